Context: an optimization exercise on an open-source flow, tuned for small area. The choices shown serve that exercise and are no tape-out recipe.
Where RTL was checked, it was by simulation tests only, not by an equivalence proof against the original.
Runs are listed by start time; runs that overlapped did not see each other's results, and the first one shown may already differ from the original design.
Not every run is shown, and edits may drop behaviour that the tests do not exercise.
Only the layout flow was run in runs 1, 3, 4 and 13 to 15; the RTL was not checked for function there.

==> design.v <==
module nChannelServoController #(			
	parameter channels=16,					 
	parameter ADDR_WIDTH=(
   (channels <= 2) ? 1 : 
   (channels <= 4) ? 2 : 
   (channels <= 8) ? 3 : 
   (channels <= 16) ? 4 : 
   (channels <= 32) ? 5 : 
   (channels <= 64) ? 6 : 
   (channels <= 128) ? 7 : 
   (channels <= 256) ? 8 : 
   (channels <= 512) ? 9 : 
   (channels <= 1024) ? 10 : 
   (channels <= 2048) ? 11 : 
   (channels <= 4096) ? 12 : 16 )
)
(								 
	input clock,										
	input reset,						 
	input [7:0] control,					 
	input [ADDR_WIDTH-1:0] address,				 
	input load,						 
	output [channels-1:0] pwm,				 
	output reg [6:0] decodedValue1,				 
	output reg [6:0] decodedValue2				 
);
wire enable;
frequencyDivider FrequencyDivider(			
	.clock(clock),
	.reset(reset),
	.enable(enable)
);
genvar i;							 
integer x;							 
reg [channels-1:0] load_value;					 
always @ (*) begin
	case(control[3:0])					 
		4'b0000: decodedValue1=7'b1000000;
		4'b0001: decodedValue1=7'b1111001;
		4'b0010: decodedValue1=7'b0100100;
		4'b0011: decodedValue1=7'b0110000;
		4'b0100: decodedValue1=7'b0011001;
		4'b0101: decodedValue1=7'b0010010;
		4'b0110: decodedValue1=7'b0000010;
		4'b0111: decodedValue1=7'b0111000;
		4'b1000: decodedValue1=7'b0000000;
		4'b1001: decodedValue1=7'b0011000;
		4'b1010: decodedValue1=7'b1001000;
		4'b1011: decodedValue1=7'b0000011;
		4'b1100: decodedValue1=7'b0100111;
		4'b1101: decodedValue1=7'b0100000;
		4'b1110: decodedValue1=7'b0000100;
		4'b1111: decodedValue1=7'b0001110;
	endcase
	case(control[7:4])					 
		4'b0000: decodedValue2=7'b1000000;
		4'b0001: decodedValue2=7'b1111001;
		4'b0010: decodedValue2=7'b0100100;
		4'b0011: decodedValue2=7'b0110000;
		4'b0100: decodedValue2=7'b0011001;
		4'b0101: decodedValue2=7'b0010010;
		4'b0110: decodedValue2=7'b0000010;
		4'b0111: decodedValue2=7'b0111000;
		4'b1000: decodedValue2=7'b0000000;
		4'b1001: decodedValue2=7'b0011000;
		4'b1010: decodedValue2=7'b1001000;
		4'b1011: decodedValue2=7'b0000011;
		4'b1100: decodedValue2=7'b0100111;
		4'b1101: decodedValue2=7'b0100000;
		4'b1110: decodedValue2=7'b0000100;
		4'b1111: decodedValue2=7'b0001110;
	endcase
end
always @ (*) begin						 
	for(x=0;x<channels;x=x+1) begin					
		if((address==x[ADDR_WIDTH-1:0])&load) begin	 
			load_value[x]=1'b1;									
		end
		else begin
			load_value[x]=1'b0;			 
		end
	end
end
generate
	for(i=0;i<channels;i=i+1) begin : servo			 
		singleChannelServo servoMotor_loop(
			.clock(clock),
			.reset(reset),
			.enable(enable),
			.load(load_value[i]),
			.control(control),
			.pwm(pwm[i])
		);
	end
endgenerate
endmodule
module frequencyDivider#(
	parameter frequency=50000000
)
(
	input clock,
	input reset,
	output enable
);
integer count;
integer count_next;
reg dividedClock;
localparam integer countmax=frequency/256000;				 
localparam integer counttotal=frequency/128000;				 
always @ (*) begin
	if(count==(counttotal)) begin
		count_next=0;
	end
	else begin
		count_next=count;
	end
	count_next=count_next+1;
end
assign enable=(count_next<=(countmax))&~dividedClock;		 
always @ (posedge clock) begin
	if(reset) begin
		count<=0;
		dividedClock<=1'b0;
	end
	else begin
		count<=count_next;
		if(count_next<=(countmax)) begin		 
			dividedClock<=1'b1;
		end
		else begin					 
			dividedClock<=1'b0;
		end
	end
end
endmodule
module singleChannelServo(
	input clock,
	input reset,
	input enable,						 
	input load,						 
	input [7:0] control,					 
	output reg pwm						 
);
integer counter;						 
integer countermax;		 				 
localparam integer countertotal=2560;					 
always @ (posedge clock) begin
	if(reset) begin
		counter=0;
		countermax=0;
		pwm<=1'b0;
	end
	else if(enable) begin
		if(load==1'b1) begin
			countermax=(64+control);		 
		end
		if(counter==(countertotal)) begin
			counter=0;
		end
		counter=counter+1;
		if(counter<=(countermax)) begin
			pwm<=1'b1;
		end
		else begin
			pwm<=1'b0;
		end
	end
end
endmodule
==> run.sh <==
#!/bin/bash
# synth_recipe.tcl (not shown) runs the flow's synth.tcl, then flattens the netlist and writes it again
# the make line also repeats each setting of config.mk as NAME=value (left out here)
make -C /OpenROAD-flow-scripts/flow DESIGN_CONFIG=/design/flow/config.mk WORK_HOME=/design/flow/orfs CLKGATE_MAP_FILE= SYNTH_SCRIPT=/design/flow/synth_recipe.tcl finish
==> config.mk <==
export PLATFORM = sky130hd
export DESIGN_NAME = nChannelServoController
export DESIGN_NICKNAME = nChannelServoController
export VERILOG_FILES = /design/flow/design.v
export SDC_FILE = /design/flow/constraint.sdc
export NUM_CORES = 4
export LEC_CHECK = 0
export CAP_MARGIN = 20
export CORE_MARGIN = 2
export CORE_UTILIZATION = 40
export SLEW_MARGIN = 20
==> constraint.sdc <==
create_clock -name core_clock -period 20.0 [get_ports {clock}]
set_input_delay 4.0000 -clock core_clock [delete_from_list [all_inputs] [get_ports {clock}]]
set_output_delay 4.0000 -clock core_clock [all_outputs]
set_load 0.01 [all_outputs]
==> implementation parameters, run 1 <==
Parameter                              Value

Run status
  Run status ... no timing/DRC/antenna violations

Setup path
  Arrival time at the worst endpoint ... 6480 ps
  Worst Setup Path Type ... primary input to output port
  Crit path capture type ... output port
  CP Launch Type ... primary input
  Worst-path fanout max ... 9
  Required time of the critical path ... 16000 ps

Clocking
  # resized after CTS ... 0
  CTS clock-pin slew for the worst setup and hold paths ... 60 ps
  CTS Buf Count ... 121
  Deepest clock path buffer count ... 3
  Number of clock sinks ... 1073
  TritonCTS clock tree ... yes
  CTS H-Tree Depth ... 3
  Insertion delay to the later sink of the worst-skew pair ... 740 ps
  Hold bufs inserted after CTS ... 0
  Root buffer cell ... sky130_fd_sc_hd__clkbuf_16
  Post-CTS setup buffer count ... 0

Timing
  Number of setup violations in the final report ... 0
  Hold Fails Final Rpt ... 0
  Achievable Freq ... 0.09542 GHz
  Final critical path time including I/O delays and setup ... 10480 ps
  Setup Total Neg Slack ... 0 ps
  Final clock period utilization by the worst path ... 52.40%
  Slew at the pin closest to its max-slew limit ... 1072 ps
  Slew margin rel. ... 28.27%
  Final setup skew ... 23.85 ps
  RSZ-0062 raised after global routing ... no
  Number of max-slew violations in the final report ... 0

GRT
  First-pass GRT wire length ... 243.6 mm
  Overall routing resource usage ... 17.87%
  Initial antenna violation count ... 1
  Vias in the first global route ... 49140
  Grt ovf ... 0
  Largest net degree at the start of global routing ... 186

Floorplanning
  Core area ... 155800 sq um
  Width of the chip ... 399.9 um
  Vertical extent of the die ... 399.9 um
  Row count ... 145
  Die ar. ... 159900 sq um
  # IOs ... 45
  Effective utilization at floorplan ... 40.22%

Final layout
  NumNets Final ... 8017
  Post-route core utilization ... 43.92%
  Non-filler cells, final ... 9619
  Share of post-route cells with drive strength above 1 ... 5.833%
  Synthesis-to-layout area growth ... 9.197%

Place
  Weighted congestion reported at the end of routability-driven placement ... 0.8243
  Post-DP HPWL ... 95.79 mm
  Count of buffers inserted at the top-level ports ... 44
  Placed cells ... 9397

Yosys
  Count of cell types in the netlist ... 80
  Async set or reset register ratio after synthesis ... 0%
  Post-synth top area share ... 34.27%
  Cell with the most instances after synthesis ... sky130_fd_sc_hd__dfxtp_1
  Most area-hungry cell type in the Yosys netlist ... sky130_fd_sc_hd__dfxtp_1
  Cells after synthesis ... 7711
  Yosys reg bits ... 1073
  Average cell area after synthesis ... 8.129 sq um
  Post-synthesis instance area ... 62690 sq um
  Cell types occupying the most area after synthesis ... sky130_fd_sc_hd__dfxtp_1 34%, sky130_fd_sc_hd__ha_1 11%, sky130_fd_sc_hd__a21oi_1 5.1%
  Most common library cells after synthesis ... 1073 x sky130_fd_sc_hd__dfxtp_1, 816 x sky130_fd_sc_hd__nand2_1, 665 x sky130_fd_sc_hd__nor2_1
  Post-Synthesis Net Count ... 8266
  Count of warnings emitted by yosys ... 3
  Most used DFF post-synth ... sky130_fd_sc_hd__dfxtp_1
  Sequential-to-total area share from yosys stat ... 34.27%
  Number of enable flip-flop cells after synthesis ... 0

Hold path
  Worst min-delay path class ... flip-flop to flip-flop

Routing
  Detailed Routing Iterations Pass 1 ... 5
  WL per Instance ... 15.10 um
  Wire length after detailed routing ... 145.2 mm
  Number of nets still failing antenna checks after routing ... 0
  DRC violations left ... 0
  Number of DRC violations after detailed-routing iteration 0 ... 3243
  Average via count per standard cell ... 5.396
  Vias ... 51900

Run
  Maxcap violations ... 0
==> placed cells by master (no fill, tap or decap), types with 215 or more instances in the layout <==
| master | count |
|---|---|
| sky130_fd_sc_hd__ha_1 | 539 |
| sky130_fd_sc_hd__o21ai_0 | 423 |
| sky130_fd_sc_hd__xor2_1 | 215 |
| sky130_fd_sc_hd__a21oi_1 | 633 |
| sky130_fd_sc_hd__and2_1 | 391 |
| sky130_fd_sc_hd__dfxtp_1 | 1073 |
| sky130_fd_sc_hd__nor2_1 | 665 |
| sky130_fd_sc_hd__nand3_1 | 229 |
| sky130_fd_sc_hd__or3_1 | 249 |
| sky130_fd_sc_hd__nand2_1 | 816 |
| sky130_fd_sc_hd__xnor2_1 | 316 |
==> layer usage <==
metal,vias up,track usage (%),wire length [um]
li1,26820,-,-
met1,24250,24.61,72170
met2,641,29.51,65280
met3,185,2.336,4671
met4,0,4.236,3107
met5,-,0,0
==> final cells by class <==
cell class	count	area, sq um
Sequential cell	1073	21480
Clock buffer	169	3530
Inverter	93	349.1
Antenna cell	1	2.502
Multi-Input combinational cell	6070	38900
Timing Repair Buffer	103	915.9
Fill cell	15270	87390
Tap cell	2058	2575
Clock inverter	52	695.7
==> cell families (layout without fill, tap and decap cells) <==
kind of cell,count (synthesis),after routing,synth area share [%]
other,0,1,0
AO/OA/AOI/OAI,1580,1580,14.98
multiplexers,84,84,1.365
flip-flops,1073,1073,34.27
adder cells (fa/ha/maj),540,540,10.78
XOR/XNOR,531,531,7.419
AND/OR/NAND/NOR,3335,3335,27.39
buffers and inverters,568,417,3.798
==> worst max-delay path, stage by stage <==
cell,delay [ps]
sky130_fd_sc_hd__clkdlybuf4s50_1,590
sky130_fd_sc_hd__clkinv_1,460
sky130_fd_sc_hd__ha_1,520
sky130_fd_sc_hd__o21ai_0,170
sky130_fd_sc_hd__nand2_1,70
sky130_fd_sc_hd__o21ai_0,110
sky130_fd_sc_hd__clkdlybuf4s50_1,560
==> sequential cells by signal, indices dropped and copies added (netlist names) <==
name / flops
servo.servoMotor_loop.countermax: 512
servo.servoMotor_loop.counter: 512
FrequencyDivider.count: 32
FrequencyDivider.dividedClock: 1
servo.servoMotor_loop.pwm: 16
==> per-stage QoR <==
step | setup WS, ps | hold WS, ps | cell area, sq um
2_1_floorplan | 10810 | 429.6 | 62690
3_3_place_gp | 9526 | 441.0 | 64210
3_5_place_dp | 9523 | 443.5 | 64210
4_1_cts | 9511 | 460.1 | 68440
5_1_grt | 9380 | 466.0 | 68450
6_report | 9520 | 455.6 | 68450
==> final timing paths <==
kind | from | to | slack, ps | cells past startpoint
worst min-delay path | servo[3].servoMotor_loop.countermax[12]$_SDFFE_PP0P_ | servo[3].servoMotor_loop.countermax[12]$_SDFFE_PP0P_ | 460 | 1
worst max-delay path | control[1] | decodedValue1[1] | 9520 | 7
worst max register to register | FrequencyDivider.count[18]$_SDFF_PP0_ | servo[15].servoMotor_loop.counter[30]$_SDFFE_PP0P_ | 13880 | 18
worst min register to register | servo[3].servoMotor_loop.countermax[12]$_SDFFE_PP0P_ | servo[3].servoMotor_loop.countermax[12]$_SDFFE_PP0P_ | 460 | 1
Power of run 1 is not shown: the default activity estimate is doubtful for this run.
==> inputs of run 2 (changes only) <==
==> design.v (replaced) <==
module nChannelServoController (
	input clock,
	input reset,
	input [7:0] control,
	input [3:0] address,
	input load,
	output [15:0] pwm,
	output reg [6:0] decodedValue1,
	output reg [6:0] decodedValue2
);
function [6:0] seg7;
	input [3:0] v;
	case (v)
		4'h0: seg7 = 7'b1000000;
		4'h1: seg7 = 7'b1111001;
		4'h2: seg7 = 7'b0100100;
		4'h3: seg7 = 7'b0110000;
		4'h4: seg7 = 7'b0011001;
		4'h5: seg7 = 7'b0010010;
		4'h6: seg7 = 7'b0000010;
		4'h7: seg7 = 7'b0111000;
		4'h8: seg7 = 7'b0000000;
		4'h9: seg7 = 7'b0011000;
		4'hA: seg7 = 7'b1001000;
		4'hB: seg7 = 7'b0000011;
		4'hC: seg7 = 7'b0100111;
		4'hD: seg7 = 7'b0100000;
		4'hE: seg7 = 7'b0000100;
		4'hF: seg7 = 7'b0001110;
	endcase
endfunction
always @(*) begin
	decodedValue1 = seg7(control[3:0]);
	decodedValue2 = seg7(control[7:4]);
end
reg [8:0] count;
wire tick = (count == 9'd390);
always @(posedge clock) begin
	if (reset)
		count <= 9'd390;
	else
		count <= tick ? 9'd1 : count + 9'd1;
end
reg [7:0] lo;
reg [3:0] hi;
always @(posedge clock) begin
	if (reset) begin
		lo <= 8'd191;
		hi <= 4'd10;
	end else if (tick) begin
		lo <= lo + 8'd1;
		if (lo == 8'd255)
			hi <= hi + 4'd1;
		else if (lo == 8'd191 && hi == 4'd10)
			hi <= 4'd0;
	end
end
wire early = (hi == 4'd0);
wire mid   = (hi == 4'd1);
function lt8;
	input [7:0] a;
	input [7:0] b;
	integer j;
	reg l;
	begin
		l = b[0] & ~a[0];
		for (j = 1; j < 8; j = j + 1)
			l = (b[j] & l) | (b[j] & ~a[j]) | (l & ~a[j]);
		lt8 = l;
	end
endfunction
reg [7:0] duty   [0:15];
reg [15:0] loaded;
genvar i;
generate
	for (i = 0; i < 16; i = i + 1) begin : ch
		always @(posedge clock) begin
			if (tick && load && address == i)
				duty[i] <= control;
			if (reset)
				loaded[i] <= 1'b0;
			else if (tick && load && address == i)
				loaded[i] <= 1'b1;
		end
		assign pwm[i] = loaded[i] & (early | (mid & lt8(lo, duty[i])));
	end
endgenerate
endmodule
==> run 2 against run 1 <==
  * Maximum frequency is 0.40% lower
  * Clock-buffer cell count is 151 lower
  * Final area is 87% lower
  * Hold slack better by 35 ps
  * Non-clock buffer count is 46 lower
  * Largest cell class is now flip-flops and latches
==> implementation parameters, run 2 <==
Parameter                              Value

Timing
  RSZ-0062 raised after global routing ... no (unchanged)
  Final critical path time including I/O delays and setup ... 10520 ps (was 10480 ps)
  Slew margin rel. ... 27.92% (was 28.27%)
  Final setup skew ... 11.58 ps (was 23.85 ps)
  Setup Total Neg Slack ... 0 ps (unchanged)
  Hold Fails Final Rpt ... 0 (unchanged)
  Number of max-slew violations in the final report ... 0 (unchanged)
  Slew at the pin closest to its max-slew limit ... 1075 ps (was 1072 ps)
  Number of setup violations in the final report ... 0 (unchanged)
  Achievable Freq ... 0.09504 GHz (was 0.09542 GHz)
  Final clock period utilization by the worst path ... 52.61% (was 52.40%)

Yosys
  Most common library cells after synthesis ... 128 x sky130_fd_sc_hd__edfxtp_1, 76 x sky130_fd_sc_hd__inv_1, 57 x sky130_fd_sc_hd__nand2_1 (was 1073 x sky130_fd_sc_hd__dfxtp_1, 816 x sky130_fd_sc_hd__nand2_1, 665 x sky130_fd_sc_hd__nor2_1)
  Most area-hungry cell type in the Yosys netlist ... sky130_fd_sc_hd__edfxtp_1 (was sky130_fd_sc_hd__dfxtp_1)
  Cells after synthesis ... 698 (was 7711)
  Async set or reset register ratio after synthesis ... 0% (unchanged)
  Share of the synthesized area in compound gates (AO/OA/AOI/OAI) ... 15.95% (was 14.98%)
  Cell types occupying the most area after synthesis ... sky130_fd_sc_hd__edfxtp_1 50%, sky130_fd_sc_hd__dfxtp_1 9.6%, sky130_fd_sc_hd__inv_1 3.7% (was sky130_fd_sc_hd__dfxtp_1 34%, sky130_fd_sc_hd__ha_1 11%, sky130_fd_sc_hd__a21oi_1 5.1%)
  Average cell area after synthesis ... 11.08 sq um (was 8.129 sq um)
  Sequential-to-total area share from yosys stat ... 59.28% (was 34.27%)
  Post-Synthesis Net Count ... 730 (was 8266)
  Fraction of the mapped netlist area in adder cells ... 4.821% (was 10.78%)
  Post-synth top area share ... 49.70% (was 34.27%)
  Most used DFF post-synth ... sky130_fd_sc_hd__edfxtp_1 (was sky130_fd_sc_hd__dfxtp_1)
  Largest family of logic cells by synthesized area ... compound AO/OA/AOI/OAI gates (was simple AND/OR/NAND/NOR gates)
  Simple-gate portion of the synthesized area ... 12.23% (was 27.39%)
  Xor/xnor share of the synthesized area ... 1.472% (was 7.419%)
  Yosys reg bits ... 165 (was 1073)
  Count of cell types in the netlist ... 39 (was 80)
  Number of enable flip-flop cells after synthesis ... 128 (was 0)
  Cell with the most instances after synthesis ... sky130_fd_sc_hd__edfxtp_1 (was sky130_fd_sc_hd__dfxtp_1)
  Post-synthesis mux area share ... 0.6471% (was 1.365%)
  Post-synthesis instance area ... 7734 sq um (was 62690 sq um)
  Count of warnings emitted by yosys ... 2 (was 3)

Clocking
  Post-CTS setup buffer count ... 0 (unchanged)
  TritonCTS clock tree ... yes (unchanged)
  CTS clock-pin slew for the worst setup and hold paths ... 60 ps (about the same)
  Root buffer cell ... sky130_fd_sc_hd__clkbuf_16 (unchanged)
  Insertion delay to the later sink of the worst-skew pair ... 420 ps (was 740 ps)
  Deepest clock path buffer count ... 2 (was 3)
  Number of clock sinks ... 165 (was 1073)
  # resized after CTS ... 0 (unchanged)
  Hold bufs inserted after CTS ... 0 (unchanged)
  CTS Buf Count ... 17 (was 121)
  CTS H-Tree Depth ... 4 (was 3)

Final layout
  Commonest non-fill, non-tap cell in the layout ... sky130_fd_sc_hd__edfxtp_1 (was sky130_fd_sc_hd__dfxtp_1)
  NumNets Final ... 769 (was 8017)
  Ant. Diodes ... 0 (was 1)
  Synthesis-to-layout area growth ... 17.21% (was 9.197%)
  Total of fill cells in the finished design ... 1662 (was 15270)
  Most frequent cells in the layout ... 128 x sky130_fd_sc_hd__edfxtp_1, 75 x sky130_fd_sc_hd__inv_1, 57 x sky130_fd_sc_hd__nand2_1 (was 1073 x sky130_fd_sc_hd__dfxtp_1, 816 x sky130_fd_sc_hd__nand2_1, 665 x sky130_fd_sc_hd__nor2_1)
  Register ranked first by flip-flop count ... duty
  Max reg flops ... 128
  Share of post-route cells with drive strength above 1 ... 7.200% (was 5.833%)

GRT
  Grt ovf ... 0 (unchanged)
  Overall routing resource usage ... 18.54% (was 17.87%)
  Initial antenna violation count ... 0 (was 1)
  Largest net degree at the start of global routing ... 37 (was 186)
  Vias in the first global route ... 5496 (was 49140)
  First-pass GRT wire length ... 28.72 mm (was 243.6 mm)

Setup path
  CP Launch Type ... primary input (unchanged)
  CP dominant cell by count ... sky130_fd_sc_hd__clkdlybuf4s50_1
  Termination of the worst setup path ... decodedValue2[1] (was decodedValue1[1])
  Worst-path fanout max ... 21 (was 9)
  R2r worst-path depth ... 4 (was 18)
  Worst Setup Path Type ... primary input to output port (unchanged)
  Critical path, cell by cell ... clkdlybuf4s50_1 > inv_1 > ha_1 > xor2_1 > nand2_1 > o21ai_0 > clkdlybuf4s50_1 (was clkdlybuf4s50_1 > clkinv_1 > ha_1 > o21ai_0 > nand2_1 > o21ai_0 > clkdlybuf4s50_1)
  End of the worst register-to-register path ... duty[13][6]$_DFFE_PP_ (was servo[15].servoMotor_loop.counter[30]$_SDFFE_PP0P_)
  Slack of the worst reg-to-reg path ... 16790 ps (was 13880 ps)
  Critical path depth ... 7 (unchanged)
  Cell at the slowest stage of the critical path ... sky130_fd_sc_hd__clkdlybuf4s50_1 (unchanged)
  Worst R2R Start ... count[4]$_SDFF_PP0_ (was FrequencyDivider.count[18]$_SDFF_PP0_)
  Arrival time at the worst endpoint ... 6520 ps (was 6480 ps)
  Delay of the slowest cell on the worst path ... 1040 ps (was 590 ps)
  Top delay family on crit path ... buffers and inverters (unchanged)
  Startpoint of the worst setup timing path ... control[5] (was control[1])
  Crit path capture type ... output port (unchanged)
  Buf+Inv Stages, Crit Path ... 3 (unchanged)
  Required time of the critical path ... 16000 ps (about the same)

Routing
  DRC violations left ... 0 (unchanged)
  Number of DRC violations after detailed-routing iteration 0 ... 353 (was 3243)
  Number of nets still failing antenna checks after routing ... 0 (unchanged)
  Average via count per standard cell ... 5.453 (was 5.396)
  Detailed Routing Iterations Pass 1 ... 6 (was 5)
  Wire length after detailed routing ... 18.17 mm (was 145.2 mm)
  WL per Instance ... 17.99 um (was 15.10 um)
  Vias ... 5508 (was 51900)

Place
  Count of buffers inserted at the top-level ports ... 44 (unchanged)
  Weighted congestion reported at the end of routability-driven placement ... 0.8203 (was 0.8243)
  Post-DP HPWL ... 10.87 mm (was 95.79 mm)

Floorplanning
  # IOs ... 45 (unchanged)
  Die ar. ... 20460 sq um (was 159900 sq um)
  Row count ... 50 (was 145)
  Effective utilization at floorplan ... 41.07% (was 40.22%)
  Core area ... 18830 sq um (was 155800 sq um)
  Vertical extent of the die ... 143.0 um (was 399.9 um)
  Width of the chip ... 143.0 um (was 399.9 um)

Run status
  Run status ... no timing/DRC/antenna violations (unchanged)

Hold path
  Worst min-delay path class ... flip-flop to flip-flop (unchanged)

Run
  Maxcap violations ... 0 (unchanged)
## run 2: changes by cell type in the layout (fill, tap and decap cells not counted), sizes merged, moves of 140 or more
cell / before / now
or3: 252 / 0
nand3: 233 / 7
and2: 391 / 0
dfxtp: 1073 / 37
xnor2: 316 / 6
nor4: 141 / 1
xor2: 215 / 7
o21ai: 425 / 43
nand4: 207 / 4
clkbuf: 169 / 18
nand2: 817 / 57
a21oi: 634 / 8
nor2: 666 / 40
ha: 540 / 17
## run 2: logic make-up after synthesis
family	after synthesis
multiplexers	5
adder cells (fa/ha/maj)	33
buffers and inverters	115
XOR/XNOR	13
AO/OA/AOI/OAI	179
flip-flops	165
AND/OR/NAND/NOR	188
## run 2: how the worst min path moves through the flow
stage,startpoint,cells past startpoint,end
finish,loaded[9]$_SDFFE_PP0P_,1,loaded[9]$_SDFFE_PP0P_
floorplan,count[0]$_SDFF_PP0_,1,count[0]$_SDFF_PP0_
CTS,loaded[1]$_SDFFE_PP0P_,1,loaded[1]$_SDFFE_PP0P_
global placement,loaded[1]$_SDFFE_PP0P_,1,loaded[1]$_SDFFE_PP0P_
detailed placement,loaded[1]$_SDFFE_PP0P_,1,loaded[1]$_SDFFE_PP0P_
global route,loaded[7]$_SDFFE_PP0P_,1,loaded[7]$_SDFFE_PP0P_
## run 2: per-layer routing
layer | GRT usage, % | share of wire (%) | wire length (um) | vias to the layer above
met1 | 23.03 | 44 | 7961 | 2684
met5 | 0 | 0 | 0 | -
met2 | 31.78 | 49 | 8946 | 143
met3 | 4.393 | 5.3 | 971 | 33
met4 | 6.149 | 1.6 | 294 | 0
li1 | - | - | - | 2648
## run 2: per-stage QoR
| step | instances | area (sq um) | worst slack (ps) | hold slack (ps) | utilization [%] |
|---|---|---|---|---|---|
| 6_report | 1010 | 9065 | 9478 | 490.5 | 48.14 |
| 3_5_place_dp | 978 | 8473 | 9471 | 477.1 | 45.00 |
| 5_1_grt | 1010 | 9065 | 9271 | 514.9 | 48.14 |
| 2_1_floorplan | 698 | 7734 | 11120 | 457.9 | - |
| 4_1_cts | 1010 | 9055 | 9452 | 493.3 | 48.09 |
| 3_3_place_gp | 978 | 8473 | 9572 | 471.8 | 45.00 |
## run 2: cell type report
class	instances	area, sq um	area share [%]
clock buffer	18	429.2	4.734
clock inverter	14	152.6	1.684
multi-input combinational	418	2743	30.26
timing repair buffer	57	538.0	5.935
inverter	78	292.8	3.230
sequential	165	4584	50.57
tap	260	325.3	3.589
## run 2: worst register-to-register path: stages (launching register included)
cell	delay (ps)
sky130_fd_sc_hd__dfxtp_1	340
sky130_fd_sc_hd__or4b_4	560
sky130_fd_sc_hd__nor2_1	750
sky130_fd_sc_hd__nand4b_1	460
sky130_fd_sc_hd__nor2_1	710
Power of run 2 is not shown: the default activity estimate is doubtful for this run.
==> inputs of run 3 (changes only) <==
==> design.v (replaced) <==
module nChannelServoController (
	input clock,
	input reset,
	input [7:0] control,
	input [3:0] address,
	input load,
	output [15:0] pwm,
	output reg [6:0] decodedValue1,
	output reg [6:0] decodedValue2
);
function [6:0] seg7;
	input [3:0] v;
	case (v)
		4'h0: seg7 = 7'b1000000;
		4'h1: seg7 = 7'b1111001;
		4'h2: seg7 = 7'b0100100;
		4'h3: seg7 = 7'b0110000;
		4'h4: seg7 = 7'b0011001;
		4'h5: seg7 = 7'b0010010;
		4'h6: seg7 = 7'b0000010;
		4'h7: seg7 = 7'b0111000;
		4'h8: seg7 = 7'b0000000;
		4'h9: seg7 = 7'b0011000;
		4'hA: seg7 = 7'b1001000;
		4'hB: seg7 = 7'b0000011;
		4'hC: seg7 = 7'b0100111;
		4'hD: seg7 = 7'b0100000;
		4'hE: seg7 = 7'b0000100;
		4'hF: seg7 = 7'b0001110;
	endcase
endfunction
always @(*) begin
	decodedValue1 = seg7(control[3:0]);
	decodedValue2 = seg7(control[7:4]);
end
reg [3:0] ptr;
reg [4:0] slow;
wire wrap = (ptr == 4'd14);
wire tick = wrap & (slow == 5'd25);
always @(posedge clock) begin
	if (reset) begin
		ptr  <= 4'd14;
		slow <= 5'd25;
	end else begin
		ptr <= wrap ? 4'd0 : ptr + 4'd1;
		if (wrap)
			slow <= tick ? 5'd0 : slow + 5'd1;
	end
end
reg [7:0] lo;
reg [3:0] hi;
always @(posedge clock) begin
	if (reset) begin
		lo <= 8'hC1;
		hi <= 4'd0;
	end else if (tick) begin
		lo <= lo + 8'd1;
		if (lo == 8'hFF)
			hi <= hi + 4'd1;
		else if (lo == 8'hC0 && hi == 4'd10)
			hi <= 4'd0;
	end
end
function le8;
	input [7:0] a;
	input [7:0] b;
	integer j;
	reg l;
	begin
		l = 1'b1;
		for (j = 0; j < 8; j = j + 1)
			l = (b[j] & l) | (b[j] & ~a[j]) | (l & ~a[j]);
		le8 = l;
	end
endfunction
function high;
	input [7:0] d;
	input [7:0] lo_;
	input [3:0] hi_;
	high = (hi_ == 4'd0) | ((hi_ == 4'd1) & le8(lo_, d));
endfunction
reg [3:0] paddr;
reg [7:0] pctl;
always @(posedge clock) begin
	if (reset | tick)
		paddr <= (load & ~reset) ? address : 4'hF;
	if (tick)
		pctl <= control;
end
reg sweep;
always @(posedge clock)
	sweep <= reset | (sweep & ~(wrap & ~tick));
reg [8:0] ring [0:14];			 
wire wr = (paddr == ptr);
wire [8:0] ins = wr ? {1'b1, pctl} : {ring[0][8] & ~sweep, ring[0][7:0]};
integer j;
always @(posedge clock) begin
	for (j = 0; j < 14; j = j + 1)
		ring[j] <= ring[j + 1];
	ring[14] <= ins;
end
reg [14:0] shadow;
always @(posedge clock)
	shadow <= {ring[0][8] & high(ring[0][7:0], lo, hi), shadow[14:1]};
wire upd = tick & ~sweep;
wire ovr = ~reset & high(control, lo, hi);
reg [14:0] pwm_r;
genvar r;
generate
	for (r = 0; r < 15; r = r + 1) begin : ch
		wire sel = reset | (tick & load & (address == r));
		always @(posedge clock)
			pwm_r[r] <= sel ? ovr : (upd ? shadow[(r + 1) % 15] : pwm_r[r]);
	end
endgenerate
reg [7:0] duty15;
reg loaded15;
reg pwm15;
wire sel15 = tick & load & (address == 4'd15);
wire [7:0] duty15_n = sel15 ? control : duty15;
wire loaded15_n = ~reset & (loaded15 | sel15);
always @(posedge clock) begin
	duty15 <= duty15_n;
	loaded15 <= loaded15_n;
	if (reset)
		pwm15 <= 1'b0;
	else if (tick)
		pwm15 <= loaded15_n & high(duty15_n, lo, hi);
end
assign pwm = {pwm15, pwm_r};
endmodule
--- a/config.mk
+++ b/config.mk
@@ -6,4 +6,5 @@
 export NUM_CORES = 4
 export LEC_CHECK = 0
+export ABC_AREA = 1
 export CAP_MARGIN = 20
 export CORE_MARGIN = 2
==> run 3 against run 2 <==
  * Still clean on timing, DRC and antenna
  * Register-to-register slack better by 510 ps
  * Worst setup slack better by 250 ps
  * Clock skew down 0.89 ps
  * Synthesized cell count down 7.0%
  * Non-clock buffer count down 11
  * Hold slack worse by 170 ps
  * Critical path depth down 1
  * Final area down 11%
  * Sequential share of layout area up 4.5 points
  * Routed wire length down 32%
  * Core utilization up 1.2 points
==> implementation parameters, run 3 <==
Parameter                              Value

Floorplanning
  Width of the chip ... 133.0 um (was 143.0 um)
  # IOs ... 45 (unchanged)
  Vertical extent of the die ... 133.0 um (was 143.0 um)
  Row count ... 47 (was 50)
  Core area ... 16410 sq um (was 18830 sq um)
  Die ar. ... 17680 sq um (was 20460 sq um)
  Effective utilization at floorplan ... 40.54% (was 41.07%)

Place
  Count of buffers inserted at the top-level ports ... 44 (unchanged)
  Weighted congestion reported at the end of routability-driven placement ... 0.7945 (was 0.8203)
  Post-DP HPWL ... 8.271 mm (was 10.87 mm)
  Pre-CTS setup slack ... 9760 ps (was 9471 ps)

Final layout
  Most frequent cells in the layout ... 182 x sky130_fd_sc_hd__dfxtp_1, 125 x sky130_fd_sc_hd__nand2_1, 71 x sky130_fd_sc_hd__inv_1 (was 128 x sky130_fd_sc_hd__edfxtp_1, 75 x sky130_fd_sc_hd__inv_1, 57 x sky130_fd_sc_hd__nand2_1)
  Synthesis-to-layout area growth ... 21.63% (was 17.21%)
  Commonest non-fill, non-tap cell in the layout ... sky130_fd_sc_hd__dfxtp_1 (was sky130_fd_sc_hd__edfxtp_1)
  Register ranked first by flip-flop count ... ring (was duty)
  Total of fill cells in the finished design ... 1498 (was 1662)
  Post-route core utilization ... 49.31% (was 48.14%)
  Max reg flops ... 135 (was 128)
  Share of post-route cells with drive strength above 1 ... 8.901% (was 7.200%)
  NumNets Final ... 736 (was 769)
  Ant. Diodes ... 0 (unchanged)

Routing
  Detailed Routing Iterations Pass 1 ... 5 (was 6)
  DRC violations left ... 0 (unchanged)
  Average via count per standard cell ... 4.661 (was 5.453)
  WL per Instance ... 13.23 um (was 17.99 um)
  Wire length after detailed routing ... 12.42 mm (was 18.17 mm)
  Number of DRC violations after detailed-routing iteration 0 ... 285 (was 353)
  Vias ... 4377 (was 5508)
  Number of nets still failing antenna checks after routing ... 0 (unchanged)

Yosys
  Async set or reset register ratio after synthesis ... 0% (unchanged)
  Average cell area after synthesis ... 10.25 sq um (was 11.08 sq um)
  Sequential-to-total area share from yosys stat ... 66.97% (was 59.28%)
  Cell types occupying the most area after synthesis ... sky130_fd_sc_hd__dfxtp_1 55%, sky130_fd_sc_hd__edfxtp_1 12%, sky130_fd_sc_hd__nand2_1 7.1% (was sky130_fd_sc_hd__edfxtp_1 50%, sky130_fd_sc_hd__dfxtp_1 9.6%, sky130_fd_sc_hd__inv_1 3.7%)
  Number of enable flip-flop cells after synthesis ... 27 (was 128)
  Count of warnings emitted by yosys ... 2 (unchanged)
  Count of cell types in the netlist ... 38 (was 39)
  Post-Synthesis Net Count ... 682 (was 730)
  Yosys reg bits ... 209 (was 165)
  Post-synth top area share ... 54.78% (was 49.70%)
  Cell with the most instances after synthesis ... sky130_fd_sc_hd__dfxtp_1 (was sky130_fd_sc_hd__edfxtp_1)
  Most common library cells after synthesis ... 182 x sky130_fd_sc_hd__dfxtp_1, 125 x sky130_fd_sc_hd__nand2_1, 71 x sky130_fd_sc_hd__inv_1 (was 128 x sky130_fd_sc_hd__edfxtp_1, 76 x sky130_fd_sc_hd__inv_1, 57 x sky130_fd_sc_hd__nand2_1)
  Most used DFF post-synth ... sky130_fd_sc_hd__dfxtp_1 (was sky130_fd_sc_hd__edfxtp_1)
  Post-synthesis instance area ... 6651 sq um (was 7734 sq um)
  Cells after synthesis ... 649 (was 698)
  Most area-hungry cell type in the Yosys netlist ... sky130_fd_sc_hd__dfxtp_1 (was sky130_fd_sc_hd__edfxtp_1)

Run status
  Run status ... no timing/DRC/antenna violations (unchanged)

GRT
  Initial antenna violation count ... 0 (unchanged)
  Grt ovf ... 0 (unchanged)
  Largest net degree at the start of global routing ... 35 (was 37)
  First-pass GRT wire length ... 20.72 mm (was 28.72 mm)
  Overall routing resource usage ... 14.31% (was 18.54%)
  Vias in the first global route ... 4352 (was 5496)

Timing
  Slew at the pin closest to its max-slew limit ... 780.8 ps (was 1075 ps)
  Final critical path time including I/O delays and setup ... 10270 ps (was 10520 ps)
  Number of setup violations in the final report ... 0 (unchanged)
  Final clock period utilization by the worst path ... 51.36% (was 52.61%)
  Slew margin rel. ... 47.79% (was 27.92%)
  Number of max-slew violations in the final report ... 0 (unchanged)
  RSZ-0062 raised after global routing ... no (unchanged)
  Setup Total Neg Slack ... 0 ps (unchanged)
  Hold Fails Final Rpt ... 0 (unchanged)
  Final setup skew ... 10.68 ps (was 11.58 ps)
  Achievable Freq ... 0.09736 GHz (was 0.09504 GHz)
  Post-layout worst setup margin ... 9729 ps (was 9478 ps)

Clocking
  CTS clock-pin slew for the worst setup and hold paths ... 60 ps (about the same)
  Hold bufs inserted after CTS ... 0 (unchanged)
  Insertion delay to the later sink of the worst-skew pair ... 500 ps (was 420 ps)
  Root buffer cell ... sky130_fd_sc_hd__clkbuf_16 (unchanged)
  # resized after CTS ... 0 (unchanged)
  CTS H-Tree Depth ... 1 (was 4)
  Number of clock sinks ... 209 (was 165)
  Deepest clock path buffer count ... 3 (was 2)
  CTS Buf Count ... 22 (was 17)
  Post-CTS setup buffer count ... 0 (unchanged)
  TritonCTS clock tree ... yes (unchanged)

Setup path
  Worst Setup Path Type ... primary input to output port (unchanged)
  CP dominant cell by count ... sky130_fd_sc_hd__clkdlybuf4s50_1 (unchanged)
  Crit path capture type ... output port (unchanged)
  Cell at the slowest stage of the critical path ... sky130_fd_sc_hd__clkdlybuf4s50_1 (unchanged)
  Required time of the critical path ... 16000 ps (about the same)
  Delay of the slowest cell on the worst path ... 630 ps (was 1040 ps)
  CP Launch Type ... primary input (unchanged)
  Arrival time at the worst endpoint ... 6270 ps (was 6520 ps)
  Top delay family on crit path ... buffers and inverters (unchanged)
  Buf+Inv Stages, Crit Path ... 3 (unchanged)
  Critical path, cell by cell ... clkdlybuf4s50_1 > inv_1 > ha_1 > or2_2 > a22oi_1 > clkdlybuf4s50_1 (was clkdlybuf4s50_1 > inv_1 > ha_1 > xor2_1 > nand2_1 > o21ai_0 > clkdlybuf4s50_1)
  Worst-path fanout max ... 7 (was 21)

Run
  Maxcap violations ... 0 (unchanged)

Hold path
  Worst min-delay path class ... flip-flop to flip-flop (unchanged)
[run 3: cell types whose count changed after synthesis, moves of 21 or more]
cell / before / now
sky130_fd_sc_hd__o22ai_1: 34 / 13
sky130_fd_sc_hd__a22oi_1: 32 / 2
sky130_fd_sc_hd__dfxtp_1: 37 / 182
sky130_fd_sc_hd__nand3_1: 7 / 38
sky130_fd_sc_hd__edfxtp_1: 128 / 27
sky130_fd_sc_hd__nand2_1: 57 / 125
sky130_fd_sc_hd__clkbuf_1: 35 / 8
[run 3: kinds of logic after synthesis]
family          Yosys count  share of synthesized area (%)
xor+xnor                  6                         0.7901
compound gates           90                          7.788
flops                   209                          66.97
simple gates            232                          15.07
buf+inv                  90                          5.324
fa+ha+maj                18                          3.386
mux                       4                         0.6772
[run 3: final cells by class]
type	count	area [sq um]	area share, %
tap	220	275.3	3.402
clock inverter	12	128.9	1.593
multi-input combinational	350	1843	22.78
timing repair buffer	46	475.5	5.877
inverter	74	277.8	3.433
clock buffer	28	635.6	7.856
sequential	209	4454	55.06
[run 3: stage by stage]
| stage | std cells | instance area (sq um) | hold WS (ps) |
|---|---|---|---|
| after floorplan | 649 | 6651 | 309.6 |
| after global placement | 898 | 7298 | 312.4 |
| after detailed placement | 898 | 7298 | 312.1 |
| after CTS | 938 | 8063 | 320.3 |
| after global routing | 939 | 8090 | 326.1 |
| final | 939 | 8090 | 324.3 |
[run 3: final timing paths]
kind / cells after the start / slack [ps] / startpoint / endpoint
max reg2reg: 7 / 17300 / slow[0]$_SDFFE_PP1N_ / pwm_r[11]$_DFFE_PP_
max: 6 / 9730 / control[4] / decodedValue2[3]
min: 0 / 320 / ring[7][8]$_DFF_P_ / ring[6][8]$_DFF_P_
min reg2reg: 0 / 320 / ring[7][8]$_DFF_P_ / ring[6][8]$_DFF_P_
[run 3: metal layers]
layer	up-vias	routed length [um]	global-route usage, %
met3	21	665	2.989
li1	2218	-	-
met1	2039	5940	19.48
met5	-	0	0
met4	0	313	4.839
met2	99	5502	22.80
[run 3: worst register-to-register path: stages, from the launching register on]
cell	delay (ps)
sky130_fd_sc_hd__dfxtp_1	420
sky130_fd_sc_hd__ha_1	180
sky130_fd_sc_hd__nand2_1	80
sky130_fd_sc_hd__nor2_4	170
sky130_fd_sc_hd__nand2_2	230
sky130_fd_sc_hd__inv_1	550
sky130_fd_sc_hd__nand2_1	540
sky130_fd_sc_hd__nand2_1	240
Power of run 3 is not shown: the default activity estimate is doubtful for this run.
==> inputs of run 4 (changes only) <==
--- a/config.mk
+++ b/config.mk
@@ -9,4 +9,5 @@
 export CAP_MARGIN = 20
 export CORE_MARGIN = 2
-export CORE_UTILIZATION = 40
+export CORE_UTILIZATION = 60
+export CTS_BUF_LIST = sky130_fd_sc_hd__clkbuf_4
 export SLEW_MARGIN = 20
==> run 4 against run 3 <==
  * Still clean on timing, DRC and antenna
  * Final area down 3.8%
  * Hold slack worse by 48 ps
  * Worst setup slack better by 57 ps
  * Flip-flop and latch count unchanged
  * Sequential share of layout area up 2.2 points
  * Register-to-register slack about the same
  * Global-route usage up 7.5 points
  * Clock-buffer cell count up 41
  * Die area down 32%
  * Critical path type unchanged
==> implementation parameters, run 4 <==
Parameter                              Value

Run status
  Run status ... no timing/DRC/antenna violations (unchanged)

Setup path
  Crit path capture type ... output port (unchanged)
  Slack of the worst reg-to-reg path ... 17300 ps (about the same)
  CP Launch Type ... primary input (unchanged)
  Arrival time at the worst endpoint ... 6210 ps (was 6270 ps)
  Worst Setup Path Type ... primary input to output port (unchanged)
  End of the worst register-to-register path ... pwm_r[8]$_DFFE_PP_ (was pwm_r[11]$_DFFE_PP_)
  R2r worst-path depth ... 7 (unchanged)
  Worst R2R Start ... slow[0]$_SDFFE_PP1N_ (unchanged)
  Worst-path fanout max ... 8 (was 7)
  Required time of the critical path ... 16000 ps (about the same)

Routing
  Detailed Routing Iterations Pass 1 ... 4 (was 5)
  Wire length after detailed routing ... 12.46 mm (was 12.42 mm)
  Number of DRC violations after detailed-routing iteration 0 ... 262 (was 285)
  Number of nets still failing antenna checks after routing ... 0 (unchanged)
  Vias ... 4513 (was 4377)
  WL per Instance ... 13.89 um (was 13.23 um)
  Average via count per standard cell ... 5.031 (was 4.661)
  DRC violations left ... 0 (unchanged)

Final layout
  Share of post-route cells with drive strength above 1 ... 12.68% (was 8.901%)
  Area of all sequential standard cells ... 4454 sq um (unchanged)
  Register ranked first by flip-flop count ... ring (unchanged)
  Total of fill cells in the finished design ... 866 (was 1498)
  Commonest non-fill, non-tap cell in the layout ... sky130_fd_sc_hd__dfxtp_1 (unchanged)
  Max reg flops ... 135 (unchanged)
  NumNets Final ... 761 (was 736)
  Most frequent cells in the layout ... 182 x sky130_fd_sc_hd__dfxtp_1, 125 x sky130_fd_sc_hd__nand2_1, 71 x sky130_fd_sc_hd__inv_1 (unchanged)
  Ant. Diodes ... 0 (unchanged)
  Synthesis-to-layout area growth ... 16.99% (was 21.63%)
  Area occupied by multi-input gates ... 1843 sq um (unchanged)

Floorplanning
  Vertical extent of the die ... 109.3 um (was 133.0 um)
  Width of the chip ... 109.3 um (was 133.0 um)
  Row count ... 38 (was 47)
  Effective utilization at floorplan ... 61.36% (was 40.54%)
  # IOs ... 45 (unchanged)
  Core area ... 10840 sq um (was 16410 sq um)
  Die ar. ... 11940 sq um (was 17680 sq um)

Clocking
  CTS H-Tree Depth ... 2 (was 1)
  TritonCTS clock tree ... yes (unchanged)
  Root buffer cell ... sky130_fd_sc_hd__clkbuf_4 (was sky130_fd_sc_hd__clkbuf_16)
  Deepest clock path buffer count ... 3 (unchanged)
  CTS clock-pin slew for the worst setup and hold paths ... 70 ps (was 60 ps)
  Number of clock sinks ... 209 (unchanged)
  Post-CTS setup buffer count ... 0 (unchanged)
  CTS Buf Count ... 49 (was 22)
  Hold bufs inserted after CTS ... 0 (unchanged)
  # resized after CTS ... 0 (unchanged)
  Insertion delay to the later sink of the worst-skew pair ... 640 ps (was 500 ps)

GRT
  First-pass GRT wire length ... 20.12 mm (was 20.72 mm)
  Largest net degree at the start of global routing ... 35 (unchanged)
  Initial antenna violation count ... 0 (unchanged)
  Grt ovf ... 0 (unchanged)
  Overall routing resource usage ... 21.83% (was 14.31%)
  Vias in the first global route ... 4346 (was 4352)

Yosys
  Cell types occupying the most area after synthesis ... sky130_fd_sc_hd__dfxtp_1 55%, sky130_fd_sc_hd__edfxtp_1 12%, sky130_fd_sc_hd__nand2_1 7.1% (unchanged)
  Cells after synthesis ... 649 (unchanged)
  Sequential-to-total area share from yosys stat ... 66.97% (unchanged)
  Most used DFF post-synth ... sky130_fd_sc_hd__dfxtp_1 (unchanged)
  Count of warnings emitted by yosys ... 2 (unchanged)
  Async set or reset register ratio after synthesis ... 0% (unchanged)
  Post-Synthesis Net Count ... 682 (unchanged)
  Cell with the most instances after synthesis ... sky130_fd_sc_hd__dfxtp_1 (unchanged)
  Yosys reg bits ... 209 (unchanged)
  Count of cell types in the netlist ... 38 (unchanged)
  Post-synthesis instance area ... 6651 sq um (unchanged)
  Most area-hungry cell type in the Yosys netlist ... sky130_fd_sc_hd__dfxtp_1 (unchanged)
  Number of enable flip-flop cells after synthesis ... 27 (unchanged)
  Post-synth top area share ... 54.78% (unchanged)
  Average cell area after synthesis ... 10.25 sq um (unchanged)
  Most common library cells after synthesis ... 182 x sky130_fd_sc_hd__dfxtp_1, 125 x sky130_fd_sc_hd__nand2_1, 71 x sky130_fd_sc_hd__inv_1 (unchanged)

Timing
  Slew at the pin closest to its max-slew limit ... 1066 ps (was 780.8 ps)
  Setup Total Neg Slack ... 0 ps (unchanged)
  Final clock period utilization by the worst path ... 51.07% (was 51.36%)
  Number of max-slew violations in the final report ... 0 (unchanged)
  Final critical path time including I/O delays and setup ... 10210 ps (was 10270 ps)
  Slew margin rel. ... 28.83% (was 47.79%)
  Achievable Freq ... 0.09790 GHz (was 0.09736 GHz)
  Number of setup violations in the final report ... 0 (unchanged)
  RSZ-0062 raised after global routing ... no (unchanged)
  Hold Fails Final Rpt ... 0 (unchanged)
  Final setup skew ... 49.04 ps (was 10.68 ps)

Place
  Post-DP HPWL ... 8.032 mm (was 8.271 mm)
  Weighted congestion reported at the end of routability-driven placement ... 0.8551 (was 0.7945)
  Count of buffers inserted at the top-level ports ... 44 (unchanged)

Run
  Maxcap violations ... 0 (unchanged)

Hold path
  Endpoint, Worst Hold ... ring[9][4]$_DFF_P_ (was ring[6][8]$_DFF_P_)
  Launch instance of the worst min-delay path ... ring[10][4]$_DFF_P_ (was ring[7][8]$_DFF_P_)
  Worst min-delay path class ... flip-flop to flip-flop (unchanged)
  Number of cells traversed by the worst hold path ... 0 (unchanged)
[run 4: worst max-delay path, stage by stage]
cell	delay, ps
sky130_fd_sc_hd__clkdlybuf4s50_1	620
sky130_fd_sc_hd__inv_1	160
sky130_fd_sc_hd__ha_1	330
sky130_fd_sc_hd__or2_2	320
sky130_fd_sc_hd__a21oi_1	210
sky130_fd_sc_hd__clkdlybuf4s50_1	570
[run 4: layout make-up]
type,instances,share of cell area [%]
clock buffer,69,6.657
clock inverter,11,0.9326
multi-input combinational,350,23.69
sequential,209,57.24
timing repair buffer,44,5.660
inverter,74,3.570
tap,140,2.251
[run 4: cells by family after synthesis]
logic type	count (synthesis)	synth area share [%]
buffers and inverters	90	5.324
multiplexers	4	0.6772
AND/OR/NAND/NOR	232	15.07
adder cells (fa/ha/maj)	18	3.386
AO/OA/AOI/OAI	90	7.788
flip-flops	209	66.97
XOR/XNOR	6	0.7901
[run 4: per-stage QoR]
stage	worst slack [ps]	hold slack (ps)	util, %	std cells	area [sq um]
finish	9785	276.6	71.78	897	7781
global route	9704	314.9	71.78	897	7781
CTS	9812	293.8	71.78	897	7781
detailed placement	9809	312.1	66.33	817	7191
global placement	9861	312.0	66.33	817	7191
floorplan	11040	309.6	-	649	6651
[run 4: worst max-delay path by stage]
stage	endpoint	slack (ps)	depth (start not counted)	start
after floorplan	decodedValue2[3]	11040	4	control[5]
after global placement	decodedValue2[3]	9860	6	control[4]
after detailed placement	decodedValue2[3]	9810	6	control[4]
after CTS	decodedValue1[3]	9810	6	control[1]
after global routing	decodedValue1[3]	9700	6	control[1]
final	decodedValue1[1]	9790	6	control[1]
[run 4: per-layer routing]
metal	track usage [%]	vias up	part of all wire [%]
li1	-	2284	-
met1	28.31	2098	46
met2	34.16	106	46
met3	6.283	25	5.7
met4	9.765	0	2.4
met5	0	-	0
Power of run 4 is not shown: the default activity estimate is doubtful for this run.
==> inputs of run 5 (changes only) <==
--- a/design.v
+++ b/design.v
@@ -34,16 +34,18 @@
 	decodedValue2 = seg7(control[7:4]);
 end
+localparam [3:0] P = 4'd8;
+localparam [4:0] E = 5'd10;
 reg [3:0] ptr;
 reg [4:0] slow;
-wire wrap = (ptr == 4'd14);
-wire tick = wrap & (slow == 5'd25);
+wire wrap = (ptr == P);
+wire send = (slow == E);
+wire tick = wrap & send;
 always @(posedge clock) begin
 	if (reset) begin
-		ptr  <= 4'd14;
-		slow <= 5'd25;
+		ptr  <= P;
+		slow <= E;
 	end else begin
-		ptr <= wrap ? 4'd0 : ptr + 4'd1;
-		if (wrap)
-			slow <= tick ? 5'd0 : slow + 5'd1;
+		ptr  <= {ptr[2:0], ptr[3] ^ ptr[2]};
+		slow <= {slow[3] & ~send, slow[2:0], slow[4] ^ slow[2]};
 	end
 end
@@ -84,5 +86,5 @@
 always @(posedge clock) begin
 	if (reset | tick)
-		paddr <= (load & ~reset) ? address : 4'hF;
+		paddr <= (load & ~reset) ? ~address : 4'h0;
 	if (tick)
 		pctl <= control;
@@ -100,4 +102,5 @@
 	ring[14] <= ins;
 end
+localparam [59:0] POS = {4'd1, 4'd2, 4'd5, 4'd3, 4'd9, 4'd6, 4'd11, 4'd0, 4'd4, 4'd8, 4'd10, 4'd14, 4'd7, 4'd13, 4'd12};
 reg [14:0] shadow;
 always @(posedge clock)
@@ -111,5 +114,5 @@
 		wire sel = reset | (tick & load & (address == r));
 		always @(posedge clock)
-			pwm_r[r] <= sel ? ovr : (upd ? shadow[(r + 1) % 15] : pwm_r[r]);
+			pwm_r[r] <= sel ? ovr : (upd ? shadow[POS[4*r +: 4]] : pwm_r[r]);
 	end
 endgenerate
--- a/config.mk
+++ b/config.mk
@@ -10,4 +10,6 @@
 export CORE_MARGIN = 2
 export CORE_UTILIZATION = 60
-export CTS_BUF_LIST = sky130_fd_sc_hd__clkbuf_4
+export CTS_BUF_LIST = sky130_fd_sc_hd__clkbuf_16
+export CTS_CLUSTER_DIAMETER = 100
+export CTS_CLUSTER_SIZE = 28
 export SLEW_MARGIN = 20
==> run 5 against run 4 <==
  * Via count fell by 6.5%
  * Hold slack better by 46 ps
  * Flip-flop and latch count did not move
  * Sequential share of layout area up 2.4 points
  * Die area decreased by 0.69%
  * Critical path depth unchanged
  * Worst setup slack better by 43 ps
  * Global-route usage decreased by 1.8 points
  * Synthesized cell count shrank 0.92%
  * Register-to-register slack improved by 60 ps
  * Cell count fell by 7.6%
  * Clock skew fell by 32 ps
  * Critical endpoint is now decodedValue1[3]
==> implementation parameters, run 5 <==
Parameter                              Value

Timing
  Slew margin rel. ... 47.68% (was 28.83%)
  Setup Total Neg Slack ... 0 ps (unchanged)
  Final critical path time including I/O delays and setup ... 10170 ps (was 10210 ps)
  Hold Fails Final Rpt ... 0 (unchanged)
  Final setup skew ... 17.40 ps (was 49.04 ps)
  Number of setup violations in the final report ... 0 (unchanged)
  Number of max-slew violations in the final report ... 0 (unchanged)
  Slew at the pin closest to its max-slew limit ... 784.0 ps (was 1066 ps)
  Achievable Freq ... 0.09831 GHz (was 0.09790 GHz)
  RSZ-0062 raised after global routing ... no (unchanged)
  Final clock period utilization by the worst path ... 50.86% (was 51.07%)
  Post-layout worst setup margin ... 9828 ps (was 9785 ps)

GRT
  Met2 Use GR ... 31.59% (was 34.16%)
  Met3 Track Usage GR ... 3.288% (was 6.283%)
  Vias in the first global route ... 4075 (was 4346)
  Grt ovf ... 0 (unchanged)
  Initial antenna violation count ... 0 (unchanged)
  First-pass GRT wire length ... 18.89 mm (was 20.12 mm)
  M1 GR Usage ... 28.59% (was 28.31%)
  Overall routing resource usage ... 20.05% (was 21.83%)
  Largest net degree at the start of global routing ... 47 (was 35)
  Layer with the highest usage ... met2 (unchanged)

Setup path
  Cell at the slowest stage of the critical path ... sky130_fd_sc_hd__clkdlybuf4s50_1 (unchanged)
  Required time of the critical path ... 16000 ps (about the same)
  Critical path, cell by cell ... clkdlybuf4s50_1 > inv_1 > ha_1 > or2_2 > a22oi_1 > clkdlybuf4s50_1 (was clkdlybuf4s50_1 > inv_1 > ha_1 > or2_2 > a21oi_1 > clkdlybuf4s50_1)
  Worst-path fanout max ... 8 (unchanged)
  Delay of the slowest cell on the worst path ... 620 ps (about the same)
  CP Launch Type ... primary input (unchanged)
  Arrival time at the worst endpoint ... 6170 ps (was 6210 ps)
  CP dominant cell by count ... sky130_fd_sc_hd__clkdlybuf4s50_1 (unchanged)
  Crit path capture type ... output port (unchanged)
  Worst Setup Path Type ... primary input to output port (unchanged)

Floorplanning
  # IOs ... 45 (unchanged)
  Vertical extent of the die ... 108.9 um (was 109.3 um)
  Die ar. ... 11860 sq um (was 11940 sq um)
  Core area ... 10790 sq um (was 10840 sq um)
  Width of the chip ... 108.9 um (was 109.3 um)
  Effective utilization at floorplan ... 61.19% (was 61.36%)
  Row count ... 38 (unchanged)

Final layout
  Most frequent cells in the layout ... 182 x sky130_fd_sc_hd__dfxtp_1, 123 x sky130_fd_sc_hd__nand2_1, 80 x sky130_fd_sc_hd__inv_1 (was 182 x sky130_fd_sc_hd__dfxtp_1, 125 x sky130_fd_sc_hd__nand2_1, 71 x sky130_fd_sc_hd__inv_1)
  Synthesis-to-layout area growth ... 13.02% (was 16.99%)
  Ant. Diodes ... 0 (unchanged)
  Max reg flops ... 135 (unchanged)
  Share of post-route cells with drive strength above 1 ... 4.644% (was 12.68%)
  Non-filler cells, final ... 829 (was 897)
  Register ranked first by flip-flop count ... ring (unchanged)
  Commonest non-fill, non-tap cell in the layout ... sky130_fd_sc_hd__dfxtp_1 (unchanged)
  NumNets Final ... 717 (was 761)
  Total of fill cells in the finished design ... 831 (was 866)

Yosys
  Simple-gate portion of the synthesized area ... 14.97% (was 15.07%)
  Yosys reg bits ... 209 (unchanged)
  Sequential-to-total area share from yosys stat ... 67.45% (was 66.97%)
  Post-synth top area share ... 55.17% (was 54.78%)
  Most common library cells after synthesis ... 182 x sky130_fd_sc_hd__dfxtp_1, 123 x sky130_fd_sc_hd__nand2_1, 75 x sky130_fd_sc_hd__inv_1 (was 182 x sky130_fd_sc_hd__dfxtp_1, 125 x sky130_fd_sc_hd__nand2_1, 71 x sky130_fd_sc_hd__inv_1)
  Post-synthesis instance area ... 6604 sq um (was 6651 sq um)
  Largest family of logic cells by synthesized area ... simple AND/OR/NAND/NOR gates (unchanged)
  Cell types occupying the most area after synthesis ... sky130_fd_sc_hd__dfxtp_1 55%, sky130_fd_sc_hd__edfxtp_1 12%, sky130_fd_sc_hd__nand2_1 7.0% (was sky130_fd_sc_hd__dfxtp_1 55%, sky130_fd_sc_hd__edfxtp_1 12%, sky130_fd_sc_hd__nand2_1 7.1%)
  Post-Synthesis Net Count ... 675 (was 682)
  Cells after synthesis ... 643 (was 649)
  Count of cell types in the netlist ... 40 (was 38)
  Post-synthesis mux area share ... 0.6821% (was 0.6772%)
  Average cell area after synthesis ... 10.27 sq um (was 10.25 sq um)
  Most used DFF post-synth ... sky130_fd_sc_hd__dfxtp_1 (unchanged)
  Cell with the most instances after synthesis ... sky130_fd_sc_hd__dfxtp_1 (unchanged)
  Share of the synthesized area in compound gates (AO/OA/AOI/OAI) ... 7.465% (was 7.788%)
  Number of enable flip-flop cells after synthesis ... 27 (unchanged)
  Async set or reset register ratio after synthesis ... 0% (unchanged)
  Xor/xnor share of the synthesized area ... 0.6631% (was 0.7901%)
  Fraction of the mapped netlist area in adder cells ... 3.221% (was 3.386%)
  Most area-hungry cell type in the Yosys netlist ... sky130_fd_sc_hd__dfxtp_1 (unchanged)
  Count of warnings emitted by yosys ... 2 (unchanged)

Clocking
  Deepest clock path buffer count ... 3 (unchanged)
  CTS Buf Count ... 11 (was 49)
  CTS H-Tree Depth ... 1 (was 2)
  Post-CTS setup buffer count ... 0 (unchanged)
  TritonCTS clock tree ... yes (unchanged)
  Root buffer cell ... sky130_fd_sc_hd__clkbuf_16 (was sky130_fd_sc_hd__clkbuf_4)
  CTS clock-pin slew for the worst setup and hold paths ... 100 ps (was 70 ps)
  Hold bufs inserted after CTS ... 0 (unchanged)
  Insertion delay to the later sink of the worst-skew pair ... 450 ps (was 640 ps)
  # resized after CTS ... 0 (unchanged)
  Number of clock sinks ... 209 (unchanged)

Run
  Maxcap violations ... 0 (unchanged)

Run status
  Run status ... no timing/DRC/antenna violations (unchanged)

Routing
  Number of DRC violations after detailed-routing iteration 0 ... 255 (was 262)
  Wire length after detailed routing ... 11.41 mm (was 12.46 mm)
  Number of nets still failing antenna checks after routing ... 0 (unchanged)
  DRC violations left ... 0 (unchanged)
  WL per Instance ... 13.76 um (was 13.89 um)
  Vias ... 4219 (was 4513)
  Detailed Routing Iterations Pass 1 ... 5 (was 4)
  Average via count per standard cell ... 5.089 (was 5.031)

Place
  Placed cells ... 812 (was 817)
  Weighted congestion reported at the end of routability-driven placement ... 0.8476 (was 0.8551)
  Count of buffers inserted at the top-level ports ... 44 (unchanged)
  Post-DP HPWL ... 7.645 mm (was 8.032 mm)
  Pre-CTS setup slack ... 9830 ps (was 9809 ps)

Hold path
  Worst min-delay path class ... flip-flop to flip-flop (unchanged)
run 5: cell types whose count changed after synthesis, moves of 3 or more:
cell                       delta
sky130_fd_sc_hd__a21oi_1      -7
sky130_fd_sc_hd__clkbuf_1     +4
sky130_fd_sc_hd__inv_1        +4
sky130_fd_sc_hd__nand2_2      -4
sky130_fd_sc_hd__nor2_2       +3
sky130_fd_sc_hd__o21ai_0      +5
run 5: cell type report:
class	count	area [sq um]	share of cell area, %
flip-flops and latches	209	4454	59.68
multi-input cells	340	1783	23.89
repair buffers	45	447.9	6.002
inverters	78	292.8	3.923
clock buffers	11	275.3	3.688
well taps	140	175.2	2.347
clock inverters	6	35.03	0.4694
run 5: critical path: cells and delay by family:
family	cells	cell delay, ps
fa+ha+maj	1	330
compound gates	1	180
buf+inv	3	1350
simple gates	1	310
run 5: stage by stage:
step                      hold WS, ps  util, %  cell area [sq um]
after floorplan                 309.6        -               6604
after global placement          313.0    66.28               7153
after detailed placement        312.1    66.28               7153
after CTS                       328.1    69.15               7463
after global routing            334.9    69.15               7463
final                           322.8    69.15               7463
run 5: worst paths after layout:
| path | from | to | slack [ps] | cells past startpoint |
|---|---|---|---|---|
| worst max-delay path | control[1] | decodedValue1[3] | 9830 | 6 |
| worst min-delay path | ring[1][1]$_DFF_P_ | ring[0][1]$_DFF_P_ | 320 | 0 |
| worst max register to register | ptr[2]$_SDFF_PP0_ | pwm15$_SDFFE_PP0N_ | 17360 | 17 |
| worst min register to register | ring[1][1]$_DFF_P_ | ring[0][1]$_DFF_P_ | 320 | 0 |
run 5: kinds of logic (layout without fill, tap and decap cells):
logic type | after synthesis | after routing
flip-flops | 209 | 209
buffers and inverters | 94 | 140
AND/OR/NAND/NOR | 228 | 228
XOR/XNOR | 5 | 5
adder cells (fa/ha/maj) | 17 | 17
multiplexers | 4 | 4
AO/OA/AOI/OAI | 86 | 86
run 5: per-layer routing:
metal | up-vias | share of wire (%) | wire (um)
met4 | 0 | 1.4 | 162
met1 | 1970 | 49 | 5552
met5 | - | 0 | 0
met2 | 94 | 45 | 5155
met3 | 12 | 4.7 | 534
li1 | 2143 | - | -
Power of run 5 is not shown: the default activity estimate is doubtful for this run.
==> inputs of run 6 (changes only) <==
--- a/config.mk
+++ b/config.mk
@@ -10,6 +10,6 @@
 export CORE_MARGIN = 2
 export CORE_UTILIZATION = 60
-export CTS_BUF_LIST = sky130_fd_sc_hd__clkbuf_16
+export CTS_BUF_LIST = sky130_fd_sc_hd__clkbuf_8
 export CTS_CLUSTER_DIAMETER = 100
-export CTS_CLUSTER_SIZE = 28
+export CTS_CLUSTER_SIZE = 16
 export SLEW_MARGIN = 20
==> run 6 against run 5 <==
  * Still clean on timing, DRC and antenna
  * Sequential share of layout area rose by 0.24 points
  * Maximum frequency barely moved
  * Global-route usage fell by 0.26 points
  * Synthesized area did not move
  * Worst setup slack got worse by 9.6 ps
  * Hold slack improved by 1.8 ps
  * Register-to-register slack improved by 20 ps
  * Critical endpoint unchanged
==> implementation parameters, run 6 <==
Parameter                              Value

Yosys
  Most common library cells after synthesis ... 182 x sky130_fd_sc_hd__dfxtp_1, 123 x sky130_fd_sc_hd__nand2_1, 75 x sky130_fd_sc_hd__inv_1 (unchanged)
  Yosys reg bits ... 209 (unchanged)
  Post-synth top area share ... 55.17% (unchanged)
  Sequential-to-total area share from yosys stat ... 67.45% (unchanged)
  Post-synthesis instance area ... 6604 sq um (unchanged)
  Async set or reset register ratio after synthesis ... 0% (unchanged)
  Number of enable flip-flop cells after synthesis ... 27 (unchanged)
  Count of cell types in the netlist ... 40 (unchanged)
  Most area-hungry cell type in the Yosys netlist ... sky130_fd_sc_hd__dfxtp_1 (unchanged)
  Most used DFF post-synth ... sky130_fd_sc_hd__dfxtp_1 (unchanged)
  Post-Synthesis Net Count ... 675 (unchanged)
  Cell with the most instances after synthesis ... sky130_fd_sc_hd__dfxtp_1 (unchanged)
  Cell types occupying the most area after synthesis ... sky130_fd_sc_hd__dfxtp_1 55%, sky130_fd_sc_hd__edfxtp_1 12%, sky130_fd_sc_hd__nand2_1 7.0% (unchanged)
  Count of warnings emitted by yosys ... 2 (unchanged)
  Cells after synthesis ... 643 (unchanged)
  Average cell area after synthesis ... 10.27 sq um (unchanged)

GRT
  Met2 Use GR ... 31.10% (was 31.59%)
  Layer with the highest usage ... met2 (unchanged)
  Largest net degree at the start of global routing ... 47 (unchanged)
  Met3 Track Usage GR ... 3.108% (was 3.288%)
  Grt ovf ... 0 (unchanged)
  First-pass GRT wire length ... 18.73 mm (was 18.89 mm)
  Vias in the first global route ... 4036 (was 4075)
  M1 GR Usage ... 28.39% (was 28.59%)
  Overall routing resource usage ... 19.79% (was 20.05%)
  Initial antenna violation count ... 0 (unchanged)

Floorplanning
  Width of the chip ... 108.9 um (unchanged)
  Row count ... 38 (unchanged)
  Vertical extent of the die ... 108.9 um (unchanged)
  Die ar. ... 11860 sq um (unchanged)
  Core area ... 10790 sq um (unchanged)
  Effective utilization at floorplan ... 61.19% (unchanged)
  # IOs ... 45 (unchanged)

Timing
  Setup Total Neg Slack ... 0 ps (unchanged)
  Worst hold-check slack ... 324.6 ps (was 322.8 ps)
  Slew at the pin closest to its max-slew limit ... 788.6 ps (was 784.0 ps)
  Number of setup violations in the final report ... 0 (unchanged)
  RSZ-0062 raised after global routing ... no (unchanged)
  Final setup skew ... 22.98 ps (was 17.40 ps)
  Slew margin rel. ... 47.37% (was 47.68%)
  Final clock period utilization by the worst path ... 50.91% (was 50.86%)
  Number of max-slew violations in the final report ... 0 (unchanged)
  Hold Fails Final Rpt ... 0 (unchanged)
  Final critical path time including I/O delays and setup ... 10180 ps (was 10170 ps)
  Achievable Freq ... 0.09822 GHz (was 0.09831 GHz)

Routing
  Detailed Routing Iterations Pass 1 ... 5 (unchanged)
  Vias ... 4236 (was 4219)
  Number of DRC violations after detailed-routing iteration 0 ... 256 (was 255)
  Average via count per standard cell ... 5.055 (was 5.089)
  WL per Instance ... 13.62 um (was 13.76 um)
  DRC violations left ... 0 (unchanged)
  Wire length after detailed routing ... 11.41 mm (about the same)
  Number of nets still failing antenna checks after routing ... 0 (unchanged)

Final layout
  Area of all sequential standard cells ... 4454 sq um (unchanged)
  Share of post-route cells with drive strength above 1 ... 5.444% (was 4.644%)
  Area occupied by multi-input gates ... 1783 sq um (unchanged)
  Ant. Diodes ... 0 (unchanged)
  Area of all placed cells without fillers ... 7433 sq um (was 7463 sq um)
  Most frequent cells in the layout ... 182 x sky130_fd_sc_hd__dfxtp_1, 123 x sky130_fd_sc_hd__nand2_1, 83 x sky130_fd_sc_hd__inv_1 (was 182 x sky130_fd_sc_hd__dfxtp_1, 123 x sky130_fd_sc_hd__nand2_1, 80 x sky130_fd_sc_hd__inv_1)
  Total of fill cells in the finished design ... 839 (was 831)
  Register ranked first by flip-flop count ... ring (unchanged)
  Max reg flops ... 135 (unchanged)
  Commonest non-fill, non-tap cell in the layout ... sky130_fd_sc_hd__dfxtp_1 (unchanged)
  NumNets Final ... 723 (was 717)
  Synthesis-to-layout area growth ... 12.56% (was 13.02%)

Setup path
  Required time of the critical path ... 16000 ps (about the same)
  CP Launch Type ... primary input (unchanged)
  Crit path capture type ... output port (unchanged)
  Cell at the slowest stage of the critical path ... sky130_fd_sc_hd__clkdlybuf4s50_1 (unchanged)
  Delay of the slowest cell on the worst path ... 620 ps (about the same)
  Worst-path fanout max ... 8 (unchanged)
  Worst Setup Path Type ... primary input to output port (unchanged)
  CP dominant cell by count ... sky130_fd_sc_hd__clkdlybuf4s50_1 (unchanged)
  Buf+Inv Stages, Crit Path ... 3 (unchanged)
  Arrival time at the worst endpoint ... 6180 ps (was 6170 ps)
  Critical path, cell by cell ... clkdlybuf4s50_1 > inv_1 > ha_1 > or2_2 > a22oi_1 > clkdlybuf4s50_1 (unchanged)
  Top delay family on crit path ... buffers and inverters (unchanged)

Clocking
  # resized after CTS ... 0 (unchanged)
  Hold bufs inserted after CTS ... 0 (unchanged)
  Number of clock sinks ... 209 (unchanged)
  CTS clock-pin slew for the worst setup and hold paths ... 100 ps (about the same)
  TritonCTS clock tree ... yes (unchanged)
  Root buffer cell ... sky130_fd_sc_hd__clkbuf_8 (was sky130_fd_sc_hd__clkbuf_16)
  Deepest clock path buffer count ... 3 (unchanged)
  Post-CTS setup buffer count ... 0 (unchanged)
  CTS Buf Count ... 17 (was 11)
  CTS H-Tree Depth ... 1 (unchanged)
  Insertion delay to the later sink of the worst-skew pair ... 480 ps (was 450 ps)

Place
  Post-DP HPWL ... 7.645 mm (unchanged)
  Count of buffers inserted at the top-level ports ... 44 (unchanged)
  Area post-placement ... 7153 sq um (unchanged)
  Weighted congestion reported at the end of routability-driven placement ... 0.8476 (unchanged)

Run status
  Run status ... no timing/DRC/antenna violations (unchanged)

Hold path
  Worst min-delay path class ... flip-flop to flip-flop (unchanged)

Run
  Maxcap violations ... 0 (unchanged)
==> run 6: logic make-up (layout without fill, tap and decap cells) <==
family                   count (synthesis)  after routing  synth area share [%]
buffers and inverters                   94            149                 5.551
flip-flops                             209            209                 67.45
AO/OA/AOI/OAI                           86             86                 7.465
multiplexers                             4              4                0.6820
adder cells (fa/ha/maj)                 17             17                 3.221
XOR/XNOR                                 5              5                0.6631
AND/OR/NAND/NOR                        228            228                 14.97
==> run 6: worst reg2reg max path: cells and delay by family, from the launching register on <==
family                   cells  cell delay [ps]
AND/OR/NAND/NOR             15             1950
buffers and inverters        1               80
flip-flops                   1              330
adder cells (fa/ha/maj)      1              180
==> run 6: cell type report <==
class,count,area share (%)
multi-input combinational,340,23.99
clock buffer,17,3.148
timing repair buffer,45,6.026
sequential,209,59.92
inverter,78,3.939
clock inverter,9,0.6228
tap,140,2.357
==> run 6: stage by stage <==
step | cells | worst slack (ps) | utilization, %
after floorplan | 643 | 11040 | -
after global placement | 812 | 9862 | 66.28
after detailed placement | 812 | 9830 | 66.28
after CTS | 838 | 9814 | 68.87
after global routing | 838 | 9737 | 68.87
final | 838 | 9819 | 68.87
==> run 6: worst paths after layout <==
| path | startpoint | depth (start not counted) | slack, ps | endpoint |
|---|---|---|---|---|
| min reg2reg | ring[8][0]$_DFF_P_ | 0 | 320 | ring[7][0]$_DFF_P_ |
| max reg2reg | ptr[2]$_SDFF_PP0_ | 17 | 17380 | pwm15$_SDFFE_PP0N_ |
| min | ring[8][0]$_DFF_P_ | 0 | 320 | ring[7][0]$_DFF_P_ |
| max | control[1] | 6 | 9820 | decodedValue1[3] |
==> run 6: metal layers <==
| metal | vias to the layer above | share of wire, % |
|---|---|---|
| met1 | 1974 | 50 |
| met5 | - | 0 |
| li1 | 2156 | - |
| met4 | 0 | 1.8 |
| met3 | 16 | 4.1 |
| met2 | 90 | 44 |
Power of run 6 is not shown: the default activity estimate is doubtful for this run.
==> inputs of run 7 (changes only) <==
==> flow/run.sh (new file) <==
#!/bin/bash
# The standard layout, with the input and output port buffers made from
# the smallest buffer cell (sky130_fd_sc_hd__buf_1) instead of the one
# buffer_ports picks by default. Everything else is the standard flow.
set -euo pipefail
export BUFFER_PORTS_ARGS="-buffer_cell sky130_fd_sc_hd__buf_1"
bash standard.sh > standard.log 2>&1
==> standard.sh (new file) <==
#!/bin/bash
# synth_recipe.tcl (not shown) runs the flow's synth.tcl, then flattens the netlist and writes it again
# the make line also repeats each setting of config.mk as NAME=value (left out here)
make -C /OpenROAD-flow-scripts/flow DESIGN_CONFIG=/design/flow/config.mk WORK_HOME=/design/flow/orfs CLKGATE_MAP_FILE= SYNTH_SCRIPT=/design/flow/synth_recipe.tcl "${@:-finish}"
removed: run.sh
==> run 7 against run 6 <==
  * Worst setup slack improved by 710 ps
  * Clock skew increased by 1.5 ps
  * Flip-flop and latch count unchanged
  * Register-to-register slack got worse by 50 ps
  * Critical path type unchanged
==> implementation parameters, run 7 <==
Parameter                              Value

Timing
  Number of setup violations in the final report ... 0 (unchanged)
  Worst hold-check slack ... 315.9 ps (was 324.6 ps)
  Final setup skew ... 24.44 ps (was 22.98 ps)
  Hold Fails Final Rpt ... 0 (unchanged)
  Final clock period utilization by the worst path ... 47.34% (was 50.91%)
  Setup Total Neg Slack ... 0 ps (unchanged)
  Slew at the pin closest to its max-slew limit ... 783.6 ps (was 788.6 ps)
  Number of max-slew violations in the final report ... 0 (unchanged)
  RSZ-0062 raised after global routing ... no (unchanged)
  Final critical path time including I/O delays and setup ... 9467 ps (was 10180 ps)
  Slew margin rel. ... 47.71% (was 47.37%)
  Achievable Freq ... 0.1056 GHz (was 0.09822 GHz)

Yosys
  Sequential-to-total area share from yosys stat ... 67.45% (unchanged)
  Post-synth top area share ... 55.17% (unchanged)
  Most area-hungry cell type in the Yosys netlist ... sky130_fd_sc_hd__dfxtp_1 (unchanged)
  Async set or reset register ratio after synthesis ... 0% (unchanged)
  Post-synthesis instance area ... 6604 sq um (unchanged)
  Count of cell types in the netlist ... 40 (unchanged)
  Cell with the most instances after synthesis ... sky130_fd_sc_hd__dfxtp_1 (unchanged)
  Cell types occupying the most area after synthesis ... sky130_fd_sc_hd__dfxtp_1 55%, sky130_fd_sc_hd__edfxtp_1 12%, sky130_fd_sc_hd__nand2_1 7.0% (unchanged)
  Post-Synthesis Net Count ... 675 (unchanged)
  Most used DFF post-synth ... sky130_fd_sc_hd__dfxtp_1 (unchanged)
  Cells after synthesis ... 643 (unchanged)
  Yosys reg bits ... 209 (unchanged)
  Count of warnings emitted by yosys ... 2 (unchanged)
  Most common library cells after synthesis ... 182 x sky130_fd_sc_hd__dfxtp_1, 123 x sky130_fd_sc_hd__nand2_1, 75 x sky130_fd_sc_hd__inv_1 (unchanged)
  Number of enable flip-flop cells after synthesis ... 27 (unchanged)
  Average cell area after synthesis ... 10.27 sq um (unchanged)

Final layout
  Register ranked first by flip-flop count ... ring (unchanged)
  Area of all sequential standard cells ... 4454 sq um (unchanged)
  Max reg flops ... 135 (unchanged)
  Area occupied by multi-input gates ... 1783 sq um (unchanged)
  Non-filler cells, final ... 839 (was 838)
  Total of fill cells in the finished design ... 859 (was 839)
  Share of post-route cells with drive strength above 1 ... 5.579% (was 5.444%)
  Post-route core utilization ... 66.39% (was 68.87%)
  NumNets Final ... 723 (unchanged)
  Ant. Diodes ... 0 (unchanged)
  Synthesis-to-layout area growth ... 8.507% (was 12.56%)
  Most frequent cells in the layout ... 182 x sky130_fd_sc_hd__dfxtp_1, 123 x sky130_fd_sc_hd__nand2_1, 83 x sky130_fd_sc_hd__inv_1 (unchanged)
  Commonest non-fill, non-tap cell in the layout ... sky130_fd_sc_hd__dfxtp_1 (unchanged)

Clocking
  Insertion delay to the later sink of the worst-skew pair ... 500 ps (was 480 ps)
  Post-CTS setup buffer count ... 0 (unchanged)
  Hold bufs inserted after CTS ... 0 (unchanged)
  # resized after CTS ... 0 (unchanged)
  TritonCTS clock tree ... yes (unchanged)
  Number of clock sinks ... 209 (unchanged)
  Deepest clock path buffer count ... 3 (unchanged)
  CTS Buf Count ... 17 (unchanged)
  CTS H-Tree Depth ... 1 (unchanged)
  CTS clock-pin slew for the worst setup and hold paths ... 80 ps (was 100 ps)
  Root buffer cell ... sky130_fd_sc_hd__clkbuf_8 (unchanged)

Routing
  Detailed Routing Iterations Pass 1 ... 5 (unchanged)
  Average via count per standard cell ... 5.008 (was 5.055)
  WL per Instance ... 13.59 um (was 13.62 um)
  Vias ... 4202 (was 4236)
  Wire length after detailed routing ... 11.40 mm (was 11.41 mm)
  DRC violations left ... 0 (unchanged)
  Number of nets still failing antenna checks after routing ... 0 (unchanged)
  Number of DRC violations after detailed-routing iteration 0 ... 274 (was 256)

Setup path
  Worst-path fanout max ... 8 (unchanged)
  Crit path capture type ... output port (unchanged)
  CP Launch Type ... primary input (unchanged)
  Worst Setup Path Type ... primary input to output port (unchanged)
  R2r worst-path depth ... 17 (unchanged)
  CP dominant cell by count ... sky130_fd_sc_hd__buf_1 (was sky130_fd_sc_hd__clkdlybuf4s50_1)
  Delay of the slowest cell on the worst path ... 340 ps (was 620 ps)
  Arrival time at the worst endpoint ... 5470 ps (was 6180 ps)
  Worst R2R Start ... ptr[2]$_SDFF_PP0_ (unchanged)
  End of the worst register-to-register path ... pwm15$_SDFFE_PP0N_ (unchanged)
  Critical path, cell by cell ... buf_1 > inv_1 > ha_1 > or2_2 > a22oi_1 > buf_1 (was clkdlybuf4s50_1 > inv_1 > ha_1 > or2_2 > a22oi_1 > clkdlybuf4s50_1)
  Startpoint of the worst setup timing path ... control[1] (unchanged)
  Required time of the critical path ... 16000 ps (about the same)
  Slack of the worst reg-to-reg path ... 17330 ps (was 17380 ps)
  Cell at the slowest stage of the critical path ... sky130_fd_sc_hd__ha_1 (was sky130_fd_sc_hd__clkdlybuf4s50_1)

Floorplanning
  Width of the chip ... 108.9 um (unchanged)
  Vertical extent of the die ... 108.9 um (unchanged)
  Effective utilization at floorplan ... 61.19% (unchanged)
  Die ar. ... 11860 sq um (unchanged)
  # IOs ... 45 (unchanged)
  Core area ... 10790 sq um (unchanged)
  Row count ... 38 (unchanged)

Run
  Maxcap violations ... 0 (unchanged)

GRT
  Largest net degree at the start of global routing ... 29 (was 47)
  Vias in the first global route ... 3853 (was 4036)
  Grt ovf ... 0 (unchanged)
  Initial antenna violation count ... 0 (unchanged)
  Overall routing resource usage ... 19.56% (was 19.79%)
  First-pass GRT wire length ... 18.43 mm (was 18.73 mm)

Run status
  Run status ... no timing/DRC/antenna violations (unchanged)

Hold path
  Number of cells traversed by the worst hold path ... 0 (unchanged)
  Endpoint, Worst Hold ... ring[4][0]$_DFF_P_ (was ring[7][0]$_DFF_P_)
  Worst min-delay path class ... flip-flop to flip-flop (unchanged)
  Launch instance of the worst min-delay path ... ring[5][0]$_DFF_P_ (was ring[8][0]$_DFF_P_)

Place
  Count of buffers inserted at the top-level ports ... 44 (unchanged)
  Placed cells ... 812 (unchanged)
  Weighted congestion reported at the end of routability-driven placement ... 0.8442 (was 0.8476)
  Post-DP HPWL ... 7.581 mm (was 7.645 mm)
==> run 7: cell counts after synthesis <==
Identical to the previous run, type by type.
==> run 7: final cells by class <==
| type | count | share of cell area [%] |
|---|---|---|
| inverters | 78 | 4.086 |
| clock inverters | 10 | 0.7508 |
| flip-flops and latches | 209 | 62.16 |
| repair buffers | 45 | 2.410 |
| multi-input cells | 340 | 24.88 |
| well taps | 140 | 2.445 |
| clock buffers | 17 | 3.265 |
==> run 7: layer usage <==
metal / wire length (um) / part of all wire, % / vias to the layer above / global-route usage (%)
li1: - / - / 2164 / -
met1: 5721 / 50 / 1925 / 29.25
met2: 4826 / 42 / 87 / 28.57
met3: 514 / 4.5 / 26 / 3.646
met4: 339 / 3.0 / 0 / 6.593
met5: 0 / 0 / - / 0
==> run 7: worst max-delay path by stage <==
stage / to / slack, ps / cells after the start
floorplan: decodedValue2[1] / 11040 / 4
global placement: decodedValue1[3] / 10600 / 6
detailed placement: decodedValue1[3] / 10550 / 6
CTS: decodedValue1[3] / 10550 / 6
global route: decodedValue1[3] / 10380 / 6
finish: decodedValue1[3] / 10530 / 6
==> run 7: critical path, delay by kind of cell <==
kind / cells / cell delay (ps)
AO/OA/AOI/OAI: 1 / 180
AND/OR/NAND/NOR: 1 / 320
buffers and inverters: 3 / 630
adder cells (fa/ha/maj): 1 / 340
==> run 7: logic make-up (layout without fill, tap and decap cells) <==
kind of cell	count (synthesis)	count (layout)	synth area share, %
AO/OA/AOI/OAI	86	86	7.465
XOR/XNOR	5	5	0.6631
adder cells (fa/ha/maj)	17	17	3.221
buffers and inverters	94	150	5.551
flip-flops	209	209	67.45
multiplexers	4	4	0.6820
AND/OR/NAND/NOR	228	228	14.97
==> run 7: stage by stage <==
step	setup WS (ps)	area, sq um
6_report	10530	7166
4_1_cts	10550	7166
2_1_floorplan	11040	6604
3_5_place_dp	10550	6878
3_3_place_gp	10600	6878
5_1_grt	10380	7166
Power of run 7 is not shown: the default activity estimate is doubtful for this run.
==> inputs of run 8 (changes only) <==
==> flow/run.sh (replaced) <==
#!/bin/bash
# The standard layout with two changes:
#  - synthesis maps the combinational logic with flow/abc_area.script (see
#    flow/synth.tcl); everything else in synthesis is synth_recipe.tcl;
#  - the input and output port buffers are made from the smallest buffer cell
#    (sky130_fd_sc_hd__buf_1) instead of the one buffer_ports picks by default.
set -euo pipefail
export FLOW_WORK="$PWD"
export BUFFER_PORTS_ARGS="-buffer_cell sky130_fd_sc_hd__buf_1"
sed "s#SYNTH_SCRIPT=[^ ]*#SYNTH_SCRIPT=$PWD/flow/synth.tcl#" standard.sh > own.sh
grep -q "SYNTH_SCRIPT=$PWD/flow/synth.tcl" own.sh
bash own.sh > standard.log 2>&1
==> flow/abc_area.script (new file) <==
strash
dch
map -a
strash
dch
map -a
topo
dnsize -c
==> flow/synth.tcl (new file) <==
# The standard flow's synthesis script (synth_recipe.tcl, run unchanged) with one change:
# the abc call that maps the combinational logic reads flow/abc_area.script,
# an area-only mapping, instead of ORFS's abc_area.script. Registers are
# mapped before abc, by dfflibmap, exactly as in the standard synthesis.
set my_abc_script [file join $::env(FLOW_WORK) flow abc_area.script]
rename abc my_yosys_abc
proc abc {args} {
  set i [lsearch -exact $args -script]
  if { $i >= 0 } {
    set args [lreplace $args [expr { $i + 1 }] [expr { $i + 1 }] $::my_abc_script]
  }
  puts "abc script: $::my_abc_script"
  my_yosys_abc {*}$args
}
source [file join $::env(FLOW_WORK) synth_recipe.tcl]
==> run 8 against run 7 <==
  * The flow now stops in synthesis
==> implementation parameters, run 8 <==
Parameter                              Value

Run status
  Run status ... aborted with a tool error (was no timing/DRC/antenna violations)
  Stage where the flow stopped ... synthesis
  Error message ... ERROR: TCL interpreter returned an error: can't rename "abc": command doesn't exist

Yosys
  Count of warnings emitted by yosys ... 2 (unchanged)
==> inputs of run 9 (changes only) <==
--- a/flow/synth.tcl
+++ b/flow/synth.tcl
@@ -4,5 +4,4 @@
 # mapped before abc, by dfflibmap, exactly as in the standard synthesis.
 set my_abc_script [file join $::env(FLOW_WORK) flow abc_area.script]
-rename abc my_yosys_abc
 proc abc {args} {
   set i [lsearch -exact $args -script]
@@ -11,5 +10,5 @@
   }
   puts "abc script: $::my_abc_script"
-  my_yosys_abc {*}$args
+  yosys abc {*}$args
 }
 source [file join $::env(FLOW_WORK) synth_recipe.tcl]
==> run 9 against run 8 <==
  * The run now finishes clean
==> implementation parameters, run 9 <==
Parameter                              Value

Run
  Maxcap violations ... 0

Floorplanning
  Die ar. ... 11140 sq um
  Effective utilization at floorplan ... 60.74%
  Row count ... 37
  Vertical extent of the die ... 105.5 um
  # IOs ... 45
  Core area ... 10180 sq um
  Width of the chip ... 105.5 um

Yosys
  Share of the synthesized area in compound gates (AO/OA/AOI/OAI) ... 10.92%
  Count of cell types in the netlist ... 25
  Average cell area after synthesis ... 11.31 sq um
  Post-synthesis instance area ... 6186 sq um
  Number of enable flip-flop cells after synthesis ... 27
  Post-synthesis mux area share ... 0%
  Cells after synthesis ... 547
  Sequential-to-total area share from yosys stat ... 72.01%
  Cell with the most instances after synthesis ... sky130_fd_sc_hd__dfxtp_1
  Cell types occupying the most area after synthesis ... sky130_fd_sc_hd__dfxtp_1 59%, sky130_fd_sc_hd__edfxtp_1 13%, sky130_fd_sc_hd__nand2_1 5.0%
  Post-synth top area share ... 58.90%
  Fraction of the mapped netlist area in adder cells ... 3.439%
  Most common library cells after synthesis ... 182 x sky130_fd_sc_hd__dfxtp_1, 82 x sky130_fd_sc_hd__nand2_1, 54 x sky130_fd_sc_hd__o21ai_0
  Largest family of logic cells by synthesized area ... compound AO/OA/AOI/OAI gates
  Simple-gate portion of the synthesized area ... 10.03%
  Post-Synthesis Net Count ... 579
  Count of warnings emitted by yosys ... 2 (unchanged)
  Yosys reg bits ... 209
  Async set or reset register ratio after synthesis ... 0%
  Most area-hungry cell type in the Yosys netlist ... sky130_fd_sc_hd__dfxtp_1
  Xor/xnor share of the synthesized area ... 0.5663%
  Most used DFF post-synth ... sky130_fd_sc_hd__dfxtp_1

Clocking
  Insertion delay to the later sink of the worst-skew pair ... 490 ps
  Root buffer cell ... sky130_fd_sc_hd__clkbuf_8
  # resized after CTS ... 0
  Number of clock sinks ... 209
  Deepest clock path buffer count ... 3
  TritonCTS clock tree ... yes
  CTS H-Tree Depth ... 1
  Post-CTS setup buffer count ... 0
  CTS Buf Count ... 17
  CTS clock-pin slew for the worst setup and hold paths ... 110 ps
  Hold bufs inserted after CTS ... 0

Timing
  Number of setup violations in the final report ... 0
  RSZ-0062 raised after global routing ... no
  Achievable Freq ... 0.1056 GHz
  Hold Fails Final Rpt ... 0
  Slew margin rel. ... 36.74%
  Final critical path time including I/O delays and setup ... 9465 ps
  Final setup skew ... 35.57 ps
  Setup Total Neg Slack ... 0 ps
  Number of max-slew violations in the final report ... 0
  Final clock period utilization by the worst path ... 47.33%
  Slew at the pin closest to its max-slew limit ... 945.4 ps

Final layout
  Most frequent cells in the layout ... 182 x sky130_fd_sc_hd__dfxtp_1, 82 x sky130_fd_sc_hd__nand2_1, 54 x sky130_fd_sc_hd__o21ai_0
  Ant. Diodes ... 0
  Commonest non-fill, non-tap cell in the layout ... sky130_fd_sc_hd__dfxtp_1
  Register ranked first by flip-flop count ... ring
  Share of post-route cells with drive strength above 1 ... 4.376%
  Non-filler cells, final ... 753
  Synthesis-to-layout area growth ... 10.07%
  Area of all placed cells without fillers ... 6809 sq um
  Max reg flops ... 135
  NumNets Final ... 643

Routing
  Vias ... 3867
  Average via count per standard cell ... 5.135
  Detailed Routing Iterations Pass 1 ... 4
  Wire length after detailed routing ... 10.27 mm
  WL per Instance ... 13.64 um
  Number of nets still failing antenna checks after routing ... 0
  Number of DRC violations after detailed-routing iteration 0 ... 134
  DRC violations left ... 0

Place
  Placed cells ... 728
  Post-DP HPWL ... 7.110 mm
  Area post-placement ... 6529 sq um
  Count of buffers inserted at the top-level ports ... 44
  Weighted congestion reported at the end of routability-driven placement ... 0.8329

Setup path
  End of the worst register-to-register path ... pwm15$_SDFFE_PP0N_
  Crit path capture type ... output port
  Arrival time at the worst endpoint ... 5470 ps
  R2r worst-path depth ... 20
  Required time of the critical path ... 16000 ps
  Worst R2R Start ... ptr[2]$_SDFF_PP0_
  Slack of the worst reg-to-reg path ... 15270 ps
  Worst-path fanout max ... 8
  CP Launch Type ... primary input
  Worst Setup Path Type ... primary input to output port

Hold path
  Number of cells traversed by the worst hold path ... 0
  Endpoint, Worst Hold ... ring[9][8]$_DFF_P_
  Worst min-delay path class ... flip-flop to flip-flop
  Launch instance of the worst min-delay path ... ring[10][8]$_DFF_P_

GRT
  Overall routing resource usage ... 18.65%
  Grt ovf ... 0
  Vias in the first global route ... 3557
  Largest net degree at the start of global routing ... 34
  First-pass GRT wire length ... 16.68 mm
  Initial antenna violation count ... 0

Run status
  Run status ... no timing/DRC/antenna violations (was aborted with a tool error)
-- run 9: metal layers --
metal	vias up	routed length, um	GRT usage [%]
li1	1980	-	-
met1	1786	5018	25.85
met2	79	4562	29.82
met3	22	407	3.030
met4	0	285	6.861
met5	-	0	0
-- run 9: kinds of logic after synthesis --
group | after synthesis
adder cells (fa/ha/maj) | 17
AO/OA/AOI/OAI | 119
AND/OR/NAND/NOR | 149
XOR/XNOR | 4
flip-flops | 209
buffers and inverters | 49
-- run 9: area by class of cell --
type                    count  area, sq um
well taps                 136        170.2
flip-flops and latches    209         4454
fillers                   813         3376
clock inverters             8        46.29
repair buffers             46        180.2
multi-input cells         289         1544
inverters                  48        180.2
clock buffers              17        234.0
-- run 9: through the flow --
stage               setup WS, ps  hold WS, ps  utilization, %
global placement           10610        310.2           64.10
CTS                        10530        323.4           66.86
global route               10370        331.4           66.86
floorplan                  11030        309.6               -
detailed placement         10540        312.1           64.10
finish                     10530        319.6           66.86
-- run 9: worst max-delay path by stage --
stage | from | endpoint | slack [ps] | cells after the start
2_1_floorplan | control[4] | decodedValue2[3] | 11030 | 4
3_5_place_dp | control[1] | decodedValue1[3] | 10540 | 6
3_3_place_gp | control[1] | decodedValue1[3] | 10610 | 6
4_1_cts | control[1] | decodedValue1[3] | 10530 | 6
5_1_grt | control[1] | decodedValue1[3] | 10370 | 6
6_report | control[1] | decodedValue1[3] | 10530 | 6
-- run 9: critical path: stages --
cell and delay (ps):
sky130_fd_sc_hd__buf_1 250, sky130_fd_sc_hd__clkinv_1 220, sky130_fd_sc_hd__ha_1 340, sky130_fd_sc_hd__or2_2 310, sky130_fd_sc_hd__a32oi_1 170, sky130_fd_sc_hd__buf_1 170
Power of run 9 is not shown: the default activity estimate is doubtful for this run.
==> inputs of run 10 (changes only) <==
==> flow/run.sh (replaced) <==
#!/bin/bash
# The standard layout (standard.sh) with these changes:
#  - synthesis maps the combinational logic with flow/abc_area.script, an
#    area-only abc mapping (see flow/synth.tcl), and leaves adders to abc
#    instead of extracting half/full adder cells first (ADDER_MAP_FILE empty);
#    registers are mapped exactly as in the standard flow's synthesis;
#  - the input and output port buffers are made from the smallest buffer cell
#    (sky130_fd_sc_hd__buf_1) instead of the one buffer_ports picks by default.
# The make output goes to standard.log; ORFS keeps each step's log in orfs/logs.
set -euo pipefail
export FLOW_WORK="$PWD"
export BUFFER_PORTS_ARGS="-buffer_cell sky130_fd_sc_hd__buf_1"
sed "s#SYNTH_SCRIPT=[^ ]*#SYNTH_SCRIPT=$PWD/flow/synth.tcl ADDER_MAP_FILE=#" standard.sh > own.sh
grep -q "SYNTH_SCRIPT=$PWD/flow/synth.tcl ADDER_MAP_FILE=" own.sh
bash own.sh > standard.log 2>&1
==> flow/abc_area.script (replaced) <==
strash
ifraig
dch
map -a
topo
dnsize -c
==> run 10 against run 9 <==
  * Largest cell class unchanged
  * Still clean
  * Register-to-register slack improved by 480 ps
  * Synthesized cell count is 2.7% lower
  * Routed wire length down 4.3%
  * Worst setup slack improved by 310 ps
  * Hold slack better by 9.6 ps
  * Sequential share of layout area grew 2.1 points
==> implementation parameters, run 10 <==
Parameter                              Value

Setup path
  Worst Setup Path Type ... primary input to output port (unchanged)
  Arrival time at the worst endpoint ... 5150 ps (was 5470 ps)
  CP Launch Type ... primary input (unchanged)
  Crit path capture type ... output port (unchanged)
  Critical path, cell by cell ... buf_1 > clkinv_1 > nor2_1 > nor2_1 > xor2_1 > buf_1 (was buf_1 > clkinv_1 > ha_1 > or2_2 > a32oi_1 > buf_1)
  Buf+Inv Stages, Crit Path ... 3 (unchanged)
  Top delay family on crit path ... buffers and inverters (unchanged)
  Delay of the slowest cell on the worst path ... 240 ps (was 340 ps)
  Cell at the slowest stage of the critical path ... sky130_fd_sc_hd__clkinv_1 (was sky130_fd_sc_hd__ha_1)
  Worst-path fanout max ... 8 (unchanged)
  Required time of the critical path ... 16000 ps (about the same)

GRT
  Largest net degree at the start of global routing ... 37 (was 34)
  Initial antenna violation count ... 0 (unchanged)
  First-pass GRT wire length ... 16.73 mm (was 16.68 mm)
  Vias in the first global route ... 3619 (was 3557)
  Grt ovf ... 0 (unchanged)
  Overall routing resource usage ... 18.87% (was 18.65%)

Routing
  Average via count per standard cell ... 5.090 (was 5.135)
  Wire length after detailed routing ... 9.829 mm (was 10.27 mm)
  Vias ... 3751 (was 3867)
  Number of nets still failing antenna checks after routing ... 0 (unchanged)
  Detailed Routing Iterations Pass 1 ... 5 (was 4)
  WL per Instance ... 13.34 um (was 13.64 um)
  Number of DRC violations after detailed-routing iteration 0 ... 265 (was 134)
  DRC violations left ... 0 (unchanged)

Yosys
  Cell with the most instances after synthesis ... sky130_fd_sc_hd__dfxtp_1 (unchanged)
  Post-synth top area share ... 61.04% (was 58.90%)
  Number of enable flip-flop cells after synthesis ... 27 (unchanged)
  Post-Synthesis Net Count ... 547 (was 579)
  Cells after synthesis ... 532 (was 547)
  Sequential-to-total area share from yosys stat ... 74.62% (was 72.01%)
  Async set or reset register ratio after synthesis ... 0% (unchanged)
  Cell types occupying the most area after synthesis ... sky130_fd_sc_hd__dfxtp_1 61%, sky130_fd_sc_hd__edfxtp_1 14%, sky130_fd_sc_hd__nand2_1 4.7% (was sky130_fd_sc_hd__dfxtp_1 59%, sky130_fd_sc_hd__edfxtp_1 13%, sky130_fd_sc_hd__nand2_1 5.0%)
  Most common library cells after synthesis ... 182 x sky130_fd_sc_hd__dfxtp_1, 75 x sky130_fd_sc_hd__nand2_1, 52 x sky130_fd_sc_hd__clkinv_1, 52 x sky130_fd_sc_hd__o21ai_0, 44 x sky130_fd_sc_hd__nor2_1 (was 182 x sky130_fd_sc_hd__dfxtp_1, 82 x sky130_fd_sc_hd__nand2_1, 54 x sky130_fd_sc_hd__o21ai_0)
  Yosys reg bits ... 209 (unchanged)
  Post-synthesis instance area ... 5969 sq um (was 6186 sq um)
  Count of warnings emitted by yosys ... 2 (unchanged)
  Average cell area after synthesis ... 11.22 sq um (was 11.31 sq um)
  Most used DFF post-synth ... sky130_fd_sc_hd__dfxtp_1 (unchanged)
  Most area-hungry cell type in the Yosys netlist ... sky130_fd_sc_hd__dfxtp_1 (unchanged)
  Count of cell types in the netlist ... 23 (was 25)

Floorplanning
  Die ar. ... 10760 sq um (was 11140 sq um)
  Width of the chip ... 103.7 um (was 105.5 um)
  Core area ... 9729 sq um (was 10180 sq um)
  # IOs ... 45 (unchanged)
  Vertical extent of the die ... 103.7 um (was 105.5 um)
  Row count ... 36 (was 37)
  Effective utilization at floorplan ... 61.36% (was 60.74%)

Timing
  Hold Fails Final Rpt ... 0 (unchanged)
  RSZ-0062 raised after global routing ... no (unchanged)
  Setup Total Neg Slack ... 0 ps (unchanged)
  Slew at the pin closest to its max-slew limit ... 939.2 ps (was 945.4 ps)
  Achievable Freq ... 0.1093 GHz (was 0.1056 GHz)
  Final setup skew ... 29.05 ps (was 35.57 ps)
  Number of max-slew violations in the final report ... 0 (unchanged)
  Final clock period utilization by the worst path ... 45.77% (was 47.33%)
  Final critical path time including I/O delays and setup ... 9153 ps (was 9465 ps)
  Slew margin rel. ... 37.16% (was 36.74%)
  Number of setup violations in the final report ... 0 (unchanged)
  Worst hold-check slack ... 329.2 ps (was 319.6 ps)

Run status
  Run status ... no timing/DRC/antenna violations (unchanged)

Clocking
  CTS clock-pin slew for the worst setup and hold paths ... 100 ps (was 110 ps)
  Hold bufs inserted after CTS ... 0 (unchanged)
  CTS Buf Count ... 17 (unchanged)
  Insertion delay to the later sink of the worst-skew pair ... 480 ps (was 490 ps)
  Root buffer cell ... sky130_fd_sc_hd__clkbuf_8 (unchanged)
  Post-CTS setup buffer count ... 0 (unchanged)
  CTS H-Tree Depth ... 1 (unchanged)
  # resized after CTS ... 0 (unchanged)
  TritonCTS clock tree ... yes (unchanged)
  Deepest clock path buffer count ... 3 (unchanged)
  Number of clock sinks ... 209 (unchanged)

Final layout
  Commonest non-fill, non-tap cell in the layout ... sky130_fd_sc_hd__dfxtp_1 (unchanged)
  Max reg flops ... 135 (unchanged)
  Area of all sequential standard cells ... 4454 sq um (unchanged)
  Synthesis-to-layout area growth ... 10.50% (was 10.07%)
  Post-route core utilization ... 67.80% (was 66.86%)
  NumNets Final ... 612 (was 643)
  Register ranked first by flip-flop count ... ring (unchanged)
  Ant. Diodes ... 0 (unchanged)
  Total of fill cells in the finished design ... 760 (was 813)
  Share of post-route cells with drive strength above 1 ... 4.305% (was 4.376%)
  Most frequent cells in the layout ... 182 x sky130_fd_sc_hd__dfxtp_1, 75 x sky130_fd_sc_hd__nand2_1, 52 x sky130_fd_sc_hd__clkinv_1, 52 x sky130_fd_sc_hd__o21ai_0 (was 182 x sky130_fd_sc_hd__dfxtp_1, 82 x sky130_fd_sc_hd__nand2_1, 54 x sky130_fd_sc_hd__o21ai_0)
  Area occupied by multi-input gates ... 1313 sq um (was 1544 sq um)
  Non-filler cells, final ... 737 (was 753)

Place
  Post-DP HPWL ... 6.660 mm (was 7.110 mm)
  Count of buffers inserted at the top-level ports ... 44 (unchanged)
  Placed cells ... 711 (was 728)
  Weighted congestion reported at the end of routability-driven placement ... 0.8136 (was 0.8329)

Run
  Maxcap violations ... 0 (unchanged)

Hold path
  Worst min-delay path class ... flip-flop to flip-flop (unchanged)
## run 10: cell types whose count changed in the layout (fill, tap and decap cells not counted), moves of 3 or more
cell and change:
sky130_fd_sc_hd__ha_1 -17, sky130_fd_sc_hd__nor2_1 +12, sky130_fd_sc_hd__nand2_1 -7, sky130_fd_sc_hd__o221ai_1 -7, sky130_fd_sc_hd__a21oi_1 -6, sky130_fd_sc_hd__a221oi_1 +4
sky130_fd_sc_hd__clkinv_1 +4, sky130_fd_sc_hd__xor2_1 +4, sky130_fd_sc_hd__nor3_1 +3, sky130_fd_sc_hd__o22ai_1 +3
## run 10: per-stage QoR
stage               setup slack, ps  area [sq um]
finish                        10850          6596
global placement              11010          6316
CTS                           10880          6596
global route                  10740          6596
floorplan                     11360          5969
detailed placement            10890          6316
## run 10: cell type report
| cell class | count | share of cell area [%] |
|---|---|---|
| multi-input cells | 270 | 19.90 |
| flip-flops and latches | 209 | 67.53 |
| repair buffers | 47 | 2.845 |
| inverters | 52 | 2.959 |
| clock buffers | 17 | 3.547 |
| well taps | 133 | 2.523 |
| clock inverters | 9 | 0.7018 |
## run 10: cells by family after synthesis
family / share of synthesized area [%]
flip-flops: 74.62
AND/OR/NAND/NOR: 10.75
AO/OA/AOI/OAI: 10.19
buffers and inverters: 3.396
XOR/XNOR: 0.8803
adder cells (fa/ha/maj): 0.1677
## run 10: worst register-to-register path: stages, from the launching register on
cell,delay [ps]
sky130_fd_sc_hd__dfxtp_1,340
sky130_fd_sc_hd__clkinv_1,70
sky130_fd_sc_hd__nand2_1,70
sky130_fd_sc_hd__nor3_1,160
sky130_fd_sc_hd__clkinv_1,110
sky130_fd_sc_hd__nor2_1,90
sky130_fd_sc_hd__buf_4,230
sky130_fd_sc_hd__clkinv_1,280
sky130_fd_sc_hd__nor2_1,280
sky130_fd_sc_hd__nand3_1,490
sky130_fd_sc_hd__nand2_1,180
sky130_fd_sc_hd__o21ai_0,160
sky130_fd_sc_hd__a211oi_1,300
sky130_fd_sc_hd__nor2_1,60
sky130_fd_sc_hd__a221oi_1,220
sky130_fd_sc_hd__a221oi_1,80
sky130_fd_sc_hd__a21oi_1,130
sky130_fd_sc_hd__o21ai_0,100
sky130_fd_sc_hd__maj3_1,380
sky130_fd_sc_hd__o21ai_0,170
sky130_fd_sc_hd__a31oi_1,100
sky130_fd_sc_hd__nand3_1,90
sky130_fd_sc_hd__nand2_1,50
## run 10: routing by layer
metal	up-vias	part of all wire, %	GRT usage (%)	wire, um
met5	-	0	0	0
met4	0	2.5	6.950	247
li1	1912	-	-	-
met3	29	3.9	3.210	379
met2	83	47	31.03	4658
met1	1727	46	25.38	4543
## run 10: path summary, 6_finish.rpt
| kind | from | endpoint | slack [ps] | cells past startpoint |
|---|---|---|---|---|
| hold / removal | ring[12][8]$_DFF_P_ | ring[11][8]$_DFF_P_ | 330 | 0 |
| setup / recovery | control[6] | decodedValue2[3] | 10850 | 6 |
| setup reg to reg | ptr[2]$_SDFF_PP0_ | pwm15$_SDFFE_PP0N_ | 15750 | 22 |
| hold reg to reg | ring[12][8]$_DFF_P_ | ring[11][8]$_DFF_P_ | 330 | 0 |
Power of run 10 is not shown: the default activity estimate is doubtful for this run.
==> inputs of run 11 (changes only) <==
--- a/design.v
+++ b/design.v
@@ -51,17 +51,17 @@
 end
 reg [7:0] lo;
-reg [3:0] hi;
+reg [4:0] h;
 always @(posedge clock) begin
 	if (reset) begin
 		lo <= 8'hC1;
-		hi <= 4'd0;
+		h  <= 5'b00000;
 	end else if (tick) begin
 		lo <= lo + 8'd1;
 		if (lo == 8'hFF)
-			hi <= hi + 4'd1;
-		else if (lo == 8'hC0 && hi == 4'd10)
-			hi <= 4'd0;
+			h <= {h[3:0], ~h[4]};
 	end
 end
+wire early = ~h[4] & ~h[0] & lo[7] & lo[6] & (|lo[5:0]);
+wire mid   = h[0] & ~h[1];
 function le8;
 	input [7:0] a;
@@ -79,6 +79,7 @@
 	input [7:0] d;
 	input [7:0] lo_;
-	input [3:0] hi_;
-	high = (hi_ == 4'd0) | ((hi_ == 4'd1) & le8(lo_, d));
+	input early_;
+	input mid_;
+	high = early_ | (mid_ & le8(lo_, d));
 endfunction
 reg [3:0] paddr;
@@ -105,7 +106,7 @@
 reg [14:0] shadow;
 always @(posedge clock)
-	shadow <= {ring[0][8] & high(ring[0][7:0], lo, hi), shadow[14:1]};
+	shadow <= {ring[0][8] & high(ring[0][7:0], lo, early, mid), shadow[14:1]};
 wire upd = tick & ~sweep;
-wire ovr = ~reset & high(control, lo, hi);
+wire ovr = ~reset & high(control, lo, early, mid);
 reg [14:0] pwm_r;
 genvar r;
@@ -129,5 +130,5 @@
 		pwm15 <= 1'b0;
 	else if (tick)
-		pwm15 <= loaded15_n & high(duty15_n, lo, hi);
+		pwm15 <= loaded15_n & high(duty15_n, lo, early, mid);
 end
 assign pwm = {pwm15, pwm_r};
--- a/flow/run.sh
+++ b/flow/run.sh
@@ -5,4 +5,5 @@
 #    instead of extracting half/full adder cells first (ADDER_MAP_FILE empty);
 #    registers are mapped exactly as in the standard flow's synthesis;
+#  - clock tree synthesis adds no dummy loads (CTS_ARGS);
 #  - the input and output port buffers are made from the smallest buffer cell
 #    (sky130_fd_sc_hd__buf_1) instead of the one buffer_ports picks by default.
@@ -11,4 +12,6 @@
 export FLOW_WORK="$PWD"
 export BUFFER_PORTS_ARGS="-buffer_cell sky130_fd_sc_hd__buf_1"
+# CTS as ORFS runs it from config.mk's CTS settings, without dummy loads.
+export CTS_ARGS="-sink_clustering_enable -repair_clock_nets -sink_clustering_size 20 -sink_clustering_max_diameter 100 -buf_list sky130_fd_sc_hd__clkbuf_8 -dont_use_dummy_load"
 sed "s#SYNTH_SCRIPT=[^ ]*#SYNTH_SCRIPT=$PWD/flow/synth.tcl ADDER_MAP_FILE=#" standard.sh > own.sh
 grep -q "SYNTH_SCRIPT=$PWD/flow/synth.tcl ADDER_MAP_FILE=" own.sh
--- a/config.mk
+++ b/config.mk
@@ -12,4 +12,4 @@
 export CTS_BUF_LIST = sky130_fd_sc_hd__clkbuf_8
 export CTS_CLUSTER_DIAMETER = 100
-export CTS_CLUSTER_SIZE = 16
+export CTS_CLUSTER_SIZE = 20
 export SLEW_MARGIN = 20
==> run 11 against run 10 <==
  * Sequential share of layout area up 1.5 points
  * Via count shrank 0.91%
  * Non-clock buffer count unchanged
  * Maximum frequency about the same
  * First-iteration DRC count fell by 36%
  * Die area fell by 0.40%
  * Global-route usage barely moved
==> implementation parameters, run 11 <==
Parameter                              Value

Floorplanning
  Row count ... 36 (unchanged)
  # IOs ... 45 (unchanged)
  Width of the chip ... 103.5 um (was 103.7 um)
  Effective utilization at floorplan ... 61.38% (was 61.36%)
  Core area ... 9684 sq um (was 9729 sq um)
  Vertical extent of the die ... 103.5 um (was 103.7 um)
  Die ar. ... 10720 sq um (was 10760 sq um)

Yosys
  Simple-gate portion of the synthesized area ... 10.92% (was 10.75%)
  Post-synthesis instance area ... 5944 sq um (was 5969 sq um)
  Yosys reg bits ... 210 (was 209)
  Post-Synthesis Net Count ... 540 (was 547)
  Most common library cells after synthesis ... 183 x sky130_fd_sc_hd__dfxtp_1, 81 x sky130_fd_sc_hd__nand2_1, 46 x sky130_fd_sc_hd__o21ai_0 (was 182 x sky130_fd_sc_hd__dfxtp_1, 75 x sky130_fd_sc_hd__nand2_1, 52 x sky130_fd_sc_hd__clkinv_1, 52 x sky130_fd_sc_hd__o21ai_0, 44 x sky130_fd_sc_hd__nor2_1)
  Fraction of the mapped netlist area in adder cells ... 0% (was 0.1677%)
  Cell types occupying the most area after synthesis ... sky130_fd_sc_hd__dfxtp_1 62%, sky130_fd_sc_hd__edfxtp_1 14%, sky130_fd_sc_hd__nand2_1 5.1% (was sky130_fd_sc_hd__dfxtp_1 61%, sky130_fd_sc_hd__edfxtp_1 14%, sky130_fd_sc_hd__nand2_1 4.7%)
  Largest family of logic cells by synthesized area ... simple AND/OR/NAND/NOR gates (unchanged)
  Most area-hungry cell type in the Yosys netlist ... sky130_fd_sc_hd__dfxtp_1 (unchanged)
  Post-synthesis mux area share ... 0% (unchanged)
  Number of enable flip-flop cells after synthesis ... 27 (unchanged)
  Sequential-to-total area share from yosys stat ... 75.27% (was 74.62%)
  Share of the synthesized area in compound gates (AO/OA/AOI/OAI) ... 10.38% (was 10.19%)
  Count of warnings emitted by yosys ... 2 (unchanged)
  Cells after synthesis ... 525 (was 532)
  Async set or reset register ratio after synthesis ... 0% (unchanged)
  Post-synth top area share ... 61.63% (was 61.04%)
  Count of cell types in the netlist ... 22 (was 23)
  Xor/xnor share of the synthesized area ... 0.5893% (was 0.8803%)
  Most used DFF post-synth ... sky130_fd_sc_hd__dfxtp_1 (unchanged)
  Average cell area after synthesis ... 11.32 sq um (was 11.22 sq um)
  Cell with the most instances after synthesis ... sky130_fd_sc_hd__dfxtp_1 (unchanged)

Routing
  Detailed Routing Iterations Pass 1 ... 5 (unchanged)
  Number of DRC violations after detailed-routing iteration 0 ... 170 (was 265)
  Number of nets still failing antenna checks after routing ... 0 (unchanged)
  WL per Instance ... 13.93 um (was 13.34 um)
  Wire length after detailed routing ... 10.01 mm (was 9.829 mm)
  Vias ... 3717 (was 3751)
  Average via count per standard cell ... 5.177 (was 5.090)
  DRC violations left ... 0 (unchanged)

Final layout
  Share of post-route cells with drive strength above 1 ... 3.761% (was 4.305%)
  Register ranked first by flip-flop count ... ring (unchanged)
  Non-filler cells, final ... 718 (was 737)
  Max reg flops ... 135 (unchanged)
  Most frequent cells in the layout ... 183 x sky130_fd_sc_hd__dfxtp_1, 81 x sky130_fd_sc_hd__nand2_1, 46 x sky130_fd_sc_hd__o21ai_0 (was 182 x sky130_fd_sc_hd__dfxtp_1, 75 x sky130_fd_sc_hd__nand2_1, 52 x sky130_fd_sc_hd__clkinv_1, 52 x sky130_fd_sc_hd__o21ai_0)
  NumNets Final ... 602 (was 612)
  Synthesis-to-layout area growth ... 9.072% (was 10.50%)
  Area of all placed cells without fillers ... 6484 sq um (was 6596 sq um)
  Ant. Diodes ... 0 (unchanged)
  Post-route core utilization ... 66.95% (was 67.80%)
  Commonest non-fill, non-tap cell in the layout ... sky130_fd_sc_hd__dfxtp_1 (unchanged)
  Total of fill cells in the finished design ... 774 (was 760)

GRT
  Grt ovf ... 0 (unchanged)
  Overall routing resource usage ... 18.90% (was 18.87%)
  Initial antenna violation count ... 0 (unchanged)
  First-pass GRT wire length ... 16.65 mm (was 16.73 mm)
  Largest net degree at the start of global routing ... 34 (was 37)
  Vias in the first global route ... 3471 (was 3619)

Clocking
  Post-CTS setup buffer count ... 0 (unchanged)
  CTS clock-pin slew for the worst setup and hold paths ... 120 ps (was 100 ps)
  # resized after CTS ... 0 (unchanged)
  CTS H-Tree Depth ... 1 (unchanged)
  Insertion delay to the later sink of the worst-skew pair ... 480 ps (about the same)
  Hold bufs inserted after CTS ... 0 (unchanged)
  Number of clock sinks ... 210 (was 209)
  Deepest clock path buffer count ... 3 (unchanged)
  Root buffer cell ... sky130_fd_sc_hd__clkbuf_8 (unchanged)
  TritonCTS clock tree ... yes (unchanged)
  CTS Buf Count ... 14 (was 17)

Setup path
  Arrival time at the worst endpoint ... 5150 ps (about the same)
  Worst-path fanout max ... 7 (was 8)
  Worst Setup Path Type ... primary input to output port (unchanged)
  Crit path capture type ... output port (unchanged)
  Required time of the critical path ... 16000 ps (about the same)
  CP Launch Type ... primary input (unchanged)

Run status
  Run status ... no timing/DRC/antenna violations (unchanged)

Run
  Maxcap violations ... 0 (unchanged)

Place
  Placed cells ... 704 (was 711)
  Weighted congestion reported at the end of routability-driven placement ... 0.8973 (was 0.8136)
  Area post-placement ... 6291 sq um (was 6316 sq um)
  Post-DP HPWL ... 6.691 mm (was 6.660 mm)
  Count of buffers inserted at the top-level ports ... 44 (unchanged)

Timing
  Achievable Freq ... 0.1092 GHz (was 0.1093 GHz)
  Final critical path time including I/O delays and setup ... 9155 ps (was 9153 ps)
  Slew margin rel. ... 42.29% (was 37.16%)
  Number of setup violations in the final report ... 0 (unchanged)
  RSZ-0062 raised after global routing ... no (unchanged)
  Slew at the pin closest to its max-slew limit ... 862.4 ps (was 939.2 ps)
  Number of max-slew violations in the final report ... 0 (unchanged)
  Hold Fails Final Rpt ... 0 (unchanged)
  Final clock period utilization by the worst path ... 45.77% (about the same)
  Setup Total Neg Slack ... 0 ps (unchanged)
  Final setup skew ... 57.18 ps (was 29.05 ps)

Hold path
  Worst min-delay path class ... flip-flop to flip-flop (unchanged)
==> run 11: cell count changes after synthesis, moves of 3 or more <==
cell,change
sky130_fd_sc_hd__nand2_1,+6
sky130_fd_sc_hd__o21ai_0,-6
sky130_fd_sc_hd__clkinv_1,-9
sky130_fd_sc_hd__nor4_1,-3
==> run 11: cells by family after synthesis <==
kind of cell,count (synthesis)
flops,210
simple gates,159
compound gates,108
buf+inv,44
xor+xnor,4
==> run 11: metrics by stage <==
stage	hold WS [ps]	worst slack (ps)
after global placement	310.1	10950
after detailed placement	312.1	10890
final	321.8	10850
after global routing	332.9	10760
after floorplan	309.6	11340
after CTS	326.2	10890
==> run 11: cell type report <==
cell class	instances	area [sq um]	share of cell area [%]
multi-input combinational	271	1301	20.07
sequential	210	4474	69.01
clock buffer	14	192.7	2.972
tap	133	166.4	2.567
timing repair buffer	47	187.7	2.895
inverter	43	161.4	2.489
==> run 11: final timing paths <==
path                                           from             endpoint  slack, ps  cells after the start
worst max register to register    ptr[2]$_SDFF_PP0_   pwm15$_SDFFE_PP0N_      16210                     18
worst max-delay path                     control[2]     decodedValue1[0]      10850                      6
worst min register to register  ring[14][7]$_DFF_P_  ring[13][7]$_DFF_P_        320                      0
worst min-delay path            ring[14][7]$_DFF_P_  ring[13][7]$_DFF_P_        320                      0
==> run 11: routing by layer <==
layer / global-route usage (%) / up-vias / share of wire, %
met1: 26.72 / 1715 / 48
li1: - / 1889 / -
met2: 30.18 / 88 / 45
met5: 0 / - / 0
met3: 3.335 / 25 / 4.0
met4: 5.695 / 0 / 2.4
==> run 11: worst max-delay path: stages <==
cell,delay [ps]
sky130_fd_sc_hd__buf_1,220
sky130_fd_sc_hd__clkinv_1,230
sky130_fd_sc_hd__nor2_1,210
sky130_fd_sc_hd__nor2_1,130
sky130_fd_sc_hd__a31oi_1,180
sky130_fd_sc_hd__buf_1,170
Power of run 11 is not shown: the default activity estimate is doubtful for this run.
==> inputs of run 12 (changes only) <==
--- a/flow/run.sh
+++ b/flow/run.sh
@@ -13,5 +13,5 @@
 export BUFFER_PORTS_ARGS="-buffer_cell sky130_fd_sc_hd__buf_1"
 # CTS as ORFS runs it from config.mk's CTS settings, without dummy loads.
-export CTS_ARGS="-sink_clustering_enable -repair_clock_nets -sink_clustering_size 20 -sink_clustering_max_diameter 100 -buf_list sky130_fd_sc_hd__clkbuf_8 -dont_use_dummy_load"
+export CTS_ARGS="-sink_clustering_enable -repair_clock_nets -sink_clustering_size 16 -sink_clustering_max_diameter 100 -buf_list sky130_fd_sc_hd__clkbuf_8 -dont_use_dummy_load"
 sed "s#SYNTH_SCRIPT=[^ ]*#SYNTH_SCRIPT=$PWD/flow/synth.tcl ADDER_MAP_FILE=#" standard.sh > own.sh
 grep -q "SYNTH_SCRIPT=$PWD/flow/synth.tcl ADDER_MAP_FILE=" own.sh
--- a/config.mk
+++ b/config.mk
@@ -12,4 +12,4 @@
 export CTS_BUF_LIST = sky130_fd_sc_hd__clkbuf_8
 export CTS_CLUSTER_DIAMETER = 100
-export CTS_CLUSTER_SIZE = 20
+export CTS_CLUSTER_SIZE = 16
 export SLEW_MARGIN = 20
==> run 12 against run 11 <==
  * Cell count up 0.42%
  * First-iteration DRC count grew 1.8%
  * Worst setup slack improved by 8.5 ps
  * Critical path depth is the same
  * Core utilization is 0.43 points higher
  * Synthesized cell count did not move
  * Maximum frequency barely moved
  * Final area grew 0.64%
  * Routed wire length barely moved
  * Hold slack got worse by 63 ps
  * Non-clock buffer count unchanged
  * Clock skew rose by 5.5 ps
  * Critical endpoint is now decodedValue2[0]
  * Highest routed layer unchanged
==> implementation parameters, run 12 <==
Parameter                              Value

Run status
  Run status ... no timing/DRC/antenna violations (unchanged)

Clocking
  Deepest clock path buffer count ... 3 (unchanged)
  CTS H-Tree Depth ... 1 (unchanged)
  Number of clock sinks ... 210 (unchanged)
  CTS Buf Count ... 17 (was 14)
  CTS clock-pin slew for the worst setup and hold paths ... 90 ps (was 120 ps)
  Insertion delay to the later sink of the worst-skew pair ... 480 ps (about the same)
  TritonCTS clock tree ... yes (unchanged)
  Post-CTS setup buffer count ... 0 (unchanged)
  Root buffer cell ... sky130_fd_sc_hd__clkbuf_8 (unchanged)
  # resized after CTS ... 0 (unchanged)
  Hold bufs inserted after CTS ... 0 (unchanged)

Timing
  Slew margin rel. ... 42.59% (was 42.29%)
  Achievable Freq ... 0.1093 GHz (was 0.1092 GHz)
  Hold Fails Final Rpt ... 0 (unchanged)
  Final clock period utilization by the worst path ... 45.73% (was 45.77%)
  Final setup skew ... 62.72 ps (was 57.18 ps)
  Slew at the pin closest to its max-slew limit ... 858.0 ps (was 862.4 ps)
  Setup Total Neg Slack ... 0 ps (unchanged)
  RSZ-0062 raised after global routing ... no (unchanged)
  Number of max-slew violations in the final report ... 0 (unchanged)
  Final critical path time including I/O delays and setup ... 9146 ps (was 9155 ps)
  Number of setup violations in the final report ... 0 (unchanged)

GRT
  Largest net degree at the start of global routing ... 34 (unchanged)
  Initial antenna violation count ... 0 (unchanged)
  First-pass GRT wire length ... 16.62 mm (was 16.65 mm)
  Grt ovf ... 0 (unchanged)
  Overall routing resource usage ... 18.87% (was 18.90%)
  Vias in the first global route ... 3500 (was 3471)

Yosys
  Average cell area after synthesis ... 11.32 sq um (unchanged)
  Cell types occupying the most area after synthesis ... sky130_fd_sc_hd__dfxtp_1 62%, sky130_fd_sc_hd__edfxtp_1 14%, sky130_fd_sc_hd__nand2_1 5.1% (unchanged)
  Post-synthesis instance area ... 5944 sq um (unchanged)
  Number of enable flip-flop cells after synthesis ... 27 (unchanged)
  Count of warnings emitted by yosys ... 2 (unchanged)
  Cells after synthesis ... 525 (unchanged)
  Most common library cells after synthesis ... 183 x sky130_fd_sc_hd__dfxtp_1, 81 x sky130_fd_sc_hd__nand2_1, 46 x sky130_fd_sc_hd__o21ai_0 (unchanged)
  Async set or reset register ratio after synthesis ... 0% (unchanged)
  Most used DFF post-synth ... sky130_fd_sc_hd__dfxtp_1 (unchanged)
  Cell with the most instances after synthesis ... sky130_fd_sc_hd__dfxtp_1 (unchanged)
  Most area-hungry cell type in the Yosys netlist ... sky130_fd_sc_hd__dfxtp_1 (unchanged)
  Count of cell types in the netlist ... 22 (unchanged)
  Yosys reg bits ... 210 (unchanged)
  Post-Synthesis Net Count ... 540 (unchanged)
  Post-synth top area share ... 61.63% (unchanged)
  Sequential-to-total area share from yosys stat ... 75.27% (unchanged)

Setup path
  Worst-path fanout max ... 9 (was 7)
  Arrival time at the worst endpoint ... 5150 ps (about the same)
  Delay of the slowest cell on the worst path ... 250 ps (was 230 ps)
  Worst Setup Path Type ... primary input to output port (unchanged)
  Cell at the slowest stage of the critical path ... sky130_fd_sc_hd__nor2_1 (was sky130_fd_sc_hd__clkinv_1)
  Critical path, cell by cell ... buf_1 > clkinv_1 > nor2_1 > nor2_1 > o22ai_1 > buf_1 (was buf_1 > clkinv_1 > nor2_1 > nor2_1 > a31oi_1 > buf_1)
  R2r worst-path depth ... 18 (unchanged)
  Crit path capture type ... output port (unchanged)
  Slack of the worst reg-to-reg path ... 16280 ps (was 16210 ps)
  Required time of the critical path ... 16000 ps (about the same)
  CP Launch Type ... primary input (unchanged)

Routing
  DRC violations left ... 0 (unchanged)
  Number of nets still failing antenna checks after routing ... 0 (unchanged)
  WL per Instance ... 13.88 um (was 13.93 um)
  Average via count per standard cell ... 5.154 (was 5.177)
  Wire length after detailed routing ... 10.01 mm (about the same)
  Detailed Routing Iterations Pass 1 ... 4 (was 5)
  Vias ... 3716 (was 3717)
  Number of DRC violations after detailed-routing iteration 0 ... 173 (was 170)

Place
  Post-DP HPWL ... 6.691 mm (unchanged)
  Count of buffers inserted at the top-level ports ... 44 (unchanged)
  Weighted congestion reported at the end of routability-driven placement ... 0.8973 (unchanged)

Final layout
  Max reg flops ... 135 (unchanged)
  Share of post-route cells with drive strength above 1 ... 4.252% (was 3.761%)
  Commonest non-fill, non-tap cell in the layout ... sky130_fd_sc_hd__dfxtp_1 (unchanged)
  Most frequent cells in the layout ... 183 x sky130_fd_sc_hd__dfxtp_1, 81 x sky130_fd_sc_hd__nand2_1, 46 x sky130_fd_sc_hd__o21ai_0 (unchanged)
  Ant. Diodes ... 0 (unchanged)
  Register ranked first by flip-flop count ... ring (unchanged)
  Synthesis-to-layout area growth ... 9.766% (was 9.072%)
  NumNets Final ... 605 (was 602)

Floorplanning
  Width of the chip ... 103.5 um (unchanged)
  Effective utilization at floorplan ... 61.38% (unchanged)
  Core area ... 9684 sq um (unchanged)
  Die ar. ... 10720 sq um (unchanged)
  Vertical extent of the die ... 103.5 um (unchanged)
  Row count ... 36 (unchanged)
  # IOs ... 45 (unchanged)

Run
  Maxcap violations ... 0 (unchanged)

Hold path
  Worst min-delay path class ... flip-flop to flip-flop (unchanged)
  Number of cells traversed by the worst hold path ... 0 (unchanged)
## run 12: cell count changes in the layout (fill, tap and decap cells not counted), sizes merged
cell / before / now
clkbuf: 14 / 17
## run 12: metrics by stage
step | std cells | util, % | worst slack [ps] | hold slack, ps | cell area (sq um)
6_report | 721 | 67.38 | 10850 | 259.3 | 6525
2_1_floorplan | 525 | - | 11340 | 309.6 | 5944
3_5_place_dp | 704 | 64.96 | 10890 | 312.1 | 6291
3_3_place_gp | 704 | 64.96 | 10950 | 310.1 | 6291
4_1_cts | 721 | 67.38 | 10890 | 255.6 | 6525
5_1_grt | 721 | 67.38 | 10760 | 256.3 | 6525
## run 12: worst paths after layout
check	start	end
worst max-delay path	control[6]	decodedValue2[0]
worst min-delay path	ring[14][8]$_SDFF_PP1_	ring[13][8]$_DFF_P_
worst max register to register	ptr[2]$_SDFF_PP0_	pwm15$_SDFFE_PP0N_
worst min register to register	ring[14][8]$_SDFF_PP1_	ring[13][8]$_DFF_P_
## run 12: metal layers
metal	share of wire (%)	vias up	global-route usage, %
li1	-	1898	-
met2	46	81	30.18
met4	2.5	0	6.274
met5	0	-	0
met3	3.7	21	3.272
met1	48	1716	26.42
## run 12: critical path: cells and delay by family
kind | cells | cell delay [ps]
compound gates | 1 | 160
buf+inv | 3 | 590
simple gates | 2 | 380
## run 12: logic make-up (layout without fill, tap and decap cells)
logic type | Yosys count | after routing | share of synthesized area (%)
and+or+nand+nor | 159 | 159 | 10.92
AOI/OAI and AO/OA | 108 | 108 | 10.38
DFF | 210 | 210 | 75.27
xor gates and xnor gates | 4 | 4 | 0.5895
buffers and inverters | 44 | 107 | 2.841
## run 12: final cells by class
class	count	area (sq um)
Timing Repair Buffer	47	187.7
Clock buffer	17	234.0
Sequential cell	210	4474
Multi-Input combinational cell	271	1301
Inverter	43	161.4
Tap cell	133	166.4
Fill cell	781	3159
Power of run 12 is not shown: the default activity estimate is doubtful for this run.
==> inputs of run 13 (changes only) <==
--- a/design.v
+++ b/design.v
@@ -50,16 +50,17 @@
 	end
 end
-reg [7:0] lo;
+reg [7:0] nlo;			 
 reg [4:0] h;
 always @(posedge clock) begin
 	if (reset) begin
-		lo <= 8'hC1;
-		h  <= 5'b00000;
+		nlo <= ~8'hC1;
+		h   <= 5'b00000;
 	end else if (tick) begin
-		lo <= lo + 8'd1;
-		if (lo == 8'hFF)
+		nlo <= nlo - 8'd1;
+		if (nlo == 8'h00)
 			h <= {h[3:0], ~h[4]};
 	end
 end
+wire [7:0] lo = ~nlo;
 wire early = ~h[4] & ~h[0] & lo[7] & lo[6] & (|lo[5:0]);
 wire mid   = h[0] & ~h[1];
==> flow/abc_area.script (replaced) <==
strash
ifraig
dch
map -a
strash
dch
map -a
topo
dnsize -c
==> run 13 against run 12 <==
  * Flip-flop and latch count unchanged
  * Still clean on timing, DRC and antenna
  * Global-route usage fell by 0.29 points
  * Largest cell class unchanged
  * Critical endpoint is now decodedValue1[5]
  * Clock-buffer cell count is the same
  * Register-to-register slack got worse by 850 ps
  * First-iteration DRC count increased by 8.7%
  * Clock skew is 9.3 ps lower
  * Maximum frequency is 0.55% lower
  * Hold slack improved by 19 ps
==> implementation parameters, run 13 <==
Parameter                              Value

Yosys
  Number of enable flip-flop cells after synthesis ... 27 (unchanged)
  Yosys reg bits ... 210 (unchanged)
  Post-synth top area share ... 61.89% (was 61.63%)
  Sequential-to-total area share from yosys stat ... 75.59% (was 75.27%)
  Average cell area after synthesis ... 11.32 sq um (about the same)
  Count of warnings emitted by yosys ... 2 (unchanged)
  Post-synthesis instance area ... 5919 sq um (was 5944 sq um)
  Async set or reset register ratio after synthesis ... 0% (unchanged)
  Most area-hungry cell type in the Yosys netlist ... sky130_fd_sc_hd__dfxtp_1 (unchanged)
  Count of cell types in the netlist ... 21 (was 22)
  Most used DFF post-synth ... sky130_fd_sc_hd__dfxtp_1 (unchanged)
  Post-Synthesis Net Count ... 538 (was 540)
  Most common library cells after synthesis ... 183 x sky130_fd_sc_hd__dfxtp_1, 82 x sky130_fd_sc_hd__nand2_1, 51 x sky130_fd_sc_hd__o21ai_0 (was 183 x sky130_fd_sc_hd__dfxtp_1, 81 x sky130_fd_sc_hd__nand2_1, 46 x sky130_fd_sc_hd__o21ai_0)
  Cells after synthesis ... 523 (was 525)
  Cell types occupying the most area after synthesis ... sky130_fd_sc_hd__dfxtp_1 62%, sky130_fd_sc_hd__edfxtp_1 14%, sky130_fd_sc_hd__nand2_1 5.2% (was sky130_fd_sc_hd__dfxtp_1 62%, sky130_fd_sc_hd__edfxtp_1 14%, sky130_fd_sc_hd__nand2_1 5.1%)
  Cell with the most instances after synthesis ... sky130_fd_sc_hd__dfxtp_1 (unchanged)

Hold path
  Worst min-delay path class ... flip-flop to flip-flop (unchanged)

Setup path
  Worst Setup Path Type ... primary input to output port (unchanged)
  Crit path capture type ... output port (unchanged)
  Buf+Inv Stages, Crit Path ... 4 (was 3)
  Delay of the slowest cell on the worst path ... 320 ps (was 250 ps)
  Worst-path fanout max ... 7 (was 9)
  CP Launch Type ... primary input (unchanged)
  Required time of the critical path ... 16000 ps (about the same)
  Cell at the slowest stage of the critical path ... sky130_fd_sc_hd__o21ai_0 (was sky130_fd_sc_hd__nor2_1)
  Arrival time at the worst endpoint ... 5200 ps (was 5150 ps)
  Critical path, cell by cell ... buf_1 > clkinv_1 > o21ai_0 > clkinv_1 > o21ai_0 > buf_1 (was buf_1 > clkinv_1 > nor2_1 > nor2_1 > o22ai_1 > buf_1)
  Top delay family on crit path ... buffers and inverters (unchanged)

Floorplanning
  Core area ... 9684 sq um (unchanged)
  Die ar. ... 10680 sq um (was 10720 sq um)
  # IOs ... 45 (unchanged)
  Row count ... 36 (unchanged)
  Vertical extent of the die ... 103.3 um (was 103.5 um)
  Width of the chip ... 103.3 um (was 103.5 um)
  Effective utilization at floorplan ... 61.12% (was 61.38%)

Clocking
  Root buffer cell ... sky130_fd_sc_hd__clkbuf_8 (unchanged)
  TritonCTS clock tree ... yes (unchanged)
  # resized after CTS ... 0 (unchanged)
  Number of clock sinks ... 210 (unchanged)
  Hold bufs inserted after CTS ... 0 (unchanged)
  Deepest clock path buffer count ... 3 (unchanged)
  CTS H-Tree Depth ... 1 (unchanged)
  Insertion delay to the later sink of the worst-skew pair ... 470 ps (was 480 ps)
  Post-CTS setup buffer count ... 0 (unchanged)
  CTS Buf Count ... 17 (unchanged)
  CTS clock-pin slew for the worst setup and hold paths ... 90 ps (about the same)

GRT
  Largest net degree at the start of global routing ... 38 (was 34)
  Initial antenna violation count ... 0 (unchanged)
  Vias in the first global route ... 3308 (was 3500)
  First-pass GRT wire length ... 15.47 mm (was 16.62 mm)
  Overall routing resource usage ... 18.58% (was 18.87%)
  Grt ovf ... 0 (unchanged)

Run
  Maxcap violations ... 0 (unchanged)

Timing
  Final setup skew ... 53.43 ps (was 62.72 ps)
  Final clock period utilization by the worst path ... 45.99% (was 45.73%)
  RSZ-0062 raised after global routing ... no (unchanged)
  Final critical path time including I/O delays and setup ... 9197 ps (was 9146 ps)
  Slew margin rel. ... 36.52% (was 42.59%)
  Number of max-slew violations in the final report ... 0 (unchanged)
  Achievable Freq ... 0.1087 GHz (was 0.1093 GHz)
  Hold Fails Final Rpt ... 0 (unchanged)
  Number of setup violations in the final report ... 0 (unchanged)
  Setup Total Neg Slack ... 0 ps (unchanged)
  Slew at the pin closest to its max-slew limit ... 948.7 ps (was 858.0 ps)
  Worst hold-check slack ... 278.0 ps (was 259.3 ps)

Routing
  Wire length after detailed routing ... 9.528 mm (was 10.01 mm)
  DRC violations left ... 0 (unchanged)
  Average via count per standard cell ... 5.042 (was 5.154)
  Detailed Routing Iterations Pass 1 ... 4 (unchanged)
  Vias ... 3615 (was 3716)
  Number of DRC violations after detailed-routing iteration 0 ... 188 (was 173)
  Number of nets still failing antenna checks after routing ... 0 (unchanged)
  WL per Instance ... 13.29 um (was 13.88 um)

Final layout
  Register ranked first by flip-flop count ... ring (unchanged)
  Area of all sequential standard cells ... 4474 sq um (unchanged)
  Total of fill cells in the finished design ... 762 (was 781)
  Share of post-route cells with drive strength above 1 ... 3.596% (was 4.252%)
  Ant. Diodes ... 0 (unchanged)
  Area occupied by multi-input gates ... 1257 sq um (was 1301 sq um)
  Most frequent cells in the layout ... 183 x sky130_fd_sc_hd__dfxtp_1, 82 x sky130_fd_sc_hd__nand2_1, 51 x sky130_fd_sc_hd__o21ai_0 (was 183 x sky130_fd_sc_hd__dfxtp_1, 81 x sky130_fd_sc_hd__nand2_1, 46 x sky130_fd_sc_hd__o21ai_0)
  NumNets Final ... 601 (was 605)
  Commonest non-fill, non-tap cell in the layout ... sky130_fd_sc_hd__dfxtp_1 (unchanged)
  Synthesis-to-layout area growth ... 9.554% (was 9.766%)
  Max reg flops ... 135 (unchanged)

Run status
  Run status ... no timing/DRC/antenna violations (unchanged)

Place
  Post-DP HPWL ... 6.482 mm (was 6.691 mm)
  Weighted congestion reported at the end of routability-driven placement ... 0.8757 (was 0.8973)
  Count of buffers inserted at the top-level ports ... 44 (unchanged)
==> run 13: metrics by stage <==
step | cells | worst slack, ps | instance area, sq um | util (%)
after floorplan | 523 | 11310 | 5919 | -
after global placement | 700 | 10940 | 6251 | 64.55
after detailed placement | 700 | 10820 | 6251 | 64.55
after CTS | 717 | 10820 | 6485 | 66.96
after global routing | 717 | 10630 | 6485 | 66.96
final | 717 | 10800 | 6485 | 66.96
==> run 13: logic make-up after synthesis <==
group | after synthesis | share of synthesized area, %
AO/OA/AOI/OAI | 117 | 10.82
buffers and inverters | 49 | 3.171
flip-flops | 210 | 75.59
AND/OR/NAND/NOR | 141 | 9.533
XOR/XNOR | 6 | 0.8878
==> run 13: cell type report <==
class / instances / share of cell area, %
Clock buffer: 17 / 3.608
Inverter: 48 / 2.778
Multi-Input combinational cell: 264 / 19.39
Sequential cell: 210 / 68.99
Tap cell: 133 / 2.566
Timing Repair Buffer: 45 / 2.663
==> run 13: path summary, 6_finish.rpt <==
path	from	to	slack, ps	depth (start not counted)
setup reg to reg	ptr[3]$_SDFF_PP1_	h[1]$_SDFFE_PP0P_	15430	24
hold reg to reg	ring[12][7]$_DFF_P_	ring[11][7]$_DFF_P_	280	0
setup / recovery	control[1]	decodedValue1[5]	10800	6
hold / removal	ring[12][7]$_DFF_P_	ring[11][7]$_DFF_P_	280	0
==> run 13: worst reg2reg max path, stage by stage (launching register included) <==
cell	delay [ps]
sky130_fd_sc_hd__dfxtp_1	370
sky130_fd_sc_hd__clkinv_1	90
sky130_fd_sc_hd__nor2_1	100
sky130_fd_sc_hd__clkinv_1	90
sky130_fd_sc_hd__nor3_1	180
sky130_fd_sc_hd__clkinv_1	120
sky130_fd_sc_hd__nor2_1	730
sky130_fd_sc_hd__clkinv_1	390
sky130_fd_sc_hd__nor2_1	180
sky130_fd_sc_hd__clkinv_1	110
sky130_fd_sc_hd__nor2_1	110
sky130_fd_sc_hd__clkinv_1	110
sky130_fd_sc_hd__nor2_1	110
sky130_fd_sc_hd__clkinv_1	100
sky130_fd_sc_hd__nor2_1	110
sky130_fd_sc_hd__clkinv_1	110
sky130_fd_sc_hd__nor2_1	110
sky130_fd_sc_hd__clkinv_1	110
sky130_fd_sc_hd__nor2_1	170
sky130_fd_sc_hd__clkinv_1	130
sky130_fd_sc_hd__nor2_1	120
sky130_fd_sc_hd__clkinv_1	110
sky130_fd_sc_hd__nor2_1	270
sky130_fd_sc_hd__clkinv_1	210
sky130_fd_sc_hd__a221oi_1	260
==> run 13: per-layer routing <==
metal	track usage, %	vias up	wire length, um
met5	0	-	0
met4	5.567	0	201
met3	3.427	16	404
met2	29.42	59	4312
met1	26.31	1681	4609
li1	-	1859	-
Power of run 13 is not shown: the default activity estimate is doubtful for this run.
==> inputs of run 14 (changes only) <==
--- a/flow/run.sh
+++ b/flow/run.sh
@@ -13,5 +13,5 @@
 export BUFFER_PORTS_ARGS="-buffer_cell sky130_fd_sc_hd__buf_1"
 # CTS as ORFS runs it from config.mk's CTS settings, without dummy loads.
-export CTS_ARGS="-sink_clustering_enable -repair_clock_nets -sink_clustering_size 16 -sink_clustering_max_diameter 100 -buf_list sky130_fd_sc_hd__clkbuf_8 -dont_use_dummy_load"
+export CTS_ARGS="-sink_clustering_enable -repair_clock_nets -sink_clustering_size 24 -sink_clustering_max_diameter 100 -buf_list sky130_fd_sc_hd__clkbuf_16 -dont_use_dummy_load"
 sed "s#SYNTH_SCRIPT=[^ ]*#SYNTH_SCRIPT=$PWD/flow/synth.tcl ADDER_MAP_FILE=#" standard.sh > own.sh
 grep -q "SYNTH_SCRIPT=$PWD/flow/synth.tcl ADDER_MAP_FILE=" own.sh
==> run 14 against run 13 <==
  * Hold slack better by 37 ps
  * Maximum frequency increased by 0.18%
  * Largest cell class unchanged
  * Critical endpoint unchanged
  * Still clean on timing, DRC and antenna
  * Die area unchanged
  * Critical path depth is the same
  * Synthesized area stayed put
  * Clock skew shrank 36 ps
  * Final area increased by 1.0%
==> implementation parameters, run 14 <==
Parameter                              Value

Yosys
  Share of the synthesized area in compound gates (AO/OA/AOI/OAI) ... 10.82% (unchanged)
  Most common library cells after synthesis ... 183 x sky130_fd_sc_hd__dfxtp_1, 82 x sky130_fd_sc_hd__nand2_1, 51 x sky130_fd_sc_hd__o21ai_0 (unchanged)
  Yosys reg bits ... 210 (unchanged)
  Cells after synthesis ... 523 (unchanged)
  Fraction of the mapped netlist area in adder cells ... 0% (unchanged)
  Count of warnings emitted by yosys ... 2 (unchanged)
  Largest family of logic cells by synthesized area ... compound AO/OA/AOI/OAI gates (unchanged)
  Sequential-to-total area share from yosys stat ... 75.59% (unchanged)
  Most area-hungry cell type in the Yosys netlist ... sky130_fd_sc_hd__dfxtp_1 (unchanged)
  Cell types occupying the most area after synthesis ... sky130_fd_sc_hd__dfxtp_1 62%, sky130_fd_sc_hd__edfxtp_1 14%, sky130_fd_sc_hd__nand2_1 5.2% (unchanged)
  Async set or reset register ratio after synthesis ... 0% (unchanged)
  Xor/xnor share of the synthesized area ... 0.8878% (unchanged)
  Count of cell types in the netlist ... 21 (unchanged)
  Post-synthesis instance area ... 5919 sq um (unchanged)
  Simple-gate portion of the synthesized area ... 9.533% (unchanged)
  Post-synthesis mux area share ... 0% (unchanged)
  Post-synth top area share ... 61.89% (unchanged)
  Most used DFF post-synth ... sky130_fd_sc_hd__dfxtp_1 (unchanged)
  Number of enable flip-flop cells after synthesis ... 27 (unchanged)
  Cell with the most instances after synthesis ... sky130_fd_sc_hd__dfxtp_1 (unchanged)
  Post-Synthesis Net Count ... 538 (unchanged)
  Average cell area after synthesis ... 11.32 sq um (unchanged)

Floorplanning
  # IOs ... 45 (unchanged)
  Core area ... 9684 sq um (unchanged)
  Row count ... 36 (unchanged)
  Effective utilization at floorplan ... 61.12% (unchanged)
  Width of the chip ... 103.3 um (unchanged)
  Die ar. ... 10680 sq um (unchanged)
  Vertical extent of the die ... 103.3 um (unchanged)

GRT
  Initial antenna violation count ... 0 (unchanged)
  Overall routing resource usage ... 18.62% (was 18.58%)
  Largest net degree at the start of global routing ... 38 (unchanged)
  Vias in the first global route ... 3255 (was 3308)
  First-pass GRT wire length ... 15.47 mm (unchanged)
  Grt ovf ... 0 (unchanged)

Hold path
  Worst min-delay path class ... flip-flop to flip-flop (unchanged)
  Launch instance of the worst min-delay path ... ring[2][7]$_DFF_P_ (was ring[12][7]$_DFF_P_)
  Number of cells traversed by the worst hold path ... 0 (unchanged)
  Endpoint, Worst Hold ... ring[1][7]$_DFF_P_ (was ring[11][7]$_DFF_P_)

Clocking
  # resized after CTS ... 0 (unchanged)
  CTS clock-pin slew for the worst setup and hold paths ... 80 ps (was 90 ps)
  Insertion delay to the later sink of the worst-skew pair ... 440 ps (was 470 ps)
  Hold bufs inserted after CTS ... 0 (unchanged)
  Deepest clock path buffer count ... 3 (unchanged)
  Root buffer cell ... sky130_fd_sc_hd__clkbuf_16 (was sky130_fd_sc_hd__clkbuf_8)
  CTS H-Tree Depth ... 1 (unchanged)
  Number of clock sinks ... 210 (unchanged)
  CTS Buf Count ... 12 (was 17)
  Post-CTS setup buffer count ... 0 (unchanged)
  TritonCTS clock tree ... yes (unchanged)

Routing
  Detailed Routing Iterations Pass 1 ... 5 (was 4)
  Number of nets still failing antenna checks after routing ... 0 (unchanged)
  WL per Instance ... 13.38 um (was 13.29 um)
  Vias ... 3575 (was 3615)
  DRC violations left ... 0 (unchanged)
  Number of DRC violations after detailed-routing iteration 0 ... 180 (was 188)
  Average via count per standard cell ... 5.021 (was 5.042)
  Wire length after detailed routing ... 9.524 mm (was 9.528 mm)

Final layout
  Most frequent cells in the layout ... 183 x sky130_fd_sc_hd__dfxtp_1, 82 x sky130_fd_sc_hd__nand2_1, 51 x sky130_fd_sc_hd__o21ai_0 (unchanged)
  Share of post-route cells with drive strength above 1 ... 2.763% (was 3.596%)
  Total of fill cells in the finished design ... 747 (was 762)
  Non-filler cells, final ... 712 (was 717)
  Commonest non-fill, non-tap cell in the layout ... sky130_fd_sc_hd__dfxtp_1 (unchanged)
  Max reg flops ... 135 (unchanged)
  NumNets Final ... 596 (was 601)
  Area of all placed cells without fillers ... 6551 sq um (was 6485 sq um)
  Synthesis-to-layout area growth ... 10.67% (was 9.554%)
  Register ranked first by flip-flop count ... ring (unchanged)
  Ant. Diodes ... 0 (unchanged)

Setup path
  CP Launch Type ... primary input (unchanged)
  Slack of the worst reg-to-reg path ... 15460 ps (was 15430 ps)
  R2r worst-path depth ... 24 (unchanged)
  Arrival time at the worst endpoint ... 5180 ps (was 5200 ps)
  Crit path capture type ... output port (unchanged)
  Required time of the critical path ... 16000 ps (about the same)
  End of the worst register-to-register path ... h[1]$_SDFFE_PP0P_ (unchanged)
  Worst R2R Start ... ptr[3]$_SDFF_PP1_ (unchanged)
  Worst-path fanout max ... 7 (unchanged)
  Worst Setup Path Type ... primary input to output port (unchanged)

Timing
  Final critical path time including I/O delays and setup ... 9180 ps (was 9197 ps)
  Slew margin rel. ... 36.97% (was 36.52%)
  Number of setup violations in the final report ... 0 (unchanged)
  Slew at the pin closest to its max-slew limit ... 942.0 ps (was 948.7 ps)
  Final clock period utilization by the worst path ... 45.90% (was 45.99%)
  Achievable Freq ... 0.1089 GHz (was 0.1087 GHz)
  Setup Total Neg Slack ... 0 ps (unchanged)
  Final setup skew ... 17.44 ps (was 53.43 ps)
  RSZ-0062 raised after global routing ... no (unchanged)
  Hold Fails Final Rpt ... 0 (unchanged)
  Number of max-slew violations in the final report ... 0 (unchanged)

Place
  Placed cells ... 700 (unchanged)
  Weighted congestion reported at the end of routability-driven placement ... 0.8757 (unchanged)
  Count of buffers inserted at the top-level ports ... 44 (unchanged)
  Area post-placement ... 6251 sq um (unchanged)
  Post-DP HPWL ... 6.482 mm (unchanged)

Run
  Maxcap violations ... 0 (unchanged)

Run status
  Run status ... no timing/DRC/antenna violations (unchanged)
run 14: cell count changes in the layout (fill, tap and decap cells not counted), sizes merged:
cell	previous run	this run
clkbuf	17	12
run 14: area by class of cell:
cell class	instances	area (sq um)	share of cell area [%]
Sequential cell	210	4474	68.30
Multi-Input combinational cell	264	1257	19.19
Timing Repair Buffer	45	172.7	2.636
Tap cell	133	166.4	2.540
Clock buffer	12	300.3	4.584
Inverter	48	180.2	2.750
run 14: how the worst max path moves through the flow:
stage                                   to        from  slack (ps)  depth (start not counted)
after global placement    decodedValue2[5]  control[4]       10940                          6
after global routing      decodedValue1[5]  control[1]       10620                          6
after floorplan           decodedValue2[5]  control[4]       11310                          4
after detailed placement  decodedValue1[5]  control[1]       10820                          6
final                     decodedValue1[5]  control[1]       10820                          6
after CTS                 decodedValue1[5]  control[1]       10820                          6
run 14: worst max-delay path: stages:
cell,delay [ps]
sky130_fd_sc_hd__buf_1,230
sky130_fd_sc_hd__clkinv_1,200
sky130_fd_sc_hd__o21ai_0,320
sky130_fd_sc_hd__clkinv_1,100
sky130_fd_sc_hd__o21ai_0,160
sky130_fd_sc_hd__buf_1,170
run 14: logic make-up after synthesis:
family,after synthesis
compound gates,117
xor+xnor,6
simple gates,141
flops,210
buf+inv,49
run 14: metal layers:
metal	wire, um	up-vias	global-route usage (%)
li1	-	1856	-
met3	383	17	3.226
met1	4661	1638	26.18
met5	0	-	0
met4	232	0	5.972
met2	4247	64	29.67
run 14: per-stage QoR:
step,utilization [%],setup slack (ps),hold slack (ps)
final,67.65,10820,314.8
after global routing,67.65,10620,318.8
after CTS,67.65,10820,314.3
after detailed placement,64.55,10820,312.1
after global placement,64.55,10940,309.9
after floorplan,-,11310,309.6
Power of run 14 is not shown: the default activity estimate is doubtful for this run.
==> inputs of run 15 (changes only) <==
--- a/flow/run.sh
+++ b/flow/run.sh
@@ -13,5 +13,5 @@
 export BUFFER_PORTS_ARGS="-buffer_cell sky130_fd_sc_hd__buf_1"
 # CTS as ORFS runs it from config.mk's CTS settings, without dummy loads.
-export CTS_ARGS="-sink_clustering_enable -repair_clock_nets -sink_clustering_size 24 -sink_clustering_max_diameter 100 -buf_list sky130_fd_sc_hd__clkbuf_16 -dont_use_dummy_load"
+export CTS_ARGS="-sink_clustering_enable -repair_clock_nets -sink_clustering_size 10 -sink_clustering_max_diameter 100 -buf_list sky130_fd_sc_hd__clkbuf_4 -dont_use_dummy_load"
 sed "s#SYNTH_SCRIPT=[^ ]*#SYNTH_SCRIPT=$PWD/flow/synth.tcl ADDER_MAP_FILE=#" standard.sh > own.sh
 grep -q "SYNTH_SCRIPT=$PWD/flow/synth.tcl ADDER_MAP_FILE=" own.sh
==> run 15 against run 14 <==
  * Still clean on timing, DRC and antenna
  * Non-clock buffer count unchanged
  * Die area unchanged
  * Cell count up 1.8%
  * Worst setup slack worse by 63 ps
  * Sequential share of layout area up 1.2 points
  * Maximum frequency down 0.68%
  * Critical path type unchanged
  * Highest routed layer unchanged
==> implementation parameters, run 15 <==
Parameter                              Value

Clocking
  Post-CTS setup buffer count ... 0 (unchanged)
  Number of clock sinks ... 210 (unchanged)
  Deepest clock path buffer count ... 3 (unchanged)
  Hold bufs inserted after CTS ... 0 (unchanged)
  Root buffer cell ... sky130_fd_sc_hd__clkbuf_4 (was sky130_fd_sc_hd__clkbuf_16)
  Insertion delay to the later sink of the worst-skew pair ... 570 ps (was 440 ps)
  CTS Buf Count ... 24 (was 12)
  # resized after CTS ... 0 (unchanged)
  CTS clock-pin slew for the worst setup and hold paths ... 100 ps (was 80 ps)
  CTS H-Tree Depth ... 1 (unchanged)
  TritonCTS clock tree ... yes (unchanged)

Final layout
  Register ranked first by flip-flop count ... ring (unchanged)
  Max reg flops ... 135 (unchanged)
  Synthesis-to-layout area growth ... 8.687% (was 10.67%)
  Share of post-route cells with drive strength above 1 ... 4.738% (was 2.763%)
  NumNets Final ... 608 (was 596)
  Commonest non-fill, non-tap cell in the layout ... sky130_fd_sc_hd__dfxtp_1 (unchanged)
  Most frequent cells in the layout ... 183 x sky130_fd_sc_hd__dfxtp_1, 82 x sky130_fd_sc_hd__nand2_1, 51 x sky130_fd_sc_hd__o21ai_0 (unchanged)

Routing
  Wire length after detailed routing ... 9.599 mm (was 9.524 mm)
  Detailed Routing Iterations Pass 1 ... 5 (unchanged)
  WL per Instance ... 13.24 um (was 13.38 um)
  Average via count per standard cell ... 5.008 (was 5.021)
  DRC violations left ... 0 (unchanged)
  Vias ... 3631 (was 3575)
  Number of DRC violations after detailed-routing iteration 0 ... 163 (was 180)
  Number of nets still failing antenna checks after routing ... 0 (unchanged)

Floorplanning
  Vertical extent of the die ... 103.3 um (unchanged)
  Effective utilization at floorplan ... 61.12% (unchanged)
  Width of the chip ... 103.3 um (unchanged)
  Row count ... 36 (unchanged)
  Core area ... 9684 sq um (unchanged)
  # IOs ... 45 (unchanged)
  Die ar. ... 10680 sq um (unchanged)

Timing
  Slew at the pin closest to its max-slew limit ... 936.9 ps (was 942.0 ps)
  Final critical path time including I/O delays and setup ... 9243 ps (was 9180 ps)
  Final clock period utilization by the worst path ... 46.21% (was 45.90%)
  RSZ-0062 raised after global routing ... no (unchanged)
  Final setup skew ... 9.906 ps (was 17.44 ps)
  Number of max-slew violations in the final report ... 0 (unchanged)
  Hold Fails Final Rpt ... 0 (unchanged)
  Setup Total Neg Slack ... 0 ps (unchanged)
  Number of setup violations in the final report ... 0 (unchanged)
  Achievable Freq ... 0.1082 GHz (was 0.1089 GHz)
  Slew margin rel. ... 37.31% (was 36.97%)

GRT
  Grt ovf ... 0 (unchanged)
  First-pass GRT wire length ... 15.71 mm (was 15.47 mm)
  Vias in the first global route ... 3383 (was 3255)
  Initial antenna violation count ... 0 (unchanged)
  Largest net degree at the start of global routing ... 38 (unchanged)
  Overall routing resource usage ... 18.88% (was 18.62%)

Yosys
  Cells after synthesis ... 523 (unchanged)
  Post-synth top area share ... 61.89% (unchanged)
  Sequential-to-total area share from yosys stat ... 75.59% (unchanged)
  Async set or reset register ratio after synthesis ... 0% (unchanged)
  Cell types occupying the most area after synthesis ... sky130_fd_sc_hd__dfxtp_1 62%, sky130_fd_sc_hd__edfxtp_1 14%, sky130_fd_sc_hd__nand2_1 5.2% (unchanged)
  Most used DFF post-synth ... sky130_fd_sc_hd__dfxtp_1 (unchanged)
  Count of warnings emitted by yosys ... 2 (unchanged)
  Post-Synthesis Net Count ... 538 (unchanged)
  Most common library cells after synthesis ... 183 x sky130_fd_sc_hd__dfxtp_1, 82 x sky130_fd_sc_hd__nand2_1, 51 x sky130_fd_sc_hd__o21ai_0 (unchanged)
  Cell with the most instances after synthesis ... sky130_fd_sc_hd__dfxtp_1 (unchanged)
  Most area-hungry cell type in the Yosys netlist ... sky130_fd_sc_hd__dfxtp_1 (unchanged)
  Count of cell types in the netlist ... 21 (unchanged)
  Number of enable flip-flop cells after synthesis ... 27 (unchanged)
  Post-synthesis instance area ... 5919 sq um (unchanged)
  Yosys reg bits ... 210 (unchanged)
  Average cell area after synthesis ... 11.32 sq um (unchanged)

Hold path
  Launch instance of the worst min-delay path ... ring[2][7]$_DFF_P_ (unchanged)
  Endpoint, Worst Hold ... ring[1][7]$_DFF_P_ (unchanged)
  Number of cells traversed by the worst hold path ... 0 (unchanged)
  Worst min-delay path class ... flip-flop to flip-flop (unchanged)

Place
  Weighted congestion reported at the end of routability-driven placement ... 0.8757 (unchanged)
  Post-DP HPWL ... 6.482 mm (unchanged)
  Count of buffers inserted at the top-level ports ... 44 (unchanged)

Setup path
  Worst R2R Start ... ptr[3]$_SDFF_PP1_ (unchanged)
  R2r worst-path depth ... 24 (unchanged)
  Worst-path fanout max ... 7 (unchanged)
  Crit path capture type ... output port (unchanged)
  Worst Setup Path Type ... primary input to output port (unchanged)
  Arrival time at the worst endpoint ... 5240 ps (was 5180 ps)
  CP Launch Type ... primary input (unchanged)
  Slack of the worst reg-to-reg path ... 15480 ps (was 15460 ps)
  Required time of the critical path ... 16000 ps (about the same)
  End of the worst register-to-register path ... h[1]$_SDFFE_PP0P_ (unchanged)

Run status
  Run status ... no timing/DRC/antenna violations (unchanged)

Run
  Maxcap violations ... 0 (unchanged)
run 15: cell counts after synthesis:
Identical to the previous run, type by type.
run 15: critical path: stages:
cell,delay [ps]
sky130_fd_sc_hd__buf_1,230
sky130_fd_sc_hd__clkinv_1,230
sky130_fd_sc_hd__o21ai_0,280
sky130_fd_sc_hd__clkinv_1,120
sky130_fd_sc_hd__o21ai_0,190
sky130_fd_sc_hd__buf_1,180
run 15: cell families (layout without fill, tap and decap cells):
kind of cell    Yosys count  count (layout)  share of synthesized area [%]
buf+inv                  49             117                          3.171
simple gates            141             141                          9.533
flops                   210             210                          75.59
xor+xnor                  6               6                         0.8878
compound gates          117             117                          10.82
other cells               0               1                              0
run 15: stage by stage:
step                      hold WS [ps]  utilization, %  setup slack, ps  area (sq um)  std cells
after CTS                        321.0           66.41            10820          6431        724
after global placement           309.9           64.55            10940          6251        700
after detailed placement         312.1           64.55            10820          6251        700
after floorplan                  309.6               -            11310          5919        523
after global routing             322.4           66.41            10630          6431        724
final                            328.1           66.43            10760          6434        725
run 15: worst max-delay path by stage:
stage | from | end | cells past startpoint
after floorplan | control[4] | decodedValue2[5] | 4
after global placement | control[4] | decodedValue2[5] | 6
after detailed placement | control[1] | decodedValue1[5] | 6
after CTS | control[1] | decodedValue1[5] | 6
after global routing | control[1] | decodedValue1[5] | 6
final | control[4] | decodedValue2[5] | 6
run 15: per-layer routing:
metal  track usage (%)  part of all wire, %  vias to the layer above
met5                 0                    0                        -
met1             26.40                   48                     1658
li1                  -                    -                     1886
met3             3.898                  4.0                       21
met4             6.478                  2.6                        0
met2             29.57                   45                       66
run 15: area by class of cell:
type	instances	area [sq um]
diodes	1	2.502
clock buffers	24	180.2
fillers	779	3251
inverters	48	180.2
multi-input cells	264	1257
flip-flops and latches	210	4474
well taps	133	166.4
repair buffers	45	172.7
Power of run 15 is not shown: the default activity estimate is doubtful for this run.
==> inputs of run 16 (changes only) <==
--- a/design.v
+++ b/design.v
@@ -105,7 +105,9 @@
 end
 localparam [59:0] POS = {4'd1, 4'd2, 4'd5, 4'd3, 4'd9, 4'd6, 4'd11, 4'd0, 4'd4, 4'd8, 4'd10, 4'd14, 4'd7, 4'd13, 4'd12};
-reg [14:0] shadow;
+wire level = ring[0][8] & high(ring[0][7:0], lo, early, mid);
+reg [14:1] shadow;
 always @(posedge clock)
-	shadow <= {ring[0][8] & high(ring[0][7:0], lo, early, mid), shadow[14:1]};
+	shadow <= {level, shadow[14:2]};
+wire [14:0] lvl = {shadow, level};
 wire upd = tick & ~sweep;
 wire ovr = ~reset & high(control, lo, early, mid);
@@ -116,5 +118,5 @@
 		wire sel = reset | (tick & load & (address == r));
 		always @(posedge clock)
-			pwm_r[r] <= sel ? ovr : (upd ? shadow[POS[4*r +: 4]] : pwm_r[r]);
+			pwm_r[r] <= sel ? ovr : (upd ? lvl[POS[4*r +: 4]] : pwm_r[r]);
 	end
 endgenerate
--- a/config.mk
+++ b/config.mk
@@ -10,6 +10,6 @@
 export CORE_MARGIN = 2
 export CORE_UTILIZATION = 60
-export CTS_BUF_LIST = sky130_fd_sc_hd__clkbuf_8
+export CTS_BUF_LIST = sky130_fd_sc_hd__clkbuf_4
 export CTS_CLUSTER_DIAMETER = 100
-export CTS_CLUSTER_SIZE = 16
+export CTS_CLUSTER_SIZE = 10
 export SLEW_MARGIN = 20
==> run 16 against run 15 <==
  * Maximum frequency decreased by 0.12%
  * Critical endpoint unchanged
  * Routed wire length grew 0.47%
  * Largest cell class unchanged
  * Still clean
  * Clock-buffer cell count is the same
==> implementation parameters, run 16 <==
Parameter                              Value

Place
  Pre-CTS setup slack ... 10750 ps (was 10820 ps)
  Area post-placement ... 6230 sq um (was 6251 sq um)
  Post-DP HPWL ... 6.315 mm (was 6.482 mm)
  Weighted congestion reported at the end of routability-driven placement ... 0.8076 (was 0.8757)
  Count of buffers inserted at the top-level ports ... 44 (unchanged)

Yosys
  Cells after synthesis ... 520 (was 523)
  Sequential-to-total area share from yosys stat ... 75.52% (was 75.59%)
  Most common library cells after synthesis ... 182 x sky130_fd_sc_hd__dfxtp_1, 76 x sky130_fd_sc_hd__nand2_1, 54 x sky130_fd_sc_hd__o21ai_0 (was 183 x sky130_fd_sc_hd__dfxtp_1, 82 x sky130_fd_sc_hd__nand2_1, 51 x sky130_fd_sc_hd__o21ai_0)
  Cell with the most instances after synthesis ... sky130_fd_sc_hd__dfxtp_1 (unchanged)
  Yosys reg bits ... 209 (was 210)
  Async set or reset register ratio after synthesis ... 0% (unchanged)
  Post-Synthesis Net Count ... 535 (was 538)
  Count of cell types in the netlist ... 21 (unchanged)
  Number of enable flip-flop cells after synthesis ... 27 (unchanged)
  Cell types occupying the most area after synthesis ... sky130_fd_sc_hd__dfxtp_1 62%, sky130_fd_sc_hd__edfxtp_1 14%, sky130_fd_sc_hd__nand2_1 4.8% (was sky130_fd_sc_hd__dfxtp_1 62%, sky130_fd_sc_hd__edfxtp_1 14%, sky130_fd_sc_hd__nand2_1 5.2%)
  Average cell area after synthesis ... 11.34 sq um (was 11.32 sq um)
  Most used DFF post-synth ... sky130_fd_sc_hd__dfxtp_1 (unchanged)
  Post-synthesis instance area ... 5898 sq um (was 5919 sq um)
  Most area-hungry cell type in the Yosys netlist ... sky130_fd_sc_hd__dfxtp_1 (unchanged)
  Count of warnings emitted by yosys ... 2 (unchanged)
  Post-synth top area share ... 61.77% (was 61.89%)

Floorplanning
  Width of the chip ... 103.1 um (was 103.3 um)
  # IOs ... 45 (unchanged)
  Effective utilization at floorplan ... 61.19% (was 61.12%)
  Core area ... 9639 sq um (was 9684 sq um)
  Vertical extent of the die ... 103.1 um (was 103.3 um)
  Row count ... 36 (unchanged)
  Die ar. ... 10640 sq um (was 10680 sq um)

Setup path
  R2r worst-path depth ... 25 (was 24)
  Cell at the slowest stage of the critical path ... sky130_fd_sc_hd__buf_1 (was sky130_fd_sc_hd__o21ai_0)
  Worst R2R Start ... ptr[3]$_SDFF_PP1_ (unchanged)
  Top delay family on crit path ... buffers and inverters (unchanged)
  Crit path capture type ... output port (unchanged)
  Worst Setup Path Type ... primary input to output port (unchanged)
  Worst-path fanout max ... 9 (was 7)
  Arrival time at the worst endpoint ... 5250 ps (was 5240 ps)
  Required time of the critical path ... 16000 ps (about the same)
  Buf+Inv Stages, Crit Path ... 4 (unchanged)
  Delay of the slowest cell on the worst path ... 310 ps (was 280 ps)
  Slack of the worst reg-to-reg path ... 15750 ps (was 15480 ps)
  Critical path, cell by cell ... buf_1 > clkinv_1 > o21ai_0 > clkinv_1 > o21ai_0 > buf_1 (unchanged)
  End of the worst register-to-register path ... h[1]$_SDFFE_PP0P_ (unchanged)
  CP Launch Type ... primary input (unchanged)

Run status
  Run status ... no timing/DRC/antenna violations (unchanged)

Clocking
  CTS H-Tree Depth ... 1 (unchanged)
  # resized after CTS ... 0 (unchanged)
  Number of clock sinks ... 209 (was 210)
  Insertion delay to the later sink of the worst-skew pair ... 560 ps (was 570 ps)
  Post-CTS setup buffer count ... 0 (unchanged)
  CTS clock-pin slew for the worst setup and hold paths ... 110 ps (was 100 ps)
  Hold bufs inserted after CTS ... 0 (unchanged)
  Root buffer cell ... sky130_fd_sc_hd__clkbuf_4 (unchanged)
  CTS Buf Count ... 24 (unchanged)
  Deepest clock path buffer count ... 3 (unchanged)
  TritonCTS clock tree ... yes (unchanged)

GRT
  Initial antenna violation count ... 0 (unchanged)
  Vias in the first global route ... 3459 (was 3383)
  Overall routing resource usage ... 18.56% (was 18.88%)
  Grt ovf ... 0 (unchanged)
  Largest net degree at the start of global routing ... 38 (unchanged)
  First-pass GRT wire length ... 15.81 mm (was 15.71 mm)

Timing
  Slew margin rel. ... 34.68% (was 37.31%)
  Post-layout worst setup margin ... 10750 ps (was 10760 ps)
  Final setup skew ... 17.62 ps (was 9.906 ps)
  Final clock period utilization by the worst path ... 46.27% (was 46.21%)
  Number of max-slew violations in the final report ... 0 (unchanged)
  Hold Fails Final Rpt ... 0 (unchanged)
  Achievable Freq ... 0.1081 GHz (was 0.1082 GHz)
  Slew at the pin closest to its max-slew limit ... 973.2 ps (was 936.9 ps)
  Final critical path time including I/O delays and setup ... 9254 ps (was 9243 ps)
  Number of setup violations in the final report ... 0 (unchanged)
  Setup Total Neg Slack ... 0 ps (unchanged)
  RSZ-0062 raised after global routing ... no (unchanged)

Final layout
  NumNets Final ... 606 (was 608)
  Share of post-route cells with drive strength above 1 ... 5.093% (was 4.738%)
  Total of fill cells in the finished design ... 779 (unchanged)
  Area occupied by multi-input gates ... 1252 sq um (was 1257 sq um)
  Area of all placed cells without fillers ... 6417 sq um (was 6434 sq um)
  Area of all sequential standard cells ... 4454 sq um (was 4474 sq um)
  Register ranked first by flip-flop count ... ring (unchanged)
  Post-route core utilization ... 66.58% (was 66.43%)
  Max reg flops ... 135 (unchanged)
  Commonest non-fill, non-tap cell in the layout ... sky130_fd_sc_hd__dfxtp_1 (unchanged)
  Synthesis-to-layout area growth ... 8.803% (was 8.687%)
  Most frequent cells in the layout ... 182 x sky130_fd_sc_hd__dfxtp_1, 76 x sky130_fd_sc_hd__nand2_1, 53 x sky130_fd_sc_hd__o21ai_0 (was 183 x sky130_fd_sc_hd__dfxtp_1, 82 x sky130_fd_sc_hd__nand2_1, 51 x sky130_fd_sc_hd__o21ai_0)
  Ant. Diodes ... 0 (was 1)

Routing
  Number of nets still failing antenna checks after routing ... 0 (unchanged)
  Vias ... 3719 (was 3631)
  Wire length after detailed routing ... 9.644 mm (was 9.599 mm)
  Detailed Routing Iterations Pass 1 ... 6 (was 5)
  Number of DRC violations after detailed-routing iteration 0 ... 165 (was 163)
  DRC violations left ... 0 (unchanged)
  WL per Instance ... 13.36 um (was 13.24 um)
  Average via count per standard cell ... 5.151 (was 5.008)

Hold path
  Number of cells traversed by the worst hold path ... 0 (unchanged)
  Endpoint, Worst Hold ... ring[0][8]$_DFF_P_ (was ring[1][7]$_DFF_P_)
  Worst min-delay path class ... flip-flop to flip-flop (unchanged)
  Launch instance of the worst min-delay path ... ring[1][8]$_DFF_P_ (was ring[2][7]$_DFF_P_)

Run
  Maxcap violations ... 0 (unchanged)
-- run 16: routing by layer --
layer | vias up | share of wire [%] | global-route usage [%]
met5 | - | 0 | 0
met4 | 0 | 1.3 | 5.364
met3 | 14 | 5.2 | 4.475
met2 | 97 | 45 | 28.17
met1 | 1728 | 49 | 26.74
li1 | 1880 | - | -
-- run 16: how the worst max path moves through the flow --
stage,startpoint,to,cells past startpoint
final,control[4],decodedValue2[5],6
after CTS,control[4],decodedValue2[5],6
after global placement,control[4],decodedValue2[5],6
after floorplan,control[1],decodedValue1[5],4
after detailed placement,control[4],decodedValue2[5],6
after global routing,control[4],decodedValue2[5],6
-- run 16: cell type report --
cell class              count  area share, %
inverters                  49          2.866
clock buffers              24          2.808
flip-flops and latches    209          69.41
repair buffers             46          2.808
multi-input cells         261          19.52
well taps                 133          2.593
-- run 16: through the flow --
step                      hold slack, ps  std cells
after global routing               340.7        722
after floorplan                    309.6        520
after detailed placement           312.1        697
after global placement             309.9        697
final                              323.3        722
after CTS                          332.5        721
-- run 16: cells by family after synthesis --
kind of cell	Yosys count	share of synthesized area, %
flops	209	75.52
simple gates	137	9.334
compound gates	118	11.01
buf+inv	50	3.246
xor+xnor	6	0.8910
Power of run 16 is not shown: the default activity estimate is doubtful for this run.
==> inputs of run 17 (changes only) <==
--- a/design.v
+++ b/design.v
@@ -87,6 +87,8 @@
 reg [7:0] pctl;
 always @(posedge clock) begin
-	if (reset | tick)
-		paddr <= (load & ~reset) ? ~address : 4'h0;
+	if (reset)
+		paddr <= 4'h0;
+	else if (tick)
+		paddr <= load ? ~address : 4'h0;
 	if (tick)
 		pctl <= control;
@@ -111,12 +113,17 @@
 wire [14:0] lvl = {shadow, level};
 wire upd = tick & ~sweep;
-wire ovr = ~reset & high(control, lo, early, mid);
+wire ovr = high(control, lo, early, mid);
 reg [14:0] pwm_r;
 genvar r;
 generate
 	for (r = 0; r < 15; r = r + 1) begin : ch
-		wire sel = reset | (tick & load & (address == r));
+		wire sel = tick & load & (address == r);
 		always @(posedge clock)
-			pwm_r[r] <= sel ? ovr : (upd ? lvl[POS[4*r +: 4]] : pwm_r[r]);
+			if (reset)
+				pwm_r[r] <= 1'b0;
+			else if (sel)
+				pwm_r[r] <= ovr;
+			else if (upd)
+				pwm_r[r] <= lvl[POS[4*r +: 4]];
 	end
 endgenerate
==> run 17 against run 16 <==
  * Critical path type unchanged
  * Clock-buffer cell count stayed put
  * Clock skew up 3.2 ps
  * Critical path depth grew 2
  * Die area fell by 1.1%
  * Core utilization rose by 1.6 points
  * Routed wire length is 4.8% higher
  * Via count increased by 3.4%
  * First-iteration DRC count is 9.1% higher
  * Synthesized area down 1.1%
  * Maximum frequency fell by 1.4%
  * Still clean on timing, DRC and antenna
==> implementation parameters, run 17 <==
Parameter                              Value

Clocking
  CTS Buf Count ... 24 (unchanged)
  # resized after CTS ... 0 (unchanged)
  Number of clock sinks ... 209 (unchanged)
  TritonCTS clock tree ... yes (unchanged)
  CTS H-Tree Depth ... 1 (unchanged)
  Post-CTS setup buffer count ... 0 (unchanged)
  Deepest clock path buffer count ... 3 (unchanged)
  CTS clock-pin slew for the worst setup and hold paths ... 100 ps (was 110 ps)
  Insertion delay to the later sink of the worst-skew pair ... 570 ps (was 560 ps)
  Hold bufs inserted after CTS ... 0 (unchanged)
  Root buffer cell ... sky130_fd_sc_hd__clkbuf_4 (unchanged)

Yosys
  Async set or reset register ratio after synthesis ... 0% (unchanged)
  Most common library cells after synthesis ... 201 x sky130_fd_sc_hd__dfxtp_1, 65 x sky130_fd_sc_hd__nor2_1, 63 x sky130_fd_sc_hd__nand2_1 (was 182 x sky130_fd_sc_hd__dfxtp_1, 76 x sky130_fd_sc_hd__nand2_1, 54 x sky130_fd_sc_hd__o21ai_0)
  Number of enable flip-flop cells after synthesis ... 8 (was 27)
  Post-synthesis instance area ... 5831 sq um (was 5898 sq um)
  Yosys reg bits ... 209 (unchanged)
  Cell types occupying the most area after synthesis ... sky130_fd_sc_hd__dfxtp_1 69%, sky130_fd_sc_hd__nor2_1 4.2%, sky130_fd_sc_hd__edfxtp_1 4.1% (was sky130_fd_sc_hd__dfxtp_1 62%, sky130_fd_sc_hd__edfxtp_1 14%, sky130_fd_sc_hd__nand2_1 4.8%)
  Average cell area after synthesis ... 11.00 sq um (was 11.34 sq um)
  Sequential-to-total area share from yosys stat ... 73.13% (was 75.52%)
  Post-synth top area share ... 69.01% (was 61.77%)
  Cells after synthesis ... 530 (was 520)
  Cell with the most instances after synthesis ... sky130_fd_sc_hd__dfxtp_1 (unchanged)
  Count of warnings emitted by yosys ... 2 (unchanged)
  Post-Synthesis Net Count ... 545 (was 535)
  Most used DFF post-synth ... sky130_fd_sc_hd__dfxtp_1 (unchanged)
  Count of cell types in the netlist ... 26 (was 21)
  Most area-hungry cell type in the Yosys netlist ... sky130_fd_sc_hd__dfxtp_1 (unchanged)

Floorplanning
  Effective utilization at floorplan ... 62.51% (was 61.19%)
  Row count ... 35 (was 36)
  Core area ... 9328 sq um (was 9639 sq um)
  # IOs ... 45 (unchanged)
  Die ar. ... 10520 sq um (was 10640 sq um)
  Width of the chip ... 102.6 um (was 103.1 um)
  Vertical extent of the die ... 102.6 um (was 103.1 um)

Hold path
  Endpoint, Worst Hold ... ring[12][3]$_DFF_P_ (was ring[0][8]$_DFF_P_)
  Launch instance of the worst min-delay path ... ring[13][3]$_DFF_P_ (was ring[1][8]$_DFF_P_)
  Number of cells traversed by the worst hold path ... 0 (unchanged)
  Worst min-delay path class ... flip-flop to flip-flop (unchanged)

Final layout
  NumNets Final ... 618 (was 606)
  Most frequent cells in the layout ... 201 x sky130_fd_sc_hd__dfxtp_1, 65 x sky130_fd_sc_hd__nor2_1, 63 x sky130_fd_sc_hd__nand2_1 (was 182 x sky130_fd_sc_hd__dfxtp_1, 76 x sky130_fd_sc_hd__nand2_1, 53 x sky130_fd_sc_hd__o21ai_0)
  Register ranked first by flip-flop count ... ring (unchanged)
  Share of post-route cells with drive strength above 1 ... 5.158% (was 5.093%)
  Synthesis-to-layout area growth ... 9.077% (was 8.803%)
  Max reg flops ... 135 (unchanged)
  Ant. Diodes ... 0 (unchanged)
  Commonest non-fill, non-tap cell in the layout ... sky130_fd_sc_hd__dfxtp_1 (unchanged)
  Total of fill cells in the finished design ... 723 (was 779)
  Post-route core utilization ... 68.18% (was 66.58%)

Timing
  Slew at the pin closest to its max-slew limit ... 932.4 ps (was 973.2 ps)
  Number of setup violations in the final report ... 0 (unchanged)
  Post-layout worst setup margin ... 10610 ps (was 10750 ps)
  Setup Total Neg Slack ... 0 ps (unchanged)
  Final critical path time including I/O delays and setup ... 9388 ps (was 9254 ps)
  Final clock period utilization by the worst path ... 46.94% (was 46.27%)
  Final setup skew ... 20.77 ps (was 17.62 ps)
  Achievable Freq ... 0.1065 GHz (was 0.1081 GHz)
  Number of max-slew violations in the final report ... 0 (unchanged)
  Hold Fails Final Rpt ... 0 (unchanged)
  Slew margin rel. ... 37.61% (was 34.68%)
  RSZ-0062 raised after global routing ... no (unchanged)

Place
  Count of buffers inserted at the top-level ports ... 44 (unchanged)
  Post-DP HPWL ... 6.614 mm (was 6.315 mm)
  Pre-CTS setup slack ... 10670 ps (was 10750 ps)
  Weighted congestion reported at the end of routability-driven placement ... 0.7708 (was 0.8076)

GRT
  Vias in the first global route ... 3606 (was 3459)
  Largest net degree at the start of global routing ... 24 (was 38)
  First-pass GRT wire length ... 16.80 mm (was 15.81 mm)
  Grt ovf ... 0 (unchanged)
  Initial antenna violation count ... 0 (unchanged)
  Overall routing resource usage ... 19.95% (was 18.56%)

Setup path
  Slack of the worst reg-to-reg path ... 16450 ps (was 15750 ps)
  Worst-path fanout max ... 7 (was 9)
  Worst R2R Start ... ptr[3]$_SDFF_PP1_ (unchanged)
  Required time of the critical path ... 16000 ps (about the same)
  Crit path capture type ... output port (unchanged)
  Arrival time at the worst endpoint ... 5390 ps (was 5250 ps)
  CP Launch Type ... primary input (unchanged)
  End of the worst register-to-register path ... h[0]$_SDFFE_PP0P_ (was h[1]$_SDFFE_PP0P_)
  R2r worst-path depth ... 23 (was 25)
  Worst Setup Path Type ... primary input to output port (unchanged)
  Startpoint of the worst setup timing path ... control[6] (was control[4])

Run
  Maxcap violations ... 0 (unchanged)

Routing
  Average via count per standard cell ... 5.266 (was 5.151)
  DRC violations left ... 0 (unchanged)
  Met3 layer wire length in the routed design ... 564 um (was 498 um)
  Number of nets still failing antenna checks after routing ... 0 (unchanged)
  WL per Instance ... 13.84 um (was 13.36 um)
  Vias ... 3844 (was 3719)
  Detail Route met2 WL ... 4.631 mm (was 4.323 mm)
  Number of DRC violations after detailed-routing iteration 0 ... 180 (was 165)
  Highest metal used ... met4 (unchanged)
  Detailed Routing Iterations Pass 1 ... 4 (was 6)
  Wire length after detailed routing ... 10.10 mm (was 9.644 mm)
  Metal1 wirelength ... 4.722 mm (was 4.690 mm)

Run status
  Run status ... no timing/DRC/antenna violations (unchanged)
[run 17: stage by stage]
step	std cells	hold slack, ps	instance area, sq um
3_3_place_gp	706	309.7	6180
6_report	730	324.0	6360
2_1_floorplan	530	309.6	5831
4_1_cts	730	330.1	6360
5_1_grt	730	330.1	6360
3_5_place_dp	706	312.1	6180
[run 17: worst max path at each step]
stage / end / slack, ps / cells after the start
after floorplan: decodedValue2[1] / 11270 / 6
after global placement: decodedValue2[1] / 10870 / 8
after detailed placement: decodedValue2[1] / 10670 / 8
after CTS: decodedValue2[1] / 10690 / 8
after global routing: decodedValue2[1] / 10460 / 8
final: decodedValue2[1] / 10610 / 8
[run 17: cell type report]
class                           count  area, sq um  area share, %
Inverter                           49        183.9          2.892
Sequential cell                   209         4264          67.05
Multi-Input combinational cell    271         1375          21.62
Tap cell                          129        161.4          2.538
Timing Repair Buffer               48        195.2          3.069
Clock buffer                       24        180.2          2.833
[run 17: kinds of logic after synthesis]
kind of cell / Yosys count / share of synthesized area [%]
AOI/OAI and AO/OA: 121 / 12.98
and+or+nand+nor: 144 / 9.699
xor gates and xnor gates: 6 / 0.9013
buffers and inverters: 50 / 3.283
DFF: 209 / 73.13
[run 17: per-layer routing]
layer | global-route usage [%] | up-vias
li1 | - | 1930
met1 | 27.08 | 1776
met2 | 32.58 | 114
met3 | 4.068 | 24
met4 | 5.949 | 0
met5 | 0 | -
[run 17: critical path: stages]
cell and delay, ps:
sky130_fd_sc_hd__buf_1 250, sky130_fd_sc_hd__clkinv_1 210, sky130_fd_sc_hd__nor2_1 230, sky130_fd_sc_hd__nor2_1 100, sky130_fd_sc_hd__a21oi_1 220, sky130_fd_sc_hd__a21oi_1 70
sky130_fd_sc_hd__a21oi_1 120, sky130_fd_sc_hd__buf_1 180
Power of run 17 is not shown: the default activity estimate is doubtful for this run.
==> inputs of run 18 (changes only) <==
--- a/flow/run.sh
+++ b/flow/run.sh
@@ -13,5 +13,5 @@
 export BUFFER_PORTS_ARGS="-buffer_cell sky130_fd_sc_hd__buf_1"
 # CTS as ORFS runs it from config.mk's CTS settings, without dummy loads.
-export CTS_ARGS="-sink_clustering_enable -repair_clock_nets -sink_clustering_size 10 -sink_clustering_max_diameter 100 -buf_list sky130_fd_sc_hd__clkbuf_4 -dont_use_dummy_load"
+export CTS_ARGS="-sink_clustering_enable -repair_clock_nets -sink_clustering_size 9 -sink_clustering_max_diameter 100 -buf_list sky130_fd_sc_hd__clkbuf_4 -dont_use_dummy_load"
 sed "s#SYNTH_SCRIPT=[^ ]*#SYNTH_SCRIPT=$PWD/flow/synth.tcl ADDER_MAP_FILE=#" standard.sh > own.sh
 grep -q "SYNTH_SCRIPT=$PWD/flow/synth.tcl ADDER_MAP_FILE=" own.sh
--- a/config.mk
+++ b/config.mk
@@ -12,4 +12,4 @@
 export CTS_BUF_LIST = sky130_fd_sc_hd__clkbuf_4
 export CTS_CLUSTER_DIAMETER = 100
-export CTS_CLUSTER_SIZE = 10
+export CTS_CLUSTER_SIZE = 9
 export SLEW_MARGIN = 20
==> run 18 against run 17 <==
  * Sequential share of layout area fell by 0.24 points
  * Clock skew rose by 31 ps
  * Clock-buffer cell count rose by 3
  * Core utilization rose by 0.24 points
  * Hold slack got worse by 16 ps
==> implementation parameters, run 18 <==
Parameter                              Value

Timing
  Achievable Freq ... 0.1067 GHz (was 0.1065 GHz)
  RSZ-0062 raised after global routing ... no (unchanged)
  Number of setup violations in the final report ... 0 (unchanged)
  Slew at the pin closest to its max-slew limit ... 944.0 ps (was 932.4 ps)
  Hold Fails Final Rpt ... 0 (unchanged)
  Setup Total Neg Slack ... 0 ps (unchanged)
  Slew margin rel. ... 36.84% (was 37.61%)
  Final critical path time including I/O delays and setup ... 9373 ps (was 9388 ps)
  Final clock period utilization by the worst path ... 46.86% (was 46.94%)
  Number of max-slew violations in the final report ... 0 (unchanged)
  Final setup skew ... 51.89 ps (was 20.77 ps)

Final layout
  Max reg flops ... 135 (unchanged)
  NumNets Final ... 621 (was 618)
  Commonest non-fill, non-tap cell in the layout ... sky130_fd_sc_hd__dfxtp_1 (unchanged)
  Register ranked first by flip-flop count ... ring (unchanged)
  Share of post-route cells with drive strength above 1 ... 5.629% (was 5.158%)
  Total of fill cells in the finished design ... 718 (was 723)
  Most frequent cells in the layout ... 201 x sky130_fd_sc_hd__dfxtp_1, 65 x sky130_fd_sc_hd__nor2_1, 63 x sky130_fd_sc_hd__nand2_1 (unchanged)
  Synthesis-to-layout area growth ... 9.463% (was 9.077%)
  Ant. Diodes ... 0 (unchanged)

Yosys
  Number of enable flip-flop cells after synthesis ... 8 (unchanged)
  Cells after synthesis ... 530 (unchanged)
  Average cell area after synthesis ... 11.00 sq um (unchanged)
  Count of cell types in the netlist ... 26 (unchanged)
  Cell with the most instances after synthesis ... sky130_fd_sc_hd__dfxtp_1 (unchanged)
  Count of warnings emitted by yosys ... 2 (unchanged)
  Most area-hungry cell type in the Yosys netlist ... sky130_fd_sc_hd__dfxtp_1 (unchanged)
  Post-synth top area share ... 69.01% (unchanged)
  Yosys reg bits ... 209 (unchanged)
  Most common library cells after synthesis ... 201 x sky130_fd_sc_hd__dfxtp_1, 65 x sky130_fd_sc_hd__nor2_1, 63 x sky130_fd_sc_hd__nand2_1 (unchanged)
  Post-synthesis instance area ... 5831 sq um (unchanged)
  Post-Synthesis Net Count ... 545 (unchanged)
  Sequential-to-total area share from yosys stat ... 73.13% (unchanged)
  Async set or reset register ratio after synthesis ... 0% (unchanged)
  Most used DFF post-synth ... sky130_fd_sc_hd__dfxtp_1 (unchanged)
  Cell types occupying the most area after synthesis ... sky130_fd_sc_hd__dfxtp_1 69%, sky130_fd_sc_hd__nor2_1 4.2%, sky130_fd_sc_hd__edfxtp_1 4.1% (unchanged)

Routing
  Highest metal used ... met4 (unchanged)
  DRC violations left ... 0 (unchanged)
  Metal1 wirelength ... 4.639 mm (was 4.722 mm)
  Vias ... 3831 (was 3844)
  Number of nets still failing antenna checks after routing ... 0 (unchanged)
  Wire length after detailed routing ... 9.971 mm (was 10.10 mm)
  Number of DRC violations after detailed-routing iteration 0 ... 179 (was 180)
  Average via count per standard cell ... 5.226 (was 5.266)
  Detail Route met2 WL ... 4.655 mm (was 4.631 mm)
  Detailed Routing Iterations Pass 1 ... 5 (was 4)
  WL per Instance ... 13.60 um (was 13.84 um)
  Met3 layer wire length in the routed design ... 533 um (was 564 um)

GRT
  First-pass GRT wire length ... 16.65 mm (was 16.80 mm)
  Overall routing resource usage ... 19.89% (was 19.95%)
  Initial antenna violation count ... 0 (unchanged)
  Grt ovf ... 0 (unchanged)
  Vias in the first global route ... 3607 (was 3606)
  Largest net degree at the start of global routing ... 24 (unchanged)

Place
  Count of buffers inserted at the top-level ports ... 44 (unchanged)
  Weighted congestion reported at the end of routability-driven placement ... 0.7708 (unchanged)
  Post-DP HPWL ... 6.614 mm (unchanged)

Setup path
  Delay of the slowest cell on the worst path ... 240 ps (was 250 ps)
  Top delay family on crit path ... buffers and inverters (unchanged)
  Worst-path fanout max ... 7 (unchanged)
  Worst Setup Path Type ... primary input to output port (unchanged)
  CP dominant cell by count ... sky130_fd_sc_hd__a21oi_1 (unchanged)
  Crit path capture type ... output port (unchanged)
  Cell at the slowest stage of the critical path ... sky130_fd_sc_hd__buf_1 (unchanged)
  Arrival time at the worst endpoint ... 5370 ps (was 5390 ps)
  Critical path, cell by cell ... buf_1 > clkinv_1 > nor2_1 > nor2_1 > a21oi_1 > a21oi_1 > a21oi_1 > buf_1 (unchanged)
  Required time of the critical path ... 16000 ps (about the same)
  CP Launch Type ... primary input (unchanged)
  Buf+Inv Stages, Crit Path ... 3 (unchanged)

Clocking
  CTS H-Tree Depth ... 1 (unchanged)
  Hold bufs inserted after CTS ... 0 (unchanged)
  TritonCTS clock tree ... yes (unchanged)
  Number of clock sinks ... 209 (unchanged)
  CTS Buf Count ... 27 (was 24)
  # resized after CTS ... 0 (unchanged)
  CTS clock-pin slew for the worst setup and hold paths ... 90 ps (was 100 ps)
  Root buffer cell ... sky130_fd_sc_hd__clkbuf_4 (unchanged)
  Insertion delay to the later sink of the worst-skew pair ... 570 ps (about the same)
  Post-CTS setup buffer count ... 0 (unchanged)
  Deepest clock path buffer count ... 3 (unchanged)

Floorplanning
  Core area ... 9328 sq um (unchanged)
  Effective utilization at floorplan ... 62.51% (unchanged)
  Die ar. ... 10520 sq um (unchanged)
  Width of the chip ... 102.6 um (unchanged)
  # IOs ... 45 (unchanged)
  Row count ... 35 (unchanged)
  Vertical extent of the die ... 102.6 um (unchanged)

Hold path
  Worst min-delay path class ... flip-flop to flip-flop (unchanged)

Run
  Maxcap violations ... 0 (unchanged)

Run status
  Run status ... no timing/DRC/antenna violations (unchanged)
-- run 18: cell counts after synthesis --
No cell type changed its count.
-- run 18: path summary, 6_finish.rpt --
kind	startpoint	end	slack, ps	cells past startpoint
worst max-delay path	control[6]	decodedValue2[1]	10630	8
worst min-delay path	shadow[6]$_DFF_P_	shadow[5]$_DFF_P_	310	0
worst min register to register	shadow[6]$_DFF_P_	shadow[5]$_DFF_P_	310	0
worst max register to register	ptr[3]$_SDFF_PP1_	h[4]$_SDFFE_PP0P_	16470	23
-- run 18: area by class of cell --
type                            count  area [sq um]  area share, %
Sequential cell                   209          4264          66.81
Tap cell                          129         161.4          2.529
Inverter                           49         183.9          2.882
Timing Repair Buffer               48         195.2          3.058
Clock buffer                       27         202.7          3.176
Multi-Input combinational cell    271          1375          21.54
-- run 18: logic make-up (layout without fill, tap and decap cells) --
logic type	count (synthesis)	count (layout)	synth area share, %
buffers and inverters	50	124	3.283
AOI/OAI and AO/OA	121	121	12.98
xor gates and xnor gates	6	6	0.9013
DFF	209	209	73.13
and+or+nand+nor	144	144	9.699
-- run 18: worst reg2reg max path: stages, from the launching register on --
cell and delay [ps]:
sky130_fd_sc_hd__dfxtp_1 370, sky130_fd_sc_hd__nand2_1 80, sky130_fd_sc_hd__nor3_1 170, sky130_fd_sc_hd__clkinv_1 110, sky130_fd_sc_hd__nor2_1 150, sky130_fd_sc_hd__clkinv_1 260, sky130_fd_sc_hd__nor2_1 170, sky130_fd_sc_hd__clkinv_1 110
sky130_fd_sc_hd__nor2_1 100, sky130_fd_sc_hd__clkinv_1 110, sky130_fd_sc_hd__nor2_1 110, sky130_fd_sc_hd__clkinv_1 100, sky130_fd_sc_hd__nor2_1 110, sky130_fd_sc_hd__clkinv_1 110, sky130_fd_sc_hd__nor2_1 110, sky130_fd_sc_hd__clkinv_1 100
sky130_fd_sc_hd__nor2_1 100, sky130_fd_sc_hd__clkinv_1 100, sky130_fd_sc_hd__nor2_1 100, sky130_fd_sc_hd__clkinv_1 110, sky130_fd_sc_hd__nor2_1 240, sky130_fd_sc_hd__clkinv_1 230, sky130_fd_sc_hd__o21ai_0 210, sky130_fd_sc_hd__a21oi_1 60
-- run 18: metrics by stage --
stage	util, %	setup slack (ps)	hold WS [ps]	instances	area, sq um
after CTS	68.42	10690	305.2	733	6382
after global placement	66.25	10870	309.7	706	6180
final	68.42	10630	308.1	733	6382
after detailed placement	66.25	10670	312.1	706	6180
after global routing	68.42	10460	305.0	733	6382
after floorplan	-	11270	309.6	530	5831
-- run 18: routing by layer --
metal  track usage (%)  up-vias
met5                 0        -
met4             6.564        0
met3             3.797       18
met2             32.38      108
met1             26.97     1766
li1                  -     1939
Power of run 18 is not shown: the default activity estimate is doubtful for this run.

static timing again, ports no longer ideal:
How much do the figures lean on ideal ports? The routed layouts below were timed once more, with nothing changed but the port constraints. Step 1 assumes that a clkbuf_16 drives the clock port and a buf_2 every other input. Step 2 also shifts input and output timing later by t, the mid clock arrival at the registers, as if the neighbouring blocks saw the same clock. Slacks: ideal / step 1 / step 2; pairs: ideal / step 1.
| run | t (ns) | setup WS [ns] | hold WS [ns] | latest minus earliest clock arrival (ns) |
|---|---|---|---|---|
| run 1 | 0.805 | 9.520 / 9.493 / 9.493 | 0.456 / 0.456 / 0.456 | 0.034 / 0.034 |
| run 2 | 0.460 | 9.478 / 9.456 / 9.456 | 0.491 / 0.491 / 0.491 | 0.011 / 0.011 |
| run 3 | 0.528 | 9.729 / 9.695 / 9.695 | 0.324 / 0.324 / 0.324 | 0.016 / 0.015 |
| run 4 | 0.650 | 9.785 / 9.750 / 9.750 | 0.277 / 0.277 / 0.277 | 0.051 / 0.050 |
| run 5 | 0.484 | 9.828 / 9.804 / 9.804 | 0.323 / 0.323 / 0.323 | 0.018 / 0.017 |
| run 6 | 0.500 | 9.819 / 9.795 / 9.795 | 0.325 / 0.325 / 0.325 | 0.025 / 0.025 |
| run 7 | 0.520 | 10.533 / 10.510 / 10.510 | 0.316 / 0.316 / 0.316 | 0.024 / 0.025 |
| run 9 | 0.511 | 10.535 / 10.512 / 10.512 | 0.320 / 0.320 / 0.320 | 0.036 / 0.036 |
| run 10 | 0.502 | 10.847 / 10.824 / 10.824 | 0.329 / 0.329 / 0.329 | 0.029 / 0.029 |
| run 11 | 0.487 | 10.845 / 10.823 / 10.823 | 0.322 / 0.322 / 0.322 | 0.057 / 0.057 |
| run 12 | 0.482 | 10.854 / 10.830 / 10.830 | 0.259 / 0.259 / 0.259 | 0.063 / 0.064 |
| run 13 | 0.484 | 10.803 / 10.778 / 10.778 | 0.278 / 0.278 / 0.278 | 0.060 / 0.061 |
| run 14 | 0.473 | 10.820 / 10.795 / 10.795 | 0.315 / 0.315 / 0.315 | 0.018 / 0.017 |
| run 15 | 0.600 | 10.757 / 10.735 / 10.735 | 0.328 / 0.328 / 0.328 | 0.011 / 0.010 |
| run 16 | 0.581 | 10.746 / 10.723 / 10.723 | 0.323 / 0.323 / 0.323 | 0.019 / 0.019 |
| run 17 | 0.591 | 10.612 / 10.586 / 10.586 | 0.324 / 0.324 / 0.324 | 0.021 / 0.021 |
| run 18 | 0.574 | 10.627 / 10.601 / 10.601 | 0.308 / 0.308 / 0.308 | 0.052 / 0.052 |
After both steps every run listed still meets setup and hold. The setup slack of run 4, which loses most, moves by -0.035 ns with the drivers and by -0.035 ns with both steps.
